Background: an optimization exercise with open tools, aiming at small area. Do not read the settings as production practice. In this exercise RTL edits were held to simulation tests only and were not proved equivalent to the original. Runs are listed by start time; runs that overlapped did not see each other's results, and the first one shown may already differ from the original design. Not every run is shown, and edits may drop behaviour that the tests do not exercise.

<file path="design/flow/config.mk">
export PLATFORM = sky130hd
export DESIGN_NAME = top
export DESIGN_NICKNAME = top
export VERILOG_FILES = /design/flow/design.v
export SDC_FILE = /design/flow/constraint.sdc
export NUM_CORES = 4
export LEC_CHECK = 0
export CAP_MARGIN = 20
export CORE_MARGIN = 2
export CORE_UTILIZATION = 40
export SLEW_MARGIN = 20
</file>
<file path="design/flow/constraint.sdc">
create_clock -name core_clock -period 10.0 [get_ports {clk}]
set_input_delay 2.0000 -clock core_clock [delete_from_list [all_inputs] [get_ports {clk}]]
set_output_delay 2.0000 -clock core_clock [all_outputs]
set_load 0.01 [all_outputs]
</file>
<file path="design/flow/design.v">
`timescale 1ns/1ns
`default_nettype none
module top (input wire clk,
	    input wire rst,
	    input wire mic_data_1,
	    input wire mic_data_2,
            output wire serial_tx,
	    output wire mic_clk_1,
	    output wire mic_clk_2,
            output wire serial_split);
wire [17:0] CIC_to_correlator_1;
wire [17:0] CIC_to_correlator_2;
wire correlated_data;
wire load_data_1;
wire load_data_2;
wire clk_3MHz;
wire pdm_ce;
assign mic_clk_1 = clk_3MHz;
assign mic_clk_2 = clk_3MHz;
assign serial_tx = correlated_data;
assign serial_split = correlated_data;
divider #(4) PDM1 ( .clk_in(clk), .rst(rst), .clk_out(clk_3MHz), .rise(pdm_ce));
CICfilter #(64) CIC1 ( .clk(clk), .ce(pdm_ce), .rst(rst), .d_in(mic_data_1), .d_out(CIC_to_correlator_1), .load(load_data_1));
CICfilter #(64) CIC2 ( .clk(clk), .ce(pdm_ce), .rst(rst), .d_in(mic_data_2), .d_out(CIC_to_correlator_2), .load(load_data_2));
lagcorrelator LAG1 ( .clk_in(clk), .rst(rst), .d_in_1(CIC_to_correlator_1), .d_in_2(CIC_to_correlator_2), .sample_ready(load_data_1), .data_out(correlated_data));
endmodule
module CICfilter #(parameter width = 64)
		       (input wire        clk,
			input wire        ce,
			input wire        rst,
			input wire        d_in,
			output reg [17:0] d_out,
		        output reg        load);
parameter decimation_ratio = 64;  
reg [width-1:0] d_tmp, d_d_tmp;
reg [width-1:0] d1;
reg [width-1:0] d2;
reg [width-1:0] d3;
reg [width-1:0] d4;
reg [width-1:0] d5;
reg [width-1:0] d6, d_d6;
reg [width-1:0] d7, d_d7;
reg [width-1:0] d8, d_d8;
reg [width-1:0] d9, d_d9;
reg [width-1:0] d10;
reg [15:0] count;
reg v_comb;   
always @(posedge clk)
begin
  if (rst)
  begin
    d1 <= 0;
    d2 <= 0;
    d3 <= 0;
    d4 <= 0;
    d5 <= 0;
    d_tmp <= 0;
    count <= 16'b0;
    load <= 1'b1;
    v_comb <= 1'b0;
  end else if (ce)
  begin
  d1 <= d1 + d_in;
  d2 <= d1 + d2;
  d3 <= d2 + d3;
  d4 <= d3 + d4;
  d5 <= d4 + d5;
  if (count == decimation_ratio - 1)
  begin
    count <= 16'b0;
    d_tmp <= d5;
    load <= 1'b0;  
    v_comb <= 1'b1;
  end else
  begin
    load <= 1'b1;
    count <= count + 16'd1;
    v_comb <= 1'b0;
  end
  end
end
always @(posedge clk)   
begin
  if (rst)
  begin
    d6 <= 0;
    d7 <= 0;
    d8 <= 0;
    d9 <= 0;
    d10 <= 0;
    d_d_tmp <= 0;
    d_d6 <= 0;
    d_d7 <= 0;
    d_d8 <= 0;
    d_d9 <= 0;
    d_out <= 18'b0;
  end else if (ce)
  begin
    if (v_comb)
    begin
      d_d_tmp <= d_tmp;
      d6 <= d_tmp - d_d_tmp;
      d_d6 <= d6;
      d7 <= d6 - d_d6;
      d_d7 <= d7;
      d8 <= d7 - d_d7;
      d_d8 <= d8;
      d9 <= d8 - d_d8;
      d_d9 <= d9;
      d10 <= d9 - d_d9;
      d_out <= d10[17:0];
    end
  end
end								
endmodule
module lagcorrelator( input  wire        clk_in,
		      input  wire        rst,
	              input  wire [17:0] d_in_1,
		      input  wire [17:0] d_in_2,
		      input  wire  sample_ready,
		      output wire      data_out);
reg [17:0] hold_1;
reg [17:0] hold_2;
reg [17:0] d1_1;
reg [17:0] d1_2;
reg [17:0] d1_3;
reg [17:0] d1_4;
reg [17:0] d1_5;
reg [17:0] d2_1;
reg [17:0] d2_2;
reg [17:0] d2_3;
reg [17:0] d2_4;
reg [17:0] d2_5;
reg [35:0] prod0;
reg [35:0] prod1;
reg [35:0] prod2;
reg [35:0] prod3;
reg [35:0] prod4;
reg [35:0] prod5;
reg [35:0] prod6;
reg [35:0] prod7;
reg [35:0] prod8;
reg [35:0] prod9;
reg [63:0] lags0;
reg [63:0] lags1;
reg [63:0] lags2;
reg [63:0] lags3;
reg [63:0] lags4;
reg [63:0] lags5;
reg [63:0] lags6;
reg [63:0] lags7;
reg [63:0] lags8;
reg [63:0] lags9;
reg [639:0] lagbuffer;
reg loaded;
reg [7:0] counter;  
reg [11:0] sample_counter;  
reg transfer_active;          
reg [9:0] transfer_counter;  
always @(posedge clk_in)
if (rst)
begin
  hold_1 <= 18'b0;
  hold_2 <= 18'b0;
  d1_1 <= 18'b0;
  d1_2 <= 18'b0;
  d1_3 <= 18'b0;
  d1_4 <= 18'b0;
  d1_5 <= 18'b0;
  d2_1 <= 18'b0;
  d2_2 <= 18'b0;
  d2_3 <= 18'b0;
  d2_4 <= 18'b0;
  d2_5 <= 18'b0;
  prod0 <= 36'b0;
  prod1 <= 36'b0;
  prod2 <= 36'b0;
  prod3 <= 36'b0;
  prod4 <= 36'b0;
  prod5 <= 36'b0;
  prod6 <= 36'b0;
  prod7 <= 36'b0;
  prod8 <= 36'b0;
  prod9 <= 36'b0;
  lags0 <= 64'b0;
  lags1 <= 64'b0;
  lags2 <= 64'b0;
  lags3 <= 64'b0;
  lags4 <= 64'b0;
  lags5 <= 64'b0;
  lags6 <= 64'b0;
  lags7 <= 64'b0;
  lags8 <= 64'b0;
  lags9 <= 64'b0;
  lagbuffer <= 640'b0;
  loaded <= 1'b0;
  counter <= 8'b0;
  sample_counter <= 12'b0;
  transfer_active <= 1'b0;
  transfer_counter <= 10'b0;
end else
begin
  counter <= counter + 1;
  if (sample_ready == 0 && loaded == 0)
  begin
    counter <= 0;  
    sample_counter <= sample_counter + 1;  
    hold_1 <= d_in_1;
    hold_2 <= d_in_2;
    loaded <= 1;
  end else if (counter == 1)
  begin
    d1_5 <= d1_4;
    d1_4 <= d1_3;
    d1_3 <= d1_2;
    d1_2 <= d1_1;
    d1_1 <= hold_1;
  end else if (counter == 2)
  begin
    prod9 <= d1_1 * d2_5;
    prod7 <= d1_2 * d2_4;
    prod5 <= d1_3 * d2_3;
    prod3 <= d1_4 * d2_2;
    prod1 <= d1_5 * d2_1;
  end else if (counter == 3)
  begin
    d2_5 <= d2_4;
    d2_4 <= d2_3;
    d2_3 <= d2_2;
    d2_2 <= d2_1;
    d2_1 <= hold_2;
  end else if (counter == 4)
  begin
    prod8 <= d1_1 * d2_5;
    prod6 <= d1_2 * d2_4;
    prod4 <= d1_3 * d2_3;
    prod2 <= d1_4 * d2_2;
    prod0 <= d1_5 * d2_1;
  end else if (counter == 5)
  begin
    lags9 <= lags9 + prod9;
    lags8 <= lags8 + prod8;
    lags7 <= lags7 + prod7;
    lags6 <= lags6 + prod6;
    lags5 <= lags5 + prod5;
    lags4 <= lags4 + prod4;
    lags3 <= lags3 + prod3;
    lags2 <= lags2 + prod2;
    lags1 <= lags1 + prod1;
    lags0 <= lags0 + prod0;
  end else if (counter == 100)
  begin
    loaded <= 0;
  end
  if (counter == 6 && sample_counter == 3125)  
  begin
    lagbuffer[639:576] <= lags9;
    lagbuffer[575:512] <= lags8;
    lagbuffer[511:448] <= lags7;
    lagbuffer[447:384] <= lags6;
    lagbuffer[383:320] <= lags5;
    lagbuffer[319:256] <= lags4;
    lagbuffer[255:192] <= lags3;
    lagbuffer[191:128] <= lags2;
    lagbuffer[127:64] <= lags1;
    lagbuffer[63:0] <= lags0;
  end else if (counter == 7 && sample_counter == 3125)
  begin
    lags9 <= 0;
    lags8 <= 0;
    lags7 <= 0;
    lags6 <= 0;
    lags5 <= 0;
    lags4 <= 0;
    lags3 <= 0;
    lags2 <= 0;
    lags1 <= 0;
    lags0 <= 0;
  end
  if (counter == 7 && sample_counter == 3125)
  begin
    transfer_active <= 1'b1;
    transfer_counter <= 1'b0;
  end
  if (transfer_active == 1)
  begin
    transfer_counter <= transfer_counter + 1;
  end
  if (transfer_counter == 640)
  begin
    transfer_active <= 0;
    transfer_counter <= 0;
    sample_counter <= 0;
  end
end
assign data_out = (transfer_active == 1 && transfer_counter < 640) ? lagbuffer[transfer_counter] : 1;
endmodule
module divider(input wire clk_in, input wire rst, output wire clk_out, output wire rise);
parameter M = 104;
localparam N = $clog2(M);
reg [N-1:0] divcounter;
always @(posedge clk_in)
  if (rst)
    divcounter <= 0;
  else
    divcounter <= (divcounter == M - 1) ? 0 : divcounter + 1;
assign clk_out = divcounter[N-1];
assign rise = (divcounter == (1 << (N-1)) - 1);
endmodule
</file>
<file path="design/flow/run.sh">
#!/bin/bash
# synth_recipe.tcl (not shown) runs the flow's synth.tcl, then flattens the netlist and writes it again
# the make line also repeats each setting of config.mk as NAME=value (left out here)
make -C /OpenROAD-flow-scripts/flow DESIGN_CONFIG=/design/flow/config.mk WORK_HOME=/design/flow/orfs CLKGATE_MAP_FILE= SYNTH_SCRIPT=/design/flow/synth_recipe.tcl finish
</file>
==> flow_summary.json, run 1 <==
{
  "status": "finished clean",
  "worstPathCellList": "buf_12, mux4_2, nor2b_1, a211oi_1, a311oi_1, a211oi_2, nor4_1, a211oi_1, o31ai_1, clkdlybuf4s50_1",
  "std_cell_rows": 245,
  "grt_setup_unrepaired": "false",
  "syn2layout_area_growth_pct": 8.19,
  "synth_edf_count": 0,
  "finalHoldViolations": 0,
  "cts_tree": "built",
  "grt_max_degree": 212,
  "syn_inst": 21900,
  "cp-start-kind": "register",
  "io_buffers": 7,
  "r2r_start": "LAG1.d2_3[3]$_SDFFE_PP0P_",
  "hpwl_um": 346000,
  "grt_pass1_vias": 140000,
  "fillCellCount": 44600,
  "drive_gt1_share_pct": 4.44,
  "cts_max_level": 5,
  "reg2reg_to": "LAG1.prod5[34]$_SDFFE_PP0P_",
  "cts_resized": 0,
  "synth_ff_type": "dfxtp_1",
  "setup_tns_ns": 0,
  "path_max_fanout": 49,
  "ys.warnings.count": 3,
  "grt_pass1_wl_um": 783000,
  "drtAntennaViolNets": 0,
  "cts_num_sinks": 2537,
  "maxSlewViolCount": 0,
  "die_w_um": 672,
  "dr.first_iter.drc_count": 10100,
  "syn_area_um2": 178000,
  "vias": 144000,
  "min_path_type": "register to register",
  "slew_headroom_pct": 8.02,
  "endpoint_kind": "primary output",
  "wl_per_cell_um": 18.0,
  "synth_compound_area_share_pct": 13.7,
  "grt_usage_pct": 21.3,
  "io_pins": 8,
  "critPathMaxStageDelay_ns": 0.81,
  "setup_viol": 0,
  "synth-xor-area-share_pct": 4.52,
  "grt.overflow.total": 0,
  "drtPass1Iterations": 8,
  "numCtsBuffers": 302,
  "ctsHoldBuffers": 0,
  "fin_worst_skew_ns": 0.0914,
  "root_buffer": "clkbuf_16",
  "ys_ff_latch": 2537,
  "start_util_pct": 40.1,
  "dieArea_um2": 451000,
  "multi_input_area_um2": 116000,
  "synth-adder-area-share_pct": 23.3,
  "ff2ff_path_depth": 22,
  "period_share_pct": 80.7,
  "synthMuxAreaShare_pct": 3.28,
  "worstHoldEndpoint": "CIC2.d_out[14]$_SDFFE_PP0P_",
  "path_clk_slew_ns": 0.06,
  "synth_top_family_by_area": "adder cells",
  "min_from": "CIC2.d10[14]$_SDFFE_PP0P_",
  "worstPathRequired_ns": 8.00,
  "ys_types": 92,
  "ys_seq_area_share_pct": 28.5,
  "yosysTopAreaCell": "dfxtp_1",
  "yosys-top-cells-area": "dfxtp_1 (28%), fa_1 (15%), nand2_1 (10%), ha_1 (8.6%), a21oi_1 (6.7%)",
  "arrival_ns": 6.07,
  "r2r_slack_ns": 2.70,
  "clockBufferDepth": 4,
  "seq_area_um2": 50800,
  "min_period_ns": 8.07,
  "async_reset_ff_share_pct": 0,
  "avgSynthCellArea_um2": 8.15,
  "vias_per_cell": 5.28,
  "synth_top_area_share_pct": 28.5,
  "antenna_found_initial": 6,
  "yosys.area_share.simple_pct": 20.1,
  "wirelength_um": 492000,
  "tightestPinTransition_ns": 1.38,
  "worstHoldPathCells": 2,
  "critPathSlowestCell": "a311oi_1",
  "clk_latency_ns": 0.95,
  "final_nets": 23700,
  "die_h_um": 672,
  "core_um2": 444000,
  "path_class": "register to primary output",
  "timing.fmax_mhz": 124,
  "cpMostUsedCell": "a211oi_1",
  "cts_setup_buffers": 0,
  "cap_violations": 0,
  "globalplace.congestion": 0.893,
  "drcViolationCount": 0,
  "syn_nets": 24400
}
==> flip-flops by register name, summed over array words and instances (netlist names), 64 cells and up <==
| register | count |
|---|---|
| LAG1.lags1 | 64 |
| LAG1.lags3 | 64 |
| LAG1.lagbuffer | 640 |
| LAG1.lags7 | 64 |
| LAG1.lags5 | 64 |
| LAG1.lags0 | 64 |
| LAG1.lags8 | 64 |
| LAG1.lags9 | 64 |
| LAG1.lags6 | 64 |
| LAG1.lags2 | 64 |
| LAG1.lags4 | 64 |
==> cells in the final DEF (no fill, tap or decap), types with 52 or more instances in the layout <==
cell type / netlist / final
inv_1: 1910 / 1908
and3_1: 166 / 164
buf_4: 8 / 148
o21bai_1: 78 / 78
nor2b_1: 147 / 147
or3_1: 117 / 116
nand3_1: 335 / 333
xor2_1: 336 / 336
mux4_2: 167 / 167
a21oi_1: 2371 / 2371
nand2b_1: 88 / 88
clkbuf_8: 0 / 52
o21ai_0: 503 / 501
o21a_1: 102 / 102
ha_1: 1232 / 1231
clkbuf_16: 0 / 311
nand4_1: 129 / 129
a31oi_1: 127 / 127
clkinv_2: 0 / 53
a211oi_1: 182 / 181
nor3_1: 240 / 239
a21o_1: 367 / 367
o211ai_1: 55 / 55
xnor2_1: 584 / 584
fa_1: 1308 / 1308
nor2_1: 1126 / 1120
and2_1: 748 / 744
nand2_1: 4872 / 4867
dfxtp_1: 2537 / 2532
clkbuf_1: 1139 / 61
mux2i_1: 205 / 205
==> logic make-up after synthesis <==
group | Yosys count
fa+ha+maj | 2540
xor+xnor | 920
mux | 376
flops | 2537
compound gates | 4163
simple gates | 8192
buf+inv | 3146
==> layer usage <==
| layer | routed length, um | vias up | GRT usage (%) |
|---|---|---|---|
| met5 | 13 | - | 0 |
| met4 | 14700 | 2 | 6.17 |
| met3 | 28400 | 654 | 2.83 |
| met2 | 219000 | 3483 | 34.2 |
| met1 | 229000 | 69800 | 29.8 |
| li1 | - | 70300 | - |
==> how the worst max path moves through the flow <==
stage	start	end	slack, ns
finish	LAG1.transfer_counter[0]$_SDFFE_PP0P_	serial_split	1.93
global route	LAG1.transfer_counter[0]$_SDFFE_PP0P_	serial_split	1.69
CTS	LAG1.transfer_counter[0]$_SDFFE_PP0P_	serial_split	1.83
detailed placement	LAG1.d1_2[9]$_SDFFE_PP0P_	LAG1.prod6[33]$_SDFFE_PP0P_	2.77
global placement	LAG1.transfer_counter[0]$_SDFFE_PP0P_	serial_tx	2.79
floorplan	LAG1.d1_5[7]$_SDFFE_PP0P_	LAG1.prod0[34]$_SDFFE_PP0P_	3.46
==> cells in the mapped netlist (all sizes together) (46+ instances only) <==
cell type / count
nand2: 4872
dfxtp: 2537
a21oi: 2375
inv: 1910
fa: 1308
ha: 1232
clkbuf: 1139
nor2: 1126
and2: 749
xnor2: 584
o21ai: 511
a21o: 367
xor2: 336
nand3: 335
nor3: 240
mux2i: 205
a211oi: 184
mux4: 167
and3: 166
nor2b: 147
nand4: 129
a31oi: 127
or3: 117
o21a: 102
buf: 97
nand2b: 88
o21bai: 78
o211ai: 55
or2: 51
nor4: 46
==> cell type report <==
type	count	share of cell area [%]
multi-input cells	16200	60.0
clock inverters	119	0.755
flip-flops and latches	2537	26.3
diodes	10	0.0130
clock buffers	424	4.52
inverters	1910	3.72
well taps	5928	3.84
repair buffers	170	0.772
==> per-stage QoR <==
| stage | util, % | setup slack, ns | cells | instance area (um2) | hold WS [ns] |
|---|---|---|---|---|---|
| 2_1_floorplan | - | 3.46 | 21900 | 178000 | 0.429 |
| 3_3_place_gp | 41.1 | 2.79 | 26700 | 183000 | 0.434 |
| 3_5_place_dp | 41.1 | 2.77 | 26700 | 183000 | 0.440 |
| 4_1_cts | 43.4 | 1.83 | 27300 | 193000 | 0.408 |
| 5_1_grt | 43.4 | 1.69 | 27300 | 193000 | 0.419 |
| 6_report | 43.4 | 1.93 | 27300 | 193000 | 0.416 |
==> critical path, delay by kind of cell, from the launching register on <==
kind,cells,cell delay [ns]
AOI/OAI and AO/OA,5,2.04
buffers and inverters,2,1.19
DFF,1,0.80
muxes,1,0.32
and+or+nand+nor,2,0.66
Power of run 1 is not shown: the default activity estimate is doubtful for this run.
==> run 2: changes to the inputs <==
==> design/flow/design.v (replaced) <==
`timescale 1ns/1ns
`default_nettype none
module top (input wire clk,
            input wire rst,
            input wire mic_data_1,
            input wire mic_data_2,
            output wire serial_tx,
            output wire mic_clk_1,
            output wire mic_clk_2,
            output wire serial_split);
localparam [11:0] NSAMP = 12'd3125;
reg [7:0] cnt;
always @(posedge clk)
  if (rst) cnt <= 8'd0;
  else     cnt <= cnt + 8'd1;
reg fresh;   
always @(posedge clk)
  if (rst) fresh <= 1'b1;
  else if (cnt == 8'd255) fresh <= 1'b0;
assign mic_clk_1 = cnt[1];
assign mic_clk_2 = cnt[1];
wire [1:0] ph = cnt[1:0] - 2'd1;   
wire snap  = (cnt >= 8'd253) || (cnt == 8'd0);  
wire ifresh = fresh && (cnt[7:2] == 6'd0);       
wire win   = (cnt >= 8'd2) && (cnt < 8'd20);  
wire bfirst = (cnt == 8'd2);
wire [17:0] dout1, dout2;
wire so1, so2;
cic18 CIC1 (.clk(clk), .snap(snap), .win(win), .bfirst(bfirst), .ifresh(ifresh),
            .fresh(fresh), .ph(ph), .d_in(mic_data_1), .d_out(dout1), .so(so1));
cic18 CIC2 (.clk(clk), .snap(snap), .win(win), .bfirst(bfirst), .ifresh(ifresh),
            .fresh(fresh), .ph(ph), .d_in(mic_data_2), .d_out(dout2), .so(so2));
reg [17:0] a1, a2, a3, a4;
reg [17:0] b1, b2, b3, b4, b5, b6, b7;
wire fz = ~fresh;
always @(posedge clk)
  if (win) begin
    a1 <= {so1, a1[17:1]};
    a2 <= {a1[0] & fz, a2[17:1]};
    a3 <= {a2[0] & fz, a3[17:1]};
    a4 <= {a3[0] & fz, a4[17:1]};
    b1 <= {so2, b1[17:1]};
    b2 <= {b1[0] & fz, b2[17:1]};
    b3 <= {b2[0] & fz, b3[17:1]};
    b4 <= {b3[0] & fz, b4[17:1]};
    b5 <= {b4[0] & fz, b5[17:1]};
    b6 <= {b5[0] & fz, b6[17:1]};
    b7 <= {b6[0] & fz, b7[17:1]};
  end
reg [4:0]  bi0, bi1;
reg        op0, op1;
reg [17:0] bs0, bs1;
reg [17:0] pa0, pa1;
always @* begin
  op0 = 1'b0; bi0 = 5'd0; bs0 = dout2; pa0 = a4;
  if (cnt >= 8'd24 && cnt < 8'd42)        begin op0 = 1'b1; bi0 = cnt - 8'd24;  bs0 = dout2; end
  else if (cnt >= 8'd72 && cnt < 8'd90)   begin op0 = 1'b1; bi0 = cnt - 8'd72;  bs0 = b1; end
  else if (cnt >= 8'd120 && cnt < 8'd138) begin op0 = 1'b1; bi0 = cnt - 8'd120; bs0 = b2; end
  else if (cnt >= 8'd168 && cnt < 8'd186) begin op0 = 1'b1; bi0 = cnt - 8'd168; bs0 = b3; end
  else if (cnt >= 8'd216 && cnt < 8'd234) begin op0 = 1'b1; bi0 = cnt - 8'd216; bs0 = b3; pa0 = a3; end
  op1 = 1'b0; bi1 = 5'd0; bs1 = b4; pa1 = a2;
  if (cnt >= 8'd140 && cnt < 8'd158)      begin op1 = 1'b1; bi1 = cnt - 8'd140; bs1 = b4; pa1 = a3; end
  else if (cnt >= 8'd188 && cnt < 8'd206) begin op1 = 1'b1; bi1 = cnt - 8'd188; bs1 = b4; end
  else if (cnt >= 8'd236 && cnt < 8'd254) begin op1 = 1'b1; bi1 = cnt - 8'd236; bs1 = b5; end
  else if (cnt >= 8'd28 && cnt < 8'd46)   begin op1 = 1'b1; bi1 = cnt - 8'd28;  bs1 = b6; end
  else if (cnt >= 8'd76 && cnt < 8'd94)   begin op1 = 1'b1; bi1 = cnt - 8'd76;  bs1 = b7; end
end
wire mb0 = op0 & bs0[bi0];
wire mb1 = op1 & bs1[bi1];
reg  [17:0] s0, s1;
wire [18:0] sum0 = {1'b0, s0} + (mb0 ? {1'b0, pa0} : 19'd0);
wire [18:0] sum1 = {1'b0, s1} + (mb1 ? {1'b0, pa1} : 19'd0);
always @(posedge clk)
  if (rst) begin
    s0 <= 18'd0; s1 <= 18'd0;
  end else begin
    s0 <= sum0[18:1];
    s1 <= sum1[18:1];
  end
wire p0 = sum0[0];
wire p1 = sum1[0];
reg [11:0] sc;       
reg        act;      
reg [1:0]  q;        
wire [7:0] u  = cnt - 8'd7;
wire [3:0] tl = {q, u[7:6]};           
wire [5:0] ti = u[5:0];                
wire       tend = act && q == 2'd2 && u[7];    
always @(posedge clk)
  if (rst) begin
    sc <= 12'd0; act <= 1'b0; q <= 2'd0;
  end else begin
    if (cnt == 8'd254) sc <= sc + 12'd1;
    if (cnt == 8'd6) begin
      if (sc == NSAMP) begin act <= 1'b1; q <= 2'd0; end
      else if (act) q <= q + 2'd1;
    end
    if (tend) begin act <= 1'b0; sc <= 12'd0; end
  end
wire sending = act && !tend && (ti < 6'd48);
reg [255:0] r0, r1;
reg         c0, c1;
wire [9:0] clr;
genvar g;
generate
  for (g = 0; g < 10; g = g + 1) begin : gclr
    assign clr[g] = sending && (tl == g);
  end
endgenerate
wire [1:0] add0 = {1'b0, r0[0] & ~fresh} + {1'b0, p0} + {1'b0, c0};
wire [1:0] add1 = {1'b0, r1[0] & ~fresh} + {1'b0, p1} + {1'b0, c1};
reg [255:0] n0, n1;
always @* begin
  n0 = {add0[0], r0[255:1]};
  n1 = {add1[0], r1[255:1]};
  if (clr[0]) n0[16]  = 1'b0;
  if (clr[1]) n0[0]   = 1'b0;
  if (clr[2]) n0[240] = 1'b0;
  if (clr[3]) n0[224] = 1'b0;
  if (clr[4]) n0[208] = 1'b0;
  if (clr[5]) n1[68]  = 1'b0;
  if (clr[6]) n1[52]  = 1'b0;
  if (clr[7]) n1[36]  = 1'b0;
  if (clr[8]) n1[20]  = 1'b0;
  if (clr[9]) n1[4]   = 1'b0;
end
always @(posedge clk) begin
  r0 <= n0;
  r1 <= n1;
end
always @(posedge clk)
  if (rst) begin c0 <= 1'b0; c1 <= 1'b0; end
  else begin c0 <= add0[1]; c1 <= add1[1]; end
reg tb;
always @* begin
  case (tl)
    4'd0: tb = r0[17];
    4'd1: tb = r0[1];
    4'd2: tb = r0[241];
    4'd3: tb = r0[225];
    4'd4: tb = r0[209];
    4'd5: tb = r1[69];
    4'd6: tb = r1[53];
    4'd7: tb = r1[37];
    4'd8: tb = r1[21];
    default: tb = r1[5];
  endcase
end
wire tx = !(act && !tend) | (sending & tb);
assign serial_tx = tx;
assign serial_split = tx;
endmodule
module cic18 (input wire clk, input wire snap, input wire win,
              input wire bfirst, input wire ifresh, input wire fresh,
              input wire [1:0] ph, input wire d_in,
              output wire [17:0] d_out, output wire so);
reg [19:0] i1, i2, i3, i4, i5;
reg        c1, c2, c3, c4, c5;
reg [17:0] dt, ddt;
reg [17:0] d6, dd6, d7, dd7, d8, dd8, d9, dd9, d10;
wire       first = (ph == 2'd0);
wire [4:0] h1 = ifresh ? 5'd0 : i1[4:0];
wire [4:0] h2 = ifresh ? 5'd0 : i2[4:0];
wire [4:0] h3 = ifresh ? 5'd0 : i3[4:0];
wire [4:0] h4 = ifresh ? 5'd0 : i4[4:0];
wire [4:0] h5 = ifresh ? 5'd0 : i5[4:0];
wire [5:0] s1 = {1'b0, h1} + {5'd0, first ? d_in : c1 & ~ifresh};
wire [5:0] s2 = {1'b0, h2} + {1'b0, h1} + {5'd0, ~first & ~ifresh & c2};
wire [5:0] s3 = {1'b0, h3} + {1'b0, h2} + {5'd0, ~first & ~ifresh & c3};
wire [5:0] s4 = {1'b0, h4} + {1'b0, h3} + {5'd0, ~first & ~ifresh & c4};
wire [5:0] s5 = {1'b0, h5} + {1'b0, h4} + {5'd0, ~first & ~ifresh & c5};
always @(posedge clk) begin
  i1 <= {s1[4:0], i1[19:5]};
  i2 <= {s2[4:0], i2[19:5]};
  i3 <= {s3[4:0], i3[19:5]};
  i4 <= {s4[4:0], i4[19:5]};
  i5 <= {s5[4:0], i5[19:5]};
  c1 <= s1[5]; c2 <= s2[5]; c3 <= s3[5]; c4 <= s4[5]; c5 <= s5[5];
end
reg [17:0] dout;
wire dt0 = dt[0] & ~fresh;
always @(posedge clk)
  if (snap) begin
    case (ph)
      2'd0: dt[4:0]   <= h5;
      2'd1: dt[9:5]   <= h5;
      2'd2: dt[14:10] <= h5;
      default: dt[17:15] <= h5[2:0];
    endcase
  end else if (win) dt <= {1'b0, dt[17:1]};
wire x0 = dt0,        y0 = ddt[0] & ~fresh;
wire x1 = d6[0] & ~fresh, y1 = dd6[0] & ~fresh;
wire x2 = d7[0] & ~fresh, y2 = dd7[0] & ~fresh;
wire x3 = d8[0] & ~fresh, y3 = dd8[0] & ~fresh;
wire x4 = d9[0] & ~fresh, y4 = dd9[0] & ~fresh;
wire x5 = d10[0] & ~fresh;
reg  [4:0] bw;                      
wire [4:0] xs = {x4, x3, x2, x1, x0};
wire [4:0] ys = {y4, y3, y2, y1, y0};
wire [4:0] bin = bfirst ? 5'd0 : bw;
wire [4:0] df = xs ^ ys ^ bin;
wire [4:0] bo = (~xs & ys) | (~(xs ^ ys) & bin);
always @(posedge clk)
  if (win) begin
    bw   <= bo;
    ddt  <= {x0, ddt[17:1]};
    d6   <= {df[0], d6[17:1]};  dd6 <= {x1, dd6[17:1]};
    d7   <= {df[1], d7[17:1]};  dd7 <= {x2, dd7[17:1]};
    d8   <= {df[2], d8[17:1]};  dd8 <= {x3, dd8[17:1]};
    d9   <= {df[3], d9[17:1]};  dd9 <= {x4, dd9[17:1]};
    d10  <= {df[4], d10[17:1]};
    dout <= {x5, dout[17:1]};
  end
assign d_out = dout;
assign so = dout[0] & ~fresh;
endmodule
==> run 2 against run 1 <==
- still clean
- critical path depth grew 11
- via count is 86% lower
- highest routed layer is now met4
- clock skew decreased by 0.066 ns
- cell count shrank 84%
==> flow_summary.json, run 2 <==
{
  "fin_worst_skew_ns": 0.0250,
  "dieArea_um2": 111000,
  "yosys-top-cells-area": "edfxtp_1 (45%), dfxtp_1 (36%), ha_1 (2.7%), fa_1 (1.4%), mux2i_1 (1.2%)",
  "yosysTopAreaCell": "edfxtp_1",
  "drtPass1Iterations": 8,
  "start_util_pct": 40.3,
  "io_buffers": 7,
  "path_max_fanout": 20,
  "synth_ff_type": "dfxtp_1",
  "synth_top_area_share_pct": 44.5,
  "ys_ff_latch": 1424,
  "tightestPinTransition_ns": 1.13,
  "wl_met2_um": 28300,
  "numCtsBuffers": 137,
  "root_buffer": "clkbuf_16",
  "cts_resized": 0,
  "min_period_ns": 7.36,
  "antenna_found_initial": 0,
  "path_class": "register to register",
  "slew_headroom_pct": 24.8,
  "critPathMaxStageDelay_ns": 0.79,
  "endpoint_kind": "register",
  "vias_per_cell": 4.71,
  "std_cell_rows": 120,
  "syn2layout_area_growth_pct": 14.7,
  "cp-start-kind": "register",
  "cts_max_level": 4,
  "timing.fmax_mhz": 136,
  "path_clk_slew_ns": 0.06,
  "stdcell_count": 4230,
  "mostFrequentLayoutCells": "dfxtp_1 (781), edfxtp_1 (640), clkbuf_16 (146)",
  "cap_violations": 0,
  "grt_setup_unrepaired": "false",
  "core_um2": 107000,
  "syn_nets": 2746,
  "synth-adder-area-share_pct": 4.09,
  "wirelength_um": 64600,
  "async_reset_ff_share_pct": 0,
  "avgSynthCellArea_um2": 16.5,
  "synthMuxAreaShare_pct": 1.60,
  "placed_cells": 3979,
  "synth_most_common_cell": "dfxtp_1",
  "yosys.area_share.simple_pct": 5.71,
  "grt_usage_pct": 11.8,
  "ys_types": 74,
  "cts_num_sinks": 1424,
  "die_w_um": 333,
  "clockBufferDepth": 3,
  "ys_seq_area_share_pct": 80.9,
  "drtAntennaViolNets": 0,
  "final_area_um2": 49500,
  "period_share_pct": 73.6,
  "final_nets": 2842,
  "clk_latency_ns": 0.71,
  "drcViolationCount": 0,
  "maxSlewViolCount": 0,
  "wl_met3_um": 3070,
  "placed_cell_area_um2": 44900,
  "ys.warnings.count": 2,
  "r2r_slack_ns": 2.64,
  "critPathBufInv": 1,
  "diodes": 0,
  "final_util_pct": 46.3,
  "synth_top_family_by_area": "simple AND/OR/NAND/NOR gates",
  "synth_compound_area_share_pct": 5.02,
  "met1_length_um": 31600,
  "ctsHoldBuffers": 0,
  "dr.max_layer_used": "met4",
  "crit_family": "compound AO/OA/AOI/OAI gates",
  "synthTopCellsByCount": "dfxtp_1 (784), edfxtp_1 (640), nand2_1 (135)",
  "hpwl_um": 36800,
  "grt_pass1_vias": 20100,
  "syn_inst": 2619,
  "globalplace.congestion": 0.851,
  "synth-xor-area-share_pct": 1.36,
  "cts_setup_buffers": 0,
  "drive_gt1_share_pct": 9.48,
  "vias": 19900,
  "grt.overflow.total": 0,
  "die_h_um": 333,
  "min_path_type": "register to register",
  "setup_viol": 0,
  "worstPathCellList": "inv_2, ha_1, a211oi_1, a32o_1, nor2_1, a31oi_2, mux2i_1, a31oi_1, a311oi_1, nand4_2, a21oi_1, ha_1, o21a_1, a21oi_1, o21ai_0, a211oi_1, nor3_1, a2111oi_0, o21bai_1, a31oi_1, mux2_2",
  "arrival_ns": 7.96,
  "final_common_cell": "dfxtp_1",
  "synth_edf_count": 640,
  "wl_per_cell_um": 15.3,
  "grt_max_degree": 197,
  "finalHoldViolations": 0,
  "reg_top3": "r0 (256), r1 (256)",
  "worstPathRequired_ns": 10.60,
  "io_pins": 8,
  "dr.first_iter.drc_count": 1598,
  "cts_tree": "built",
  "syn_area_um2": 43200,
  "critPathSlowestCell": "a32o_1",
  "grt_pass1_wl_um": 107000,
  "status": "finished clean"
}
run 2: cell types whose count changed after synthesis, moves of 1139 or more:
cell | previous run | this run
a21oi_1 | 2371 | 59
dfxtp_1 | 2537 | 784
fa_1 | 1308 | 30
ha_1 | 1232 | 93
inv_1 | 1910 | 71
nand2_1 | 4872 | 135
run 2: worst paths after layout:
check / from / endpoint / cells past startpoint
max: cnt[2]$_SDFF_PP0_ / s0[16]$_SDFF_PP0_ / 21
min: r0[44]$_DFF_P_ / r0[43]$_DFF_P_ / 0
max reg2reg: cnt[2]$_SDFF_PP0_ / s0[16]$_SDFF_PP0_ / 21
min reg2reg: r0[44]$_DFF_P_ / r0[43]$_DFF_P_ / 0
run 2: metal layers:
| metal | global-route usage [%] | vias to the layer above |
|---|---|---|
| li1 | - | 9530 |
| met1 | 17.1 | 9779 |
| met2 | 17.2 | 453 |
| met3 | 2.74 | 145 |
| met4 | 4.72 | 0 |
| met5 | 0 | - |
run 2: cell families after synthesis:
family | after synthesis
and+or+nand+nor | 503
AOI/OAI and AO/OA | 301
buffers and inverters | 138
DFF | 1424
xor gates and xnor gates | 67
adders and majority gates | 123
muxes | 63
run 2: layout make-up:
type                       instances  area (um2)
sequential                      1424       34900
inverter                          72         274
timing repair buffer              23         214
tap                             1403        1760
multi-input combinational       1057        7750
clock buffer                     199        4070
clock inverter                    52         551
fill                            8982       57500
run 2: through the flow:
step / worst slack (ns) / TNS, ns / hold WS [ns]
after global placement: 3.03 / 0 / 0.310
after detailed placement: 2.77 / 0 / 0.312
after global routing: 2.13 / 0 / 0.321
after floorplan: -6.53 / -3687.05 / 0.310
after CTS: 2.71 / 0 / 0.313
final: 2.64 / 0 / 0.311
Power of run 2 is not shown: the default activity estimate is doubtful for this run.
==> run 3: changes to the inputs <==
==> design/flow/design.v (replaced) <==
`timescale 1ns/1ns
`default_nettype none
module top (input wire clk,
            input wire rst,
            input wire mic_data_1,
            input wire mic_data_2,
            output wire serial_tx,
            output wire mic_clk_1,
            output wire mic_clk_2,
            output wire serial_split);
localparam [11:0] NSAMP = 12'd3125;
reg [7:0] cnt;
always @(posedge clk)
  if (rst) cnt <= 8'd0;
  else     cnt <= cnt + 8'd1;
reg fresh;   
always @(posedge clk)
  if (rst) fresh <= 1'b1;
  else if (cnt == 8'd255) fresh <= 1'b0;
assign mic_clk_1 = cnt[1];
assign mic_clk_2 = cnt[1];
wire [1:0] ph = cnt[1:0] - 2'd1;   
wire snap  = (cnt >= 8'd253) || (cnt == 8'd0);  
wire ifresh = fresh && (cnt[7:2] == 6'd0);       
wire win   = (cnt >= 8'd2) && (cnt < 8'd20);  
wire bfirst = (cnt == 8'd2);
wire so1, so2;
cicint CIC1 (.clk(clk), .snap(snap), .win(win), .ifresh(ifresh), .ph(ph),
             .d_in(mic_data_1), .so(so1));
cicint CIC2 (.clk(clk), .snap(snap), .win(win), .ifresh(ifresh), .ph(ph),
             .d_in(mic_data_2), .so(so2));
wire zero = fresh;   
wire [237:0] qa, qb;
combring RA (.clk(clk), .win(win), .bfirst(bfirst), .zero(zero), .x(so1 & ~fresh), .q(qa));
combring RB (.clk(clk), .win(win), .bfirst(bfirst), .zero(zero), .x(so2 & ~fresh), .q(qb));
reg [118:0] rc;
reg [118:0] nc;
integer kc;
always @* begin
  nc = {rc[0], rc[118:1]};
  if (win) begin
    nc[107] = qb[0];
    if (zero)
      for (kc = 0; kc < 6; kc = kc + 1) nc[18*kc+17] = 1'b0;
  end
end
always @(posedge clk) rc <= nc;
reg [17:0] a2, a3, a4;
wire fz = ~fresh;
always @(posedge clk)
  if (win) begin
    a2 <= {qa[18] & fz, a2[17:1]};
    a3 <= {a2[0] & fz, a3[17:1]};
    a4 <= {a3[0] & fz, a4[17:1]};
  end
reg        mb0, mb1;
reg [17:0] pa0, pa1;
always @* begin
  mb0 = 1'b0; pa0 = a4;
  if (cnt >= 8'd24 && cnt < 8'd42)        mb0 = qb[32];     
  else if (cnt >= 8'd72 && cnt < 8'd90)   mb0 = qb[204];    
  else if (cnt >= 8'd120 && cnt < 8'd138) mb0 = qb[138];    
  else if (cnt >= 8'd168 && cnt < 8'd186) mb0 = rc[61];     
  else if (cnt >= 8'd216 && cnt < 8'd234) begin mb0 = rc[13]; pa0 = a3; end
  mb1 = 1'b0; pa1 = a2;
  if (cnt >= 8'd140 && cnt < 8'd158)      begin mb1 = rc[71]; pa1 = a3; end   
  else if (cnt >= 8'd188 && cnt < 8'd206) mb1 = rc[23];     
  else if (cnt >= 8'd236 && cnt < 8'd254) mb1 = rc[76];     
  else if (cnt >= 8'd28 && cnt < 8'd46)   mb1 = rc[28];     
  else if (cnt >= 8'd76 && cnt < 8'd94)   mb1 = rc[81];     
end
reg  [17:0] s0, s1;
wire [18:0] sum0 = {1'b0, s0} + (mb0 ? {1'b0, pa0} : 19'd0);
wire [18:0] sum1 = {1'b0, s1} + (mb1 ? {1'b0, pa1} : 19'd0);
always @(posedge clk)
  if (rst) begin
    s0 <= 18'd0; s1 <= 18'd0;
  end else begin
    s0 <= sum0[18:1];
    s1 <= sum1[18:1];
  end
wire p0 = sum0[0];
wire p1 = sum1[0];
reg [11:0] sc;       
reg        act;      
reg [1:0]  q;        
wire [7:0] u  = cnt - 8'd7;
wire [3:0] tl = {q, u[7:6]};           
wire [5:0] ti = u[5:0];                
wire       tend = act && q == 2'd2 && u[7];    
always @(posedge clk)
  if (rst) begin
    sc <= 12'd0; act <= 1'b0; q <= 2'd0;
  end else begin
    if (cnt == 8'd254) sc <= sc + 12'd1;
    if (cnt == 8'd6) begin
      if (sc == NSAMP) begin act <= 1'b1; q <= 2'd0; end
      else if (act) q <= q + 2'd1;
    end
    if (tend) begin act <= 1'b0; sc <= 12'd0; end
  end
wire sending = act && !tend && (ti < 6'd48);
reg [255:0] r0, r1;
reg         c0, c1;
wire [9:0] clr;
genvar g;
generate
  for (g = 0; g < 10; g = g + 1) begin : gclr
    assign clr[g] = sending && (tl == g);
  end
endgenerate
wire [1:0] add0 = {1'b0, r0[0] & ~fresh} + {1'b0, p0} + {1'b0, c0};
wire [1:0] add1 = {1'b0, r1[0] & ~fresh} + {1'b0, p1} + {1'b0, c1};
reg [255:0] n0, n1;
always @* begin
  n0 = {add0[0], r0[255:1]};
  n1 = {add1[0], r1[255:1]};
  if (clr[0]) n0[16]  = 1'b0;
  if (clr[1]) n0[0]   = 1'b0;
  if (clr[2]) n0[240] = 1'b0;
  if (clr[3]) n0[224] = 1'b0;
  if (clr[4]) n0[208] = 1'b0;
  if (clr[5]) n1[68]  = 1'b0;
  if (clr[6]) n1[52]  = 1'b0;
  if (clr[7]) n1[36]  = 1'b0;
  if (clr[8]) n1[20]  = 1'b0;
  if (clr[9]) n1[4]   = 1'b0;
end
always @(posedge clk) begin
  r0 <= n0;
  r1 <= n1;
end
always @(posedge clk)
  if (rst) begin c0 <= 1'b0; c1 <= 1'b0; end
  else begin c0 <= add0[1]; c1 <= add1[1]; end
reg tb;
always @* begin
  case (tl)
    4'd0: tb = r0[17];
    4'd1: tb = r0[1];
    4'd2: tb = r0[241];
    4'd3: tb = r0[225];
    4'd4: tb = r0[209];
    4'd5: tb = r1[69];
    4'd6: tb = r1[53];
    4'd7: tb = r1[37];
    4'd8: tb = r1[21];
    default: tb = r1[5];
  endcase
end
wire tx = !(act && !tend) | (sending & tb);
assign serial_tx = tx;
assign serial_split = tx;
endmodule
module cicint (input wire clk, input wire snap, input wire win,
               input wire ifresh, input wire [1:0] ph, input wire d_in,
               output wire so);
reg [19:0] i1, i2, i3, i4, i5;
reg        c1, c2, c3, c4, c5;
reg [17:0] dt;
wire       first = (ph == 2'd0);
wire [4:0] h1 = ifresh ? 5'd0 : i1[4:0];
wire [4:0] h2 = ifresh ? 5'd0 : i2[4:0];
wire [4:0] h3 = ifresh ? 5'd0 : i3[4:0];
wire [4:0] h4 = ifresh ? 5'd0 : i4[4:0];
wire [4:0] h5 = ifresh ? 5'd0 : i5[4:0];
wire [5:0] s1 = {1'b0, h1} + {5'd0, first ? d_in : c1 & ~ifresh};
wire [5:0] s2 = {1'b0, h2} + {1'b0, h1} + {5'd0, ~first & ~ifresh & c2};
wire [5:0] s3 = {1'b0, h3} + {1'b0, h2} + {5'd0, ~first & ~ifresh & c3};
wire [5:0] s4 = {1'b0, h4} + {1'b0, h3} + {5'd0, ~first & ~ifresh & c4};
wire [5:0] s5 = {1'b0, h5} + {1'b0, h4} + {5'd0, ~first & ~ifresh & c5};
always @(posedge clk) begin
  i1 <= {s1[4:0], i1[19:5]};
  i2 <= {s2[4:0], i2[19:5]};
  i3 <= {s3[4:0], i3[19:5]};
  i4 <= {s4[4:0], i4[19:5]};
  i5 <= {s5[4:0], i5[19:5]};
  c1 <= s1[5]; c2 <= s2[5]; c3 <= s3[5]; c4 <= s4[5]; c5 <= s5[5];
end
always @(posedge clk)
  if (snap) begin
    case (ph)
      2'd0: dt[4:0]   <= h5;
      2'd1: dt[9:5]   <= h5;
      2'd2: dt[14:10] <= h5;
      default: dt[17:15] <= h5[2:0];
    endcase
  end else if (win) dt <= {1'b0, dt[17:1]};
assign so = dt[0];
endmodule
module combring (input wire clk, input wire win, input wire bfirst,
                 input wire zero, input wire x, output wire [237:0] q);
reg  [237:0] r;
reg  [4:0]   bw;
wire [4:0] xs = {r[90], r[126], r[162], r[198], x};
wire [4:0] ys = {r[72], r[108], r[144], r[180], r[216]};
wire [4:0] bin = bfirst ? 5'd0 : bw;
wire [4:0] df  = xs ^ ys ^ bin;
wire [4:0] bo  = (~xs & ys) | (~(xs ^ ys) & bin);
reg  [237:0] n;
integer k;
always @* begin
  n = {r[0], r[237:1]};
  if (win) begin
    n[233] = x;
    n[215] = df[0];
    n[179] = df[1];
    n[143] = df[2];
    n[107] = df[3];
    n[71]  = df[4];
    if (zero)
      for (k = 0; k < 13; k = k + 1) n[18*k+17] = 1'b0;
  end
end
always @(posedge clk) begin
  r <= n;
  if (win) bw <= bo;
end
assign q = r;
endmodule
==> run 3 against run 2 <==
- still clean on timing, DRC and antenna
- register-to-register slack improved by 3.1 ns
- final area decreased by 12%
- synthesized area decreased by 13%
- worst setup slack improved by 1.5 ns
- clock skew increased by 0.00094 ns
- count of clock-buffer cells in the layout decreased by 14
- wire length decreased by 24%
- via count decreased by 17%
- critical path type is now register to primary output
==> flow_summary.json, run 3 <==
{
  "status": "finished clean",
  "drcViolationCount": 0,
  "final_common_cell": "dfxtp_1",
  "std_cell_rows": 112,
  "wirelength_um": 49200,
  "mostFrequentLayoutCells": "dfxtp_1 (1,379), clkbuf_16 (139), nand2_1 (134)",
  "yosysTopAreaCell": "dfxtp_1",
  "crit_end": "serial_tx",
  "core_um2": 92900,
  "arrival_ns": 3.84,
  "avgSynthCellArea_um2": 15.3,
  "endpoint_kind": "primary output",
  "ys.warnings.count": 3,
  "reg2reg_to": "s1[15]$_SDFF_PP0_",
  "grt_pass1_vias": 16900,
  "critPathSlowestCell": "dfxtp_1",
  "syn_nets": 2566,
  "critPathMaxStageDelay_ns": 0.79,
  "setup_tns_ns": 0,
  "ctsHoldBuffers": 0,
  "io_buffers": 7,
  "placed_cell_area_um2": 38800,
  "syn_area_um2": 37400,
  "final_area_um2": 43500,
  "die_w_um": 310,
  "cts_tree": "built",
  "start_util_pct": 40.2,
  "ys_seq_area_share_pct": 81.9,
  "final_nets": 2675,
  "min_period_ns": 5.84,
  "cts_max_level": 4,
  "fillCellCount": 7831,
  "ys_ff_latch": 1479,
  "clk_latency_ns": 0.71,
  "slew_headroom_pct": 30.2,
  "numCtsBuffers": 136,
  "cts_num_sinks": 1479,
  "cap_violations": 0,
  "r2r_slack_ns": 5.70,
  "timing.fmax_mhz": 171,
  "diodes": 0,
  "antenna_found_initial": 0,
  "worstPathCellList": "nor2_1, nand3_2, xor2_1, and3_1, o21ai_0, a41oi_1, clkdlybuf4s50_1",
  "clockBufferDepth": 3,
  "dr.first_iter.drc_count": 952,
  "vias": 16600,
  "synth_ff_type": "dfxtp_1",
  "grt_usage_pct": 10.7,
  "setup_viol": 0,
  "critPathLaunch": "cnt[5]$_SDFF_PP0_",
  "die_h_um": 310,
  "synthTopCellsByCount": "dfxtp_1 (1,379), nand2_1 (134), edfxtp_1 (100)",
  "min_from": "CIC1.i1[15]$_DFF_P_",
  "cts_resized": 0,
  "path_class": "register to primary output",
  "wl_per_cell_um": 12.5,
  "synth_most_common_cell": "dfxtp_1",
  "cts_setup_buffers": 0,
  "path_max_fanout": 18,
  "grt_max_degree": 86,
  "path_clk_slew_ns": 0.06,
  "grt.overflow.total": 0,
  "async_reset_ff_share_pct": 0,
  "tightestPinTransition_ns": 1.05,
  "syn_inst": 2448,
  "synth_edf_count": 100,
  "min_path_type": "register to register",
  "fin_worst_skew_ns": 0.0259,
  "period_share_pct": 58.4,
  "reg_top3": "r0 (256), r1 (256)",
  "drtAntennaViolNets": 0,
  "root_buffer": "clkbuf_16",
  "hpwl_um": 28000,
  "finalHoldViolations": 0,
  "synth_top_area_share_pct": 73.9,
  "io_pins": 8,
  "drtPass1Iterations": 5,
  "grt_setup_unrepaired": "false",
  "worstPathRequired_ns": 8.00,
  "grt_pass1_wl_um": 83300,
  "ys_types": 76,
  "maxSlewViolCount": 0,
  "yosys-top-cells-area": "dfxtp_1 (74%), edfxtp_1 (8.0%), ha_1 (2.8%), fa_1 (1.6%), a21o_1 (1.4%)",
  "worstHoldPathCells": 0,
  "syn2layout_area_growth_pct": 16.4,
  "vias_per_cell": 4.23,
  "cp-start-kind": "register",
  "r2r_start": "cnt[5]$_SDFF_PP0_",
  "globalplace.congestion": 0.805,
  "dieArea_um2": 95900,
  "ff2ff_path_depth": 14,
  "drive_gt1_share_pct": 10.3
}
run 3: area by class of cell:
cell class	count	area [um2]	share of cell area [%]
flip-flops and latches	1479	30600	70.4
multi-input cells	867	6310	14.5
clock buffers	185	3960	9.11
well taps	1254	1570	3.61
clock inverters	63	707	1.63
inverters	61	229	0.526
repair buffers	12	105	0.242
run 3: metal layers:
layer / up-vias / part of all wire (%) / global-route usage, %
met2: 304 / 42 / 15.6
met4: 0 / 3.0 / 5.09
li1: 8286 / - / -
met1: 7842 / 51 / 14.7
met5: - / 0 / 0
met3: 148 / 4.6 / 3.01
run 3: worst max-delay path, delay by kind of cell, from the launching register on:
family | cells | cell delay (ns)
and+or+nand+nor | 3 | 0.58
xor gates and xnor gates | 1 | 0.65
AOI/OAI and AO/OA | 2 | 0.49
DFF | 1 | 0.79
buffers and inverters | 1 | 0.61
run 3: cell families after synthesis:
group                    synth area share [%]
adder cells (fa/ha/maj)                  4.42
AO/OA/AOI/OAI                            4.91
AND/OR/NAND/NOR                          5.60
buffers and inverters                    1.23
flip-flops                               81.9
multiplexers                            0.348
XOR/XNOR                                 1.59
run 3: stage by stage:
step | hold WS [ns] | cells | worst slack [ns] | utilization [%]
2_1_floorplan | 0.310 | 2448 | 5.72 | -
3_3_place_gp | 0.310 | 3673 | 5.15 | 41.8
3_5_place_dp | 0.312 | 3673 | 5.01 | 41.8
4_1_cts | 0.303 | 3921 | 4.19 | 46.8
5_1_grt | 0.314 | 3921 | 3.89 | 46.8
6_report | 0.306 | 3921 | 4.16 | 46.8
run 3: worst min-delay path by stage:
stage,endpoint,slack (ns)
after floorplan,CIC1.i1[0]$_DFF_P_,0.31
after global placement,RA.r[23]$_DFF_P_,0.31
after detailed placement,RA.r[222]$_DFF_P_,0.31
after CTS,r1[64]$_DFF_P_,0.30
after global routing,CIC1.i1[10]$_DFF_P_,0.31
final,CIC1.i1[10]$_DFF_P_,0.31
Power of run 3 is not shown: the default activity estimate is doubtful for this run.
==> run 4: changes to the inputs <==
--- a/design/flow/config.mk
+++ b/design/flow/config.mk
@@ -7,5 +7,7 @@
 export LEC_CHECK = 0
 export CAP_MARGIN = 20
 export CORE_MARGIN = 2
-export CORE_UTILIZATION = 40
+export CORE_UTILIZATION = 60
+export CTS_BUF_LIST = sky130_fd_sc_hd__clkbuf_8
+export PLACE_DENSITY = 0.7
 export SLEW_MARGIN = 20
==> run 4 against run 3 <==
- still clean on timing, DRC and antenna
- die area decreased by 33%
- global-route usage is 5.9 points higher
- first-iteration DRC count fell by 24%
- worst setup slack got worse by 0.038 ns
- wire length increased by 3.5%
- final area is 1.7% lower
- highest routed layer unchanged
==> flow_summary.json, run 4 <==
{
  "grt_max_degree": 76,
  "synth_ff_type": "dfxtp_1",
  "grt_pass1_wl_um": 84900,
  "globalplace.congestion": 0.856,
  "stdcell_count": 3626,
  "final_common_cell": "dfxtp_1",
  "status": "finished clean",
  "critPathLaunch": "cnt[1]$_SDFF_PP0_",
  "seq_area_um2": 30600,
  "tightestPinTransition_ns": 1.06,
  "synthTopCellsByCount": "dfxtp_1 (1,379), nand2_1 (134), edfxtp_1 (100)",
  "grt_pass1_vias": 17500,
  "fin_worst_skew_ns": 0.0444,
  "core_um2": 61600,
  "syn_area_um2": 37400,
  "min_path_type": "register to register",
  "async_reset_ff_share_pct": 0,
  "syn_inst": 2448,
  "reg_top3": "r0 (256), r1 (256)",
  "vias": 16900,
  "worstPathRequired_ns": 8.00,
  "grt_setup_unrepaired": "false",
  "start_util_pct": 60.7,
  "ff2ff_path_depth": 15,
  "endpoint_kind": "primary output",
  "std_cell_rows": 91,
  "drive_gt1_share_pct": 12.6,
  "hpwl_um": 28900,
  "final_nets": 2743,
  "synth_top_area_share_pct": 73.9,
  "reg2reg_to": "s0[17]$_SDFF_PP0_",
  "drcViolationCount": 0,
  "cap_violations": 0,
  "r2r_slack_ns": 5.57,
  "cts_resized": 0,
  "wirelength_um": 50900,
  "cts_setup_buffers": 0,
  "period_share_pct": 58.8,
  "yosysTopAreaCell": "dfxtp_1",
  "drtAntennaViolNets": 0,
  "dieArea_um2": 64300,
  "grt.overflow.total": 0,
  "die_w_um": 254,
  "finalHoldViolations": 0,
  "placed_cells": 3257,
  "synth_edf_count": 100,
  "mostFrequentLayoutCells": "dfxtp_1 (1,379), clkbuf_8 (264), nand2_1 (134)",
  "syn_nets": 2566,
  "antenna_found_initial": 1,
  "cts_num_sinks": 1479,
  "slew_headroom_pct": 28.8,
  "r2r_start": "cnt[6]$_SDFF_PP0_",
  "ys.warnings.count": 3,
  "ys_types": 76,
  "grt_usage_pct": 16.6,
  "ys_seq_area_share_pct": 81.9,
  "multi_input_area_um2": 6310,
  "syn2layout_area_growth_pct": 14.4,
  "fillCellCount": 4060,
  "cts_tree": "built",
  "setup_viol": 0,
  "setup_tns_ns": 0,
  "crit_end": "serial_tx",
  "cts_max_level": 4,
  "yosys-top-cells-area": "dfxtp_1 (74%), edfxtp_1 (8.0%), ha_1 (2.8%), fa_1 (1.6%), a21o_1 (1.4%)",
  "clockBufferDepth": 3,
  "drtPass1Iterations": 7,
  "numCtsBuffers": 203,
  "io_buffers": 7,
  "timing.fmax_mhz": 170,
  "avgSynthCellArea_um2": 15.3,
  "min_period_ns": 5.88,
  "die_h_um": 254,
  "io_pins": 8,
  "ys_ff_latch": 1479,
  "arrival_ns": 3.88,
  "wl_per_cell_um": 14.0,
  "maxSlewViolCount": 0,
  "dr.first_iter.drc_count": 724,
  "vias_per_cell": 4.66,
  "path_max_fanout": 13,
  "root_buffer": "clkbuf_8",
  "ctsHoldBuffers": 0,
  "synth_most_common_cell": "dfxtp_1",
  "clk_latency_ns": 0.84,
  "cp-start-kind": "register",
  "path_class": "register to primary output",
  "path_clk_slew_ns": 0.06
}
## run 4: cell counts after synthesis
Identical to the previous run, type by type.
## run 4: stage by stage
stage	setup WS [ns]	cell area (um2)	hold slack (ns)	util, %
2_1_floorplan	5.72	37400	0.310	-
3_3_place_gp	5.02	38300	0.310	62.2
3_5_place_dp	4.93	38300	0.312	62.2
4_1_cts	4.02	42700	0.288	69.4
5_1_grt	3.79	42700	0.295	69.4
6_report	4.12	42700	0.292	69.4
## run 4: how the worst min path moves through the flow
stage / slack, ns / cells past startpoint / end / start
floorplan: 0.31 / 0 / CIC1.i1[0]$_DFF_P_ / CIC1.i1[5]$_DFF_P_
global placement: 0.31 / 0 / RB.r[139]$_DFF_P_ / RB.r[140]$_DFF_P_
detailed placement: 0.31 / 0 / RB.r[108]$_DFF_P_ / RB.r[109]$_DFF_P_
CTS: 0.29 / 0 / RB.r[113]$_DFF_P_ / RB.r[114]$_DFF_P_
global route: 0.30 / 0 / RB.r[113]$_DFF_P_ / RB.r[114]$_DFF_P_
finish: 0.29 / 0 / RB.r[113]$_DFF_P_ / RB.r[114]$_DFF_P_
## run 4: area by class of cell
type / count / share of cell area (%)
Antenna cell: 1 / 0.00585
Clock buffer: 264 / 8.50
Clock inverter: 104 / 1.88
Inverter: 61 / 0.536
Multi-Input combinational cell: 867 / 14.8
Sequential cell: 1479 / 71.6
Tap cell: 837 / 2.45
Timing Repair Buffer: 13 / 0.258
## run 4: critical path, stage by stage, from the launching register on
cell and delay, ns:
dfxtp_1 0.62, ha_1 0.33, a21o_1 0.26, nor3_4 0.07
xor2_2 0.39, mux2i_1 0.28, o22ai_1 0.11, a41oi_1 0.38
clkdlybuf4s50_1 0.61
## run 4: logic make-up (layout without fill, tap and decap cells)
| group | count (synthesis) | after routing | share of synthesized area, % |
|---|---|---|---|
| compound gates | 265 | 265 | 4.91 |
| buf+inv | 102 | 442 | 1.23 |
| flops | 1479 | 1479 | 81.9 |
| mux | 12 | 12 | 0.348 |
| other cells | 0 | 1 | 0 |
| simple gates | 409 | 409 | 5.60 |
| xor+xnor | 67 | 67 | 1.59 |
| fa+ha+maj | 114 | 114 | 4.42 |
## run 4: routing by layer
layer,track usage (%),share of wire (%),vias up
li1,-,-,8458
met1,22.5,49,8047
met2,24.8,44,273
met3,4.48,3.7,113
met4,8.08,2.6,0
met5,0,0,-
Power of run 4 is not shown: the default activity estimate is doubtful for this run.
==> run 5: changes to the inputs <==
--- a/design/flow/config.mk
+++ b/design/flow/config.mk
@@ -8,6 +8,7 @@
 export CAP_MARGIN = 20
 export CORE_MARGIN = 2
 export CORE_UTILIZATION = 60
-export CTS_BUF_LIST = sky130_fd_sc_hd__clkbuf_8
+export CTS_BUF_LIST = sky130_fd_sc_hd__clkbuf_4
+export CTS_CLUSTER_SIZE = 30
 export PLACE_DENSITY = 0.7
 export SLEW_MARGIN = 20
==> run 5 against run 4 <==
- synthesized cell count stayed put
- clock skew is 0.060 ns higher
- count of clock-buffer cells in the layout is 230 higher
- maximum frequency is 4.4% lower
- final area is 0.74% lower
- register-to-register slack hardly changed
- critical path type unchanged
- highest routed layer unchanged
==> flow_summary.json, run 5 <==
{
  "status": "finished clean",
  "wirelength_um": 51000,
  "avgSynthCellArea_um2": 15.3,
  "dr.first_iter.drc_count": 679,
  "grt_usage_pct": 16.8,
  "synthTopCellsByCount": "dfxtp_1 (1,379), nand2_1 (134), edfxtp_1 (100)",
  "start_util_pct": 60.7,
  "reg2reg_to": "s0[17]$_SDFF_PP0_",
  "worstHoldPathCells": 0,
  "drcViolationCount": 0,
  "path_max_fanout": 13,
  "async_reset_ff_share_pct": 0,
  "cts_num_sinks": 1479,
  "endpoint_kind": "primary output",
  "clk_latency_ns": 1.11,
  "r2r_start": "cnt[5]$_SDFF_PP0_",
  "path_clk_slew_ns": 0.07,
  "ys_types": 76,
  "min_path_type": "register to register",
  "syn2layout_area_growth_pct": 13.5,
  "synth_top_area_share_pct": 73.9,
  "min_period_ns": 6.15,
  "fin_worst_skew_ns": 0.104,
  "maxSlewViolCount": 0,
  "drtPass1Iterations": 5,
  "synth_edf_count": 100,
  "multi_input_area_um2": 6310,
  "drive_gt1_share_pct": 18.5,
  "fillCellCount": 4279,
  "yosys-top-cells-area": "dfxtp_1 (74%), edfxtp_1 (8.0%), ha_1 (2.8%), fa_1 (1.6%), a21o_1 (1.4%)",
  "ys_seq_area_share_pct": 81.9,
  "cp-start-kind": "register",
  "grt_max_degree": 76,
  "antenna_found_initial": 2,
  "grt_pass1_vias": 18800,
  "clockBufferDepth": 4,
  "seq_area_um2": 30600,
  "final_nets": 2891,
  "ff2ff_path_depth": 15,
  "numCtsBuffers": 351,
  "syn_area_um2": 37400,
  "std_cell_rows": 91,
  "grt_setup_unrepaired": "false",
  "io_pins": 8,
  "ys_ff_latch": 1479,
  "die_h_um": 254,
  "worstPathRequired_ns": 8.00,
  "cap_violations": 0,
  "core_um2": 61600,
  "vias": 17800,
  "grt_pass1_wl_um": 86500,
  "mostFrequentLayoutCells": "dfxtp_1 (1,379), clkbuf_4 (494), nand2_1 (134)",
  "hpwl_um": 28900,
  "syn_nets": 2566,
  "reg_top3": "r0 (256), r1 (256)",
  "drtAntennaViolNets": 0,
  "cts_tree": "built",
  "min_from": "RB.r[135]$_DFF_P_",
  "root_buffer": "clkbuf_4",
  "wl_per_cell_um": 13.2,
  "ctsHoldBuffers": 0,
  "cts_resized": 0,
  "io_buffers": 7,
  "final_common_cell": "dfxtp_1",
  "cts_setup_buffers": 0,
  "setup_tns_ns": 0,
  "r2r_slack_ns": 5.57,
  "period_share_pct": 61.5,
  "die_w_um": 254,
  "synth_ff_type": "dfxtp_1",
  "slew_headroom_pct": 25.8,
  "syn_inst": 2448,
  "globalplace.congestion": 0.856,
  "synth_most_common_cell": "dfxtp_1",
  "dieArea_um2": 64300,
  "yosysTopAreaCell": "dfxtp_1",
  "arrival_ns": 4.15,
  "setup_viol": 0,
  "cts_max_level": 5,
  "vias_per_cell": 4.62,
  "timing.fmax_mhz": 163,
  "tightestPinTransition_ns": 1.11,
  "worstHoldEndpoint": "RB.r[134]$_DFF_P_",
  "grt.overflow.total": 0,
  "ys.warnings.count": 3,
  "finalHoldViolations": 0,
  "path_class": "register to primary output"
}
## run 5: cells by family after synthesis
group	Yosys count	share of synthesized area, %
AO/OA/AOI/OAI	265	4.91
XOR/XNOR	67	1.59
adder cells (fa/ha/maj)	114	4.42
buffers and inverters	102	1.23
flip-flops	1479	81.9
multiplexers	12	0.348
AND/OR/NAND/NOR	409	5.60
## run 5: per-stage QoR
step / hold WS, ns / area, um2 / std cells / utilization [%] / worst slack, ns
after floorplan: 0.310 / 37400 / 2448 / - / 5.72
after CTS: 0.253 / 42400 / 3845 / 68.9 / 3.72
final: 0.263 / 42400 / 3850 / 68.9 / 3.85
after global routing: 0.248 / 42400 / 3850 / 68.9 / 3.52
after detailed placement: 0.312 / 38300 / 3257 / 62.2 / 4.93
after global placement: 0.310 / 38300 / 3257 / 62.2 / 5.02
## run 5: layout make-up
cell class | instances | share of cell area, %
inverter | 61 | 0.540
sequential | 1479 | 72.1
antenna | 5 | 0.0295
clock inverter | 94 | 0.947
timing repair buffer | 13 | 0.260
clock buffer | 494 | 8.74
multi-input combinational | 867 | 14.9
tap | 837 | 2.47
## run 5: critical path: stages (launching register included)
cell and delay [ns]:
dfxtp_1 0.63, ha_1 0.33, a21o_1 0.26, nor3_4 0.07, xor2_2 0.40, mux2i_1 0.27
o22ai_1 0.10, a41oi_1 0.38, clkdlybuf4s50_1 0.61
## run 5: per-layer routing
metal	track usage [%]	wire, um	up-vias
met5	0	0	-
met4	10.0	1230	0
met3	5.03	1840	111
met2	24.7	23100	302
met1	22.0	24800	8418
li1	-	-	8943
## run 5: worst max path at each step
stage                     cells after the start               from  slack, ns      endpoint
after global placement                        7  cnt[4]$_SDFF_PP0_       5.02  serial_split
after global routing                          7  cnt[5]$_SDFF_PP0_       3.52  serial_split
after floorplan                               8  cnt[1]$_SDFF_PP0_       5.72     serial_tx
after detailed placement                      7  cnt[4]$_SDFF_PP0_       4.93     serial_tx
after CTS                                     8  cnt[1]$_SDFF_PP0_       3.72     serial_tx
final                                         8  cnt[1]$_SDFF_PP0_       3.85     serial_tx
Power of run 5 is not shown: the default activity estimate is doubtful for this run.
==> run 6: changes to the inputs <==
--- a/design/flow/design.v
+++ b/design/flow/design.v
@@ -19,59 +19,48 @@
   else if (cnt == 8'd255) fresh <= 1'b0;
 assign mic_clk_1 = cnt[1];
 assign mic_clk_2 = cnt[1];
-wire [1:0] ph = cnt[1:0] - 2'd1;   
-wire snap  = (cnt >= 8'd253) || (cnt == 8'd0);  
-wire ifresh = fresh && (cnt[7:2] == 6'd0);       
-wire win   = (cnt >= 8'd2) && (cnt < 8'd20);  
-wire bfirst = (cnt == 8'd2);
+wire [1:0] ph = cnt[1:0] - 2'd1;                  
+wire snap   = (cnt >= 8'd253) || (cnt == 8'd0);   
+wire ifresh = fresh && (cnt[7:2] == 6'd0);        
+wire win    = (cnt >= 8'd122) && (cnt < 8'd140);  
+wire bfirst = (cnt == 8'd122);
+wire zero   = fresh;                               
 wire so1, so2;
 cicint CIC1 (.clk(clk), .snap(snap), .win(win), .ifresh(ifresh), .ph(ph),
              .d_in(mic_data_1), .so(so1));
 cicint CIC2 (.clk(clk), .snap(snap), .win(win), .ifresh(ifresh), .ph(ph),
              .d_in(mic_data_2), .so(so2));
-wire zero = fresh;   
 wire [237:0] qa, qb;
-combring RA (.clk(clk), .win(win), .bfirst(bfirst), .zero(zero), .x(so1 & ~fresh), .q(qa));
-combring RB (.clk(clk), .win(win), .bfirst(bfirst), .zero(zero), .x(so2 & ~fresh), .q(qb));
-reg [118:0] rc;
-reg [118:0] nc;
-integer kc;
-always @* begin
-  nc = {rc[0], rc[118:1]};
+combring RA (.clk(clk), .win(win), .bfirst(bfirst), .zero(zero), .x(so1),
+             .ext(1'b1), .xin(qb[0]), .q(qa));
+combring RB (.clk(clk), .win(win), .bfirst(bfirst), .zero(zero), .x(so2),
+             .ext(1'b0), .xin(1'b0), .q(qb));
+reg [17:0] a1, a2, a3;
+always @(posedge clk)
   if (win) begin
-    nc[107] = qb[0];
-    if (zero)
-      for (kc = 0; kc < 6; kc = kc + 1) nc[18*kc+17] = 1'b0;
-  end
-end
-always @(posedge clk) rc <= nc;
-reg [17:0] a2, a3, a4;
-wire fz = ~fresh;
-always @(posedge clk)
-  if (win) begin
-    a2 <= {qa[18] & fz, a2[17:1]};
-    a3 <= {a2[0] & fz, a3[17:1]};
-    a4 <= {a3[0] & fz, a4[17:1]};
+    a1 <= {qa[54] & ~zero, a1[17:1]};
+    a2 <= {a1[0] & ~zero, a2[17:1]};
+    a3 <= {a2[0] & ~zero, a3[17:1]};
   end
 reg        mb0, mb1;
-reg [17:0] pa0, pa1;
-always @* begin
-  mb0 = 1'b0; pa0 = a4;
-  if (cnt >= 8'd24 && cnt < 8'd42)        mb0 = qb[32];     
-  else if (cnt >= 8'd72 && cnt < 8'd90)   mb0 = qb[204];    
-  else if (cnt >= 8'd120 && cnt < 8'd138) mb0 = qb[138];    
-  else if (cnt >= 8'd168 && cnt < 8'd186) mb0 = rc[61];     
-  else if (cnt >= 8'd216 && cnt < 8'd234) begin mb0 = rc[13]; pa0 = a3; end
-  mb1 = 1'b0; pa1 = a2;
-  if (cnt >= 8'd140 && cnt < 8'd158)      begin mb1 = rc[71]; pa1 = a3; end   
-  else if (cnt >= 8'd188 && cnt < 8'd206) mb1 = rc[23];     
-  else if (cnt >= 8'd236 && cnt < 8'd254) mb1 = rc[76];     
-  else if (cnt >= 8'd28 && cnt < 8'd46)   mb1 = rc[28];     
-  else if (cnt >= 8'd76 && cnt < 8'd94)   mb1 = rc[81];     
+reg [17:0] pa1;
+always @* begin
+  mb0 = 1'b0;
+  if (cnt >= 8'd56 && cnt < 8'd74)        mb0 = qb[138];
+  else if (cnt >= 8'd104 && cnt < 8'd122) mb0 = qb[72];
+  else if (cnt >= 8'd152 && cnt < 8'd170) mb0 = qb[24];
+  else if (cnt >= 8'd200 && cnt < 8'd218) mb0 = qb[196];
+  else if (cnt >= 8'd248 || cnt < 8'd10)  mb0 = qb[130];
+  mb1 = 1'b0; pa1 = a1;
+  if (cnt >= 8'd140 && cnt < 8'd158)      begin mb1 = qa[36];  pa1 = a3; end
+  else if (cnt >= 8'd188 && cnt < 8'd206) begin mb1 = qa[226]; pa1 = a2; end
+  else if (cnt >= 8'd236 && cnt < 8'd254) begin mb1 = qa[160]; pa1 = a2; end
+  else if (cnt >= 8'd28 && cnt < 8'd46)   mb1 = qa[112];
+  else if (cnt >= 8'd76 && cnt < 8'd94)   mb1 = qa[46];
 end
 reg  [17:0] s0, s1;
-wire [18:0] sum0 = {1'b0, s0} + (mb0 ? {1'b0, pa0} : 19'd0);
-wire [18:0] sum1 = {1'b0, s1} + (mb1 ? {1'b0, pa1} : 19'd0);
+wire [18:0] sum0 = {1'b0, s0} + ((mb0 & ~fresh) ? {1'b0, a3}  : 19'd0);
+wire [18:0] sum1 = {1'b0, s1} + ((mb1 & ~fresh) ? {1'b0, pa1} : 19'd0);
 always @(posedge clk)
   if (rst) begin
     s0 <= 18'd0; s1 <= 18'd0;
@@ -115,11 +104,11 @@
 always @* begin
   n0 = {add0[0], r0[255:1]};
   n1 = {add1[0], r1[255:1]};
-  if (clr[0]) n0[16]  = 1'b0;
-  if (clr[1]) n0[0]   = 1'b0;
-  if (clr[2]) n0[240] = 1'b0;
-  if (clr[3]) n0[224] = 1'b0;
-  if (clr[4]) n0[208] = 1'b0;
+  if (clr[0]) n0[48]  = 1'b0;
+  if (clr[1]) n0[32]  = 1'b0;
+  if (clr[2]) n0[16]  = 1'b0;
+  if (clr[3]) n0[0]   = 1'b0;
+  if (clr[4]) n0[240] = 1'b0;
   if (clr[5]) n1[68]  = 1'b0;
   if (clr[6]) n1[52]  = 1'b0;
   if (clr[7]) n1[36]  = 1'b0;
@@ -136,11 +125,11 @@
 reg tb;
 always @* begin
   case (tl)
-    4'd0: tb = r0[17];
-    4'd1: tb = r0[1];
-    4'd2: tb = r0[241];
-    4'd3: tb = r0[225];
-    4'd4: tb = r0[209];
+    4'd0: tb = r0[49];
+    4'd1: tb = r0[33];
+    4'd2: tb = r0[17];
+    4'd3: tb = r0[1];
+    4'd4: tb = r0[241];
     4'd5: tb = r1[69];
     4'd6: tb = r1[53];
     4'd7: tb = r1[37];
@@ -168,7 +157,7 @@
 wire [5:0] s2 = {1'b0, h2} + {1'b0, h1} + {5'd0, ~first & ~ifresh & c2};
 wire [5:0] s3 = {1'b0, h3} + {1'b0, h2} + {5'd0, ~first & ~ifresh & c3};
 wire [5:0] s4 = {1'b0, h4} + {1'b0, h3} + {5'd0, ~first & ~ifresh & c4};
-wire [5:0] s5 = {1'b0, h5} + {1'b0, h4} + {5'd0, ~first & ~ifresh & c5};
+wire [5:0] s5 = {1'b0, snap ? 5'd0 : h5} + {1'b0, h4} + {5'd0, ~first & ~ifresh & c5};
 always @(posedge clk) begin
   i1 <= {s1[4:0], i1[19:5]};
   i2 <= {s2[4:0], i2[19:5]};
@@ -189,25 +178,26 @@
 assign so = dt[0];
 endmodule
 module combring (input wire clk, input wire win, input wire bfirst,
-                 input wire zero, input wire x, output wire [237:0] q);
+                 input wire zero, input wire x, input wire ext,
+                 input wire xin, output wire [237:0] q);
 reg  [237:0] r;
-reg  [4:0]   bw;
-wire [4:0] xs = {r[90], r[126], r[162], r[198], x};
-wire [4:0] ys = {r[72], r[108], r[144], r[180], r[216]};
-wire [4:0] bin = bfirst ? 5'd0 : bw;
-wire [4:0] df  = xs ^ ys ^ bin;
-wire [4:0] bo  = (~xs & ys) | (~(xs ^ ys) & bin);
+reg  [3:0]   bw;
+wire [3:0] xs = {r[108], r[144], r[180], r[216]};
+wire [3:0] ys = {r[90],  r[126], r[162], r[198]};
+wire [3:0] bin = bfirst ? 4'd0 : bw;
+wire [3:0] df  = xs ^ ys ^ bin;
+wire [3:0] bo  = (~xs & ys) | (~(xs ^ ys) & bin);
 reg  [237:0] n;
 integer k;
 always @* begin
   n = {r[0], r[237:1]};
   if (win) begin
     n[233] = x;
-    n[215] = df[0];
-    n[179] = df[1];
-    n[143] = df[2];
-    n[107] = df[3];
-    n[71]  = df[4];
+    n[197] = df[0];
+    n[161] = df[1];
+    n[125] = df[2];
+    n[89]  = df[3];
+    if (ext) n[53] = xin;
     if (zero)
       for (k = 0; k < 13; k = k + 1) n[18*k+17] = 1'b0;
   end
==> run 6 against run 5 <==
- worst setup slack improved by 0.041 ns
- core utilization shrank 0.10 points
- sequential share of layout area shrank 0.89 points
- worst hold slack better by 0.0022 ns
- critical path type unchanged
- still clean on timing, DRC and antenna
- count of clock-buffer cells in the layout decreased by 30
- first-iteration DRC count up 59%
- via count is 4.3% lower
- cell count fell by 6.9%
- largest cell class unchanged
==> flow_summary.json, run 6 <==
{
  "arrival_ns": 4.11,
  "grt_pass1_vias": 17900,
  "ys_types": 72,
  "multi_input_area_um2": 6180,
  "async_reset_ff_share_pct": 0,
  "vias_per_cell": 4.74,
  "numCtsBuffers": 325,
  "syn_area_um2": 34800,
  "wirelength_um": 48200,
  "setup_viol": 0,
  "syn_inst": 2311,
  "critPathLaunch": "cnt[1]$_SDFF_PP0_",
  "reg2reg_to": "s1[14]$_SDFF_PP0_",
  "cts_tree": "built",
  "hpwl_um": 27000,
  "crit_end": "serial_split",
  "path_max_fanout": 14,
  "min_path_type": "register to register",
  "final_area_um2": 39500,
  "drcViolationCount": 0,
  "drive_gt1_share_pct": 18.2,
  "grt_max_degree": 80,
  "min_period_ns": 6.11,
  "drtAntennaViolNets": 0,
  "status": "finished clean",
  "antenna_found_initial": 2,
  "clk_latency_ns": 1.09,
  "yosysTopAreaCell": "dfxtp_1",
  "grt_pass1_wl_um": 82800,
  "fillCellCount": 4036,
  "ys.warnings.count": 3,
  "placed_cells": 3045,
  "std_cell_rows": 88,
  "placed_cell_area_um2": 35700,
  "synth_most_common_cell": "dfxtp_1",
  "cap_violations": 0,
  "fin_worst_skew_ns": 0.0651,
  "synth_top_area_share_pct": 72.5,
  "path_clk_slew_ns": 0.07,
  "wl_per_cell_um": 13.4,
  "setup_tns_ns": 0,
  "dr.first_iter.drc_count": 1079,
  "io_buffers": 7,
  "met1_usage_pct": 21.9,
  "seq_area_um2": 28200,
  "worstHoldPathCells": 0,
  "die_w_um": 245,
  "cts_num_sinks": 1358,
  "mostFrequentLayoutCells": "dfxtp_1 (1,260), clkbuf_4 (464), nor2_1 (119)",
  "stdcell_count": 3584,
  "cts_max_level": 5,
  "grt.overflow.total": 0,
  "synth_edf_count": 98,
  "dieArea_um2": 60000,
  "cts_resized": 0,
  "endpoint_kind": "primary output",
  "finalHoldViolations": 0,
  "core_um2": 57500,
  "die_h_um": 245,
  "tightestPinTransition_ns": 1.03,
  "path_class": "register to primary output",
  "synthTopCellsByCount": "dfxtp_1 (1,260), nor2_1 (119), edfxtp_1 (98)",
  "globalplace.congestion": 0.858,
  "yosys-top-cells-area": "dfxtp_1 (72%), edfxtp_1 (8.5%), ha_1 (3.0%), a21o_1 (1.6%), fa_1 (1.6%)",
  "worstPathRequired_ns": 8.00,
  "start_util_pct": 60.6,
  "ys_seq_area_share_pct": 80.9,
  "ys_ff_latch": 1358,
  "root_buffer": "clkbuf_4",
  "syn_nets": 2427,
  "cts_setup_buffers": 0,
  "avgSynthCellArea_um2": 15.1,
  "clockBufferDepth": 4,
  "final_nets": 2724,
  "final_common_cell": "dfxtp_1",
  "reg_top3": "r0 (256), r1 (256)",
  "vias": 17000,
  "io_pins": 8,
  "period_share_pct": 61.1,
  "maxSlewViolCount": 0,
  "syn2layout_area_growth_pct": 13.6,
  "timing.fmax_mhz": 164,
  "slew_headroom_pct": 31.0,
  "synth_ff_type": "dfxtp_1",
  "grt_usage_pct": 17.1,
  "ff2ff_path_depth": 13,
  "grt_setup_unrepaired": "false",
  "r2r_slack_ns": 5.47,
  "cp-start-kind": "register",
  "grt_use_met3_pct": 5.05,
  "grt.busiest_layer": "met2",
  "grtUsageMet2_pct": 25.5,
  "drtPass1Iterations": 6,
  "r2r_start": "cnt[3]$_SDFF_PP0_",
  "ctsHoldBuffers": 0
}
run 6: changes by cell type after synthesis, sizes merged, moves of 11 or more:
cell	previous run	this run
a222oi	0	17
dfxtp	1379	1260
nand2	135	78
a22o	18	0
nor2	86	119
a21oi	55	44
clkbuf	15	31
run 6: worst min-delay path by stage:
stage / startpoint / end / slack, ns
floorplan: CIC1.i1[5]$_DFF_P_ / CIC1.i1[0]$_DFF_P_ / 0.31
global placement: r1[35]$_DFF_P_ / r1[34]$_DFF_P_ / 0.31
detailed placement: RB.r[71]$_DFF_P_ / RB.r[70]$_DFF_P_ / 0.31
CTS: r1[232]$_DFF_P_ / r1[231]$_DFF_P_ / 0.26
global route: r1[224]$_DFF_P_ / r1[223]$_DFF_P_ / 0.27
finish: r1[232]$_DFF_P_ / r1[231]$_DFF_P_ / 0.27
run 6: layer usage:
metal / up-vias / wire, um
li1: 8426 / -
met1: 8090 / 22900
met2: 375 / 21900
met3: 111 / 2050
met4: 0 / 1300
met5: - / 0
run 6: metrics by stage:
stage                     utilization [%]  setup slack (ns)  hold slack (ns)
after floorplan                         -              5.72            0.310
after global placement               62.1              5.11            0.310
after detailed placement             62.1              5.04            0.312
after CTS                            68.7              3.75            0.263
after global routing                 68.8              3.53            0.266
final                                68.8              3.89            0.265
run 6: layout make-up:
| class | instances | share of cell area, % |
|---|---|---|
| Antenna cell | 2 | 0.0127 |
| Clock buffer | 464 | 8.81 |
| Clock inverter | 72 | 0.836 |
| Inverter | 71 | 0.674 |
| Multi-Input combinational cell | 835 | 15.6 |
| Sequential cell | 1358 | 71.3 |
| Tap cell | 765 | 2.42 |
| Timing Repair Buffer | 17 | 0.364 |
run 6: logic make-up (layout without fill, tap and decap cells):
family          Yosys count  count (layout)  synth area share [%]
flops                  1358            1358                  80.9
simple gates            383             383                  5.52
compound gates          259             259                  5.35
buf+inv                 118             624                  1.38
fa+ha+maj               112             112                  4.63
xor+xnor                 72              72                  1.92
mux                       9               9                 0.288
other cells               0               2                     0
run 6: worst max-delay path, stage by stage, from the launching register on:
cell and delay (ns):
dfxtp_1 0.45, ha_1 0.37, a2111oi_2 0.50, xnor2_1 0.27
a221oi_1 0.32, a211oi_1 0.12, o41ai_2 0.36, nand3_1 0.16
clkdlybuf4s50_1 0.51
Power of run 6 is not shown: the default activity estimate is doubtful for this run.
==> run 7: changes to the inputs <==
--- a/design/flow/design.v
+++ b/design/flow/design.v
@@ -61,15 +61,12 @@
 reg  [17:0] s0, s1;
 wire [18:0] sum0 = {1'b0, s0} + ((mb0 & ~fresh) ? {1'b0, a3}  : 19'd0);
 wire [18:0] sum1 = {1'b0, s1} + ((mb1 & ~fresh) ? {1'b0, pa1} : 19'd0);
-always @(posedge clk)
-  if (rst) begin
-    s0 <= 18'd0; s1 <= 18'd0;
-  end else begin
-    s0 <= sum0[18:1];
-    s1 <= sum1[18:1];
-  end
-wire p0 = sum0[0];
-wire p1 = sum1[0];
+always @(posedge clk) begin
+  s0 <= sum0[18:1];
+  s1 <= sum1[18:1];
+end
+wire p0 = sum0[0] & ~fresh;
+wire p1 = sum1[0] & ~fresh;
 reg [11:0] sc;       
 reg        act;      
 reg [1:0]  q;        
@@ -98,8 +95,8 @@
     assign clr[g] = sending && (tl == g);
   end
 endgenerate
-wire [1:0] add0 = {1'b0, r0[0] & ~fresh} + {1'b0, p0} + {1'b0, c0};
-wire [1:0] add1 = {1'b0, r1[0] & ~fresh} + {1'b0, p1} + {1'b0, c1};
+wire [1:0] add0 = {1'b0, r0[0] & ~fresh} + {1'b0, p0} + {1'b0, c0 & ~fresh};
+wire [1:0] add1 = {1'b0, r1[0] & ~fresh} + {1'b0, p1} + {1'b0, c1 & ~fresh};
 reg [255:0] n0, n1;
 always @* begin
   n0 = {add0[0], r0[255:1]};
@@ -119,9 +116,10 @@
   r0 <= n0;
   r1 <= n1;
 end
-always @(posedge clk)
-  if (rst) begin c0 <= 1'b0; c1 <= 1'b0; end
-  else begin c0 <= add0[1]; c1 <= add1[1]; end
+always @(posedge clk) begin
+  c0 <= add0[1];
+  c1 <= add1[1];
+end
 reg tb;
 always @* begin
   case (tl)
@@ -166,15 +164,18 @@
   i5 <= {s5[4:0], i5[19:5]};
   c1 <= s1[5]; c2 <= s2[5]; c3 <= s3[5]; c4 <= s4[5]; c5 <= s5[5];
 end
-always @(posedge clk)
-  if (snap) begin
+reg [17:0] dn;
+always @* begin
+  dn = {dt[0], dt[17:1]};
+  if (snap)
     case (ph)
-      2'd0: dt[4:0]   <= h5;
-      2'd1: dt[9:5]   <= h5;
-      2'd2: dt[14:10] <= h5;
-      default: dt[17:15] <= h5[2:0];
+      2'd0: begin dn[16] = h5[0]; dn[17] = h5[1]; dn[0] = h5[2]; dn[1] = h5[3]; dn[2] = h5[4]; end
+      2'd1: begin dn[2] = h5[0]; dn[3] = h5[1]; dn[4] = h5[2]; dn[5] = h5[3]; dn[6] = h5[4]; end
+      2'd2: begin dn[6] = h5[0]; dn[7] = h5[1]; dn[8] = h5[2]; dn[9] = h5[3]; dn[10] = h5[4]; end
+      default: begin dn[10] = h5[0]; dn[11] = h5[1]; dn[12] = h5[2]; end
     endcase
-  end else if (win) dt <= {1'b0, dt[17:1]};
+end
+always @(posedge clk) dt <= dn;
 assign so = dt[0];
 endmodule
 module combring (input wire clk, input wire win, input wire bfirst,
@@ -204,7 +205,7 @@
 end
 always @(posedge clk) begin
   r <= n;
-  if (win) bw <= bo;
+  bw <= bo;
 end
 assign q = r;
 endmodule
--- a/design/flow/config.mk
+++ b/design/flow/config.mk
@@ -8,7 +8,8 @@
 export CAP_MARGIN = 20
 export CORE_MARGIN = 2
 export CORE_UTILIZATION = 60
-export CTS_BUF_LIST = sky130_fd_sc_hd__clkbuf_4
+export CTS_BUF_LIST = sky130_fd_sc_hd__clkbuf_16
+export CTS_CLUSTER_DIAMETER = 60
 export CTS_CLUSTER_SIZE = 30
 export PLACE_DENSITY = 0.7
 export SLEW_MARGIN = 20
==> run 7 against run 6 <==
- via count shrank 13%
- maximum frequency grew 4.7%
- clock skew fell by 0.047 ns
- die area decreased by 2.0%
- synthesized cell count down 1.3%
- worst setup slack improved by 0.28 ns
- sequential share of layout area rose by 4.2 points
- sequential cell count unchanged
- largest cell class unchanged
- highest routed layer unchanged
==> flow_summary.json, run 7 <==
{
  "status": "finished clean",
  "final_common_cell": "dfxtp_1",
  "die_w_um": 242,
  "min_path_type": "register to register",
  "arrival_ns": 3.83,
  "final_nets": 2427,
  "setup_tns_ns": 0,
  "maxSlewViolCount": 0,
  "start_util_pct": 60.6,
  "synthTopCellsByCount": "dfxtp_1 (1,304), nand2_1 (99), nor2_1 (90)",
  "syn_inst": 2281,
  "ys_ff_latch": 1358,
  "cp-start-kind": "register",
  "cts_tree": "built",
  "drtPass1Iterations": 5,
  "tightestPinTransition_ns": 0.988,
  "syn_nets": 2396,
  "worstPathRequired_ns": 8.00,
  "avgSynthCellArea_um2": 14.9,
  "io_buffers": 7,
  "grt_max_degree": 77,
  "path_max_fanout": 10,
  "endpoint_kind": "primary output",
  "ys_seq_area_share_pct": 81.3,
  "timing.fmax_mhz": 171,
  "async_reset_ff_share_pct": 0,
  "drcViolationCount": 0,
  "grt_pass1_wl_um": 72400,
  "dr.first_iter.drc_count": 693,
  "dieArea_um2": 58700,
  "antenna_found_initial": 1,
  "worstPathCellList": "ha_1, a2111oi_4, xnor2_2, mux2_2, a221oi_1, nor2_1, o21ai_1, nand3_1, clkdlybuf4s50_1",
  "cts_max_level": 2,
  "critPathSlowestCell": "dfxtp_1",
  "grt.overflow.total": 0,
  "synth_most_common_cell": "dfxtp_1",
  "clk_latency_ns": 0.66,
  "fin_worst_skew_ns": 0.0183,
  "io_pins": 8,
  "synth_top_area_share_pct": 76.6,
  "syn_area_um2": 34100,
  "path_clk_slew_ns": 0.10,
  "cts_setup_buffers": 0,
  "drive_gt1_share_pct": 4.41,
  "ctsHoldBuffers": 0,
  "wl_per_cell_um": 13.9,
  "root_buffer": "clkbuf_16",
  "clockBufferDepth": 3,
  "vias": 14700,
  "critPathMaxStageDelay_ns": 0.55,
  "grt_pass1_vias": 14700,
  "core_um2": 56300,
  "period_share_pct": 58.3,
  "numCtsBuffers": 57,
  "syn2layout_area_growth_pct": 7.84,
  "drtAntennaViolNets": 0,
  "grt_usage_pct": 15.0,
  "yosys-top-cells-area": "dfxtp_1 (77%), edfxtp_1 (4.8%), ha_1 (3.0%), fa_1 (1.6%), and2_1 (1.3%)",
  "reg_top3": "r0 (256), r1 (256)",
  "ys.warnings.count": 3,
  "cts_resized": 0,
  "vias_per_cell": 4.76,
  "min_period_ns": 5.83,
  "cap_violations": 0,
  "path_class": "register to primary output",
  "ys_types": 64,
  "grt_setup_unrepaired": "false",
  "setup_viol": 0,
  "yosysTopAreaCell": "dfxtp_1",
  "hpwl_um": 25900,
  "globalplace.congestion": 0.846,
  "cts_num_sinks": 1358,
  "synth_ff_type": "dfxtp_1",
  "synth_edf_count": 54,
  "wirelength_um": 43000,
  "mostFrequentLayoutCells": "dfxtp_1 (1,304), nand2_1 (99), nor2_1 (90)",
  "die_h_um": 242,
  "slew_headroom_pct": 33.7,
  "finalHoldViolations": 0,
  "std_cell_rows": 87
}
==> run 7: logic make-up after synthesis <==
logic type | count (synthesis) | share of synthesized area, %
flops | 1358 | 81.3
compound gates | 249 | 4.84
simple gates | 357 | 5.16
mux | 26 | 0.782
fa+ha+maj | 111 | 4.69
xor+xnor | 75 | 1.95
buf+inv | 105 | 1.27
==> run 7: metrics by stage <==
| step | area, um2 | hold slack, ns | utilization (%) | cells | setup WS [ns] |
|---|---|---|---|---|---|
| after global placement | 35000 | 0.310 | 62.2 | 3009 | 4.99 |
| after global routing | 36800 | 0.316 | 65.3 | 3091 | 3.90 |
| after CTS | 36800 | 0.313 | 65.3 | 3091 | 4.13 |
| after floorplan | 34100 | 0.310 | - | 2281 | 5.49 |
| final | 36800 | 0.314 | 65.3 | 3092 | 4.17 |
| after detailed placement | 35000 | 0.312 | 62.2 | 3009 | 4.88 |
==> run 7: critical path: cells and delay by family (launching register included) <==
family	cells	cell delay (ns)
AOI/OAI and AO/OA	3	0.59
buffers and inverters	1	0.52
DFF	1	0.55
xor gates and xnor gates	1	0.44
muxes	1	0.40
and+or+nand+nor	2	0.25
adders and majority gates	1	0.42
==> run 7: path summary, 6_finish.rpt <==
kind                            start                   to  slack [ns]  cells after the start
setup / recovery    cnt[1]$_SDFF_PP0_         serial_split        4.17                      9
hold / removal    CIC1.i1[19]$_DFF_P_  CIC1.i1[14]$_DFF_P_        0.31                      0
setup reg to reg    cnt[4]$_SDFF_PP0_       s1[17]$_DFF_P_        5.34                     18
hold reg to reg   CIC1.i1[19]$_DFF_P_  CIC1.i1[14]$_DFF_P_        0.31                      0
==> run 7: layout make-up <==
class	count	area [um2]
multi-input combinational	818	5960
clock inverter	25	355
timing repair buffer	13	115
clock buffer	57	1430
sequential	1358	27700
inverter	64	240
fill	3959	19500
tap	756	946
antenna	1	2.50
==> run 7: routing by layer <==
layer  track usage, %  vias to the layer above  routed length [um]
met2             22.7                      190               18300
met1             21.9                     6965               22100
met4             4.72                        0                1050
li1                 -                     7490                   -
met5                0                        -                   0
met3             2.76                       79                1540
Power of run 7 is not shown: the default activity estimate is doubtful for this run.
==> run 8: changes to the inputs <==
--- a/design/flow/config.mk
+++ b/design/flow/config.mk
@@ -8,8 +8,8 @@
 export CAP_MARGIN = 20
 export CORE_MARGIN = 2
 export CORE_UTILIZATION = 60
-export CTS_BUF_LIST = sky130_fd_sc_hd__clkbuf_16
-export CTS_CLUSTER_DIAMETER = 60
-export CTS_CLUSTER_SIZE = 30
+export CTS_BUF_LIST = sky130_fd_sc_hd__clkbuf_8
+export CTS_CLUSTER_DIAMETER = 50
+export CTS_CLUSTER_SIZE = 20
 export PLACE_DENSITY = 0.7
 export SLEW_MARGIN = 20
==> run 8 against run 7 <==
- still clean on timing, DRC and antenna
- via count rose by 1.2%
- final area shrank 0.27%
- worst setup slack got worse by 0.045 ns
- register-to-register slack about the same
- synthesized cell count did not move
- count of clock-buffer cells in the layout is 36 higher
- sequential cell count stayed put
- core utilization decreased by 0.18 points
- sequential share of layout area up 0.20 points
- critical path type unchanged
==> flow_summary.json, run 8 <==
{
  "async_reset_ff_share_pct": 0,
  "worstHoldEndpoint": "r1[122]$_DFF_P_",
  "globalplace.congestion": 0.846,
  "grt_usage_pct": 15.1,
  "seq_area_um2": 27700,
  "fin_worst_skew_ns": 0.0343,
  "antenna_found_initial": 1,
  "min_from": "r1[123]$_DFF_P_",
  "grt_max_degree": 77,
  "worstHoldPathCells": 0,
  "cts_setup_buffers": 0,
  "cap_violations": 0,
  "ys_seq_area_share_pct": 81.3,
  "numCtsBuffers": 87,
  "min_path_type": "register to register",
  "path_max_fanout": 10,
  "cts_tree": "built",
  "critPathMaxStageDelay_ns": 0.55,
  "clockBufferDepth": 3,
  "hpwl_um": 25900,
  "cts_num_sinks": 1358,
  "synth_edf_count": 54,
  "grt_pass1_vias": 14800,
  "std_cell_rows": 87,
  "drcViolationCount": 0,
  "drive_gt1_share_pct": 6.29,
  "path_class": "register to primary output",
  "grt_use_met3_pct": 3.35,
  "tightestPinTransition_ns": 0.990,
  "start_util_pct": 60.6,
  "timing.fmax_mhz": 170,
  "wl_per_cell_um": 13.7,
  "fillCellCount": 3991,
  "cts_resized": 0,
  "ctsHoldBuffers": 0,
  "core_um2": 56300,
  "io_pins": 8,
  "final_nets": 2457,
  "syn_inst": 2281,
  "critPathSlowestCell": "dfxtp_1",
  "ff2ff_path_depth": 18,
  "finalHoldViolations": 0,
  "grtUsageMet2_pct": 22.5,
  "placed_cell_area_um2": 35000,
  "critPathBufInv": 1,
  "die_h_um": 242,
  "cp-start-kind": "register",
  "worst_hold_slack_ns": 0.320,
  "reg2reg_to": "s1[17]$_DFF_P_",
  "worstPathCellList": "ha_1, a2111oi_4, xnor2_2, mux2_2, a221oi_1, nor2_1, o21ai_1, nand3_1, clkdlybuf4s50_1",
  "synthTopCellsByCount": "dfxtp_1 (1,304), nand2_1 (99), nor2_1 (90)",
  "path_clk_slew_ns": 0.10,
  "multi_input_area_um2": 5960,
  "slew_headroom_pct": 33.6,
  "grt.overflow.total": 0,
  "avgSynthCellArea_um2": 14.9,
  "final_area_um2": 36700,
  "synth_top_area_share_pct": 76.6,
  "dr.first_iter.drc_count": 775,
  "ys_ff_latch": 1358,
  "grt_setup_unrepaired": "false",
  "grt_pass1_wl_um": 72500,
  "ys_types": 64,
  "syn_area_um2": 34100,
  "syn2layout_area_growth_pct": 7.55,
  "io_buffers": 7,
  "clk_latency_ns": 0.72,
  "endpoint_kind": "primary output",
  "crit_family": "compound AO/OA/AOI/OAI gates",
  "syn_nets": 2396,
  "period_share_pct": 58.8,
  "mostFrequentLayoutCells": "dfxtp_1 (1,304), nand2_1 (99), clkbuf_8 (93)",
  "grt.busiest_layer": "met2",
  "drtPass1Iterations": 5,
  "final_common_cell": "dfxtp_1",
  "yosysTopAreaCell": "dfxtp_1",
  "status": "finished clean",
  "r2r_start": "cnt[4]$_SDFF_PP0_",
  "vias_per_cell": 4.74,
  "setup_viol": 0,
  "vias": 14900,
  "synth_ff_type": "dfxtp_1",
  "worstPathRequired_ns": 8.00,
  "reg_top3": "r0 (256), r1 (256)",
  "yosys-top-cells-area": "dfxtp_1 (77%), edfxtp_1 (4.8%), ha_1 (3.0%), fa_1 (1.6%), and2_1 (1.3%)",
  "met1_usage_pct": 21.7,
  "root_buffer": "clkbuf_8",
  "synth_most_common_cell": "dfxtp_1",
  "arrival_ns": 3.88,
  "dieArea_um2": 58700,
  "wirelength_um": 43200,
  "r2r_slack_ns": 5.34,
  "die_w_um": 242,
  "ys.warnings.count": 3,
  "maxSlewViolCount": 0,
  "cts_max_level": 3,
  "min_period_ns": 5.88,
  "drtAntennaViolNets": 0,
  "setup_tns_ns": 0
}
-- run 8: cell count changes in the layout (fill, tap and decap cells not counted), sizes merged --
cell / before / now
inv: 79 / 87
bufinv: 1 / 2
clkbuf: 57 / 93
clkinv: 7 / 11
clkinvlp: 2 / 4
diode: 1 / 3
-- run 8: area by class of cell --
class	count	area share [%]
antenna	3	0.0205
clock buffer	93	3.49
clock inverter	40	1.09
inverter	64	0.655
multi-input combinational	818	16.2
sequential	1358	75.6
tap	756	2.58
timing repair buffer	13	0.314
-- run 8: how the worst max path moves through the flow --
stage                      startpoint      endpoint  slack [ns]  cells after the start
floorplan           cnt[1]$_SDFF_PP0_     serial_tx        5.49                     10
global route        cnt[1]$_SDFF_PP0_     serial_tx        3.85                      9
finish              cnt[1]$_SDFF_PP0_  serial_split        4.12                      9
detailed placement  cnt[1]$_SDFF_PP0_  serial_split        4.88                      9
CTS                 cnt[1]$_SDFF_PP0_  serial_split        4.08                      9
global placement    cnt[1]$_SDFF_PP0_     serial_tx        4.99                      9
-- run 8: cell families after synthesis --
group | count (synthesis) | share of synthesized area, %
flip-flops | 1358 | 81.3
AND/OR/NAND/NOR | 357 | 5.16
AO/OA/AOI/OAI | 249 | 4.84
adder cells (fa/ha/maj) | 111 | 4.69
buffers and inverters | 105 | 1.27
XOR/XNOR | 75 | 1.95
multiplexers | 26 | 0.782
-- run 8: metrics by stage --
step                setup slack (ns)  instances  utilization, %
global route                    3.85       3143            65.2
finish                          4.12       3145            65.2
global placement                4.99       3009            62.2
floorplan                       5.49       2281               -
detailed placement              4.88       3009            62.2
CTS                             4.08       3142            65.1
-- run 8: metal layers --
layer | routed length [um] | share of wire [%]
met5 | 0 | 0
met2 | 18300 | 42
met1 | 22100 | 51
met4 | 1200 | 2.8
met3 | 1590 | 3.7
Power of run 8 is not shown: the default activity estimate is doubtful for this run.
==> run 9: changes to the inputs <==
--- a/design/flow/config.mk
+++ b/design/flow/config.mk
@@ -8,7 +8,7 @@
 export CAP_MARGIN = 20
 export CORE_MARGIN = 2
 export CORE_UTILIZATION = 60
-export CTS_BUF_LIST = sky130_fd_sc_hd__clkbuf_8
+export CTS_BUF_LIST = sky130_fd_sc_hd__clkbuf_4 sky130_fd_sc_hd__clkbuf_8
 export CTS_CLUSTER_DIAMETER = 50
 export CTS_CLUSTER_SIZE = 20
 export PLACE_DENSITY = 0.7
==> run 9 against run 8 <==
- clock skew rose by 0.00069 ns
- sequential share of layout area shrank 0.062 points
- cell count is the same
- via count decreased by 0.14%
- first-iteration DRC count rose by 2.3%
- sequential cell count stayed put
- critical path depth unchanged
- synthesized cell count unchanged
==> flow_summary.json, run 9 <==
{
  "cts_max_level": 3,
  "wl_per_cell_um": 13.7,
  "dieArea_um2": 58700,
  "numCtsBuffers": 87,
  "cts_setup_buffers": 0,
  "yosys-top-cells-area": "dfxtp_1 (77%), edfxtp_1 (4.8%), ha_1 (3.0%), fa_1 (1.6%), and2_1 (1.3%)",
  "vias_per_cell": 4.73,
  "drtPass1Iterations": 5,
  "clk_latency_ns": 0.72,
  "grt_usage_pct": 15.1,
  "hpwl_um": 25900,
  "min_period_ns": 5.88,
  "grt_setup_unrepaired": "false",
  "fillCellCount": 3989,
  "drcViolationCount": 0,
  "maxSlewViolCount": 0,
  "final_util_pct": 65.2,
  "setup_viol": 0,
  "grt.overflow.total": 0,
  "slew_headroom_pct": 33.6,
  "syn_nets": 2396,
  "synth_most_common_cell": "dfxtp_1",
  "mostFrequentLayoutCells": "dfxtp_1 (1,304), nand2_1 (99), clkbuf_8 (93)",
  "root_buffer": "clkbuf_8",
  "period_share_pct": 58.8,
  "setup_tns_ns": 0,
  "drive_gt1_share_pct": 6.62,
  "endpoint_kind": "primary output",
  "cap_violations": 0,
  "ctsHoldBuffers": 0,
  "synthTopCellsByCount": "dfxtp_1 (1,304), nand2_1 (99), nor2_1 (90)",
  "finalHoldViolations": 0,
  "synth_top_area_share_pct": 76.6,
  "globalplace.congestion": 0.846,
  "std_cell_rows": 87,
  "ys_ff_latch": 1358,
  "path_class": "register to primary output",
  "synth_edf_count": 54,
  "ys_types": 64,
  "cts_resized": 0,
  "async_reset_ff_share_pct": 0,
  "ys.warnings.count": 3,
  "grt_pass1_vias": 14800,
  "dr.first_iter.drc_count": 793,
  "cts_tree": "built",
  "start_util_pct": 60.6,
  "io_pins": 8,
  "tightestPinTransition_ns": 0.989,
  "arrival_ns": 3.88,
  "final_common_cell": "dfxtp_1",
  "worstPathRequired_ns": 8.00,
  "path_max_fanout": 10,
  "drtAntennaViolNets": 0,
  "avgSynthCellArea_um2": 14.9,
  "reg_top3": "r0 (256), r1 (256)",
  "antenna_found_initial": 1,
  "status": "finished clean",
  "core_um2": 56300,
  "ys_seq_area_share_pct": 81.3,
  "cts_num_sinks": 1358,
  "syn_inst": 2281,
  "final_nets": 2457,
  "synth_ff_type": "dfxtp_1",
  "vias": 14900,
  "min_path_type": "register to register",
  "wirelength_um": 43200,
  "grt_max_degree": 77,
  "yosysTopAreaCell": "dfxtp_1",
  "path_clk_slew_ns": 0.10,
  "clockBufferDepth": 3,
  "grt_pass1_wl_um": 72500,
  "fin_worst_skew_ns": 0.0350,
  "io_buffers": 7,
  "cp-start-kind": "register",
  "timing.fmax_mhz": 170,
  "syn_area_um2": 34100,
  "syn2layout_area_growth_pct": 7.64,
  "die_h_um": 242,
  "die_w_um": 242
}
[run 9: area by class of cell]
type,count,area [um2],area share [%]
diodes,3,7.51,0.0205
inverters,64,240,0.655
well taps,756,946,2.58
clock inverters,32,368,1.00
multi-input cells,818,5960,16.2
repair buffers,13,115,0.314
flip-flops and latches,1358,27700,75.5
clock buffers,101,1340,3.65
[run 9: worst paths after layout]
check / slack, ns / end / startpoint / depth (start not counted)
max reg2reg: 5.34 / s1[17]$_DFF_P_ / cnt[4]$_SDFF_PP0_ / 18
min reg2reg: 0.32 / r1[122]$_DFF_P_ / r1[123]$_DFF_P_ / 0
min: 0.32 / r1[122]$_DFF_P_ / r1[123]$_DFF_P_ / 0
max: 4.12 / serial_split / cnt[1]$_SDFF_PP0_ / 9
[run 9: metrics by stage]
| stage | setup slack (ns) | hold WS [ns] | std cells | instance area [um2] |
|---|---|---|---|---|
| after floorplan | 5.49 | 0.310 | 2281 | 34100 |
| after global placement | 4.99 | 0.310 | 3009 | 35000 |
| after detailed placement | 4.88 | 0.312 | 3009 | 35000 |
| after CTS | 4.08 | 0.319 | 3142 | 36700 |
| after global routing | 3.85 | 0.321 | 3143 | 36700 |
| final | 4.12 | 0.320 | 3145 | 36700 |
[run 9: worst max-delay path, stage by stage, from the launching register on]
cell,delay (ns)
dfxtp_1,0.55
ha_1,0.43
a2111oi_4,0.14
xnor2_2,0.44
mux2_2,0.40
a221oi_1,0.31
nor2_1,0.09
o21ai_1,0.13
nand3_1,0.17
clkdlybuf4s50_1,0.52
[run 9: kinds of logic (layout without fill, tap and decap cells)]
kind of cell    Yosys count  in the layout  synth area share [%]
compound gates          249            249                  4.84
xor+xnor                 75             75                  1.95
fa+ha+maj               111            111                  4.69
buf+inv                 105            210                  1.27
flops                  1358           1358                  81.3
mux                      26             26                 0.782
other cells               0              3                     0
simple gates            357            357                  5.16
[run 9: metal layers]
layer	GRT usage (%)	part of all wire, %	vias up
li1	-	-	7561
met1	21.7	51	7006
met2	22.5	42	209
met3	3.35	3.6	103
met4	5.46	2.8	0
met5	0	0	-
Power of run 9 is not shown: the default activity estimate is doubtful for this run.
==> run 10: changes to the inputs <==
--- a/design/flow/design.v
+++ b/design/flow/design.v
@@ -22,8 +22,8 @@
 wire [1:0] ph = cnt[1:0] - 2'd1;                  
 wire snap   = (cnt >= 8'd253) || (cnt == 8'd0);   
 wire ifresh = fresh && (cnt[7:2] == 6'd0);        
-wire win    = (cnt >= 8'd122) && (cnt < 8'd140);  
-wire bfirst = (cnt == 8'd122);
+wire win    = (cnt >= 8'd140) && (cnt < 8'd158);  
+wire bfirst = (cnt == 8'd140);
 wire zero   = fresh;                               
 wire so1, so2;
 cicint CIC1 (.clk(clk), .snap(snap), .win(win), .ifresh(ifresh), .ph(ph),
@@ -46,27 +46,18 @@
 reg [17:0] pa1;
 always @* begin
   mb0 = 1'b0;
-  if (cnt >= 8'd56 && cnt < 8'd74)        mb0 = qb[138];
-  else if (cnt >= 8'd104 && cnt < 8'd122) mb0 = qb[72];
-  else if (cnt >= 8'd152 && cnt < 8'd170) mb0 = qb[24];
-  else if (cnt >= 8'd200 && cnt < 8'd218) mb0 = qb[196];
-  else if (cnt >= 8'd248 || cnt < 8'd10)  mb0 = qb[130];
+  if (cnt >= 8'd73 && cnt < 8'd91)        mb0 = qb[139];
+  else if (cnt >= 8'd121 && cnt < 8'd139) mb0 = qb[73];
+  else if (cnt >= 8'd169 && cnt < 8'd187) mb0 = qb[25];
+  else if (cnt >= 8'd217 && cnt < 8'd235) mb0 = qb[197];
+  else if (cnt >= 8'd9 && cnt < 8'd27)    mb0 = qa[167];
   mb1 = 1'b0; pa1 = a1;
-  if (cnt >= 8'd140 && cnt < 8'd158)      begin mb1 = qa[36];  pa1 = a3; end
-  else if (cnt >= 8'd188 && cnt < 8'd206) begin mb1 = qa[226]; pa1 = a2; end
-  else if (cnt >= 8'd236 && cnt < 8'd254) begin mb1 = qa[160]; pa1 = a2; end
-  else if (cnt >= 8'd28 && cnt < 8'd46)   mb1 = qa[112];
-  else if (cnt >= 8'd76 && cnt < 8'd94)   mb1 = qa[46];
-end
-reg  [17:0] s0, s1;
-wire [18:0] sum0 = {1'b0, s0} + ((mb0 & ~fresh) ? {1'b0, a3}  : 19'd0);
-wire [18:0] sum1 = {1'b0, s1} + ((mb1 & ~fresh) ? {1'b0, pa1} : 19'd0);
-always @(posedge clk) begin
-  s0 <= sum0[18:1];
-  s1 <= sum1[18:1];
-end
-wire p0 = sum0[0] & ~fresh;
-wire p1 = sum1[0] & ~fresh;
+  if (cnt >= 8'd158 && cnt < 8'd176)      begin mb1 = qb[0];   pa1 = a3; end
+  else if (cnt >= 8'd206 && cnt < 8'd224) begin mb1 = qa[226]; pa1 = a2; end
+  else if (cnt >= 8'd254 || cnt < 8'd16)  begin mb1 = qa[160]; pa1 = a2; end
+  else if (cnt >= 8'd46 && cnt < 8'd64)   mb1 = qa[112];
+  else if (cnt >= 8'd94 && cnt < 8'd112)  mb1 = qa[46];
+end
 reg [11:0] sc;       
 reg        act;      
 reg [1:0]  q;        
@@ -87,7 +78,7 @@
   end
 wire sending = act && !tend && (ti < 6'd48);
 reg [255:0] r0, r1;
-reg         c0, c1;
+reg         e0, e1;
 wire [9:0] clr;
 genvar g;
 generate
@@ -95,44 +86,45 @@
     assign clr[g] = sending && (tl == g);
   end
 endgenerate
-wire [1:0] add0 = {1'b0, r0[0] & ~fresh} + {1'b0, p0} + {1'b0, c0 & ~fresh};
-wire [1:0] add1 = {1'b0, r1[0] & ~fresh} + {1'b0, p1} + {1'b0, c1 & ~fresh};
+wire        in0 = r0[18] & ~clr[3] & ~fresh;
+wire        in1 = r1[18] & ~fresh;
+wire [19:0] t0  = {1'b0, e0 & ~fresh, r0[17:0]} + ((mb0 & ~fresh) ? {2'b0, a3}  : 20'd0);
+wire [19:0] t1  = {1'b0, e1 & ~fresh, r1[17:0]} + ((mb1 & ~fresh) ? {2'b0, pa1} : 20'd0);
+wire [18:0] w0  = t0[19:1] + {in0, 17'd0};
+wire [18:0] w1  = t1[19:1] + {in1, 17'd0};
 reg [255:0] n0, n1;
 always @* begin
-  n0 = {add0[0], r0[255:1]};
-  n1 = {add1[0], r1[255:1]};
-  if (clr[0]) n0[48]  = 1'b0;
-  if (clr[1]) n0[32]  = 1'b0;
-  if (clr[2]) n0[16]  = 1'b0;
-  if (clr[3]) n0[0]   = 1'b0;
-  if (clr[4]) n0[240] = 1'b0;
-  if (clr[5]) n1[68]  = 1'b0;
-  if (clr[6]) n1[52]  = 1'b0;
-  if (clr[7]) n1[36]  = 1'b0;
-  if (clr[8]) n1[20]  = 1'b0;
-  if (clr[9]) n1[4]   = 1'b0;
+  n0 = {t0[0] & ~fresh, r0[255:19], w0[17:0]};
+  n1 = {t1[0] & ~fresh, r1[255:19], w1[17:0]};
+  if (clr[0]) n0[65]  = 1'b0;
+  if (clr[1]) n0[49]  = 1'b0;
+  if (clr[2]) n0[33]  = 1'b0;
+  if (clr[5]) n0[193] = 1'b0;
+  if (clr[4]) n1[150] = 1'b0;
+  if (clr[6]) n1[70]  = 1'b0;
+  if (clr[7]) n1[54]  = 1'b0;
+  if (clr[8]) n1[38]  = 1'b0;
+  if (clr[9]) n1[22]  = 1'b0;
 end
 always @(posedge clk) begin
   r0 <= n0;
   r1 <= n1;
-end
-always @(posedge clk) begin
-  c0 <= add0[1];
-  c1 <= add1[1];
+  e0 <= w0[18];
+  e1 <= w1[18];
 end
 reg tb;
 always @* begin
   case (tl)
-    4'd0: tb = r0[49];
-    4'd1: tb = r0[33];
-    4'd2: tb = r0[17];
-    4'd3: tb = r0[1];
-    4'd4: tb = r0[241];
-    4'd5: tb = r1[69];
-    4'd6: tb = r1[53];
-    4'd7: tb = r1[37];
-    4'd8: tb = r1[21];
-    default: tb = r1[5];
+    4'd0: tb = r0[66];
+    4'd1: tb = r0[50];
+    4'd2: tb = r0[34];
+    4'd3: tb = r0[18];
+    4'd4: tb = r1[151];
+    4'd5: tb = r0[194];
+    4'd6: tb = r1[71];
+    4'd7: tb = r1[55];
+    4'd8: tb = r1[39];
+    default: tb = r1[23];
   endcase
 end
 wire tx = !(act && !tend) | (sending & tb);
--- a/design/flow/config.mk
+++ b/design/flow/config.mk
@@ -8,7 +8,7 @@
 export CAP_MARGIN = 20
 export CORE_MARGIN = 2
 export CORE_UTILIZATION = 60
-export CTS_BUF_LIST = sky130_fd_sc_hd__clkbuf_4 sky130_fd_sc_hd__clkbuf_8
+export CTS_BUF_LIST = sky130_fd_sc_hd__clkbuf_8
 export CTS_CLUSTER_DIAMETER = 50
 export CTS_CLUSTER_SIZE = 20
 export PLACE_DENSITY = 0.7
==> run 10 against run 9 <==
- worst setup slack got worse by 0.20 ns
- critical path type unchanged
- register-to-register slack got worse by 0.63 ns
- count of clock-buffer cells in the layout is 9 lower
- die area decreased by 1.8%
- non-clock buffer count down 3
- clock skew down 0.0066 ns
- synthesized cell count decreased by 0.92%
==> flow_summary.json, run 10 <==
{
  "status": "finished clean",
  "drtPass1Iterations": 7,
  "cts_max_level": 3,
  "start_util_pct": 60.8,
  "grt_usage_pct": 15.7,
  "dpl_worst_slack_ns": 4.56,
  "async_reset_ff_share_pct": 0,
  "grt_pass1_vias": 14900,
  "timing.fmax_mhz": 165,
  "synth_ff_type": "dfxtp_1",
  "clockBufferDepth": 3,
  "cts_resized": 0,
  "min_path_type": "register to register",
  "wirelength_um": 42900,
  "setup_tns_ns": 0,
  "synthTopCellsByCount": "dfxtp_1 (1,268), nand2_1 (112), ha_1 (85)",
  "grt.overflow.total": 0,
  "synth_edf_count": 54,
  "path_clk_slew_ns": 0.11,
  "dr.first_iter.drc_count": 700,
  "reg_top3": "r0 (256), r1 (256)",
  "vias": 14800,
  "fin_worst_skew_ns": 0.0284,
  "grt_pass1_wl_um": 72700,
  "avgSynthCellArea_um2": 14.8,
  "worstPathRequired_ns": 8.00,
  "final_common_cell": "dfxtp_1",
  "fin_ws_ns": 3.92,
  "core_um2": 55100,
  "grt_max_degree": 74,
  "mostFrequentLayoutCells": "dfxtp_1 (1,268), nand2_1 (112), clkbuf_8 (92)",
  "endpoint_kind": "primary output",
  "yosysTopAreaCell": "dfxtp_1",
  "antenna_found_initial": 1,
  "path_max_fanout": 9,
  "syn_nets": 2375,
  "grt_setup_unrepaired": "false",
  "finalHoldViolations": 0,
  "io_buffers": 7,
  "io_pins": 8,
  "numCtsBuffers": 87,
  "period_share_pct": 60.8,
  "syn_area_um2": 33500,
  "ctsHoldBuffers": 0,
  "maxSlewViolCount": 0,
  "ys_seq_area_share_pct": 80.7,
  "drive_gt1_share_pct": 6.87,
  "cts_tree": "built",
  "drtAntennaViolNets": 0,
  "synth_top_area_share_pct": 75.8,
  "final_nets": 2436,
  "yosys-top-cells-area": "dfxtp_1 (76%), edfxtp_1 (4.8%), ha_1 (3.2%), fa_1 (1.6%), xnor2_1 (1.4%)",
  "dieArea_um2": 57700,
  "cap_violations": 0,
  "drcViolationCount": 0,
  "cts_setup_buffers": 0,
  "slew_headroom_pct": 38.7,
  "cp-start-kind": "register",
  "min_period_ns": 6.08,
  "hpwl_um": 26300,
  "clk_latency_ns": 0.70,
  "root_buffer": "clkbuf_8",
  "setup_viol": 0,
  "path_class": "register to primary output",
  "vias_per_cell": 4.74,
  "die_h_um": 240,
  "ys_types": 65,
  "ys_ff_latch": 1322,
  "tightestPinTransition_ns": 0.917,
  "wl_per_cell_um": 13.7,
  "globalplace.congestion": 0.807,
  "ys.warnings.count": 3,
  "final_util_pct": 65.6,
  "syn_inst": 2260,
  "die_w_um": 240,
  "syn2layout_area_growth_pct": 7.95,
  "cts_num_sinks": 1322,
  "arrival_ns": 4.08,
  "std_cell_rows": 86,
  "synth_most_common_cell": "dfxtp_1"
}
==> run 10: kinds of logic after synthesis <==
| family | count (synthesis) | synth area share [%] |
|---|---|---|
| DFF | 1322 | 80.7 |
| buffers and inverters | 97 | 1.27 |
| xor gates and xnor gates | 79 | 2.07 |
| AOI/OAI and AO/OA | 251 | 4.91 |
| muxes | 23 | 0.766 |
| adders and majority gates | 112 | 4.76 |
| and+or+nand+nor | 376 | 5.55 |
==> run 10: critical path: stages (launching register included) <==
cell	delay (ns)
dfxtp_1	0.56
ha_1	0.34
a21o_1	0.20
nor3_2	0.05
xnor2_1	0.58
mux4_2	0.58
a22o_1	0.25
o21ai_1	0.15
nand3_1	0.15
clkdlybuf4s50_1	0.52
==> run 10: worst paths after layout <==
path                                         from          endpoint  depth (start not counted)  slack [ns]
worst max register to register  cnt[1]$_SDFF_PP0_        e0$_DFF_P_                         19        4.71
worst max-delay path            cnt[0]$_SDFF_PP0_         serial_tx                          9        3.92
worst min register to register   RA.r[21]$_DFF_P_  RA.r[20]$_DFF_P_                          0        0.32
worst min-delay path             RA.r[21]$_DFF_P_  RA.r[20]$_DFF_P_                          0        0.32
==> run 10: metrics by stage <==
step	instance area [um2]	cells	hold WS (ns)
detailed placement	34300	2980	0.312
CTS	36100	3120	0.310
global placement	34300	2980	0.309
finish	36100	3121	0.317
global route	36100	3121	0.321
floorplan	33500	2260	0.310
==> run 10: cell type report <==
type	instances	area [um2]
sequential	1322	27000
fill	3960	19000
multi-input combinational	841	6060
clock buffer	92	1270
tap	748	936
clock inverter	48	556
inverter	59	221
timing repair buffer	10	92.6
antenna	1	2.50
==> run 10: layer usage <==
layer | wire length [um] | up-vias | GRT usage (%)
met5 | 0 | - | 0
met4 | 1100 | 0 | 5.87
met3 | 1660 | 100 | 3.34
met2 | 18100 | 219 | 23.8
met1 | 22000 | 6971 | 22.3
li1 | - | 7510 | -
Power of run 10 is not shown: the default activity estimate is doubtful for this run.
==> run 11: changes to the inputs <==
--- a/design/flow/design.v
+++ b/design/flow/design.v
@@ -9,6 +9,7 @@
             output wire mic_clk_2,
             output wire serial_split);
 localparam [11:0] NSAMP = 12'd3125;
+localparam [11:0] NCMP  = NSAMP - 12'd1;
 reg [7:0] cnt;
 always @(posedge clk)
   if (rst) cnt <= 8'd0;
@@ -58,23 +59,24 @@
   else if (cnt >= 8'd46 && cnt < 8'd64)   mb1 = qa[112];
   else if (cnt >= 8'd94 && cnt < 8'd112)  mb1 = qa[46];
 end
-reg [11:0] sc;       
 reg        act;      
 reg [1:0]  q;        
+reg        scclr;    
+reg        sceq;     
 wire [7:0] u  = cnt - 8'd7;
 wire [3:0] tl = {q, u[7:6]};           
 wire [5:0] ti = u[5:0];                
 wire       tend = act && q == 2'd2 && u[7];    
 always @(posedge clk)
   if (rst) begin
-    sc <= 12'd0; act <= 1'b0; q <= 2'd0;
+    act <= 1'b0; q <= 2'd0; scclr <= 1'b0;
   end else begin
-    if (cnt == 8'd254) sc <= sc + 12'd1;
     if (cnt == 8'd6) begin
-      if (sc == NSAMP) begin act <= 1'b1; q <= 2'd0; end
+      if (sceq && !fresh) begin act <= 1'b1; q <= 2'd0; end
       else if (act) q <= q + 2'd1;
     end
-    if (tend) begin act <= 1'b0; sc <= 12'd0; end
+    if (tend) begin act <= 1'b0; scclr <= 1'b1; end
+    else if (cnt == 8'd68) scclr <= 1'b0;
   end
 wire sending = act && !tend && (ti < 6'd48);
 reg [255:0] r0, r1;
@@ -88,13 +90,19 @@
 endgenerate
 wire        in0 = r0[18] & ~clr[3] & ~fresh;
 wire        in1 = r1[18] & ~fresh;
-wire [19:0] t0  = {1'b0, e0 & ~fresh, r0[17:0]} + ((mb0 & ~fresh) ? {2'b0, a3}  : 20'd0);
+wire        inc = (cnt == 8'd57);       
+wire [19:0] t0  = {1'b0, e0 & ~fresh, r0[17:0]} + ((mb0 & ~fresh) ? {2'b0, a3}  : 20'd0) + {19'd0, inc};
 wire [19:0] t1  = {1'b0, e1 & ~fresh, r1[17:0]} + ((mb1 & ~fresh) ? {2'b0, pa1} : 20'd0);
 wire [18:0] w0  = t0[19:1] + {in0, 17'd0};
 wire [18:0] w1  = t1[19:1] + {in1, 17'd0};
+wire        scw = (cnt >= 8'd57) && (cnt < 8'd69);    
+wire        o0  = (scw && scclr) ? inc : t0[0] & ~fresh;
+wire [3:0]  scb = cnt[3:0] - 4'd9;                     
+always @(posedge clk)
+  if (scw) sceq <= (inc | sceq) & (o0 == NCMP[scb]);
 reg [255:0] n0, n1;
 always @* begin
-  n0 = {t0[0] & ~fresh, r0[255:19], w0[17:0]};
+  n0 = {o0, r0[255:19], w0[17:0]};
   n1 = {t1[0] & ~fresh, r1[255:19], w1[17:0]};
   if (clr[0]) n0[65]  = 1'b0;
   if (clr[1]) n0[49]  = 1'b0;
==> design/flow/flow/run.sh (new file) <==
#!/bin/bash
set -euo pipefail
export CTS_ARGS="-sink_clustering_enable -repair_clock_nets -sink_clustering_size 20 -sink_clustering_max_diameter 50 -buf_list sky130_fd_sc_hd__clkbuf_8 -dont_use_dummy_load"
bash standard.sh finish > standard_flow.log 2>&1
==> design/flow/standard.sh (new file) <==
#!/bin/bash
# synth_recipe.tcl (not shown) runs the flow's synth.tcl, then flattens the netlist and writes it again
# the make line also repeats each setting of config.mk as NAME=value (left out here)
make -C /OpenROAD-flow-scripts/flow DESIGN_CONFIG=/design/flow/config.mk WORK_HOME=/design/flow/orfs CLKGATE_MAP_FILE= SYNTH_SCRIPT=/design/flow/synth_recipe.tcl "${@:-finish}"
removed: design/flow/run.sh
==> run 11 against run 10 <==
- still clean
- maximum frequency is 8.6% higher
- register-to-register slack better by 0.30 ns
- critical path depth stayed put
- critical path type unchanged
==> flow_summary.json, run 11 <==
{
  "drtPass1Iterations": 6,
  "worstPathRequired_ns": 8.00,
  "placed_cell_area_um2": 34100,
  "cts_resized": 0,
  "worst_hold_slack_ns": 0.270,
  "wl_per_cell_um": 14.1,
  "vias": 14700,
  "tightestPinTransition_ns": 0.888,
  "synthTopCellsByCount": "dfxtp_1 (1,257), nand2_1 (118), nor2_1 (85)",
  "ys_ff_latch": 1312,
  "avgSynthCellArea_um2": 14.9,
  "drive_gt1_share_pct": 5.47,
  "grt_setup_unrepaired": "false",
  "r2r_start": "cnt[1]$_SDFF_PP0_",
  "die_w_um": 240,
  "crit_end": "serial_tx",
  "wirelength_um": 42900,
  "reg_top3": "r0 (256), r1 (256)",
  "grt_pass1_wl_um": 73100,
  "critPathLaunch": "cnt[1]$_SDFF_PP0_",
  "io_pins": 8,
  "maxSlewViolCount": 0,
  "min_period_ns": 5.60,
  "grt_max_degree": 74,
  "core_um2": 55000,
  "endpoint_kind": "primary output",
  "ys_seq_area_share_pct": 80.6,
  "vias_per_cell": 4.81,
  "syn_area_um2": 33300,
  "root_buffer": "clkbuf_8",
  "synth_top_area_share_pct": 75.6,
  "ff2ff_path_depth": 23,
  "numCtsBuffers": 89,
  "arrival_ns": 3.60,
  "setup_viol": 0,
  "finalHoldViolations": 0,
  "globalplace.congestion": 0.798,
  "status": "finished clean",
  "dr.first_iter.drc_count": 739,
  "hpwl_um": 26600,
  "final_nets": 2417,
  "timing.fmax_mhz": 179,
  "cts_max_level": 3,
  "yosys-top-cells-area": "dfxtp_1 (76%), edfxtp_1 (5.0%), ha_1 (3.1%), fa_1 (1.6%), nand2_1 (1.3%)",
  "start_util_pct": 60.5,
  "r2r_slack_ns": 5.01,
  "ctsHoldBuffers": 0,
  "grt_pass1_vias": 15000,
  "final_util_pct": 64.3,
  "setup_tns_ns": 0,
  "dieArea_um2": 57400,
  "cap_violations": 0,
  "async_reset_ff_share_pct": 0,
  "syn2layout_area_growth_pct": 6.16,
  "ys_types": 69,
  "grt_usage_pct": 15.8,
  "cp-start-kind": "register",
  "path_max_fanout": 11,
  "path_clk_slew_ns": 0.11,
  "drcViolationCount": 0,
  "antenna_found_initial": 1,
  "drtAntennaViolNets": 0,
  "std_cell_rows": 86,
  "path_class": "register to primary output",
  "slew_headroom_pct": 40.8,
  "final_common_cell": "dfxtp_1",
  "cts_setup_buffers": 0,
  "clk_latency_ns": 0.70,
  "synth_most_common_cell": "dfxtp_1",
  "cts_num_sinks": 1312,
  "final_area_um2": 35300,
  "syn_inst": 2239,
  "reg2reg_to": "e0$_DFF_P_",
  "mostFrequentLayoutCells": "dfxtp_1 (1,257), nand2_1 (118), clkbuf_8 (89)",
  "synth_edf_count": 55,
  "die_h_um": 240,
  "io_buffers": 7,
  "grt.overflow.total": 0,
  "synth_ff_type": "dfxtp_1",
  "clockBufferDepth": 3,
  "syn_nets": 2352,
  "ys.warnings.count": 3,
  "fin_worst_skew_ns": 0.0893,
  "yosysTopAreaCell": "dfxtp_1",
  "period_share_pct": 56.0,
  "cts_tree": "built",
  "min_path_type": "register to register"
}
run 11: cell types whose count changed in the layout (fill, tap and decap cells not counted), sizes merged, moves of 6 or more:
cell,change
xnor2,-13
o21ai,-6
and2,+30
clkinv,-13
dfxtp,-11
xor2,+9
nand3b,+12
nor2b,-36
a21o,+9
inv,-21
nand3,-24
clkinvlp,-8
bufinv,-7
run 11: worst min path at each step:
stage / to / startpoint / cells after the start
after floorplan: CIC1.dt[13]$_DFF_P_ / CIC1.dt[14]$_DFF_P_ / 0
after global placement: r1[203]$_DFF_P_ / r1[204]$_DFF_P_ / 0
after detailed placement: RA.r[27]$_DFF_P_ / RA.r[28]$_DFF_P_ / 0
after CTS: RA.r[162]$_DFF_P_ / RA.r[163]$_DFF_P_ / 0
after global routing: RA.r[229]$_DFF_P_ / RA.r[230]$_DFF_P_ / 0
final: RA.r[162]$_DFF_P_ / RA.r[163]$_DFF_P_ / 0
run 11: stage by stage:
step                worst slack [ns]  cells
finish                          4.40   3051
global route                    4.13   3051
CTS                             4.32   3050
detailed placement              5.00   2961
global placement                5.19   2961
floorplan                       5.58   2239
run 11: area by class of cell:
| type | count | area (um2) |
|---|---|---|
| Sequential cell | 1312 | 26800 |
| Fill cell | 4048 | 19700 |
| Inverter | 58 | 218 |
| Tap cell | 748 | 936 |
| Clock buffer | 89 | 1220 |
| Timing Repair Buffer | 12 | 108 |
| Multi-Input combinational cell | 831 | 6030 |
| Antenna cell | 1 | 2.50 |
run 11: logic make-up (layout without fill, tap and decap cells):
| group | Yosys count | in the layout | synth area share [%] |
|---|---|---|---|
| AO/OA/AOI/OAI | 263 | 263 | 5.35 |
| XOR/XNOR | 75 | 75 | 2.05 |
| adder cells (fa/ha/maj) | 109 | 109 | 4.71 |
| buffers and inverters | 96 | 159 | 1.32 |
| flip-flops | 1312 | 1312 | 80.6 |
| multiplexers | 20 | 20 | 0.616 |
| other | 0 | 1 | 0 |
| AND/OR/NAND/NOR | 364 | 364 | 5.39 |
run 11: critical path: stages, from the launching register on:
cell             delay, ns
dfxtp_1               0.51
ha_1                  0.53
a21boi_4              0.14
xnor2_2               0.38
mux2_4                0.23
nand2_1               0.04
a21oi_1               0.18
a21oi_2               0.05
a31oi_1               0.28
clkdlybuf4s50_1       0.60
run 11: metal layers:
metal,share of wire (%),track usage (%)
met4,3.4,6.78
met5,0,0
met2,43,24.1
met3,3.5,3.37
met1,50,22.0
Power of run 11 is not shown: the default activity estimate is doubtful for this run.
==> run 12: changes to the inputs <==
==> design/flow/run.sh (new file) <==
#!/bin/bash
# synth_recipe.tcl (not shown) runs the flow's synth.tcl, then flattens the netlist and writes it again
# the make line also repeats each setting of config.mk as NAME=value (left out here)
make -C /OpenROAD-flow-scripts/flow DESIGN_CONFIG=/design/flow/config.mk WORK_HOME=/design/flow/orfs CLKGATE_MAP_FILE= SYNTH_SCRIPT=/design/flow/synth_recipe.tcl finish
removed: design/flow/flow/run.sh
removed: design/flow/standard.sh
==> run 12 against run 11 <==
- critical path depth unchanged
- worst setup slack worse by 0.056 ns
- sequential share of layout area down 1.3 points
- worst hold slack improved by 0.048 ns
- maximum frequency is 0.99% lower
- cell count is 1.8% higher
- non-clock buffer count unchanged
- synthesized cell count unchanged
- register-to-register slack got worse by 0.02 ns
- largest cell class unchanged
==> flow_summary.json, run 12 <==
{
  "status": "finished clean",
  "grt_max_degree": 74,
  "grt.overflow.total": 0,
  "synthTopCellsByCount": "dfxtp_1 (1,257), nand2_1 (118), nor2_1 (85)",
  "ys_seq_area_share_pct": 80.6,
  "async_reset_ff_share_pct": 0,
  "io_pins": 8,
  "yosys-top-cells-area": "dfxtp_1 (76%), edfxtp_1 (5.0%), ha_1 (3.1%), fa_1 (1.6%), nand2_1 (1.3%)",
  "fin_worst_skew_ns": 0.0224,
  "drive_gt1_share_pct": 7.34,
  "min_path_type": "register to register",
  "syn_nets": 2352,
  "ys_ff_latch": 1312,
  "synth_top_area_share_pct": 75.6,
  "synth_most_common_cell": "dfxtp_1",
  "timing.fmax_mhz": 177,
  "setup_viol": 0,
  "cts_num_sinks": 1312,
  "critPathBufInv": 1,
  "synth_edf_count": 55,
  "min_period_ns": 5.65,
  "grt_setup_unrepaired": "false",
  "ys.warnings.count": 3,
  "critPathSlowestCell": "clkdlybuf4s50_1",
  "worstPathRequired_ns": 8.00,
  "yosysTopAreaCell": "dfxtp_1",
  "mostFrequentLayoutCells": "dfxtp_1 (1,257), nand2_1 (118), clkbuf_8 (93)",
  "cts_resized": 0,
  "path_clk_slew_ns": 0.10,
  "core_um2": 55000,
  "final_common_cell": "dfxtp_1",
  "ff2ff_path_depth": 23,
  "ctsHoldBuffers": 0,
  "drtPass1Iterations": 5,
  "maxSlewViolCount": 0,
  "drtAntennaViolNets": 0,
  "multi_input_area_um2": 6030,
  "final_nets": 2417,
  "clk_latency_ns": 0.70,
  "finalHoldViolations": 0,
  "dieArea_um2": 57400,
  "wl_per_cell_um": 14.0,
  "drcViolationCount": 0,
  "cts_setup_buffers": 0,
  "setup_tns_ns": 0,
  "die_h_um": 240,
  "grt_usage_pct": 16.0,
  "path_max_fanout": 11,
  "arrival_ns": 3.65,
  "globalplace.congestion": 0.798,
  "endpoint_kind": "primary output",
  "grt_pass1_vias": 15100,
  "period_share_pct": 56.5,
  "std_cell_rows": 86,
  "cp.depth": 9,
  "seq_area_um2": 26800,
  "cp-start-kind": "register",
  "avgSynthCellArea_um2": 14.9,
  "r2r_slack_ns": 4.99,
  "reg_top3": "r0 (256), r1 (256)",
  "tightestPinTransition_ns": 0.884,
  "min_from": "CIC2.i4[10]$_DFF_P_",
  "start_util_pct": 60.5,
  "die_w_um": 240,
  "syn_inst": 2239,
  "fillCellCount": 3989,
  "cts_tree": "built",
  "path_class": "register to primary output",
  "clockBufferDepth": 3,
  "vias_per_cell": 4.78,
  "wirelength_um": 43400,
  "syn_area_um2": 33300,
  "numCtsBuffers": 89,
  "dr.first_iter.drc_count": 768,
  "synth_ff_type": "dfxtp_1",
  "worstHoldPathCells": 0,
  "ys_types": 69,
  "root_buffer": "clkbuf_8",
  "antenna_found_initial": 1,
  "reg2reg_to": "e0$_DFF_P_",
  "io_buffers": 7,
  "vias": 14900,
  "hpwl_um": 26600,
  "cts_max_level": 3,
  "syn2layout_area_growth_pct": 8.08,
  "grt_pass1_wl_um": 73800,
  "critPathMaxStageDelay_ns": 0.60,
  "worstHoldEndpoint": "CIC2.i4[5]$_DFF_P_",
  "worstPathCellList": "ha_1, a21boi_4, xnor2_2, mux2_4, nand2_1, a21oi_1, a21oi_2, a31oi_1, clkdlybuf4s50_1",
  "r2r_start": "cnt[1]$_SDFF_PP0_",
  "slew_headroom_pct": 41.1,
  "crit_family": "compound AO/OA/AOI/OAI gates",
  "cap_violations": 0
}
-- run 12: cell types whose count changed in the layout (fill, tap and decap cells not counted), moves of 4 or more --
cell	change
bufinv_16	+6
clkbuf_8	+4
clkinv_8	+5
clkinvlp_4	+8
inv_1	+7
inv_6	+9
inv_8	+5
-- run 12: worst max path at each step --
stage                              end  slack (ns)              start
after floorplan             e0$_DFF_P_        5.58  cnt[1]$_SDFF_PP0_
after global placement      e0$_DFF_P_        5.19  cnt[1]$_SDFF_PP0_
after detailed placement    e0$_DFF_P_        5.00  cnt[1]$_SDFF_PP0_
after CTS                    serial_tx        4.26  cnt[1]$_SDFF_PP0_
after global routing      serial_split        4.07  cnt[1]$_SDFF_PP0_
final                        serial_tx        4.35  cnt[1]$_SDFF_PP0_
-- run 12: area by class of cell --
type	instances	area share [%]
inverter	58	0.605
clock inverter	50	1.62
antenna	1	0.00696
clock buffer	93	3.56
multi-input combinational	831	16.8
tap	748	2.60
timing repair buffer	12	0.299
sequential	1312	74.5
-- run 12: worst register-to-register path: cells and delay by family, from the launching register on --
kind                       cells  cell delay [ns]
xor gates and xnor gates       2             0.24
and+or+nand+nor                6             1.25
buffers and inverters          2             0.26
DFF                            1             0.52
AOI/OAI and AO/OA              9             1.46
adders and majority gates      4             1.18
-- run 12: routing by layer --
layer	global-route usage, %	routed length, um	vias to the layer above
met4	6.76	1470	0
met2	24.6	18900	210
met1	22.1	21600	7088
met5	0	0	-
met3	3.33	1360	110
li1	-	-	7446
-- run 12: cells by family after synthesis --
logic type	after synthesis	synth area share, %
AO/OA/AOI/OAI	263	5.35
XOR/XNOR	75	2.05
multiplexers	20	0.616
AND/OR/NAND/NOR	364	5.39
adder cells (fa/ha/maj)	109	4.71
flip-flops	1312	80.6
buffers and inverters	96	1.32
-- run 12: through the flow --
| stage | utilization, % | worst slack, ns | instances | hold slack (ns) | cell area (um2) |
|---|---|---|---|---|---|
| finish | 65.4 | 4.35 | 3105 | 0.318 | 36000 |
| global placement | 62.0 | 5.19 | 2961 | 0.310 | 34100 |
| detailed placement | 62.0 | 5.00 | 2961 | 0.312 | 34100 |
| global route | 65.4 | 4.07 | 3105 | 0.321 | 36000 |
| CTS | 65.4 | 4.26 | 3104 | 0.319 | 36000 |
| floorplan | - | 5.58 | 2239 | 0.310 | 33300 |
Power of run 12 is not shown: the default activity estimate is doubtful for this run.
==> run 13: changes to the inputs <==
==> design/flow/flow/run.sh (new file) <==
#!/bin/bash
set -euo pipefail
export CTS_ARGS='-sink_clustering_enable -repair_clock_nets -sink_clustering_size 20 -sink_clustering_max_diameter 50 -buf_list {sky130_fd_sc_hd__clkbuf_4 sky130_fd_sc_hd__clkbuf_8} -dont_use_dummy_load'
bash standard.sh finish > standard_flow.log 2>&1
==> design/flow/standard.sh (new file) <==
#!/bin/bash
# synth_recipe.tcl (not shown) runs the flow's synth.tcl, then flattens the netlist and writes it again
# the make line also repeats each setting of config.mk as NAME=value (left out here)
make -C /OpenROAD-flow-scripts/flow DESIGN_CONFIG=/design/flow/config.mk WORK_HOME=/design/flow/orfs CLKGATE_MAP_FILE= SYNTH_SCRIPT=/design/flow/synth_recipe.tcl "${@:-finish}"
removed: design/flow/run.sh
==> run 13 against run 12 <==
- first-iteration DRC count fell by 3.8%
- global-route usage fell by 0.15 points
- non-clock buffer count did not move
- still clean on timing, DRC and antenna
- worst hold slack got worse by 0.048 ns
- sequential cell count did not move
- cell count fell by 1.7%
- register-to-register slack improved by 0.02 ns
- synthesized cell count did not move
- worst setup slack improved by 0.056 ns
- synthesized area did not move
==> flow_summary.json, run 13 <==
{
  "status": "finished clean",
  "endpoint_kind": "primary output",
  "wl_per_cell_um": 14.1,
  "tightestPinTransition_ns": 0.888,
  "drive_gt1_share_pct": 5.47,
  "drcViolationCount": 0,
  "hpwl_um": 26600,
  "synthTopCellsByCount": "dfxtp_1 (1,257), nand2_1 (118), nor2_1 (85)",
  "synth_ff_type": "dfxtp_1",
  "timing.fmax_mhz": 179,
  "grt_usage_pct": 15.8,
  "final_nets": 2417,
  "globalplace.congestion": 0.798,
  "finalHoldViolations": 0,
  "cts_setup_buffers": 0,
  "min_period_ns": 5.60,
  "io_pins": 8,
  "yosysTopAreaCell": "dfxtp_1",
  "setup_viol": 0,
  "die_h_um": 240,
  "syn_nets": 2352,
  "worst_hold_slack_ns": 0.270,
  "root_buffer": "clkbuf_8",
  "ys_types": 69,
  "ctsHoldBuffers": 0,
  "final_common_cell": "dfxtp_1",
  "cts_resized": 0,
  "synth_edf_count": 55,
  "dpl_worst_slack_ns": 5.00,
  "grt.overflow.total": 0,
  "wl_met3_um": 1510,
  "core_um2": 55000,
  "numCtsBuffers": 89,
  "cts_max_level": 3,
  "mostFrequentLayoutCells": "dfxtp_1 (1,257), nand2_1 (118), clkbuf_8 (89)",
  "syn_inst": 2239,
  "drtAntennaViolNets": 0,
  "synth_most_common_cell": "dfxtp_1",
  "dieArea_um2": 57400,
  "die_w_um": 240,
  "avgSynthCellArea_um2": 14.9,
  "grt_max_degree": 74,
  "wl_met2_um": 18600,
  "setup_tns_ns": 0,
  "worstPathRequired_ns": 8.00,
  "path_clk_slew_ns": 0.11,
  "period_share_pct": 56.0,
  "drtPass1Iterations": 6,
  "clk_latency_ns": 0.70,
  "maxSlewViolCount": 0,
  "grt_pass1_wl_um": 73100,
  "yosys-top-cells-area": "dfxtp_1 (76%), edfxtp_1 (5.0%), ha_1 (3.1%), fa_1 (1.6%), nand2_1 (1.3%)",
  "syn_area_um2": 33300,
  "wirelength_um": 42900,
  "start_util_pct": 60.5,
  "cts_num_sinks": 1312,
  "grt_pass1_vias": 15000,
  "ys_seq_area_share_pct": 80.6,
  "arrival_ns": 3.60,
  "dr.first_iter.drc_count": 739,
  "slew_headroom_pct": 40.8,
  "met1_length_um": 21300,
  "async_reset_ff_share_pct": 0,
  "grt_setup_unrepaired": "false",
  "dr.max_layer_used": "met4",
  "path_class": "register to primary output",
  "fin_ws_ns": 4.40,
  "min_path_type": "register to register",
  "reg_top3": "r0 (256), r1 (256)",
  "syn2layout_area_growth_pct": 6.16,
  "clockBufferDepth": 3,
  "io_buffers": 7,
  "ys.warnings.count": 3,
  "cts_tree": "built",
  "fillCellCount": 4048,
  "std_cell_rows": 86,
  "vias_per_cell": 4.81,
  "vias": 14700,
  "antenna_found_initial": 1,
  "fin_worst_skew_ns": 0.0893,
  "cap_violations": 0,
  "ys_ff_latch": 1312,
  "path_max_fanout": 11,
  "cp-start-kind": "register",
  "synth_top_area_share_pct": 75.6,
  "final_util_pct": 64.3
}
-- run 13: final cells by class --
class                      instances  area (um2)  area share, %
inverter                          58         218          0.616
tap                              748         936           2.65
antenna                            1        2.50        0.00708
multi-input combinational        831        6030           17.1
timing repair buffer              12         108          0.305
sequential                      1312       26800           75.9
clock buffer                      89        1220           3.47
-- run 13: worst paths after layout --
path                      from                 to  slack (ns)  depth (start not counted)
max reg2reg  cnt[1]$_SDFF_PP0_         e0$_DFF_P_        5.01                         23
min reg2reg  RA.r[163]$_DFF_P_  RA.r[162]$_DFF_P_        0.27                          0
min          RA.r[163]$_DFF_P_  RA.r[162]$_DFF_P_        0.27                          0
max          cnt[1]$_SDFF_PP0_          serial_tx        4.40                          9
-- run 13: routing by layer --
layer | vias up | GRT usage [%]
li1 | 7380 | -
met5 | - | 0
met4 | 0 | 6.78
met2 | 206 | 24.1
met1 | 6972 | 22.0
met3 | 107 | 3.37
-- run 13: critical path, cell delays in order (launching register included) --
cell             delay (ns)
dfxtp_1                0.51
ha_1                   0.53
a21boi_4               0.14
xnor2_2                0.38
mux2_4                 0.23
nand2_1                0.04
a21oi_1                0.18
a21oi_2                0.05
a31oi_1                0.28
clkdlybuf4s50_1        0.60
-- run 13: cell families after synthesis --
kind of cell / count (synthesis) / synth area share [%]
xor gates and xnor gates: 75 / 2.05
DFF: 1312 / 80.6
buffers and inverters: 96 / 1.32
muxes: 20 / 0.616
and+or+nand+nor: 364 / 5.39
adders and majority gates: 109 / 4.71
AOI/OAI and AO/OA: 263 / 5.35
-- run 13: through the flow --
stage | area, um2 | instances
3_5_place_dp | 34100 | 2961
3_3_place_gp | 34100 | 2961
4_1_cts | 35300 | 3050
6_report | 35300 | 3051
5_1_grt | 35300 | 3051
2_1_floorplan | 33300 | 2239
Power of run 13 is not shown: the default activity estimate is doubtful for this run.
==> run 14: changes to the inputs <==
--- a/design/flow/design.v
+++ b/design/flow/design.v
@@ -91,8 +91,8 @@
 wire        in0 = r0[18] & ~clr[3] & ~fresh;
 wire        in1 = r1[18] & ~fresh;
 wire        inc = (cnt == 8'd57);       
-wire [19:0] t0  = {1'b0, e0 & ~fresh, r0[17:0]} + ((mb0 & ~fresh) ? {2'b0, a3}  : 20'd0) + {19'd0, inc};
-wire [19:0] t1  = {1'b0, e1 & ~fresh, r1[17:0]} + ((mb1 & ~fresh) ? {2'b0, pa1} : 20'd0);
+wire [19:0] t0  = {1'b0, e0 & ~fresh, r0[17:0] & ~{18{fresh}}} + ((mb0 & ~fresh) ? {2'b0, a3}  : 20'd0) + {19'd0, inc};
+wire [19:0] t1  = {1'b0, e1 & ~fresh, r1[17:0] & ~{18{fresh}}} + ((mb1 & ~fresh) ? {2'b0, pa1} : 20'd0);
 wire [18:0] w0  = t0[19:1] + {in0, 17'd0};
 wire [18:0] w1  = t1[19:1] + {in1, 17'd0};
 wire        scw = (cnt >= 8'd57) && (cnt < 8'd69);    
==> design/flow/flow/run.sh (replaced) <==
#!/bin/bash
set -euo pipefail
export CTS_ARGS="-sink_clustering_enable -repair_clock_nets -sink_clustering_size 20 -sink_clustering_max_diameter 50 -buf_list sky130_fd_sc_hd__clkbuf_8 -dont_use_dummy_load"
bash standard.sh finish > standard_flow.log 2>&1
==> run 14 against run 13 <==
- cell count up 1.7%
- worst setup slack worse by 0.43 ns
- wire length up 2.9%
==> flow_summary.json, run 14 <==
{
  "status": "finished clean",
  "finalHoldViolations": 0,
  "hpwl_um": 27400,
  "numCtsBuffers": 89,
  "avgSynthCellArea_um2": 14.6,
  "mostFrequentLayoutCells": "dfxtp_1 (1,256), nand2_1 (108), nor2_1 (96)",
  "drtAntennaViolNets": 0,
  "io_buffers": 7,
  "cp-start-kind": "register",
  "slew_headroom_pct": 26.8,
  "cts_setup_buffers": 0,
  "min_from": "CIC1.i2[16]$_DFF_P_",
  "period_share_pct": 60.2,
  "antenna_found_initial": 4,
  "multi_input_area_um2": 6200,
  "maxSlewViolCount": 0,
  "ys_types": 69,
  "synth_most_common_cell": "dfxtp_1",
  "crit_family": "compound AO/OA/AOI/OAI gates",
  "synthTopCellsByCount": "dfxtp_1 (1,257), nand2_1 (108), nor2_1 (96)",
  "tightestPinTransition_ns": 1.10,
  "grt_usage_pct": 16.0,
  "synth_ff_type": "dfxtp_1",
  "grt.overflow.total": 0,
  "worst_hold_slack_ns": 0.258,
  "cts_tree": "built",
  "std_cell_rows": 86,
  "ctsHoldBuffers": 0,
  "yosys-top-cells-area": "dfxtp_1 (75%), edfxtp_1 (4.9%), ha_1 (3.1%), fa_1 (1.6%), and2_1 (1.3%)",
  "io_pins": 8,
  "grt_pass1_vias": 14900,
  "vias": 14900,
  "wl_per_cell_um": 14.2,
  "cts_resized": 0,
  "root_buffer": "clkbuf_8",
  "globalplace.congestion": 0.788,
  "critPathMaxStageDelay_ns": 0.56,
  "clockBufferDepth": 3,
  "path_class": "register to primary output",
  "yosysTopAreaCell": "dfxtp_1",
  "syn2layout_area_growth_pct": 6.04,
  "r2r_start": "cnt[1]$_SDFF_PP0_",
  "setup_tns_ns": 0,
  "die_w_um": 240,
  "grt_pass1_wl_um": 73600,
  "reg_top3": "r0 (256), r1 (256)",
  "synth_top_area_share_pct": 75.1,
  "wirelength_um": 44100,
  "core_um2": 55200,
  "die_h_um": 240,
  "critPathBufInv": 1,
  "dieArea_um2": 57700,
  "min_path_type": "register to register",
  "clk_latency_ns": 0.70,
  "syn_nets": 2414,
  "cap_violations": 0,
  "fillCellCount": 3965,
  "final_common_cell": "dfxtp_1",
  "grt_max_degree": 71,
  "syn_area_um2": 33500,
  "dr.first_iter.drc_count": 725,
  "grt_setup_unrepaired": "false",
  "final_nets": 2469,
  "start_util_pct": 60.7,
  "ys_seq_area_share_pct": 80.0,
  "endpoint_kind": "primary output",
  "drtPass1Iterations": 5,
  "critPathSlowestCell": "ha_1",
  "timing.fmax_mhz": 166,
  "min_period_ns": 6.02,
  "setup_viol": 0,
  "ys.warnings.count": 3,
  "worstPathCellList": "ha_1, a2111oi_4, xnor2_1, mux2_2, a32oi_1, a21oi_1, o31ai_1, nand2_1, clkdlybuf4s50_1",
  "cts_num_sinks": 1312,
  "path_max_fanout": 12,
  "fin_worst_skew_ns": 0.0746,
  "worstPathRequired_ns": 8.00,
  "vias_per_cell": 4.81,
  "cts_max_level": 3,
  "synth_edf_count": 55,
  "ys_ff_latch": 1312,
  "final_util_pct": 64.4,
  "arrival_ns": 4.02,
  "path_clk_slew_ns": 0.11,
  "syn_inst": 2301,
  "seq_area_um2": 26800,
  "drive_gt1_share_pct": 4.89,
  "critPathLaunch": "cnt[0]$_SDFF_PP0_",
  "drcViolationCount": 0,
  "async_reset_ff_share_pct": 0
}
[run 14: changes by cell type after synthesis, sizes merged, moves of 10 or more]
cell / delta
a211oi: -21
nor2: +10
a21oi: +19
nand3: +12
nor2b: +38
nand2: -12
[run 14: final timing paths]
| path | to | slack, ns | cells after the start |
|---|---|---|---|
| worst max-delay path | serial_tx | 3.98 | 9 |
| worst min-delay path | CIC1.i2[11]$_DFF_P_ | 0.26 | 0 |
| worst max register to register | e0$_DFF_P_ | 4.50 | 22 |
| worst min register to register | CIC1.i2[11]$_DFF_P_ | 0.26 | 0 |
[run 14: kinds of logic after synthesis]
| group | Yosys count | share of synthesized area (%) |
|---|---|---|
| buf+inv | 111 | 1.46 |
| fa+ha+maj | 110 | 4.71 |
| mux | 21 | 0.635 |
| flops | 1312 | 80.0 |
| compound gates | 265 | 5.18 |
| xor+xnor | 69 | 1.80 |
| simple gates | 413 | 6.18 |
[run 14: stage by stage]
step,setup WS [ns],area (um2),instances
finish,3.98,35500,3103
global route,3.66,35500,3103
global placement,4.73,34300,3013
floorplan,5.35,33500,2301
CTS,3.87,35500,3102
detailed placement,4.61,34300,3013
[run 14: routing by layer]
| layer | part of all wire [%] | GRT usage (%) | up-vias | wire [um] |
|---|---|---|---|---|
| li1 | - | - | 7538 | - |
| met1 | 51 | 23.1 | 7084 | 22600 |
| met2 | 42 | 23.8 | 201 | 18600 |
| met3 | 3.8 | 3.52 | 101 | 1700 |
| met4 | 2.9 | 5.70 | 0 | 1280 |
| met5 | 0 | 0 | - | 0 |
[run 14: area by class of cell]
type | instances | share of cell area [%]
antenna | 1 | 0.00704
sequential | 1312 | 75.5
timing repair buffer | 12 | 0.303
clock buffer | 89 | 3.45
inverter | 63 | 0.666
multi-input combinational | 878 | 17.5
tap | 748 | 2.63
Power of run 14 is not shown: the default activity estimate is doubtful for this run.
==> run 15: changes to the inputs <==
--- a/design/flow/config.mk
+++ b/design/flow/config.mk
@@ -7,9 +7,9 @@
 export LEC_CHECK = 0
 export CAP_MARGIN = 20
 export CORE_MARGIN = 2
-export CORE_UTILIZATION = 60
+export CORE_UTILIZATION = 70
 export CTS_BUF_LIST = sky130_fd_sc_hd__clkbuf_8
 export CTS_CLUSTER_DIAMETER = 50
 export CTS_CLUSTER_SIZE = 20
-export PLACE_DENSITY = 0.7
+export PLACE_DENSITY = 0.8
 export SLEW_MARGIN = 20
==> run 15 against run 14 <==
- cell count fell by 4.5%
- non-clock buffer count grew 1
- final area down 0.77%
- register-to-register slack better by 0.05 ns
- sequential cell count did not move
- critical path type unchanged
==> flow_summary.json, run 15 <==
{
  "maxSlewViolCount": 0,
  "drtPass1Iterations": 5,
  "drcViolationCount": 0,
  "syn_area_um2": 33500,
  "setup_viol": 0,
  "cts_tree": "built",
  "vias_per_cell": 5.12,
  "wl_per_cell_um": 16.7,
  "path_max_fanout": 12,
  "path_class": "register to primary output",
  "synth_ff_type": "dfxtp_1",
  "cts_setup_buffers": 0,
  "slew_headroom_pct": 30.5,
  "async_reset_ff_share_pct": 0,
  "globalplace.congestion": 0.830,
  "ys.warnings.count": 3,
  "avgSynthCellArea_um2": 14.6,
  "crit_family": "compound AO/OA/AOI/OAI gates",
  "io_pins": 8,
  "core_um2": 47400,
  "synth_edf_count": 55,
  "final_common_cell": "dfxtp_1",
  "vias": 15200,
  "finalHoldViolations": 0,
  "synth-adder-area-share_pct": 4.71,
  "reg_top3": "r0 (256), r1 (256)",
  "yosysTopAreaCell": "dfxtp_1",
  "clk_latency_ns": 0.71,
  "status": "finished clean",
  "critPathSlowestCell": "ha_1",
  "dr.first_iter.drc_count": 945,
  "fin_worst_skew_ns": 0.0964,
  "tightestPinTransition_ns": 1.04,
  "yosys.area_share.simple_pct": 6.18,
  "yosys-top-cells-area": "dfxtp_1 (75%), edfxtp_1 (4.9%), ha_1 (3.1%), fa_1 (1.6%), and2_1 (1.3%)",
  "grt_setup_unrepaired": "false",
  "cts_resized": 0,
  "ys_types": 69,
  "syn_inst": 2301,
  "drive_gt1_share_pct": 4.56,
  "cp-start-kind": "register",
  "synthMuxAreaShare_pct": 0.635,
  "grt_pass1_wl_um": 80000,
  "wirelength_um": 49400,
  "hpwl_um": 30200,
  "synthTopCellsByCount": "dfxtp_1 (1,257), nand2_1 (108), nor2_1 (96)",
  "clockBufferDepth": 3,
  "antenna_found_initial": 2,
  "synth_most_common_cell": "dfxtp_1",
  "die_w_um": 223,
  "grt_usage_pct": 20.6,
  "arrival_ns": 4.05,
  "start_util_pct": 70.6,
  "cts_max_level": 3,
  "period_share_pct": 60.5,
  "critPathBufInv": 1,
  "syn_nets": 2414,
  "worstPathCellList": "ha_1, a2111oi_4, xnor2_1, mux2_2, a32oi_1, a21oi_1, o31ai_1, nand2_1, clkdlybuf4s50_1",
  "setup_tns_ns": 0,
  "synth-xor-area-share_pct": 1.80,
  "worstPathRequired_ns": 8.00,
  "numCtsBuffers": 81,
  "mostFrequentLayoutCells": "dfxtp_1 (1,256), nand2_1 (108), nor2_1 (96)",
  "critPathMaxStageDelay_ns": 0.61,
  "drtAntennaViolNets": 0,
  "synth_compound_area_share_pct": 5.18,
  "grt_pass1_vias": 15400,
  "ctsHoldBuffers": 0,
  "dieArea_um2": 49600,
  "timing.fmax_mhz": 165,
  "min_path_type": "register to register",
  "grt_max_degree": 71,
  "diodes": 0,
  "ys_seq_area_share_pct": 80.0,
  "endpoint_kind": "primary output",
  "min_period_ns": 6.05,
  "grt.overflow.total": 0,
  "ys_ff_latch": 1312,
  "path_clk_slew_ns": 0.12,
  "cap_violations": 0,
  "std_cell_rows": 80,
  "synth_top_family_by_area": "simple AND/OR/NAND/NOR gates",
  "root_buffer": "clkbuf_8",
  "syn2layout_area_growth_pct": 5.22,
  "cts_num_sinks": 1312,
  "synth_top_area_share_pct": 75.1,
  "final_nets": 2462,
  "io_buffers": 7,
  "die_h_um": 223
}
==> run 15: layer usage <==
metal	up-vias	share of wire [%]	global-route usage, %
met5	-	0	0
met4	0	3.1	7.27
met3	104	3.7	4.17
met2	250	46	33.3
met1	7287	47	27.8
li1	7524	-	-
==> run 15: final timing paths <==
check / startpoint / endpoint / slack, ns / depth (start not counted)
setup / recovery: cnt[0]$_SDFF_PP0_ / serial_split / 3.95 / 9
hold / removal: RA.r[50]$_DFF_P_ / RA.r[49]$_DFF_P_ / 0.25 / 0
setup reg to reg: cnt[0]$_SDFF_PP0_ / e0$_DFF_P_ / 4.55 / 21
hold reg to reg: RA.r[50]$_DFF_P_ / RA.r[49]$_DFF_P_ / 0.25 / 0
==> run 15: area by class of cell <==
type                    instances  area [um2]
well taps                     615         769
flip-flops and latches       1312       26800
clock buffers                  81        1110
multi-input cells             878        6200
repair buffers                 13         115
inverters                      63         236
fillers                      2983       12200
==> run 15: worst reg2reg max path: stages (launching register included) <==
cell	delay [ns]
dfxtp_1	0.53
ha_1	0.61
o21ai_0	0.31
nand2_1	0.14
o21ai_0	0.11
a21o_1	0.22
a21oi_2	0.53
nand2_1	0.20
fa_1	0.49
fa_1	0.42
nor2b_1	0.16
o31a_1	0.17
o21ai_0	0.10
a21oi_1	0.17
a2111oi_0	0.13
o31ai_1	0.25
xnor2_1	0.15
ha_1	0.21
nand2b_1	0.11
o21ai_0	0.08
a31oi_1	0.15
o41ai_1	0.10
==> run 15: logic make-up after synthesis <==
kind of cell,after synthesis
adders and majority gates,110
DFF,1312
muxes,21
and+or+nand+nor,413
xor gates and xnor gates,69
buffers and inverters,111
AOI/OAI and AO/OA,265
==> run 15: per-stage QoR <==
stage / setup slack [ns] / instances / area (um2) / hold slack [ns] / utilization (%)
final: 3.95 / 2962 / 35300 / 0.253 / 74.3
after global routing: 3.73 / 2962 / 35300 / 0.245 / 74.3
after CTS: 3.95 / 2962 / 35300 / 0.246 / 74.3
after detailed placement: 4.57 / 2881 / 34100 / 0.312 / 72.0
after global placement: 4.60 / 2881 / 34100 / 0.310 / 72.0
after floorplan: 5.35 / 2301 / 33500 / 0.310 / -
Power of run 15 is not shown: the default activity estimate is doubtful for this run.
==> run 16: changes to the inputs <==
==> design/flow/flow/run.sh (replaced) <==
#!/bin/bash
set -euo pipefail
export CTS_ARGS='-sink_clustering_enable -repair_clock_nets -sink_clustering_size 36 -sink_clustering_max_diameter 45 -buf_list sky130_fd_sc_hd__clkbuf_16 -dont_use_dummy_load'
bash standard.sh finish > standard_flow.log 2>&1
--- a/design/flow/config.mk
+++ b/design/flow/config.mk
@@ -7,9 +7,9 @@
 export LEC_CHECK = 0
 export CAP_MARGIN = 20
 export CORE_MARGIN = 2
-export CORE_UTILIZATION = 70
+export CORE_UTILIZATION = 60
 export CTS_BUF_LIST = sky130_fd_sc_hd__clkbuf_8
 export CTS_CLUSTER_DIAMETER = 50
 export CTS_CLUSTER_SIZE = 20
-export PLACE_DENSITY = 0.8
+export PLACE_DENSITY = 0.7
 export SLEW_MARGIN = 20
==> run 16 against run 15 <==
- still clean
- synthesized area unchanged
- worst setup slack improved by 0.076 ns
- synthesized cell count unchanged
- sequential cell count unchanged
- count of clock-buffer cells in the layout increased by 17
- worst hold slack improved by 0.011 ns
- wire length decreased by 7.2%
- critical path depth unchanged
- critical path type unchanged
- highest routed layer unchanged
==> flow_summary.json, run 16 <==
{
  "die_w_um": 240,
  "die_h_um": 240,
  "yosys-top-cells-area": "dfxtp_1 (75%), edfxtp_1 (4.9%), ha_1 (3.1%), fa_1 (1.6%), and2_1 (1.3%)",
  "drive_gt1_share_pct": 5.25,
  "min_period_ns": 5.97,
  "async_reset_ff_share_pct": 0,
  "grt_pass1_wl_um": 76100,
  "ys_ff_latch": 1312,
  "avgSynthCellArea_um2": 14.6,
  "reg_top3": "r0 (256), r1 (256)",
  "mostFrequentLayoutCells": "dfxtp_1 (1,256), nand2_1 (108), clkbuf_16 (98)",
  "drcViolationCount": 0,
  "endpoint_kind": "primary output",
  "synth_ff_type": "dfxtp_1",
  "cts_setup_buffers": 0,
  "antenna_found_initial": 2,
  "syn_area_um2": 33500,
  "diodes": 0,
  "syn2layout_area_growth_pct": 9.70,
  "dieArea_um2": 57700,
  "synthTopCellsByCount": "dfxtp_1 (1,257), nand2_1 (108), nor2_1 (96)",
  "numCtsBuffers": 98,
  "clk_latency_ns": 0.65,
  "path_clk_slew_ns": 0.09,
  "period_share_pct": 59.7,
  "globalplace.congestion": 0.788,
  "slew_headroom_pct": 27.3,
  "final_util_pct": 66.6,
  "start_util_pct": 60.7,
  "final_nets": 2478,
  "grt.overflow.total": 0,
  "grt_usage_pct": 16.6,
  "vias_per_cell": 4.84,
  "yosysTopAreaCell": "dfxtp_1",
  "core_um2": 55200,
  "dr.first_iter.drc_count": 781,
  "vias": 15100,
  "syn_nets": 2414,
  "ys_seq_area_share_pct": 80.0,
  "ys.warnings.count": 3,
  "grt_max_degree": 71,
  "grt_setup_unrepaired": "false",
  "cts_max_level": 3,
  "synth_most_common_cell": "dfxtp_1",
  "hpwl_um": 27400,
  "r2r_slack_ns": 4.49,
  "synth_edf_count": 55,
  "multi_input_area_um2": 6200,
  "final_common_cell": "dfxtp_1",
  "drtAntennaViolNets": 0,
  "drtPass1Iterations": 5,
  "cts_num_sinks": 1312,
  "finalHoldViolations": 0,
  "fillCellCount": 3801,
  "min_path_type": "register to register",
  "fin_worst_skew_ns": 0.0819,
  "synth_top_area_share_pct": 75.1,
  "path_max_fanout": 12,
  "syn_inst": 2301,
  "seq_area_um2": 26800,
  "std_cell_rows": 86,
  "cap_violations": 0,
  "setup_viol": 0,
  "clockBufferDepth": 3,
  "setup_tns_ns": 0,
  "maxSlewViolCount": 0,
  "io_pins": 8,
  "grt_pass1_vias": 15300,
  "cts_resized": 0,
  "wirelength_um": 45900,
  "cp-start-kind": "register",
  "ctsHoldBuffers": 0,
  "status": "finished clean",
  "timing.fmax_mhz": 167,
  "wl_per_cell_um": 14.7,
  "path_class": "register to primary output",
  "io_buffers": 7,
  "tightestPinTransition_ns": 1.09,
  "worstPathRequired_ns": 8.00,
  "arrival_ns": 3.97,
  "cts_tree": "built",
  "root_buffer": "clkbuf_16",
  "ys_types": 69
}
## run 16: layout make-up
type / instances / share of cell area, %
multi-input cells: 878 / 16.9
flip-flops and latches: 1312 / 73.0
well taps: 748 / 2.55
inverters: 63 / 0.643
repair buffers: 12 / 0.293
clock buffers: 98 / 6.67
## run 16: cell families (layout without fill, tap and decap cells)
group	Yosys count	after routing	share of synthesized area (%)
compound gates	265	265	5.18
xor+xnor	69	69	1.80
fa+ha+maj	110	110	4.71
buf+inv	111	173	1.46
flops	1312	1312	80.0
mux	21	21	0.635
simple gates	413	413	6.18
## run 16: per-layer routing
layer,vias to the layer above,global-route usage [%],share of wire [%]
li1,7576,-,-
met1,7164,23.2,50
met2,211,25.6,44
met3,109,3.61,3.6
met4,0,5.89,2.6
met5,-,0,0
## run 16: worst max-delay path, cell delays in order (launching register included)
cell and delay, ns:
dfxtp_1 0.49, ha_1 0.56, a2111oi_4 0.16, xnor2_1 0.53
mux2_2 0.41, a32oi_1 0.16, a21oi_1 0.09, o31ai_1 0.24
nand2_1 0.17, clkdlybuf4s50_1 0.52
## run 16: stage by stage
step / hold WS [ns] / instance area [um2] / setup WS (ns) / cells
5_1_grt: 0.273 / 36800 / 3.76 / 3111
3_3_place_gp: 0.309 / 34300 / 4.73 / 3013
2_1_floorplan: 0.310 / 33500 / 5.35 / 2301
4_1_cts: 0.269 / 36800 / 3.98 / 3111
6_report: 0.264 / 36800 / 4.03 / 3111
3_5_place_dp: 0.312 / 34300 / 4.61 / 3013
## run 16: path summary, 6_finish.rpt
kind,cells after the start,startpoint,to
max,9,cnt[0]$_SDFF_PP0_,serial_tx
min,0,RB.r[104]$_DFF_P_,RB.r[103]$_DFF_P_
max reg2reg,22,cnt[0]$_SDFF_PP0_,e0$_DFF_P_
min reg2reg,0,RB.r[104]$_DFF_P_,RB.r[103]$_DFF_P_
Power of run 16 is not shown: the default activity estimate is doubtful for this run.
==> run 17: changes to the inputs <==
--- a/design/flow/design.v
+++ b/design/flow/design.v
@@ -91,10 +91,29 @@
 wire        in0 = r0[18] & ~clr[3] & ~fresh;
 wire        in1 = r1[18] & ~fresh;
 wire        inc = (cnt == 8'd57);       
-wire [19:0] t0  = {1'b0, e0 & ~fresh, r0[17:0] & ~{18{fresh}}} + ((mb0 & ~fresh) ? {2'b0, a3}  : 20'd0) + {19'd0, inc};
-wire [19:0] t1  = {1'b0, e1 & ~fresh, r1[17:0] & ~{18{fresh}}} + ((mb1 & ~fresh) ? {2'b0, pa1} : 20'd0);
-wire [18:0] w0  = t0[19:1] + {in0, 17'd0};
-wire [18:0] w1  = t1[19:1] + {in1, 17'd0};
+wire [17:0] x0 = r0[17:0] & ~{18{fresh}};
+wire [17:0] x1 = r1[17:0] & ~{18{fresh}};
+wire [17:0] y0 = a3  & {18{mb0 & ~fresh}};
+wire [17:0] y1 = pa1 & {18{mb1 & ~fresh}};
+wire [18:0] k0, k1;                        
+assign k0[0] = inc;
+assign k1[0] = 1'b0;
+genvar gb;
+generate
+  for (gb = 0; gb < 18; gb = gb + 1) begin : gadd
+    assign k0[gb+1] = (x0[gb] & y0[gb]) | (k0[gb] & (x0[gb] ^ y0[gb]));
+    assign k1[gb+1] = (x1[gb] & y1[gb]) | (k1[gb] & (x1[gb] ^ y1[gb]));
+  end
+endgenerate
+wire [19:0] t0, t1;
+assign t0[17:0] = x0 ^ y0 ^ k0[17:0];
+assign t1[17:0] = x1 ^ y1 ^ k1[17:0];
+assign t0[18] = (e0 & ~fresh) ^ k0[18];
+assign t1[18] = (e1 & ~fresh) ^ k1[18];
+assign t0[19] = e0 & ~fresh & k0[18];
+assign t1[19] = e1 & ~fresh & k1[18];
+wire [18:0] w0 = {t0[19] | (t0[18] & in0), t0[18] ^ in0, t0[17:1]};
+wire [18:0] w1 = {t1[19] | (t1[18] & in1), t1[18] ^ in1, t1[17:1]};
 wire        scw = (cnt >= 8'd57) && (cnt < 8'd69);    
 wire        o0  = (scw && scclr) ? inc : t0[0] & ~fresh;
 wire [3:0]  scb = cnt[3:0] - 4'd9;                     
@@ -151,11 +170,18 @@
 wire [4:0] h3 = ifresh ? 5'd0 : i3[4:0];
 wire [4:0] h4 = ifresh ? 5'd0 : i4[4:0];
 wire [4:0] h5 = ifresh ? 5'd0 : i5[4:0];
-wire [5:0] s1 = {1'b0, h1} + {5'd0, first ? d_in : c1 & ~ifresh};
-wire [5:0] s2 = {1'b0, h2} + {1'b0, h1} + {5'd0, ~first & ~ifresh & c2};
-wire [5:0] s3 = {1'b0, h3} + {1'b0, h2} + {5'd0, ~first & ~ifresh & c3};
-wire [5:0] s4 = {1'b0, h4} + {1'b0, h3} + {5'd0, ~first & ~ifresh & c4};
-wire [5:0] s5 = {1'b0, snap ? 5'd0 : h5} + {1'b0, h4} + {5'd0, ~first & ~ifresh & c5};
+wire       ci1 = first ? d_in : c1 & ~ifresh;
+wire       ci2 = ~first & ~ifresh & c2;
+wire       ci3 = ~first & ~ifresh & c3;
+wire       ci4 = ~first & ~ifresh & c4;
+wire       ci5 = ~first & ~ifresh & c5;
+wire [4:0] g5  = snap ? 5'd0 : h5;        
+wire [5:0] s1, s2, s3, s4, s5;
+rip5 A1 (.a(h1), .b(5'd0), .ci(ci1), .s(s1));
+rip5 A2 (.a(h2), .b(h1),   .ci(ci2), .s(s2));
+rip5 A3 (.a(h3), .b(h2),   .ci(ci3), .s(s3));
+rip5 A4 (.a(h4), .b(h3),   .ci(ci4), .s(s4));
+rip5 A5 (.a(g5), .b(h4),   .ci(ci5), .s(s5));
 always @(posedge clk) begin
   i1 <= {s1[4:0], i1[19:5]};
   i2 <= {s2[4:0], i2[19:5]};
@@ -209,3 +235,16 @@
 end
 assign q = r;
 endmodule
+module rip5 (input wire [4:0] a, input wire [4:0] b, input wire ci,
+             output wire [5:0] s);
+wire [5:0] k;
+assign k[0] = ci;
+genvar i;
+generate
+  for (i = 0; i < 5; i = i + 1) begin : g
+    assign s[i]   = a[i] ^ b[i] ^ k[i];
+    assign k[i+1] = (a[i] & b[i]) | (k[i] & (a[i] ^ b[i]));
+  end
+endgenerate
+assign s[5] = k[5];
+endmodule
==> design/flow/flow/run.sh (replaced) <==
#!/bin/bash
set -euo pipefail
export CTS_ARGS="-sink_clustering_enable -repair_clock_nets -sink_clustering_size 20 -sink_clustering_max_diameter 50 -buf_list sky130_fd_sc_hd__clkbuf_8 -dont_use_dummy_load"
bash standard.sh finish > standard_flow.log 2>&1
==> run 17 against run 16 <==
- final area decreased by 7.0%
- synthesized cell count decreased by 12%
- sequential share of layout area increased by 5.5 points
- die area decreased by 3.6%
- critical path type is now register to register
- critical endpoint is now r0[17]$_DFF_P_
- highest routed layer unchanged
==> flow_summary.json, run 17 <==
{
  "avgSynthCellArea_um2": 15.9,
  "grt_setup_unrepaired": "false",
  "clk_latency_ns": 0.69,
  "io_pins": 8,
  "cts_max_level": 3,
  "drtAntennaViolNets": 0,
  "vias": 13000,
  "drive_gt1_share_pct": 5.89,
  "ys_seq_area_share_pct": 83.1,
  "endpoint_kind": "register",
  "std_cell_rows": 84,
  "ys.warnings.count": 3,
  "core_um2": 52900,
  "fin_worst_skew_ns": 0.0914,
  "min_path_type": "register to register",
  "min_period_ns": 9.55,
  "timing.fmax_mhz": 105,
  "path_clk_slew_ns": 0.11,
  "wl_per_cell_um": 14.3,
  "grt_pass1_vias": 13300,
  "crit_family": "adder cells",
  "yosys-top-cells-area": "dfxtp_1 (78%), fa_1 (5.3%), edfxtp_1 (5.1%), nand2_1 (1.2%), and2_1 (1.1%)",
  "cp-start-kind": "register",
  "ctsHoldBuffers": 0,
  "root_buffer": "clkbuf_8",
  "antenna_found_initial": 0,
  "cts_tree": "built",
  "maxSlewViolCount": 0,
  "synth_edf_count": 55,
  "synth_ff_type": "dfxtp_1",
  "cpMostUsedCell": "fa_1",
  "start_util_pct": 61.0,
  "arrival_ns": 10.14,
  "grt_max_degree": 72,
  "tightestPinTransition_ns": 0.922,
  "cts_resized": 0,
  "async_reset_ff_share_pct": 0,
  "numCtsBuffers": 84,
  "critPathSlowestCell": "or3b_1",
  "wirelength_um": 39600,
  "dr.first_iter.drc_count": 672,
  "grt_usage_pct": 14.9,
  "ys_ff_latch": 1312,
  "io_buffers": 7,
  "diodes": 0,
  "syn_inst": 2035,
  "path_max_fanout": 7,
  "cts_setup_buffers": 0,
  "grt.overflow.total": 0,
  "vias_per_cell": 4.70,
  "syn_area_um2": 32300,
  "setup_tns_ns": 0,
  "drtPass1Iterations": 5,
  "die_h_um": 236,
  "status": "finished clean",
  "reg_top3": "r0 (256), r1 (256)",
  "critPathBufInv": 4,
  "globalplace.congestion": 0.810,
  "cap_violations": 0,
  "setup_viol": 0,
  "drcViolationCount": 0,
  "clockBufferDepth": 3,
  "syn2layout_area_growth_pct": 5.96,
  "dieArea_um2": 55600,
  "die_w_um": 236,
  "grt_pass1_wl_um": 66500,
  "final_common_cell": "dfxtp_1",
  "finalHoldViolations": 0,
  "ys_types": 64,
  "yosysTopAreaCell": "dfxtp_1",
  "critPathMaxStageDelay_ns": 0.45,
  "slew_headroom_pct": 38.0,
  "syn_nets": 2144,
  "synthTopCellsByCount": "dfxtp_1 (1,257), nand2_1 (102), fa_1 (85)",
  "cts_num_sinks": 1312,
  "worstPathRequired_ns": 10.59,
  "hpwl_um": 23600,
  "final_nets": 2199,
  "path_class": "register to register",
  "synth_most_common_cell": "dfxtp_1",
  "synth_top_area_share_pct": 78.0,
  "mostFrequentLayoutCells": "dfxtp_1 (1,256), nand2_1 (102), fa_1 (85)",
  "period_share_pct": 95.5
}
[run 17: changes by cell type in the layout (fill, tap and decap cells not counted), moves of 38 or more]
cell / change
a21o_1: -38
fa_1: +58
ha_1: -63
nor2_1: -51
clkbuf_8: +84
clkbuf_16: -98
a21oi_1: -63
[run 17: logic make-up after synthesis]
logic type	synth area share [%]
DFF	83.1
and+or+nand+nor	5.25
buffers and inverters	1.76
AOI/OAI and AO/OA	2.79
adders and majority gates	6.05
muxes	0.814
xor gates and xnor gates	0.217
[run 17: metrics by stage]
stage               util, %  hold WS, ns  instance area, um2  std cells  setup slack [ns]
floorplan                 -        0.310               32300       2035             0.736
global placement       62.5        0.310               33000       2692             0.628
CTS                    64.7        0.243               34200       2776             0.390
global route           64.7        0.246               34200       2776            0.0128
finish                 64.7        0.252               34200       2776             0.447
detailed placement     62.5        0.312               33000       2692             0.480
[run 17: per-layer routing]
layer	track usage, %	wire (um)	up-vias
met3	3.51	1530	89
met4	5.39	1230	0
met5	0	0	-
met1	21.1	19600	6309
li1	-	-	6478
met2	22.7	17200	168
[run 17: path summary, 6_finish.rpt]
path | startpoint | to | slack [ns] | depth (start not counted)
worst min-delay path | RA.r[49]$_DFF_P_ | RA.r[48]$_DFF_P_ | 0.25 | 0
worst max register to register | cnt[0]$_SDFF_PP0_ | r0[17]$_DFF_P_ | 0.45 | 30
worst min register to register | RA.r[49]$_DFF_P_ | RA.r[48]$_DFF_P_ | 0.25 | 0
worst max-delay path | cnt[0]$_SDFF_PP0_ | r0[17]$_DFF_P_ | 0.45 | 30
[run 17: final cells by class]
| cell class | count | area, um2 |
|---|---|---|
| clock buffers | 84 | 1160 |
| fillers | 3796 | 18700 |
| inverters | 82 | 308 |
| multi-input cells | 591 | 4890 |
| flip-flops and latches | 1312 | 26800 |
| well taps | 688 | 861 |
| repair buffers | 19 | 160 |
Power of run 17 is not shown: the default activity estimate is doubtful for this run.
==> run 18: changes to the inputs <==
--- a/design/flow/design.v
+++ b/design/flow/design.v
@@ -91,23 +91,21 @@
 wire        in0 = r0[18] & ~clr[3] & ~fresh;
 wire        in1 = r1[18] & ~fresh;
 wire        inc = (cnt == 8'd57);       
-wire [17:0] x0 = r0[17:0] & ~{18{fresh}};
-wire [17:0] x1 = r1[17:0] & ~{18{fresh}};
+wire [17:0] x0 = r0[17:0];
+wire [17:0] x1 = r1[17:0];
 wire [17:0] y0 = a3  & {18{mb0 & ~fresh}};
 wire [17:0] y1 = pa1 & {18{mb1 & ~fresh}};
 wire [18:0] k0, k1;                        
-assign k0[0] = inc;
+wire [19:0] t0, t1;
+assign k0[0] = inc & ~fresh;
 assign k1[0] = 1'b0;
 genvar gb;
 generate
   for (gb = 0; gb < 18; gb = gb + 1) begin : gadd
-    assign k0[gb+1] = (x0[gb] & y0[gb]) | (k0[gb] & (x0[gb] ^ y0[gb]));
-    assign k1[gb+1] = (x1[gb] & y1[gb]) | (k1[gb] & (x1[gb] ^ y1[gb]));
+    assign {k0[gb+1], t0[gb]} = {1'b0, x0[gb]} + {1'b0, y0[gb]} + {1'b0, k0[gb]};
+    assign {k1[gb+1], t1[gb]} = {1'b0, x1[gb]} + {1'b0, y1[gb]} + {1'b0, k1[gb]};
   end
 endgenerate
-wire [19:0] t0, t1;
-assign t0[17:0] = x0 ^ y0 ^ k0[17:0];
-assign t1[17:0] = x1 ^ y1 ^ k1[17:0];
 assign t0[18] = (e0 & ~fresh) ^ k0[18];
 assign t1[18] = (e1 & ~fresh) ^ k1[18];
 assign t0[19] = e0 & ~fresh & k0[18];
@@ -242,8 +240,7 @@
 genvar i;
 generate
   for (i = 0; i < 5; i = i + 1) begin : g
-    assign s[i]   = a[i] ^ b[i] ^ k[i];
-    assign k[i+1] = (a[i] & b[i]) | (k[i] & (a[i] ^ b[i]));
+    assign {k[i+1], s[i]} = {1'b0, a[i]} + {1'b0, b[i]} + {1'b0, k[i]};
   end
 endgenerate
 assign s[5] = k[5];
==> run 18 against run 17 <==
- cell count shrank 0.94%
- worst hold slack gained 0.015 ns
- largest cell class unchanged
- still clean on timing, DRC and antenna
- count of clock-buffer cells in the layout up 1
- sequential cell count did not move
- clock skew decreased by 0.012 ns
- sequential share of layout area increased by 0.44 points
- critical path depth decreased by 3
- die area shrank 1.1%
- core utilization hardly changed
- first-iteration DRC count is 0.74% lower
- via count is 1.9% lower
- non-clock buffer count is 6 higher
==> flow_summary.json, run 18 <==
{
  "start_util_pct": 60.7,
  "synth-adder-area-share_pct": 6.08,
  "grt_setup_unrepaired": "true",
  "drtPass1Iterations": 5,
  "avgSynthCellArea_um2": 16.0,
  "grt_max_degree": 74,
  "die_h_um": 235,
  "worstHoldEndpoint": "RA.r[23]$_DFF_P_",
  "wirelength_um": 39200,
  "dieArea_um2": 55000,
  "fin_worst_skew_ns": 0.0792,
  "dpl_worst_slack_ns": 0.127,
  "timing.fmax_mhz": 104,
  "clockBufferDepth": 3,
  "synthTopCellsByCount": "dfxtp_1 (1,257), nand2_1 (112), inv_1 (93)",
  "synth_top_area_share_pct": 78.9,
  "reg2reg_to": "r1[17]$_DFF_P_",
  "cts_resized": 0,
  "cp-start-kind": "register",
  "dr.max_layer_used": "met4",
  "std_cell_rows": 84,
  "vias": 12800,
  "dr.first_iter.drc_count": 667,
  "yosys-top-cells-area": "dfxtp_1 (79%), fa_1 (5.3%), edfxtp_1 (5.2%), nand2_1 (1.3%), inv_1 (1.1%)",
  "arrival_ns": 10.20,
  "synth_most_common_cell": "dfxtp_1",
  "min_from": "RA.r[24]$_DFF_P_",
  "synthMuxAreaShare_pct": 0.867,
  "ys_types": 64,
  "yosys.area_share.simple_pct": 4.42,
  "cap_violations": 0,
  "fin_ws_ns": 0.377,
  "path_clk_slew_ns": 0.11,
  "cts_max_level": 3,
  "path_max_fanout": 10,
  "synth_compound_area_share_pct": 2.61,
  "period_share_pct": 96.2,
  "numCtsBuffers": 85,
  "finalHoldViolations": 0,
  "fillCellCount": 3736,
  "grt.overflow.total": 0,
  "drtAntennaViolNets": 0,
  "synth_edf_count": 55,
  "r2r_start": "cnt[1]$_SDFF_PP0_",
  "synth-xor-area-share_pct": 0.239,
  "vias_per_cell": 4.66,
  "yosysTopAreaCell": "dfxtp_1",
  "synth_top_family_by_area": "adder cells",
  "maxSlewViolCount": 0,
  "grt_pass1_wl_um": 66500,
  "met1_length_um": 20100,
  "diodes": 0,
  "status": "finished clean",
  "wl_per_cell_um": 14.3,
  "final_common_cell": "dfxtp_1",
  "clk_latency_ns": 0.68,
  "worstPathRequired_ns": 10.58,
  "antenna_found_initial": 0,
  "endpoint_kind": "register",
  "drcViolationCount": 0,
  "min_period_ns": 9.62,
  "syn_area_um2": 31900,
  "die_w_um": 235,
  "drive_gt1_share_pct": 6.40,
  "path_class": "register to register",
  "syn2layout_area_growth_pct": 6.56,
  "syn_inst": 1995,
  "core_um2": 52600,
  "mostFrequentLayoutCells": "dfxtp_1 (1,253), nand2_1 (111), inv_1 (92)",
  "globalplace.congestion": 0.827,
  "ff2ff_path_depth": 27,
  "r2r_slack_ns": 0.38,
  "hpwl_um": 23200,
  "grt_pass1_vias": 13200,
  "slew_headroom_pct": 33.2,
  "ys_ff_latch": 1312,
  "stdcell_count": 2750,
  "io_buffers": 7,
  "worstHoldPathCells": 0,
  "ys.warnings.count": 3,
  "worst_hold_slack_ns": 0.267,
  "io_pins": 8,
  "min_path_type": "register to register",
  "cts_num_sinks": 1312,
  "syn_nets": 2103,
  "root_buffer": "clkbuf_8",
  "reg_top3": "r0 (256), r1 (256)",
  "setup_viol": 0,
  "ys_seq_area_share_pct": 84.0,
  "wl_met3_um": 1420,
  "wl_met2_um": 16500,
  "tightestPinTransition_ns": 1.00,
  "synth_ff_type": "dfxtp_1",
  "ctsHoldBuffers": 0,
  "cts_setup_buffers": 0,
  "final_nets": 2172,
  "grt_usage_pct": 14.8,
  "async_reset_ff_share_pct": 0,
  "cts_tree": "built",
  "placed_cells": 2665
}
-- run 18: how the worst max path moves through the flow --
stage | from | endpoint | cells after the start
2_1_floorplan | cnt[1]$_SDFF_PP0_ | r0[17]$_DFF_P_ | 32
3_3_place_gp | cnt[1]$_SDFF_PP0_ | r0[17]$_DFF_P_ | 30
3_5_place_dp | cnt[1]$_SDFF_PP0_ | r0[17]$_DFF_P_ | 30
4_1_cts | cnt[0]$_SDFF_PP0_ | r0[17]$_DFF_P_ | 30
5_1_grt | cnt[1]$_SDFF_PP0_ | r1[17]$_DFF_P_ | 27
6_report | cnt[1]$_SDFF_PP0_ | r1[17]$_DFF_P_ | 27
-- run 18: per-layer routing --
| metal | GRT usage [%] | vias up |
|---|---|---|
| met5 | 0 | - |
| met1 | 22.0 | 6179 |
| met3 | 3.44 | 101 |
| met4 | 5.37 | 0 |
| met2 | 21.4 | 153 |
| li1 | - | 6369 |
-- run 18: cell families after synthesis --
family | count (synthesis)
compound gates | 126
xor+xnor | 7
fa+ha+maj | 104
buf+inv | 137
flops | 1312
mux | 26
simple gates | 283
-- run 18: critical path, stage by stage, from the launching register on --
cell,delay [ns]
dfxtp_1,0.32
buf_4,0.18
a31oi_4,0.24
o21ai_1,0.11
a22oi_2,0.30
mux2i_1,0.23
a211oi_1,0.10
ha_1,0.22
fa_1,0.43
fa_1,0.44
fa_1,0.44
fa_1,0.43
fa_1,0.43
fa_1,0.44
fa_1,0.44
fa_1,0.44
fa_1,0.43
fa_1,0.43
fa_1,0.43
fa_1,0.42
fa_1,0.43
fa_1,0.43
fa_1,0.43
fa_1,0.43
fa_1,0.39
inv_1,0.08
fa_1,0.41
inv_1,0.06
-- run 18: layout make-up --
| type | count | area (um2) | share of cell area (%) |
|---|---|---|---|
| tap | 688 | 861 | 2.53 |
| clock buffer | 85 | 1170 | 3.44 |
| timing repair buffer | 25 | 209 | 0.614 |
| sequential | 1312 | 26800 | 78.9 |
| inverter | 94 | 353 | 1.04 |
| multi-input combinational | 546 | 4590 | 13.5 |
-- run 18: stage by stage --
stage | TNS (ns) | instance area [um2] | utilization [%]
3_3_place_gp | 0 | 32800 | 62.4
3_5_place_dp | 0 | 32800 | 62.4
5_1_grt | -0.0409 | 34000 | 64.7
6_report | 0 | 34000 | 64.7
4_1_cts | 0 | 33900 | 64.6
2_1_floorplan | 0 | 31900 | -
Power of run 18 is not shown: the default activity estimate is doubtful for this run.
==> run 19: changes to the inputs <==
--- a/design/flow/design.v
+++ b/design/flow/design.v
@@ -96,16 +96,18 @@
 wire [17:0] y0 = a3  & {18{mb0 & ~fresh}};
 wire [17:0] y1 = pa1 & {18{mb1 & ~fresh}};
 wire [18:0] k0, k1;                        
-wire [19:0] t0, t1;
 assign k0[0] = inc & ~fresh;
 assign k1[0] = 1'b0;
 genvar gb;
 generate
   for (gb = 0; gb < 18; gb = gb + 1) begin : gadd
-    assign {k0[gb+1], t0[gb]} = {1'b0, x0[gb]} + {1'b0, y0[gb]} + {1'b0, k0[gb]};
-    assign {k1[gb+1], t1[gb]} = {1'b0, x1[gb]} + {1'b0, y1[gb]} + {1'b0, k1[gb]};
+    assign k0[gb+1] = (x0[gb] & y0[gb]) | (x0[gb] & k0[gb]) | (y0[gb] & k0[gb]);
+    assign k1[gb+1] = (x1[gb] & y1[gb]) | (x1[gb] & k1[gb]) | (y1[gb] & k1[gb]);
   end
 endgenerate
+wire [19:0] t0, t1;
+assign t0[17:0] = x0 ^ y0 ^ k0[17:0];
+assign t1[17:0] = x1 ^ y1 ^ k1[17:0];
 assign t0[18] = (e0 & ~fresh) ^ k0[18];
 assign t1[18] = (e1 & ~fresh) ^ k1[18];
 assign t0[19] = e0 & ~fresh & k0[18];
==> run 19 against run 18 <==
- still clean on timing, DRC and antenna
- core utilization decreased by 0.27 points
- worst hold slack got worse by 0.0081 ns
- sequential cell count unchanged
- cell count increased by 0.47%
- maximum frequency increased by 0.51%
- synthesized cell count increased by 0.95%
- final area decreased by 0.42%
- via count increased by 1.0%
- register-to-register slack improved by 0.05 ns
- worst setup slack improved by 0.049 ns
- wire length increased by 0.84%
==> flow_summary.json, run 19 <==
{
  "status": "finished clean",
  "fillCellCount": 3779,
  "mostFrequentLayoutCells": "dfxtp_1 (1,256), nand2_1 (142), fa_1 (85), clkbuf_8 (85), inv_1 (84)",
  "critPathMaxStageDelay_ns": 0.44,
  "wirelength_um": 39500,
  "crit_family": "adder cells",
  "async_reset_ff_share_pct": 0,
  "worstPathRequired_ns": 10.60,
  "min_period_ns": 9.57,
  "clockBufferDepth": 3,
  "globalplace.congestion": 0.806,
  "setup_viol": 0,
  "grt_setup_unrepaired": "false",
  "avgSynthCellArea_um2": 15.8,
  "worstHoldEndpoint": "r1[53]$_DFF_P_",
  "synth_most_common_cell": "dfxtp_1",
  "vias": 12900,
  "grt_max_degree": 74,
  "cts_setup_buffers": 0,
  "min_from": "r1[54]$_SDFF_PP0_",
  "io_pins": 8,
  "path_clk_slew_ns": 0.10,
  "cap_violations": 0,
  "cts_max_level": 3,
  "slew_headroom_pct": 39.1,
  "wl_per_cell_um": 14.3,
  "endpoint_kind": "register",
  "clk_latency_ns": 0.68,
  "final_common_cell": "dfxtp_1",
  "ys_types": 59,
  "tightestPinTransition_ns": 0.914,
  "r2r_slack_ns": 0.43,
  "antenna_found_initial": 1,
  "die_w_um": 234,
  "drtPass1Iterations": 5,
  "ys_ff_latch": 1312,
  "critPathSlowestCell": "fa_1",
  "dr.first_iter.drc_count": 739,
  "root_buffer": "clkbuf_8",
  "seq_area_um2": 26800,
  "setup_tns_ns": 0,
  "syn_nets": 2124,
  "fin_worst_skew_ns": 0.0771,
  "yosys-top-cells-area": "dfxtp_1 (79%), fa_1 (5.3%), edfxtp_1 (5.2%), nand2_1 (1.7%), inv_1 (1.0%)",
  "start_util_pct": 60.6,
  "arrival_ns": 10.18,
  "synth_top_area_share_pct": 79.0,
  "reg_top3": "r0 (256), r1 (256)",
  "grt_usage_pct": 15.4,
  "syn_area_um2": 31800,
  "yosysTopAreaCell": "dfxtp_1",
  "cts_num_sinks": 1312,
  "synthTopCellsByCount": "dfxtp_1 (1,257), nand2_1 (142), inv_1 (86)",
  "drtAntennaViolNets": 0,
  "period_share_pct": 95.7,
  "grt_pass1_vias": 13200,
  "drive_gt1_share_pct": 5.54,
  "grt.overflow.total": 0,
  "worstHoldPathCells": 0,
  "std_cell_rows": 84,
  "vias_per_cell": 4.68,
  "critPathBufInv": 3,
  "synth_edf_count": 55,
  "cts_tree": "built",
  "cpMostUsedCell": "fa_1",
  "syn_inst": 2014,
  "syn2layout_area_growth_pct": 6.35,
  "dieArea_um2": 54900,
  "min_path_type": "register to register",
  "r2r_start": "cnt[1]$_SDFF_PP0_",
  "multi_input_area_um2": 4500,
  "finalHoldViolations": 0,
  "path_max_fanout": 5,
  "ys_seq_area_share_pct": 84.2,
  "diodes": 0,
  "ff2ff_path_depth": 29,
  "numCtsBuffers": 85,
  "reg2reg_to": "r0[17]$_DFF_P_",
  "drcViolationCount": 0,
  "final_nets": 2187,
  "timing.fmax_mhz": 104,
  "ys.warnings.count": 3,
  "path_class": "register to register",
  "synth_ff_type": "dfxtp_1",
  "grt_pass1_wl_um": 66600,
  "core_um2": 52600,
  "hpwl_um": 23800,
  "maxSlewViolCount": 0,
  "die_h_um": 234,
  "io_buffers": 7,
  "cp-start-kind": "register"
}
==> run 19: logic make-up after synthesis <==
family | synth area share (%)
AOI/OAI and AO/OA | 2.69
xor gates and xnor gates | 0.220
adders and majority gates | 6.17
buffers and inverters | 1.65
DFF | 84.2
muxes | 0.0314
and+or+nand+nor | 5.03
==> run 19: per-layer routing <==
layer / global-route usage [%] / up-vias / part of all wire, %
met5: 0 / - / 0
met4: 5.60 / 0 / 2.8
met3: 3.33 / 80 / 3.3
met2: 23.0 / 169 / 43
met1: 22.2 / 6234 / 51
li1: - / 6448 / -
==> run 19: what timing repair did <==
action / CTS / global route
resized for setup: 0 / 2
endpoints found under the setup margin: 0 / 2
hold buffers: 0 / 0
endpoints found under the hold margin: 0 / 0
==> run 19: through the flow <==
step	std cells	setup WS, ns	cell area, um2	hold WS, ns	util, %
2_1_floorplan	2014	0.573	31800	0.310	-
3_3_place_gp	2678	0.600	32700	0.310	62.2
3_5_place_dp	2678	0.420	32700	0.312	62.2
4_1_cts	2763	0.388	33900	0.262	64.4
5_1_grt	2763	0.0109	33900	0.246	64.4
6_report	2763	0.426	33900	0.259	64.4
==> run 19: how the worst max path moves through the flow <==
stage	from	to	depth (start not counted)
after global routing	cnt[7]$_SDFF_PP0_	r1[17]$_DFF_P_	27
after floorplan	cnt[1]$_SDFF_PP0_	r0[17]$_DFF_P_	30
after detailed placement	cnt[0]$_SDFF_PP0_	r0[17]$_DFF_P_	29
after global placement	cnt[0]$_SDFF_PP0_	r0[17]$_DFF_P_	28
final	cnt[1]$_SDFF_PP0_	r0[17]$_DFF_P_	29
after CTS	cnt[0]$_SDFF_PP0_	r0[17]$_DFF_P_	29
==> run 19: cell type report <==
class                           count  share of cell area (%)
Timing Repair Buffer               23                   0.562
Inverter                           86                   0.953
Multi-Input combinational cell    569                    13.3
Tap cell                          688                    2.54
Clock buffer                       85                    3.45
Sequential cell                  1312                    79.2
Power of run 19 is not shown: the default activity estimate is doubtful for this run.
==> run 20: changes to the inputs <==
--- a/design/flow/config.mk
+++ b/design/flow/config.mk
@@ -11,5 +11,7 @@
 export CTS_BUF_LIST = sky130_fd_sc_hd__clkbuf_8
 export CTS_CLUSTER_DIAMETER = 50
 export CTS_CLUSTER_SIZE = 20
+export GPL_ROUTABILITY_DRIVEN = 0
+export GPL_TIMING_DRIVEN = 0
 export PLACE_DENSITY = 0.7
 export SLEW_MARGIN = 20
==> run 20 against run 19 <==
- die area is the same
- synthesized cell count did not move
- worst setup slack got worse by 0.074 ns
- sequential cell count did not move
- non-clock buffer count rose by 31
- clock skew shrank 0.0094 ns
- highest routed layer unchanged
- still clean on timing, DRC and antenna
- count of clock-buffer cells in the layout shrank 2
- register-to-register slack worse by 0.07 ns
- final area grew 0.42%
- synthesized area unchanged
- sequential share of layout area shrank 0.32 points
- critical path depth is the same
==> flow_summary.json, run 20 <==
{
  "grt_pass1_wl_um": 66600,
  "antenna_found_initial": 0,
  "synth_ff_type": "dfxtp_1",
  "start_util_pct": 60.6,
  "worstHoldEndpoint": "RA.r[84]$_DFF_P_",
  "placed_cells": 2710,
  "min_period_ns": 9.65,
  "ys.warnings.count": 3,
  "std_cell_rows": 84,
  "finalHoldViolations": 0,
  "maxSlewViolCount": 0,
  "grt.overflow.total": 0,
  "cts_max_level": 3,
  "worstHoldPathCells": 0,
  "reg_top3": "r0 (256), r1 (256)",
  "cts_num_sinks": 1312,
  "ff2ff_path_depth": 29,
  "numCtsBuffers": 83,
  "drtAntennaViolNets": 0,
  "path_class": "register to register",
  "path_max_fanout": 10,
  "fin_ws_ns": 0.352,
  "hpwl_um": 24400,
  "worstPathRequired_ns": 10.60,
  "drive_gt1_share_pct": 5.80,
  "io_buffers": 7,
  "fin_worst_skew_ns": 0.0677,
  "core_um2": 52600,
  "cap_violations": 0,
  "cp-start-kind": "register",
  "timing.fmax_mhz": 104,
  "avgSynthCellArea_um2": 15.8,
  "grt_pass1_vias": 13500,
  "clockBufferDepth": 3,
  "ctsHoldBuffers": 0,
  "status": "finished clean",
  "dieArea_um2": 54900,
  "die_w_um": 234,
  "synthTopCellsByCount": "dfxtp_1 (1,257), nand2_1 (142), inv_1 (86)",
  "r2r_start": "cnt[6]$_SDFF_PP0_",
  "arrival_ns": 10.25,
  "syn_area_um2": 31800,
  "final_common_cell": "dfxtp_1",
  "wirelength_um": 39800,
  "path_clk_slew_ns": 0.11,
  "placed_cell_area_um2": 32800,
  "grt_max_degree": 55,
  "period_share_pct": 96.5,
  "setup_viol": 0,
  "synth_most_common_cell": "dfxtp_1",
  "grt_setup_unrepaired": "true",
  "drcViolationCount": 0,
  "reg2reg_to": "r1[17]$_DFF_P_",
  "final_area_um2": 34000,
  "drtPass1Iterations": 5,
  "critPathSlowestCell": "fa_1",
  "vias": 13100,
  "synth_top_area_share_pct": 79.0,
  "vias_per_cell": 4.70,
  "async_reset_ff_share_pct": 0,
  "dpl_worst_slack_ns": -0.297,
  "mostFrequentLayoutCells": "dfxtp_1 (1,256), nand2_1 (142), inv_1 (84), fa_1 (84), clkbuf_8 (83)",
  "ys_types": 59,
  "clk_latency_ns": 0.69,
  "stdcell_count": 2793,
  "tightestPinTransition_ns": 1.07,
  "syn_inst": 2014,
  "die_h_um": 234,
  "syn_nets": 2124,
  "endpoint_kind": "register",
  "slew_headroom_pct": 28.6,
  "wl_per_cell_um": 14.2,
  "yosys-top-cells-area": "dfxtp_1 (79%), fa_1 (5.3%), edfxtp_1 (5.2%), nand2_1 (1.7%), inv_1 (1.0%)",
  "yosysTopAreaCell": "dfxtp_1",
  "synth_edf_count": 55,
  "syn2layout_area_growth_pct": 6.79,
  "cts_tree": "built",
  "grt_usage_pct": 15.3,
  "critPathMaxStageDelay_ns": 0.44,
  "dr.first_iter.drc_count": 808,
  "ys_ff_latch": 1312,
  "r2r_slack_ns": 0.35,
  "min_path_type": "register to register",
  "ys_seq_area_share_pct": 84.2,
  "min_from": "RA.r[85]$_DFF_P_",
  "final_nets": 2216,
  "root_buffer": "clkbuf_8",
  "cpMostUsedCell": "fa_1",
  "io_pins": 8
}
==> run 20: cell counts after synthesis <==
No cell type changed its count.
==> run 20: cell families after synthesis <==
group           share of synthesized area [%]
flops                                    84.2
simple gates                             5.03
compound gates                           2.69
buf+inv                                  1.65
fa+ha+maj                                6.17
xor+xnor                                0.220
mux                                    0.0314
==> run 20: per-stage QoR <==
step | TNS [ns] | hold WS, ns | util [%]
finish | 0 | 0.294 | 64.7
global route | -0.00218 | 0.293 | 64.7
CTS | 0 | 0.286 | 64.6
detailed placement | -0.429 | 0.312 | 62.4
global placement | -0.0566 | 0.310 | 62.4
floorplan | 0 | 0.310 | -
==> run 20: worst max path at each step <==
stage                            from        endpoint  slack [ns]  cells past startpoint
finish              cnt[6]$_SDFF_PP0_  r1[17]$_DFF_P_        0.35                     29
global route        cnt[1]$_SDFF_PP0_  r1[17]$_DFF_P_      -0.002                     30
CTS                 cnt[0]$_SDFF_PP0_  r0[17]$_DFF_P_        0.04                     28
detailed placement  cnt[1]$_SDFF_PP0_  r0[17]$_DFF_P_       -0.30                     29
global placement    cnt[1]$_SDFF_PP0_  r0[17]$_DFF_P_       -0.06                     29
floorplan           cnt[1]$_SDFF_PP0_  r0[17]$_DFF_P_        0.57                     30
==> run 20: repair_timing <==
item / CTS / global route
resized for setup: 3 / 16
buffers inserted: 0 / 2
setup endpoints to repair: 3 / 3
==> run 20: layout make-up <==
type / instances / area, um2
clock buffers: 83 / 1140
flip-flops and latches: 1312 / 26800
repair buffers: 10 / 113
diodes: 1 / 2.50
inverters: 86 / 327
plain buffers: 44 / 200
fillers: 3786 / 18500
multi-input cells: 569 / 4540
well taps: 688 / 861
==> run 20: metal layers <==
metal	GRT usage (%)	routed length (um)	vias to the layer above
met5	0	0	-
met4	5.40	1150	0
met3	3.72	1540	87
met2	22.8	17000	182
met1	22.2	20100	6359
li1	-	-	6512
==> run 20: worst max-delay path: cells and delay by family, from the launching register on <==
| kind | cells | cell delay [ns] |
|---|---|---|
| fa+ha+maj | 19 | 7.37 |
| buf+inv | 6 | 1.28 |
| simple gates | 3 | 0.47 |
| flops | 1 | 0.35 |
| compound gates | 1 | 0.11 |
Power of run 20 is not shown: the default activity estimate is doubtful for this run.
==> run 21: changes to the inputs <==
==> design/flow/config.mk (replaced) <==
export PLATFORM = sky130hd
export DESIGN_NAME = top
export DESIGN_NICKNAME = top
export VERILOG_FILES = /design/flow/design.v
export SDC_FILE = /design/flow/constraint.sdc
export NUM_CORES = 4
export LEC_CHECK = 0
export CAP_MARGIN = 20
export CORE_MARGIN = 2
export CORE_UTILIZATION = 65
export CTS_BUF_LIST = sky130_fd_sc_hd__clkbuf_8
export CTS_CLUSTER_DIAMETER = 50
export CTS_CLUSTER_SIZE = 20
export PLACE_DENSITY = 0.75
export SLEW_MARGIN = 20
==> run 21 against run 20 <==
- global-route usage up 1.2 points
- sequential cell count stayed put
- non-clock buffer count is 33 lower
- final area shrank 0.81%
- still clean on timing, DRC and antenna
- critical endpoint is now r0[17]$_DFF_P_
- sequential share of layout area increased by 0.64 points
- via count down 1.6%
- largest cell class unchanged
- first-iteration DRC count is 8.8% lower
- synthesized area is the same
- register-to-register slack got worse by 0.02 ns
==> flow_summary.json, run 21 <==
{
  "critPathSlowestCell": "fa_1",
  "cpMostUsedCell": "fa_1",
  "ys_seq_area_share_pct": 84.2,
  "setup_tns_ns": 0,
  "cts_tree": "built",
  "critPathMaxStageDelay_ns": 0.44,
  "final_common_cell": "dfxtp_1",
  "antenna_found_initial": 0,
  "vias_per_cell": 4.80,
  "min_period_ns": 9.67,
  "grt_setup_unrepaired": "false",
  "path_clk_slew_ns": 0.12,
  "synth_most_common_cell": "dfxtp_1",
  "hpwl_um": 23900,
  "yosys.area_share.simple_pct": 5.03,
  "status": "finished clean",
  "dr.first_iter.drc_count": 737,
  "synth_compound_area_share_pct": 2.69,
  "clockBufferDepth": 3,
  "reg_top3": "r0 (256), r1 (256)",
  "cts_setup_buffers": 0,
  "r2r_slack_ns": 0.33,
  "syn_nets": 2124,
  "clk_latency_ns": 0.68,
  "grt_pass1_wl_um": 66000,
  "fin_worst_skew_ns": 0.0539,
  "endpoint_kind": "register",
  "die_h_um": 225,
  "drive_gt1_share_pct": 5.31,
  "wirelength_um": 39400,
  "cts_num_sinks": 1312,
  "wl_per_cell_um": 14.6,
  "avgSynthCellArea_um2": 15.8,
  "drcViolationCount": 0,
  "placed_cells": 2610,
  "grt.overflow.total": 0,
  "synth_ff_type": "dfxtp_1",
  "vias": 12900,
  "die_w_um": 225,
  "syn_inst": 2014,
  "setup_viol": 0,
  "synth_edf_count": 55,
  "globalplace.congestion": 0.820,
  "tightestPinTransition_ns": 0.926,
  "period_share_pct": 96.7,
  "yosys-top-cells-area": "dfxtp_1 (79%), fa_1 (5.3%), edfxtp_1 (5.2%), nand2_1 (1.7%), inv_1 (1.0%)",
  "final_nets": 2182,
  "start_util_pct": 65.5,
  "dieArea_um2": 50800,
  "synth_top_family_by_area": "adder cells",
  "path_max_fanout": 8,
  "arrival_ns": 10.28,
  "async_reset_ff_share_pct": 0,
  "syn_area_um2": 31800,
  "synth-xor-area-share_pct": 0.220,
  "ys_types": 59,
  "synth-adder-area-share_pct": 6.17,
  "seq_area_um2": 26800,
  "fillCellCount": 3206,
  "io_buffers": 7,
  "drtPass1Iterations": 4,
  "cts_max_level": 3,
  "grt_max_degree": 74,
  "drtAntennaViolNets": 0,
  "yosysTopAreaCell": "dfxtp_1",
  "io_pins": 8,
  "core_um2": 48600,
  "slew_headroom_pct": 38.3,
  "maxSlewViolCount": 0,
  "min_path_type": "register to register",
  "multi_input_area_um2": 4500,
  "stdcell_count": 2694,
  "grt_pass1_vias": 13200,
  "mostFrequentLayoutCells": "dfxtp_1 (1,255), nand2_1 (142), inv_1 (85), fa_1 (85), clkbuf_8 (82)",
  "synthTopCellsByCount": "dfxtp_1 (1,257), nand2_1 (142), inv_1 (86)",
  "cap_violations": 0,
  "synth_top_area_share_pct": 79.0,
  "finalHoldViolations": 0,
  "numCtsBuffers": 82,
  "timing.fmax_mhz": 103,
  "ys.warnings.count": 3,
  "std_cell_rows": 81,
  "grt_usage_pct": 16.5,
  "root_buffer": "clkbuf_8",
  "worstPathRequired_ns": 10.61,
  "cp-start-kind": "register",
  "syn2layout_area_growth_pct": 5.93,
  "synthMuxAreaShare_pct": 0.0314,
  "ys_ff_latch": 1312,
  "path_class": "register to register"
}
run 21: cell types whose count changed in the layout (fill, tap and decap cells not counted), moves of 2 or more:
cell      delta
buf_1        -4
buf_2        -7
buf_4       +10
clkbuf_1    -25
clkbuf_2     -3
clkbuf_4     -2
dfxtp_2      +2
ha_1         +2
run 21: cell type report:
class	count	share of cell area [%]
repair buffers	21	0.519
flip-flops and latches	1312	79.5
multi-input cells	569	13.3
clock buffers	82	3.35
diodes	2	0.0148
inverters	86	0.957
well taps	622	2.31
run 21: cell families (layout without fill, tap and decap cells):
group / count (synthesis) / count (layout)
AOI/OAI and AO/OA: 134 / 134
muxes: 1 / 1
other: 0 / 2
adders and majority gates: 106 / 106
and+or+nand+nor: 320 / 320
DFF: 1312 / 1312
xor gates and xnor gates: 8 / 8
buffers and inverters: 133 / 189
run 21: metrics by stage:
stage | worst slack, ns | hold slack (ns) | cell area [um2] | utilization, %
floorplan | 0.573 | 0.310 | 31800 | -
global placement | 0.503 | 0.310 | 32600 | 67.0
detailed placement | 0.429 | 0.312 | 32600 | 67.0
CTS | 0.319 | 0.279 | 33700 | 69.3
global route | 0.0388 | 0.275 | 33700 | 69.3
finish | 0.332 | 0.273 | 33700 | 69.3
run 21: what timing repair did:
| item | 4_1_cts | 5_1_grt |
|---|---|---|
| hold buffers | 0 | 0 |
| resized for setup | 0 | 2 |
| endpoints found under the setup margin | 0 | 1 |
run 21: critical path: cells and delay by family (launching register included):
| kind | cells | cell delay (ns) |
|---|---|---|
| flops | 1 | 0.41 |
| simple gates | 3 | 0.67 |
| buf+inv | 3 | 0.32 |
| compound gates | 2 | 0.49 |
| fa+ha+maj | 20 | 7.69 |
run 21: final timing paths:
path,start,to,cells past startpoint
worst max-delay path,cnt[0]$_SDFF_PP0_,r0[17]$_DFF_P_,28
worst min-delay path,r0[147]$_DFF_P_,r0[146]$_DFF_P_,0
worst max register to register,cnt[0]$_SDFF_PP0_,r0[17]$_DFF_P_,28
worst min register to register,r0[147]$_DFF_P_,r0[146]$_DFF_P_,0
run 21: layer usage:
layer | up-vias | GRT usage (%) | wire [um]
met5 | - | 0 | 0
met4 | 0 | 6.11 | 1080
met3 | 85 | 4.26 | 1840
met2 | 190 | 24.6 | 16900
met1 | 6209 | 23.6 | 19600
li1 | 6441 | - | -
Power of run 21 is not shown: the default activity estimate is doubtful for this run.
==> run 22: changes to the inputs <==
--- a/design/flow/design.v
+++ b/design/flow/design.v
@@ -52,12 +52,12 @@
   else if (cnt >= 8'd169 && cnt < 8'd187) mb0 = qb[25];
   else if (cnt >= 8'd217 && cnt < 8'd235) mb0 = qb[197];
   else if (cnt >= 8'd9 && cnt < 8'd27)    mb0 = qa[167];
-  mb1 = 1'b0; pa1 = a1;
-  if (cnt >= 8'd158 && cnt < 8'd176)      begin mb1 = qb[0];   pa1 = a3; end
-  else if (cnt >= 8'd206 && cnt < 8'd224) begin mb1 = qa[226]; pa1 = a2; end
-  else if (cnt >= 8'd254 || cnt < 8'd16)  begin mb1 = qa[160]; pa1 = a2; end
-  else if (cnt >= 8'd46 && cnt < 8'd64)   mb1 = qa[112];
-  else if (cnt >= 8'd94 && cnt < 8'd112)  mb1 = qa[46];
+  mb1 = 1'b0; pa1 = a2;
+  if (cnt >= 8'd121 && cnt < 8'd139)      begin mb1 = qa[19]; pa1 = a1; end
+  else if (cnt >= 8'd169 && cnt < 8'd187) mb1 = qa[227];
+  else if (cnt >= 8'd217 && cnt < 8'd235) mb1 = qa[197];
+  else if (cnt >= 8'd9 && cnt < 8'd27)    mb1 = qa[167];
+  else if (cnt >= 8'd57 && cnt < 8'd75)   mb1 = qb[101];
 end
 reg        act;      
 reg [1:0]  q;        
@@ -89,7 +89,7 @@
   end
 endgenerate
 wire        in0 = r0[18] & ~clr[3] & ~fresh;
-wire        in1 = r1[18] & ~fresh;
+wire        in1 = r1[18] & ~clr[7] & ~fresh;
 wire        inc = (cnt == 8'd57);       
 wire [17:0] x0 = r0[17:0];
 wire [17:0] x1 = r1[17:0];
@@ -127,11 +127,9 @@
   if (clr[1]) n0[49]  = 1'b0;
   if (clr[2]) n0[33]  = 1'b0;
   if (clr[5]) n0[193] = 1'b0;
-  if (clr[4]) n1[150] = 1'b0;
-  if (clr[6]) n1[70]  = 1'b0;
-  if (clr[7]) n1[54]  = 1'b0;
-  if (clr[8]) n1[38]  = 1'b0;
-  if (clr[9]) n1[22]  = 1'b0;
+  if (clr[4] | clr[9]) n1[49] = 1'b0;
+  if (clr[6]) n1[129] = 1'b0;
+  if (clr[8]) n1[161] = 1'b0;
 end
 always @(posedge clk) begin
   r0 <= n0;
@@ -146,12 +144,12 @@
     4'd1: tb = r0[50];
     4'd2: tb = r0[34];
     4'd3: tb = r0[18];
-    4'd4: tb = r1[151];
+    4'd4: tb = r1[50];
     4'd5: tb = r0[194];
-    4'd6: tb = r1[71];
-    4'd7: tb = r1[55];
-    4'd8: tb = r1[39];
-    default: tb = r1[23];
+    4'd6: tb = r1[130];
+    4'd7: tb = r1[18];
+    4'd8: tb = r1[162];
+    default: tb = r1[50];
   endcase
 end
 wire tx = !(act && !tend) | (sending & tb);
==> run 22 against run 21 <==
- still clean
- cell count fell by 2.7%
- count of clock-buffer cells in the layout rose by 2
- clock skew rose by 0.011 ns
- sequential share of layout area fell by 0.23 points
- wire length fell by 0.94%
- global-route usage barely moved
- synthesized area rose by 0.15%
- critical path type unchanged
- largest cell class unchanged
- highest routed layer unchanged
==> flow_summary.json, run 22 <==
{
  "tightestPinTransition_ns": 0.905,
  "finalHoldViolations": 0,
  "dr.first_iter.drc_count": 606,
  "root_buffer": "clkbuf_8",
  "die_w_um": 225,
  "met1_length_um": 18800,
  "cts_num_sinks": 1312,
  "final_nets": 2111,
  "synth_ff_type": "dfxtp_1",
  "globalplace.congestion": 0.839,
  "cpMostUsedCell": "fa_1",
  "timing.fmax_mhz": 104,
  "syn_inst": 1931,
  "vias_per_cell": 4.80,
  "synth_edf_count": 55,
  "grt_setup_unrepaired": "true",
  "syn_nets": 2042,
  "clockBufferDepth": 3,
  "dr.max_layer_used": "met4",
  "worstPathRequired_ns": 10.61,
  "grt_usage_pct": 16.5,
  "hpwl_um": 23900,
  "critPathSlowestCell": "fa_1",
  "mostFrequentLayoutCells": "dfxtp_1 (1,254), fa_1 (85), inv_1 (84), clkbuf_8 (84), and2_1 (69)",
  "r2r_slack_ns": 0.37,
  "crit_end": "r0[17]$_DFF_P_",
  "critPathLaunch": "cnt[0]$_SDFF_PP0_",
  "fin_worst_skew_ns": 0.0648,
  "drtAntennaViolNets": 0,
  "clk_latency_ns": 0.69,
  "antenna_found_initial": 3,
  "drtPass1Iterations": 5,
  "min_path_type": "register to register",
  "slew_headroom_pct": 39.7,
  "wl_met2_um": 17400,
  "ys_ff_latch": 1312,
  "cp-start-kind": "register",
  "path_class": "register to register",
  "core_um2": 48600,
  "worst_hold_slack_ns": 0.252,
  "endpoint_kind": "register",
  "wl_per_cell_um": 14.9,
  "cts_max_level": 3,
  "numCtsBuffers": 84,
  "path_clk_slew_ns": 0.10,
  "async_reset_ff_share_pct": 0,
  "reg_top3": "r0 (256), r1 (256)",
  "maxSlewViolCount": 0,
  "cts_setup_buffers": 0,
  "syn2layout_area_growth_pct": 6.09,
  "ff2ff_path_depth": 28,
  "io_pins": 8,
  "vias": 12600,
  "drive_gt1_share_pct": 7.01,
  "synthTopCellsByCount": "dfxtp_1 (1,257), fa_1 (85), inv_1 (84)",
  "wl_met3_um": 1700,
  "syn_area_um2": 31900,
  "min_period_ns": 9.63,
  "period_share_pct": 96.3,
  "yosys-top-cells-area": "dfxtp_1 (79%), fa_1 (5.3%), edfxtp_1 (5.2%), and2_1 (1.4%), inv_1 (0.99%)",
  "synth_top_area_share_pct": 78.9,
  "cts_tree": "built",
  "ys.warnings.count": 3,
  "grt_max_degree": 72,
  "yosysTopAreaCell": "dfxtp_1",
  "ys_types": 70,
  "grt_pass1_vias": 13100,
  "synth_most_common_cell": "dfxtp_1",
  "setup_viol": 0,
  "avgSynthCellArea_um2": 16.5,
  "arrival_ns": 10.24,
  "path_max_fanout": 8,
  "r2r_start": "cnt[0]$_SDFF_PP0_",
  "final_common_cell": "dfxtp_1",
  "grt.overflow.total": 0,
  "wirelength_um": 39000,
  "drcViolationCount": 0,
  "critPathMaxStageDelay_ns": 0.42,
  "ys_seq_area_share_pct": 84.1,
  "dieArea_um2": 50800,
  "die_h_um": 225,
  "reg2reg_to": "r0[17]$_DFF_P_",
  "status": "finished clean",
  "min_from": "r1[125]$_DFF_P_",
  "cap_violations": 0,
  "grt_pass1_wl_um": 65700,
  "std_cell_rows": 81,
  "start_util_pct": 65.6,
  "io_buffers": 7
}
[run 22: worst min-delay path by stage]
stage                           to  slack, ns  cells after the start
3_5_place_dp     RA.r[118]$_DFF_P_       0.31                      0
5_1_grt            r1[124]$_DFF_P_       0.25                      0
4_1_cts            r1[124]$_DFF_P_       0.25                      0
3_3_place_gp        r1[82]$_DFF_P_       0.31                      0
6_report           r1[124]$_DFF_P_       0.25                      0
2_1_floorplan  CIC1.dt[13]$_DFF_P_       0.31                      0
[run 22: cells by family (layout without fill, tap and decap cells)]
family                   Yosys count  count (layout)  share of synthesized area (%)
AO/OA/AOI/OAI                     85              85                           2.01
flip-flops                      1312            1312                           84.1
adder cells (fa/ha/maj)          107             107                           6.20
other                              0               2                              0
AND/OR/NAND/NOR                  252             252                           4.35
buffers and inverters            120             187                           1.55
multiplexers                      47              47                           1.58
XOR/XNOR                           8               8                          0.220
[run 22: final cells by class]
| type | count | area [um2] |
|---|---|---|
| clock buffer | 84 | 1160 |
| sequential | 1312 | 26800 |
| tap | 622 | 778 |
| antenna | 2 | 5.00 |
| fill | 3148 | 14800 |
| inverter | 85 | 319 |
| multi-input combinational | 499 | 4600 |
| timing repair buffer | 18 | 156 |
[run 22: per-stage QoR]
step / setup WS, ns / cell area, um2 / std cells / util (%) / setup TNS (ns)
after floorplan: 0.522 / 31900 / 1931 / - / 0
after global placement: 0.559 / 32700 / 2536 / 67.1 / 0
after detailed placement: 0.157 / 32700 / 2536 / 67.1 / 0
after CTS: 0.107 / 33800 / 2620 / 69.5 / 0
after global routing: -0.0164 / 33800 / 2620 / 69.5 / -0.0164
final: 0.370 / 33800 / 2622 / 69.5 / 0
[run 22: worst max-delay path: cells and delay by family (launching register included)]
kind | cells | cell delay, ns
compound gates | 2 | 0.38
fa+ha+maj | 20 | 7.92
buf+inv | 3 | 0.32
flops | 1 | 0.38
simple gates | 3 | 0.60
[run 22: repair_timing]
action / 4_1_cts / 5_1_grt
hold buffers: 0 / 0
gates resized for setup: 0 / 7
setup endpoints to repair: 0 / 4
[run 22: layer usage]
layer | track usage (%) | vias up
li1 | - | 6194
met1 | 22.9 | 6120
met2 | 25.4 | 186
met3 | 4.15 | 98
met4 | 5.94 | 0
met5 | 0 | -
Power of run 22 is not shown: the default activity estimate is doubtful for this run.
==> run 23: changes to the inputs <==
--- a/design/flow/design.v
+++ b/design/flow/design.v
@@ -43,22 +43,22 @@
     a2 <= {a1[0] & ~zero, a2[17:1]};
     a3 <= {a2[0] & ~zero, a3[17:1]};
   end
-reg        mb0, mb1;
-reg [17:0] pa1;
-always @* begin
-  mb0 = 1'b0;
-  if (cnt >= 8'd73 && cnt < 8'd91)        mb0 = qb[139];
-  else if (cnt >= 8'd121 && cnt < 8'd139) mb0 = qb[73];
-  else if (cnt >= 8'd169 && cnt < 8'd187) mb0 = qb[25];
-  else if (cnt >= 8'd217 && cnt < 8'd235) mb0 = qb[197];
-  else if (cnt >= 8'd9 && cnt < 8'd27)    mb0 = qa[167];
-  mb1 = 1'b0; pa1 = a2;
-  if (cnt >= 8'd121 && cnt < 8'd139)      begin mb1 = qa[19]; pa1 = a1; end
-  else if (cnt >= 8'd169 && cnt < 8'd187) mb1 = qa[227];
-  else if (cnt >= 8'd217 && cnt < 8'd235) mb1 = qa[197];
-  else if (cnt >= 8'd9 && cnt < 8'd27)    mb1 = qa[167];
-  else if (cnt >= 8'd57 && cnt < 8'd75)   mb1 = qb[101];
-end
+reg        mb0, mb1, ps;
+always @(posedge clk) begin
+  mb0 <= 1'b0;
+  if (cnt >= 8'd72 && cnt < 8'd90)        mb0 <= qb[140];
+  else if (cnt >= 8'd120 && cnt < 8'd138) mb0 <= qb[74];
+  else if (cnt >= 8'd168 && cnt < 8'd186) mb0 <= qb[26];
+  else if (cnt >= 8'd216 && cnt < 8'd234) mb0 <= qb[198];
+  else if (cnt >= 8'd8 && cnt < 8'd26)    mb0 <= qa[168];
+  mb1 <= 1'b0; ps <= 1'b0;
+  if (cnt >= 8'd120 && cnt < 8'd138)      begin mb1 <= qa[20]; ps <= 1'b1; end
+  else if (cnt >= 8'd168 && cnt < 8'd186) mb1 <= qa[228];
+  else if (cnt >= 8'd216 && cnt < 8'd234) mb1 <= qa[198];
+  else if (cnt >= 8'd8 && cnt < 8'd26)    mb1 <= qa[168];
+  else if (cnt >= 8'd56 && cnt < 8'd74)   mb1 <= qb[102];
+end
+wire [17:0] pa1 = ps ? a1 : a2;
 reg        act;      
 reg [1:0]  q;        
 reg        scclr;    
==> run 23 against run 22 <==
- first-iteration DRC count is 8.6% higher
- clock skew is 0.0021 ns lower
- count of clock-buffer cells in the layout is 3 lower
- highest routed layer unchanged
- core utilization is 0.33 points lower
- worst setup slack better by 0.62 ns
- maximum frequency is 6.9% higher
- synthesized cell count is 2.3% higher
- via count is 0.61% lower
- final area is 0.48% lower
- sequential share of layout area is 0.55 points higher
- sequential cell count is 3 higher
==> flow_summary.json, run 23 <==
{
  "status": "finished clean",
  "maxSlewViolCount": 0,
  "synth_most_common_cell": "dfxtp_1",
  "path_max_fanout": 19,
  "io_buffers": 7,
  "reg2reg_to": "r0[17]$_DFF_P_",
  "synth_top_area_share_pct": 79.1,
  "wl_per_cell_um": 14.8,
  "hpwl_um": 24300,
  "globalplace.congestion": 0.798,
  "seq_area_um2": 26900,
  "cpMostUsedCell": "fa_1",
  "timing.fmax_mhz": 111,
  "vias_per_cell": 4.72,
  "numCtsBuffers": 81,
  "finalHoldViolations": 0,
  "cts_resized": 0,
  "drcViolationCount": 0,
  "ys_seq_area_share_pct": 84.3,
  "drtAntennaViolNets": 0,
  "critPathSlowestCell": "dfxtp_1",
  "clockBufferDepth": 3,
  "synthTopCellsByCount": "dfxtp_1 (1,260), inv_1 (95), nand2_1 (94)",
  "grt.overflow.total": 0,
  "reg_top3": "r0 (256), r1 (256)",
  "dr.first_iter.drc_count": 658,
  "synth_ff_type": "dfxtp_1",
  "async_reset_ff_share_pct": 0,
  "root_buffer": "clkbuf_8",
  "tightestPinTransition_ns": 1.02,
  "fillCellCount": 3185,
  "syn_nets": 2086,
  "dieArea_um2": 50900,
  "worstPathRequired_ns": 10.60,
  "cap_violations": 0,
  "arrival_ns": 9.61,
  "vias": 12500,
  "drive_gt1_share_pct": 5.18,
  "setup_viol": 0,
  "multi_input_area_um2": 4430,
  "cts_setup_buffers": 0,
  "grt_setup_unrepaired": "false",
  "ys_types": 67,
  "std_cell_rows": 81,
  "endpoint_kind": "register",
  "cts_num_sinks": 1315,
  "crit_end": "r0[17]$_DFF_P_",
  "io_pins": 8,
  "cts_tree": "built",
  "drtPass1Iterations": 4,
  "syn_inst": 1975,
  "cp.depth": 25,
  "syn_area_um2": 31900,
  "path_clk_slew_ns": 0.10,
  "setup_tns_ns": 0,
  "ys_ff_latch": 1315,
  "crit_family": "adder cells",
  "grt_pass1_vias": 13000,
  "critPathMaxStageDelay_ns": 0.76,
  "period_share_pct": 90.1,
  "start_util_pct": 65.6,
  "final_nets": 2141,
  "core_um2": 48600,
  "fin_worst_skew_ns": 0.0626,
  "syn2layout_area_growth_pct": 5.56,
  "cp-start-kind": "register",
  "antenna_found_initial": 1,
  "critPathLaunch": "cnt[7]$_SDFF_PP0_",
  "grt_usage_pct": 16.4,
  "ctsHoldBuffers": 0,
  "cts_max_level": 3,
  "ys.warnings.count": 3,
  "r2r_start": "cnt[7]$_SDFF_PP0_",
  "die_h_um": 226,
  "yosys-top-cells-area": "dfxtp_1 (79%), fa_1 (5.3%), edfxtp_1 (5.2%), inv_1 (1.1%), nand2_1 (1.1%)",
  "wirelength_um": 39200,
  "clk_latency_ns": 0.68,
  "yosysTopAreaCell": "dfxtp_1",
  "min_period_ns": 9.01,
  "path_class": "register to register",
  "synth_edf_count": 55,
  "grt_pass1_wl_um": 64700,
  "final_common_cell": "dfxtp_1",
  "die_w_um": 226,
  "critPathBufInv": 3,
  "r2r_slack_ns": 0.99,
  "slew_headroom_pct": 31.8,
  "avgSynthCellArea_um2": 16.1,
  "grt_max_degree": 71,
  "mostFrequentLayoutCells": "dfxtp_1 (1,260), inv_1 (95), nand2_1 (94)",
  "ff2ff_path_depth": 25,
  "min_path_type": "register to register"
}
run 23: cell types whose count changed after synthesis, moves of 5 or more:
| cell | delta |
|---|---|
| nor2_1 | +33 |
| o21ai_0 | +16 |
| nor3_1 | -23 |
| o21a_1 | -10 |
| nand2b_1 | +10 |
| inv_1 | +11 |
| mux2_2 | -26 |
| nand2_1 | +33 |
| nand3_1 | +5 |
| and2_1 | -18 |
| nor2b_1 | -7 |
run 23: final cells by class:
| cell class | instances | area share (%) |
|---|---|---|
| flip-flops and latches | 1315 | 79.8 |
| diodes | 1 | 0.00743 |
| clock buffers | 81 | 3.31 |
| inverters | 96 | 1.07 |
| multi-input cells | 525 | 13.2 |
| repair buffers | 11 | 0.297 |
| well taps | 622 | 2.31 |
run 23: worst register-to-register path, cell delays in order, from the launching register on:
cell and delay (ns):
dfxtp_1 0.76, nor2_1 0.25, and4b_1 0.29, nand2b_1 0.12
fa_1 0.18, inv_1 0.05, fa_1 0.38, fa_1 0.40
fa_1 0.39, fa_1 0.38, fa_1 0.41, fa_1 0.39
fa_1 0.39, fa_1 0.43, fa_1 0.41, fa_1 0.39
fa_1 0.38, fa_1 0.39, fa_1 0.41, fa_1 0.41
fa_1 0.39, fa_1 0.39, fa_1 0.37, inv_1 0.09
fa_1 0.42, inv_1 0.06
run 23: layer usage:
layer	share of wire, %	routed length (um)	vias to the layer above	GRT usage (%)
met5	0	0	-	0
met4	3.8	1480	0	7.22
met3	3.7	1470	102	3.74
met2	44	17200	160	25.2
met1	49	19100	6010	22.5
li1	-	-	6249	-
run 23: worst min-delay path by stage:
stage,start,to,depth (start not counted)
floorplan,CIC1.dt[14]$_DFF_P_,CIC1.dt[13]$_DFF_P_,0
global placement,r0[251]$_DFF_P_,r0[250]$_DFF_P_,0
detailed placement,r1[245]$_DFF_P_,r1[244]$_DFF_P_,0
CTS,RB.r[155]$_DFF_P_,RB.r[154]$_DFF_P_,0
global route,RB.r[155]$_DFF_P_,RB.r[154]$_DFF_P_,0
finish,RB.r[155]$_DFF_P_,RB.r[154]$_DFF_P_,0
run 23: per-stage QoR:
step	cells	utilization [%]	cell area (um2)	setup WS [ns]	hold slack, ns
2_1_floorplan	1975	-	31900	1.60	0.310
3_3_place_gp	2569	66.9	32600	1.32	0.310
3_5_place_dp	2569	66.9	32600	0.922	0.312
4_1_cts	2650	69.2	33700	0.921	0.268
5_1_grt	2651	69.2	33700	0.591	0.267
6_report	2651	69.2	33700	0.992	0.262
run 23: cells by family (layout without fill, tap and decap cells):
logic type | after synthesis | in the layout | share of synthesized area, %
AOI/OAI and AO/OA | 100 | 100 | 2.00
DFF | 1315 | 1315 | 84.3
other | 0 | 1 | 0
muxes | 24 | 24 | 0.769
xor gates and xnor gates | 11 | 11 | 0.302
adders and majority gates | 107 | 107 | 6.20
and+or+nand+nor | 283 | 283 | 4.63
buffers and inverters | 135 | 188 | 1.83
Power of run 23 is not shown: the default activity estimate is doubtful for this run.
==> run 24: changes to the inputs <==
--- a/design/flow/config.mk
+++ b/design/flow/config.mk
@@ -7,9 +7,9 @@
 export LEC_CHECK = 0
 export CAP_MARGIN = 20
 export CORE_MARGIN = 2
-export CORE_UTILIZATION = 65
+export CORE_UTILIZATION = 55
 export CTS_BUF_LIST = sky130_fd_sc_hd__clkbuf_8
 export CTS_CLUSTER_DIAMETER = 50
 export CTS_CLUSTER_SIZE = 20
-export PLACE_DENSITY = 0.75
+export PLACE_DENSITY = 0.65
 export SLEW_MARGIN = 20
==> run 24 against run 23 <==
- count of clock-buffer cells in the layout is 9 higher
- synthesized area stayed put
- critical path type unchanged
- cell count is 5.7% higher
- synthesized cell count stayed put
- register-to-register slack better by 0.098 ns
- largest cell class unchanged
- final area is 0.90% higher
- sequential cell count stayed put
- worst hold slack worse by 0.0096 ns
- wire length is 4.6% lower
- core utilization is 10 points lower
- highest routed layer unchanged
==> flow_summary.json, run 24 <==
{
  "grt_max_degree": 71,
  "arrival_ns": 9.49,
  "cp-start-kind": "register",
  "dr.first_iter.drc_count": 568,
  "vias_per_cell": 4.50,
  "synthTopCellsByCount": "dfxtp_1 (1,260), inv_1 (95), nand2_1 (94)",
  "drcViolationCount": 0,
  "drtPass1Iterations": 5,
  "final_nets": 2150,
  "ys_seq_area_share_pct": 84.3,
  "cts_setup_buffers": 0,
  "syn2layout_area_growth_pct": 6.51,
  "grt_pass1_vias": 12800,
  "syn_area_um2": 31900,
  "yosys-top-cells-area": "dfxtp_1 (79%), fa_1 (5.3%), edfxtp_1 (5.2%), inv_1 (1.1%), nand2_1 (1.1%)",
  "synth_top_area_share_pct": 79.1,
  "async_reset_ff_share_pct": 0,
  "drtAntennaViolNets": 0,
  "tightestPinTransition_ns": 0.912,
  "mostFrequentLayoutCells": "dfxtp_1 (1,260), inv_1 (95), nand2_1 (94)",
  "worstHoldEndpoint": "RA.r[50]$_DFF_P_",
  "reg2reg_to": "r0[17]$_DFF_P_",
  "clk_latency_ns": 0.68,
  "drive_gt1_share_pct": 5.60,
  "dieArea_um2": 59900,
  "synth_edf_count": 55,
  "die_w_um": 245,
  "worstPathRequired_ns": 10.58,
  "synth_most_common_cell": "dfxtp_1",
  "die_h_um": 245,
  "min_period_ns": 8.91,
  "cts_max_level": 3,
  "finalHoldViolations": 0,
  "path_class": "register to register",
  "syn_inst": 1975,
  "cts_resized": 0,
  "grt_setup_unrepaired": "false",
  "std_cell_rows": 88,
  "reg_top3": "r0 (256), r1 (256)",
  "vias": 12600,
  "maxSlewViolCount": 0,
  "status": "finished clean",
  "start_util_pct": 55.5,
  "numCtsBuffers": 90,
  "cpMostUsedCell": "fa_1",
  "wl_per_cell_um": 13.3,
  "hpwl_um": 22000,
  "synth_ff_type": "dfxtp_1",
  "period_share_pct": 89.1,
  "final_common_cell": "dfxtp_1",
  "cap_violations": 0,
  "timing.fmax_mhz": 112,
  "yosysTopAreaCell": "dfxtp_1",
  "critPathMaxStageDelay_ns": 0.75,
  "r2r_start": "cnt[7]$_SDFF_PP0_",
  "ys.warnings.count": 3,
  "syn_nets": 2086,
  "critPathSlowestCell": "dfxtp_1",
  "cts_num_sinks": 1315,
  "path_max_fanout": 19,
  "globalplace.congestion": 0.848,
  "endpoint_kind": "register",
  "seq_area_um2": 26900,
  "grt_usage_pct": 13.3,
  "ff2ff_path_depth": 25,
  "setup_tns_ns": 0,
  "fillCellCount": 4355,
  "multi_input_area_um2": 4430,
  "ys_ff_latch": 1315,
  "fin_worst_skew_ns": 0.0803,
  "grt_pass1_wl_um": 64200,
  "grt.overflow.total": 0,
  "ys_types": 67,
  "min_path_type": "register to register",
  "cts_tree": "built",
  "min_from": "RA.r[51]$_DFF_P_",
  "clockBufferDepth": 3,
  "io_pins": 8,
  "path_clk_slew_ns": 0.11,
  "ctsHoldBuffers": 0,
  "r2r_slack_ns": 1.09,
  "setup_viol": 0,
  "root_buffer": "clkbuf_8",
  "avgSynthCellArea_um2": 16.1,
  "core_um2": 57500,
  "io_buffers": 7,
  "slew_headroom_pct": 39.1,
  "worstHoldPathCells": 0,
  "antenna_found_initial": 1,
  "wirelength_um": 37400
}
run 24: cell counts after synthesis:
Identical to the previous run, type by type.
run 24: stage by stage:
step	instances	worst slack [ns]	hold slack, ns	area [um2]	util (%)
3_5_place_dp	2712	1.13	0.312	32700	56.9
3_3_place_gp	2712	1.31	0.310	32700	56.9
2_1_floorplan	1975	1.60	0.310	31900	-
4_1_cts	2802	1.07	0.246	34000	59.1
5_1_grt	2803	0.730	0.250	34000	59.1
6_report	2803	1.09	0.253	34000	59.1
run 24: routing by layer:
metal / GRT usage [%] / up-vias / routed length [um]
met1: 19.3 / 6045 / 18900
met5: 0 / - / 0
met4: 5.88 / 0 / 1410
li1: - / 6265 / -
met2: 19.0 / 199 / 15400
met3: 3.25 / 96 / 1670
run 24: kinds of logic (layout without fill, tap and decap cells):
family	count (synthesis)	in the layout	share of synthesized area, %
fa+ha+maj	107	107	6.20
mux	24	24	0.769
xor+xnor	11	11	0.302
compound gates	100	100	2.00
simple gates	283	283	4.63
other cells	0	1	0
flops	1315	1315	84.3
buf+inv	135	197	1.83
run 24: area by class of cell:
cell class,count,area share [%]
antenna,1,0.00737
clock buffer,90,3.65
inverter,96,1.06
multi-input combinational,525,13.1
sequential,1315,79.1
tap,765,2.82
timing repair buffer,11,0.295
run 24: worst max path at each step:
stage,from,end,slack [ns],cells past startpoint
after CTS,cnt[7]$_SDFF_PP0_,r0[17]$_DFF_P_,1.07,25
final,cnt[7]$_SDFF_PP0_,r0[17]$_DFF_P_,1.09,25
after floorplan,cnt[1]$_SDFF_PP0_,r0[17]$_DFF_P_,1.60,26
after global routing,cnt[7]$_SDFF_PP0_,r0[17]$_DFF_P_,0.73,25
after detailed placement,fresh$_SDFFE_PP1N_,r1[17]$_DFF_P_,1.13,23
after global placement,fresh$_SDFFE_PP1N_,r1[17]$_DFF_P_,1.31,23
run 24: worst max-delay path, delay by kind of cell (launching register included):
kind | cells | cell delay (ns)
buffers and inverters | 3 | 0.19
AND/OR/NAND/NOR | 3 | 0.69
flip-flops | 1 | 0.75
adder cells (fa/ha/maj) | 19 | 7.20
Power of run 24 is not shown: the default activity estimate is doubtful for this run.
==> run 25: changes to the inputs <==
--- a/design/flow/config.mk
+++ b/design/flow/config.mk
@@ -7,9 +7,9 @@
 export LEC_CHECK = 0
 export CAP_MARGIN = 20
 export CORE_MARGIN = 2
-export CORE_UTILIZATION = 55
+export CORE_UTILIZATION = 70
 export CTS_BUF_LIST = sky130_fd_sc_hd__clkbuf_8
 export CTS_CLUSTER_DIAMETER = 50
 export CTS_CLUSTER_SIZE = 20
-export PLACE_DENSITY = 0.65
+export PLACE_DENSITY = 0.8
 export SLEW_MARGIN = 20
==> run 25 against run 24 <==
- critical path depth unchanged
- synthesized area is the same
- still clean
- count of clock-buffer cells in the layout is 13 lower
- synthesized cell count stayed put
- worst hold slack improved by 0.021 ns
- final area down 1.1%
==> flow_summary.json, run 25 <==
{
  "path_clk_slew_ns": 0.11,
  "final_nets": 2137,
  "arrival_ns": 9.59,
  "setup_tns_ns": 0,
  "placed_cell_area_um2": 32500,
  "drcViolationCount": 0,
  "cts_setup_buffers": 0,
  "ys_seq_area_share_pct": 84.3,
  "synth-xor-area-share_pct": 0.302,
  "syn_inst": 1975,
  "mostFrequentLayoutCells": "dfxtp_1 (1,260), inv_1 (95), nand2_1 (94)",
  "placed_cells": 2547,
  "drtAntennaViolNets": 0,
  "start_util_pct": 70.6,
  "synthTopCellsByCount": "dfxtp_1 (1,260), inv_1 (95), nand2_1 (94)",
  "synth_compound_area_share_pct": 2.00,
  "syn_nets": 2086,
  "fin_worst_skew_ns": 0.0631,
  "grt_usage_pct": 18.4,
  "ys.warnings.count": 3,
  "setup_viol": 0,
  "synth_most_common_cell": "dfxtp_1",
  "ctsHoldBuffers": 0,
  "finalHoldViolations": 0,
  "yosysTopAreaCell": "dfxtp_1",
  "tightestPinTransition_ns": 0.910,
  "grt_setup_unrepaired": "false",
  "path_class": "register to register",
  "syn_area_um2": 31900,
  "numCtsBuffers": 77,
  "synth_edf_count": 55,
  "wl_per_cell_um": 15.5,
  "async_reset_ff_share_pct": 0,
  "status": "finished clean",
  "die_h_um": 217,
  "stdcell_count": 2626,
  "core_um2": 45200,
  "antenna_found_initial": 0,
  "die_w_um": 217,
  "synth-adder-area-share_pct": 6.20,
  "globalplace.congestion": 0.783,
  "cts_tree": "built",
  "clk_latency_ns": 0.68,
  "std_cell_rows": 78,
  "yosys-top-cells-area": "dfxtp_1 (79%), fa_1 (5.3%), edfxtp_1 (5.2%), inv_1 (1.1%), nand2_1 (1.1%)",
  "grt.overflow.total": 0,
  "min_period_ns": 8.97,
  "path_max_fanout": 19,
  "dr.first_iter.drc_count": 631,
  "hpwl_um": 24500,
  "cts_num_sinks": 1315,
  "ys_types": 67,
  "syn2layout_area_growth_pct": 5.35,
  "maxSlewViolCount": 0,
  "vias_per_cell": 4.77,
  "reg_top3": "r0 (256), r1 (256)",
  "avgSynthCellArea_um2": 16.1,
  "cap_violations": 0,
  "drtPass1Iterations": 4,
  "grt_max_degree": 65,
  "final_area_um2": 33600,
  "root_buffer": "clkbuf_8",
  "clockBufferDepth": 3,
  "io_buffers": 7,
  "vias": 12500,
  "grt_pass1_vias": 13200,
  "synth_ff_type": "dfxtp_1",
  "io_pins": 8,
  "synth_top_family_by_area": "adder cells",
  "dieArea_um2": 47300,
  "drive_gt1_share_pct": 4.99,
  "timing.fmax_mhz": 112,
  "synthMuxAreaShare_pct": 0.769,
  "ys_ff_latch": 1315,
  "endpoint_kind": "register",
  "wirelength_um": 40700,
  "cts_max_level": 3,
  "grt_pass1_wl_um": 68000,
  "yosys.area_share.simple_pct": 4.63,
  "cp-start-kind": "register",
  "period_share_pct": 89.7,
  "worstPathRequired_ns": 10.62,
  "final_common_cell": "dfxtp_1",
  "cts_resized": 0,
  "synth_top_area_share_pct": 79.1,
  "min_path_type": "register to register",
  "slew_headroom_pct": 39.2
}
## run 25: stage by stage
stage | utilization [%] | hold slack [ns] | setup WS (ns)
finish | 74.4 | 0.274 | 1.03
CTS | 74.3 | 0.274 | 1.01
global placement | 72.0 | 0.310 | 1.31
floorplan | - | 0.310 | 1.60
detailed placement | 72.0 | 0.312 | 1.05
global route | 74.3 | 0.270 | 0.649
## run 25: area by class of cell
type                    instances  area, um2
diodes                          2       5.00
clock buffers                  77       1060
fillers                      2546      11600
inverters                      96        362
multi-input cells             525       4430
flip-flops and latches       1315      26900
well taps                     600        751
repair buffers                 11        113
## run 25: critical path, stage by stage, from the launching register on
cell      delay [ns]
dfxtp_1         0.74
nor2_1          0.26
and4b_1         0.33
nand2b_1        0.11
fa_1            0.18
inv_1           0.05
fa_1            0.39
fa_1            0.41
fa_1            0.39
fa_1            0.39
fa_1            0.39
fa_1            0.40
fa_1            0.40
fa_1            0.42
fa_1            0.39
fa_1            0.40
fa_1            0.39
fa_1            0.39
fa_1            0.39
fa_1            0.39
fa_1            0.40
fa_1            0.39
fa_1            0.37
inv_1           0.09
fa_1            0.42
inv_1           0.06
## run 25: kinds of logic after synthesis
family                   Yosys count
flip-flops                      1315
buffers and inverters            135
XOR/XNOR                          11
AND/OR/NAND/NOR                  283
AO/OA/AOI/OAI                    100
multiplexers                      24
adder cells (fa/ha/maj)          107
## run 25: path summary, 6_finish.rpt
check / from / endpoint / slack [ns] / cells after the start
hold / removal: CIC2.i1[16]$_DFF_P_ / CIC2.i1[11]$_DFF_P_ / 0.27 / 0
hold reg to reg: CIC2.i1[16]$_DFF_P_ / CIC2.i1[11]$_DFF_P_ / 0.27 / 0
setup reg to reg: cnt[7]$_SDFF_PP0_ / r0[17]$_DFF_P_ / 1.03 / 25
setup / recovery: cnt[7]$_SDFF_PP0_ / r0[17]$_DFF_P_ / 1.03 / 25
## run 25: routing by layer
metal,routed length [um],part of all wire [%],vias to the layer above,global-route usage (%)
met4,1030,2.5,0,6.03
met5,0,0,-,0
li1,-,-,6241,-
met1,19700,48,6042,26.3
met3,1530,3.8,82,4.10
met2,18400,45,170,28.3
Power of run 25 is not shown: the default activity estimate is doubtful for this run.
==> run 26: changes to the inputs <==
--- a/design/flow/config.mk
+++ b/design/flow/config.mk
@@ -7,9 +7,9 @@
 export LEC_CHECK = 0
 export CAP_MARGIN = 20
 export CORE_MARGIN = 2
-export CORE_UTILIZATION = 70
+export CORE_UTILIZATION = 78
 export CTS_BUF_LIST = sky130_fd_sc_hd__clkbuf_8
 export CTS_CLUSTER_DIAMETER = 50
 export CTS_CLUSTER_SIZE = 20
-export PLACE_DENSITY = 0.8
+export PLACE_DENSITY = 0.86
 export SLEW_MARGIN = 20
==> run 26 against run 25 <==
- register-to-register slack lost 0.08 ns
- critical path type unchanged
- critical path depth shrank 1
- die area shrank 10%
- via count grew 1.9%
- first-iteration DRC count grew 30%
- non-clock buffer count grew 2
- sequential share of layout area grew 0.24 points
==> flow_summary.json, run 26 <==
{
  "drive_gt1_share_pct": 5.04,
  "finalHoldViolations": 0,
  "std_cell_rows": 74,
  "timing.fmax_mhz": 110,
  "syn2layout_area_growth_pct": 5.03,
  "worstPathRequired_ns": 10.59,
  "drtPass1Iterations": 5,
  "ys.warnings.count": 3,
  "slew_headroom_pct": 35.7,
  "clockBufferDepth": 3,
  "mostFrequentLayoutCells": "dfxtp_1 (1,260), inv_1 (95), nand2_1 (94)",
  "syn_area_um2": 31900,
  "io_buffers": 7,
  "critPathLaunch": "fresh$_SDFFE_PP1N_",
  "final_nets": 2138,
  "cts_setup_buffers": 0,
  "grt.overflow.total": 0,
  "grt_pass1_vias": 13600,
  "critPathMaxStageDelay_ns": 0.88,
  "drcViolationCount": 0,
  "multi_input_area_um2": 4430,
  "stdcell_count": 2557,
  "synth_top_area_share_pct": 79.1,
  "dr.first_iter.drc_count": 820,
  "grt_usage_pct": 22.4,
  "endpoint_kind": "register",
  "diodes": 0,
  "setup_tns_ns": 0,
  "reg2reg_to": "r0[17]$_DFF_P_",
  "min_period_ns": 9.05,
  "grt_pass1_wl_um": 71800,
  "reg_top3": "r0 (256), r1 (256)",
  "wirelength_um": 45000,
  "die_w_um": 206,
  "r2r_start": "fresh$_SDFFE_PP1N_",
  "async_reset_ff_share_pct": 0,
  "synth_most_common_cell": "dfxtp_1",
  "grt_max_degree": 71,
  "path_class": "register to register",
  "final_common_cell": "dfxtp_1",
  "synth_ff_type": "dfxtp_1",
  "critPathSlowestCell": "dfxtp_1",
  "cts_tree": "built",
  "syn_nets": 2086,
  "numCtsBuffers": 76,
  "synthTopCellsByCount": "dfxtp_1 (1,260), inv_1 (95), nand2_1 (94)",
  "cp-start-kind": "register",
  "cts_max_level": 3,
  "vias": 12800,
  "tightestPinTransition_ns": 0.952,
  "maxSlewViolCount": 0,
  "avgSynthCellArea_um2": 16.1,
  "r2r_slack_ns": 0.95,
  "placed_cells": 2481,
  "cts_num_sinks": 1315,
  "cts_resized": 0,
  "crit_end": "r0[17]$_DFF_P_",
  "dieArea_um2": 42500,
  "path_clk_slew_ns": 0.11,
  "min_path_type": "register to register",
  "drtAntennaViolNets": 0,
  "path_max_fanout": 19,
  "wl_per_cell_um": 17.6,
  "vias_per_cell": 5.00,
  "io_pins": 8,
  "ctsHoldBuffers": 0,
  "status": "finished clean",
  "antenna_found_initial": 2,
  "yosysTopAreaCell": "dfxtp_1",
  "fin_worst_skew_ns": 0.0547,
  "start_util_pct": 78.6,
  "arrival_ns": 9.64,
  "ys_ff_latch": 1315,
  "yosys-top-cells-area": "dfxtp_1 (79%), fa_1 (5.3%), edfxtp_1 (5.2%), inv_1 (1.1%), nand2_1 (1.1%)",
  "fillCellCount": 1886,
  "cpMostUsedCell": "fa_1",
  "synth_edf_count": 55,
  "ys_seq_area_share_pct": 84.3,
  "syn_inst": 1975,
  "setup_viol": 0,
  "die_h_um": 206,
  "worstPathCellList": "nor2b_1, nand2_1, fa_1, inv_1, fa_1, fa_1, fa_1, fa_1, fa_1, fa_1, fa_1, fa_1, fa_1, fa_1, fa_1, fa_1, fa_1, fa_1, fa_1, fa_1, fa_1, inv_1, fa_1, inv_1",
  "cap_violations": 0,
  "ys_types": 67,
  "root_buffer": "clkbuf_8",
  "hpwl_um": 28900,
  "core_um2": 40600,
  "seq_area_um2": 26900,
  "clk_latency_ns": 0.68,
  "globalplace.congestion": 0.857,
  "grt_setup_unrepaired": "false",
  "period_share_pct": 90.5,
  "ff2ff_path_depth": 24
}
## run 26: worst max-delay path: cells and delay by family, from the launching register on
kind | cells | cell delay (ns)
adder cells (fa/ha/maj) | 19 | 7.30
flip-flops | 1 | 0.88
AND/OR/NAND/NOR | 2 | 0.61
buffers and inverters | 3 | 0.20
## run 26: area by class of cell
cell class                      instances  area share (%)
Sequential cell                      1315            80.2
Inverter                               96            1.08
Clock buffer                           76            3.12
Multi-Input combinational cell        525            13.2
Tap cell                              532            1.99
Timing Repair Buffer                   13           0.344
## run 26: logic make-up after synthesis
group / Yosys count / share of synthesized area, %
fa+ha+maj: 107 / 6.20
flops: 1315 / 84.3
buf+inv: 135 / 1.83
simple gates: 283 / 4.63
xor+xnor: 11 / 0.302
compound gates: 100 / 2.00
mux: 24 / 0.769
## run 26: stage by stage
step | util, % | hold WS [ns] | worst slack, ns | cell area (um2)
final | 82.6 | 0.292 | 0.949 | 33500
after CTS | 82.6 | 0.288 | 0.919 | 33500
after global placement | 80.0 | 0.310 | 1.24 | 32500
after detailed placement | 80.0 | 0.312 | 0.942 | 32500
after global routing | 82.6 | 0.293 | 0.579 | 33500
after floorplan | - | 0.310 | 1.60 | 31900
## run 26: worst min-delay path by stage
stage                                   start  slack [ns]  cells past startpoint                  end
after floorplan           CIC1.dt[14]$_DFF_P_        0.31                      0  CIC1.dt[13]$_DFF_P_
after global placement      RA.r[179]$_DFF_P_        0.31                      0    RA.r[178]$_DFF_P_
after detailed placement     RA.r[95]$_DFF_P_        0.31                      0     RA.r[94]$_DFF_P_
after CTS                 CIC2.i2[19]$_DFF_P_        0.29                      0  CIC2.i2[14]$_DFF_P_
after global routing      CIC2.i2[19]$_DFF_P_        0.29                      0  CIC2.i2[14]$_DFF_P_
final                     CIC2.i2[19]$_DFF_P_        0.29                      0  CIC2.i2[14]$_DFF_P_
## run 26: layer usage
metal | track usage [%] | vias to the layer above | wire (um) | part of all wire, %
li1 | - | 6233 | - | -
met1 | 29.3 | 6227 | 20000 | 44
met2 | 37.9 | 215 | 22100 | 49
met3 | 4.40 | 102 | 1630 | 3.6
met4 | 7.68 | 2 | 1290 | 2.9
met5 | 0 | - | 13 | 0.029
Power of run 26 is not shown: the default activity estimate is doubtful for this run.

==> re-timing with driven ports <==
How much do the figures lean on ideal ports? The routed layouts below were timed once more, with nothing changed but the port constraints. Step 1 sets driving cells, clkbuf_16 on the clock port and buf_2 on the other inputs (assumed; they add their load-dependent delay and slew). Step 2 times the ports against the registers' clock, not the clock port: input delays grow and output delays shrink by t, the midpoint of the rising clock arrivals with the driver on. Three values: ideal ports, drivers, drivers and shift; two values: the first two.
| run | t (ns) | setup slack, ns | pins driven straight from the clock port |
|---|---|---|---|
| run 1 | 1.025 | 1.931 / 1.812 / 2.704 | 1 |
| run 2 | 0.768 | 2.638 / 2.638 / 2.638 | 1 |
| run 3 | 0.759 | 4.159 / 4.100 / 4.859 | 1 |
| run 4 | 0.861 | 4.120 / 4.069 / 4.931 | 1 |
| run 5 | 1.114 | 3.849 / 3.792 / 4.906 | 1 |
| run 6 | 1.099 | 3.890 / 3.834 / 4.934 | 1 |
| run 7 | 0.710 | 4.167 / 4.110 / 4.820 | 1 |
| run 8 | 0.761 | 4.122 / 4.065 / 4.826 | 1 |
| run 9 | 0.761 | 4.122 / 4.065 / 4.826 | 1 |
| run 10 | 0.741 | 3.922 / 3.867 / 4.608 | 1 |
| run 11 | 0.707 | 4.404 / 4.352 / 5.010 | 1 |
| run 12 | 0.746 | 4.348 / 4.296 / 4.994 | 1 |
| run 13 | 0.707 | 4.404 / 4.352 / 5.010 | 1 |
| run 14 | 0.718 | 3.976 / 3.919 / 4.502 | 1 |
| run 15 | 0.713 | 3.953 / 3.902 / 4.550 | 1 |
| run 16 | 0.670 | 4.029 / 3.969 / 4.486 | 1 |
| run 17 | 0.692 | 0.447 / 0.447 / 0.447 | 1 |
| run 18 | 0.700 | 0.377 / 0.377 / 0.377 | 1 |
| run 19 | 0.697 | 0.426 / 0.426 / 0.426 | 1 |
| run 20 | 0.706 | 0.352 / 0.352 / 0.352 | 1 |
| run 21 | 0.707 | 0.332 / 0.332 / 0.332 | 1 |
| run 22 | 0.699 | 0.370 / 0.370 / 0.370 | 1 |
| run 23 | 0.705 | 0.992 / 0.992 / 0.992 | 1 |
| run 24 | 0.703 | 1.090 / 1.090 / 1.090 | 1 |
| run 25 | 0.704 | 1.034 / 1.034 / 1.034 | 1 |
| run 26 | 0.702 | 0.949 / 0.949 / 0.949 | 1 |
After both steps every run listed still meets setup and hold.
